This is an optimization exercise on Yosys and OpenROAD, whose aim is small area and a short achievable clock period, not a production implementation.
At most, simulation tests tie the RTL to the original design; equivalence was not proved.
Order is by start time. A run may have started before the one above it ended, and the first run may already hold edits.
The series may have gaps, and a smaller design here may also do less where the tests do not look.
The RTL of runs 4 to 10 was laid out without a check of its function.
Power and IR drop assume default switching activity.

===== run.sh =====
#!/bin/bash
# synth_recipe.tcl (not shown) runs the flow's synth.tcl, then flattens the netlist and writes it again
# the make line also repeats each setting of config.mk as NAME=value (left out here)
make -C /OpenROAD-flow-scripts/flow DESIGN_CONFIG=/design/flow/config.mk WORK_HOME=/design/flow/orfs CLKGATE_MAP_FILE= SYNTH_SCRIPT=/design/flow/synth_recipe.tcl finish

===== config.mk =====
export PLATFORM = sky130hd
export DESIGN_NAME = processor
export DESIGN_NICKNAME = processor
export VERILOG_FILES = /design/flow/design.v
export SDC_FILE = /design/flow/constraint.sdc
export NUM_CORES = 4
export LEC_CHECK = 0
export CAP_MARGIN = 20
export CORE_MARGIN = 2
export CORE_UTILIZATION = 40
export SETUP_SLACK_MARGIN = 0.1
export SLEW_MARGIN = 20

===== constraint.sdc =====
create_clock -name core_clock -period 7.5 [get_ports {clk}]
set_input_delay 1.5000 -clock core_clock [delete_from_list [all_inputs] [get_ports {clk}]]
set_output_delay 1.5000 -clock core_clock [all_outputs]
set_load 0.01 [all_outputs]

===== design.v =====
module MUX_2to1(inp1,inp2,sel,out);
input [31:0]inp1;
input [31:0]inp2;
input sel;
output wire [31:0]out;
assign out = (sel == 0)?(inp1):(inp2);
endmodule
module PipeReg(q, d, clk);
parameter n = 70;
output reg [n-1:0]q;
input [n-1:0]d;
input clk;
always@(posedge clk)
begin
	q <= d;
end
endmodule
module PipeReg1(q, d, clk);
parameter n = 103;
output reg [n-1:0]q;
input [n-1:0]d;
input clk;
always@(posedge clk)
begin
	q <= d;
end
endmodule
module PipeRegD(q, d, clk);
parameter n = 109;
output reg [n-1:0]q;
input [n-1:0]d;
input clk;
always@(posedge clk)
begin
	q <= d;
end
endmodule
module PipeRegI(q, d, clk);
parameter n = 32;
output reg [n-1:0]q;
input [n-1:0]d;
input clk;
always@(posedge clk)
begin
	q <= d;
end
endmodule
module alu_ADD(A,B,Y,cpsr);
input [31:0] A,B;
output wire [3:0] cpsr;
output wire [31:0] Y;
assign {cpsr[3], Y} = A + B;
assign cpsr[2] = ~|Y;
assign cpsr[1] = Y[31];
assign cpsr[0] = A[31]^B[31]^Y[31]^cpsr[3];
endmodule
module alu_AND(A,B,Y);
input [31:0] A,B;
output wire [31:0] Y;
assign Y = A&B;
endmodule
module alu_EXOR(A,B,Y);
input [31:0] A,B;
output wire [31:0] Y;
assign Y = A^B;
endmodule
module alu_NOT(A,B,Y);
input [31:0] A,B;
output wire [31:0] Y;
assign Y = ~A;
endmodule
module alu_OR(A,B,Y);
input [31:0] A,B;
output wire [31:0] Y;
assign Y = A|B;
     endmodule
module alu_SUB(A,B,Y,cpsr);
input [31:0] A,B;
output wire [3:0] cpsr;
output wire [31:0] Y;
assign {cpsr[3], Y} = A + ~B + 1;
assign cpsr[2] = ~|Y;
assign cpsr[1] = Y[31];
assign cpsr[0] = (A[31]^B[31]^Y[31]^cpsr[3]);
endmodule
module alu_compare(A,B,Y,cpsr);
input [31:0] A,B;
output wire [3:0] cpsr;
output wire [31:0] Y;
alu_SUB cmp_sub(A,B,Y,cpsr);
endmodule
module alu_mov(A, B, Y);
input [31:0] A, B;
output [31:0] Y;
assign Y = B;
endmodule
module alu(
		input clk,
		input rst,
		input valid,
		input [5:0] opcode,
		input [31:0] A,
		input [31:0] B,
		input s,
		input [23:0] pc_br,
		output reg [31:0] result,
		output reg [3:0] cpsr,
		output reg Br
		);
reg[3:0] mem;
reg upd;
wire [31:0] radd, rsub, r_and, ror, rnot, rxor, rcmp, rmov;
wire [3:0] cadd, csub, ccmp;
alu_ADD adder(A, B, radd, cadd);
alu_SUB sub(A, B, rsub, csub);
alu_AND andgate(A, B, r_and);
alu_OR orgate(A, B, ror);
alu_NOT notgate(A, B, rnot);
alu_EXOR exorgate(A, B, rxor);
alu_compare cmp(A, B, rcmp, ccmp);
alu_mov mov(A, B, rmov);
always@(*)
begin
 result = 32'd0;
 cpsr = 4'd0;
 upd = 1'b0;
 Br = 1'b0;
 case(opcode)
   6'b000110 :  begin
                result = radd;
                cpsr = cadd; upd = s;
   		end
   6'b001001 :  begin
                result = rsub;
                cpsr = csub; upd = s;
                end
   6'b001011 : 
                result = r_and;
   6'b001010 : 
                result = ror;
   6'b001100 :  
                result = rnot;
   6'b001110 : 
                result = rxor;
   6'b011101 :  begin
                result = rcmp;
	        cpsr = ccmp; upd = s;
		end
   6'b011100:	
   		result = rmov;
   6'b100100:   begin
		Br = valid & mem[2];
		result = {8'b00000000 , pc_br};
		end	
   default: ;
endcase
end
always @(posedge clk)
begin
 if (rst)
   mem <= 4'd0;
 else if (valid & upd)
   mem <= cpsr;
end
endmodule
module shifter(
			output [31:0] B,
			input [31:0] Rm,
			input shift,
			input shift_enable,
			input [4:0] shift_imm);
reg [31:0] temp;
always@(*)
begin
	if(shift_enable)
	begin
		if(shift)
		begin
			temp = Rm << shift_imm;
		end
		else
		begin
			temp = Rm >> shift_imm;
		end
	end
	else
	begin
		temp = Rm;
	end
end
assign B = temp;
endmodule
module sign_extend(in, out);
input [15:0] in;
output [31:0] out;
assign out = {{16{in[15]}}, in[15:0]};
endmodule
module control(instr, rn, rm, rd, imm, memEn, regW, regRn, regRm, ls, I, S, opcode, shift, shift_imm, shiftEn);
input [31:0] instr;
output reg [3:0] rn, rm, rd;
output reg memEn, regW, regRn, regRm, I, S, ls, shift, shiftEn;
output reg [4:0] shift_imm;
output reg [5:0] opcode;
output reg [15:0] imm;
reg temp;
always@(instr)
begin
	I = instr[31];
	S = instr[30];
	memEn = instr[29] & instr[28];
	ls = instr[27];
	temp = instr[29] | instr[28];
	if((memEn == 1'b1) && (instr[27] == 0))
		regW = 0;
	else 
		regW = 1;
	regRn = 1;
	regRm = ~I;
	rn = instr[23:20];
	rm = instr[3:0];
	if(temp == 1)
		rd = instr[23:20];
	else 
		rd = instr[19:16];
	opcode = instr[29:24];
	shiftEn = ~I;
	shift = instr[15];
	shift_imm = instr[14:10];
	imm = instr[15:0];
end
endmodule
module decoder(
		input [31:0]instr,
		output [3:0]rn,
		output [3:0]rm,
		output [31:0]imm_ext,
		output [5:0]opcode,
		output rn_en,
		output rm_en,
		output s, 
		output i,
		output m_en,
		output rw_en, 
		output w_en,
		output sh_en, 
		output sh,
		output [4:0]sh_imm,
		output [3:0]rd
		);
wire [15:0]imm;
control ctrl(instr, rn, rm, rd, imm, m_en, w_en, rn_en, rm_en, rw_en, i, s, opcode, sh, sh_imm, sh_en);
sign_extend s_ext(imm, imm_ext);
endmodule
module registerfile
  (input clk,
   input write,
   input [3:0] wrAddr,
   input [31:0] wrData,
   input [3:0] rdAddrm,
   output [31:0] rdDatam,
   input [3:0] rdAddrn,
   output [31:0] rdDatan);
   reg [31:0] 	 mem [0:15];
   assign rdDatam = mem[rdAddrm];
   assign rdDatan = mem[rdAddrn];
   always @(posedge clk)
   begin
      if (write) 
		begin
				mem[wrAddr] <= wrData;
		end
   end
endmodule
module fetch(
    input clk,
    input rst,
    input [31:0] br_pc,
    input Br,
    output [31:0] imem_addr,
    input [31:0] imem_rdata,
    output reg [31:0] instr
    );
    reg [31:0] pc;
    assign imem_addr = Br ? br_pc : pc;
    always @(posedge clk) begin
        instr <= imem_rdata;
        if (rst)
            pc <= 32'd0;
        else
            pc <= imem_addr + 32'd1;
    end
endmodule
module write_back(		
				output [31:0] result,
				output reg [3:0] Rd,
				output reg write,
				input [31:0] data_in,
				input [31:0] alu_in,
				input [3:0] Rd_in,
				input w_en,
				input mem_enable);
MUX_2to1 wb(alu_in, data_in, mem_enable, result);
always@(*)
begin
Rd = Rd_in;
write = w_en;
end
endmodule
module processor(
    input clk,
    input rst,
    output [31:0] imem_addr,
    input [31:0] imem_rdata,
    output dmem_en,
    output dmem_we,
    output [31:0] dmem_addr,
    output [31:0] dmem_wdata,
    input [31:0] dmem_rdata,
    output wb_en,
    output [3:0] wb_addr,
    output [31:0] wb_data
    );
wire [31:0] instr;  
wire [31:0]IF_out;  
wire [3:0]rn, rm, rd;
wire [31:0] imm_ext;
wire [5:0]opcode;
wire rn_en, rm_en, s, i, m_en, rw_en, w_en, sh_en, sh;
wire [4:0]sh_imm;
wire write;
wire [3:0]wAddr;
wire [31:0]wData;
wire [108:0]de_out;
wire [31:0] Rn_v, Rm_v;
wire [31:0]B, alu_result;
wire [31:0]B_v;
wire [3:0] cpsr;
wire Br;
wire brm_en, brw_en;
wire [102:0]em_out;
wire [31:0]d_out;
wire [69:0]mw_out;
reg if_valid, id_valid, ex_valid, mem_valid, wb_valid;
always @(posedge clk) begin
	if (rst) begin
		if_valid <= 1'b0;
		id_valid <= 1'b0;
		ex_valid <= 1'b0;
		mem_valid <= 1'b0;
		wb_valid <= 1'b0;
	end
	else begin
		if_valid <= 1'b1;
		id_valid <= if_valid & ~Br;
		ex_valid <= id_valid & ~Br;
		mem_valid <= ex_valid;
		wb_valid <= mem_valid;
	end
end
fetch Fetch_stage(clk, rst, alu_result, Br, imem_addr, imem_rdata, instr);
PipeRegI IF_ID(IF_out, instr, clk);
decoder Decstage(IF_out, rn, rm, imm_ext, opcode, rn_en, rm_en, s, i, m_en, rw_en, w_en, sh_en, sh, sh_imm, rd);
registerfile RegFile(clk, write, wAddr, wData, rm, Rm_v, rn, Rn_v);
MUX_2to1 imm_mux(Rm_v, imm_ext, i, B_v);
PipeRegD ID_EX(de_out, {IF_out[23:0], Rn_v, B_v, s, opcode, m_en, rw_en, w_en, rd, sh_en, sh, sh_imm}, clk);
assign brm_en = (de_out[13]&(~Br));
assign brw_en = (de_out[11]&(~Br));
shifter sft(B, de_out[52:21], de_out[5], de_out[6], de_out[4:0]);
alu exec(clk, rst, ex_valid, de_out[19:14], de_out[84:53], B, de_out[20], de_out[108:85], alu_result, cpsr, Br);
PipeReg1 EX_MEM(em_out, {alu_result, B, de_out[84:53], brm_en, de_out[12], brw_en, de_out[10:7]}, clk);
assign dmem_en = mem_valid & em_out[6];
assign dmem_we = dmem_en & ~em_out[5];
assign dmem_addr = em_out[70:39];
assign dmem_wdata = em_out[38:7];
assign d_out = dmem_rdata;
PipeReg MEM_WB(mw_out, {em_out[102:71], d_out, em_out[6], em_out[3:0], em_out[4]}, clk);
write_back Wb(wData, wAddr, write, mw_out[37:6], mw_out[69:38], mw_out[4:1], mw_out[0] & wb_valid, mw_out[5]);
assign wb_en = write;
assign wb_addr = wAddr;
assign wb_data = wData;
endmodule

==> results of run 1 <==
-- worst max-delay path, stage by stage (launching register included) --
cell and delay, ns:
dfxtp_4 0.43, buf_4 0.16, bufbuf_16 0.31, mux2i_1 0.12
buf_4 0.17, a22oi_1 0.32, nand4_1 0.18, a31oi_1 0.28
inv_1 0.13, ha_1 0.42, nor3b_1 0.10, nor4_1 0.33
buf_4 0.17, o21bai_1 0.09, buf_4 0.17, o41ai_4 0.33
buf_4 0.19, o21ai_1 0.10, xnor2_1 0.23, a21oi_2 0.14
a21oi_2 0.21, clkdlybuf4s50_1 0.56
-- repair_timing --
| item | 4_1_cts | 5_1_grt |
|---|---|---|
| setup buffers | 11 | 10 |
| resized for setup | 57 | 72 |
| hold buffers | 0 | 0 |
| setup endpoints to repair | 14 | 15 |
| gates cloned | 3 | 0 |
| pin swaps | 3 | 14 |
-- sequential cells by signal, summed over array words and instances, names as in the netlist --
name               cells
EX_MEM.q             103
Fetch_stage.instr     32
Fetch_stage.pc        32
ID_EX.q              102
IF_ID.q               32
MEM_WB.q              70
RegFile.mem          512
ex_valid               1
exec.mem               1
id_valid               1
if_valid               1
mem_valid              1
wb_valid               1
-- metrics by stage --
stage | utilization (%) | total power [mW] | cells
after floorplan | - | 7.02 | 3413
after CTS | 48.0 | 13.0 | 5305
final | 48.4 | 13.0 | 5323
after detailed placement | 44.7 | 8.21 | 5116
after global placement | 44.7 | 8.23 | 5116
after global routing | 48.4 | 13.5 | 5315
-- routing by layer --
metal / part of all wire (%) / vias to the layer above
met4: 4.9 / 6
met3: 8.9 / 333
li1: - / 13861
met2: 46 / 1672
met5: 0.023 / -
met1: 40 / 16439
-- cells in the final DEF (no fill, tap or decap), types with 15 or more instances in the layout --
cell	n
o21ai_0	107
o211ai_1	28
a221oi_1	22
o221ai_1	28
o31ai_1	17
nor3_1	40
dfxtp_1	352
nor2b_1	32
nand3_1	50
a31oi_1	18
xnor2_1	45
a211oi_1	34
inv_1	113
mux2_2	77
ha_1	93
edfxtp_1	512
o22ai_1	27
and2_1	15
mux2i_1	86
clkinv_2	17
mux4_2	328
clkbuf_16	100
a21oi_1	100
o21a_1	20
nor2_1	194
nand2_1	233
buf_4	336
a21oi_2	18
nand4_1	27
or3_1	18
a221o_1	19
nor4_1	17
and3_1	16
xor2_1	18
nand2b_1	32
or2_2	17
clkdlybuf4s50_1	195
dfxtp_2	16
a22oi_1	15
-- where the power goes --
group	internal [mW]	switching, mW
Clock	2.73	2.04
Combinational	1.13	1.56
Sequential	5.37	0.210
-- Yosys cell counts (45+ instances only) --
cell        n  area (sq um)
buf_4      74           556
a21oi_1   118           591
clkbuf_1  144           541
mux2_2     77           867
ha_1       99          1240
nand2_1   234           878
mux4_2    328          7390
edfxtp_1  512         15400
nor3_1     49           245
nor2_1    207           777
o21ai_0   119           596
mux2i_1   100          1000
buf_1      50           188
dfxtp_1   377          7550
xnor2_1    45           394
nand3_1    50           250
inv_1     114           428
-- path summary, 6_finish.rpt --
check,to,slack [ns],start
setup / recovery,imem_addr[23],0.19,ID_EX.q[95]
hold / removal,IF_ID.q[12],0.30,Fetch_stage.instr[12]
setup reg to reg,exec.mem[2],1.15,ID_EX.q[95]
hold reg to reg,IF_ID.q[12],0.30,Fetch_stage.instr[12]
-- kinds of logic (layout without fill, tap and decap cells) --
group | count (synthesis) | count (layout) | share of synthesized area, %
compound gates | 640 | 640 | 10.2
buf+inv | 432 | 846 | 4.50
other cells | 0 | 8 | 0
xor+xnor | 63 | 63 | 1.24
fa+ha+maj | 101 | 101 | 2.88
simple gates | 780 | 780 | 8.60
mux | 508 | 508 | 20.9
flops | 889 | 889 | 51.7
-- final cells by class --
type | instances | area, sq um | area share [%]
clock inverter | 52 | 532 | 0.996
sequential | 889 | 23000 | 43.0
timing repair buffer | 551 | 4850 | 9.09
multi-input combinational | 2092 | 20000 | 37.5
inverter | 120 | 454 | 0.851
antenna | 8 | 20.0 | 0.0375
tap | 1488 | 1860 | 3.49
clock buffer | 123 | 2680 | 5.02
==> impl_metrics.csv, run 1 <==
group,metric,value,unit
run_status,outcome,"complete, no violations",
setup_path,worstPathMaxFanout,17,
sta,drv_slew,0,
clock_tree,clk_pin_slew,0.06,ns
flow_run,drv_cap,0,
drt,dr.pass1.iters,6,
setup_path,cp-end-kind,"output pin",
place,placed_area,49400,sq um
synth,syn_area_per_cell,13.0,sq um
synth,ys_seq_area_share,51.7,%
global_routing,use_met2,45.2,%
die,die_area,114000,sq um
setup_path,required,6.00,ns
layout,fin_area,53400,sq um
clock_tree,cts_buffers,93,
sta,worst_slack,0.193,ns
pwr,vdd_drop_max,0.162,mV
setup_path,worstSetupStartpointType,"flip-flop",
clock_tree,clk_latency,0.71,ns
synth,synth-seq-cells,889,
global_routing,grtUsageMet3,5.74,%
drt,final_antenna_net_count,0,
sta,worstMarginPinSlew,1.22,ns
sta,fin_skew,0.0439,ns
sta,timing.hold.ws,0.305,ns
worst_hold_path,worstHoldPathType,"reg -> reg",
die,start_util,40.2,%
global_routing,globalRoute.totalOverflow,0,
pwr,p_leak,19.3,nW
global_routing,grt_pass1_vias,31701,
sta,min_period_over_period,97.4,%
setup_path,path_class,"reg -> out",
drt,routed_wl,164000,microns
worst_hold_path,holdPathStages,0,
clock_tree,clock-root-buffer,"clkbuf_16",
layout,fillers,9724,
sta,timing.fmax,137,MHz
layout,drive_above_1_share,28.4,%
sta,finalHoldViolCount,0,
place,numPortBuffers,200,
layout,area_growth,20.3,%
synth,syn_inst,3413,
drt,vias,32311,
pwr,cellPowerDensity,244,nW/um^2
drt,route.detailed.wl_per_inst,30.9,microns
drt,drc,0,
sta,tns,0,ns
clock_tree,cts_buffer_depth,3,
synth,synth.net_count,3580,
global_routing,track_usage,28.6,%
sta,relSlewSlack,18.7,%
global_routing,grt_max_degree,68,
clock_tree,cts_tree,"done",
global_routing,top_usage_layer,"met2",
place,dp.final_hpwl,114000,microns
drt,via_per_inst,6.07,
die,core_region_area,110000,sq um
place,gp_congestion,1.06,
setup_path,r2r_cells,25,
sta,setup_viol,0,
clock_tree,htreeDepth,3,
synth,yosysUniqueCellTypes,107,
die,fp-row-count,122,
setup_path,arrival,5.81,ns
clock_tree,clock_sinks,889,
global_routing,antenna_found_initial,15,
sta,fin_crit,7.31,ns
synth,yosys_warnings,11,
sta,rsz0062_at_grt,"yes",
die,die-width,337,microns
drt,drt-initial-drc-count,4022,
global_routing,grtUsageMet1,37.9,%
layout,finalNetCount,3914,
synth,async_flop_share,0,%
die,dieHeight,337,microns
synth,synth_edf_count,512,
place,place_worst_setup_slack,0.171,ns
synth,synthFlopType,"edfxtp_1",
die,num_io_pins,201,
synth,synth_area,44400,sq um
global_routing,grt_pass1_wl,232000,microns
==> inputs of run 2 (changes only) <==
==> design.v (replaced) <==
module alu(
    input [2:0] op,
    input [31:0] A,
    input [31:0] B,
    output reg [31:0] result
    );
wire sub = (op == 3'd1);
wire [31:0] sum = A + (B ^ {32{sub}}) + {31'd0, sub};
always @(*) begin
    case (op)
    3'd0, 3'd1: result = sum;
    3'd2: result = A & B;
    3'd3: result = A | B;
    3'd4: result = ~A;
    3'd5: result = A ^ B;
    3'd6: result = B;
    default: result = 32'd0;
    endcase
end
endmodule
module registerfile
  (input clk,
   input write,
   input [3:0] wrAddr,
   input [31:0] wrData,
   input [3:0] rdAddrm,
   output [31:0] rdDatam,
   input [3:0] rdAddrn,
   output [31:0] rdDatan);
   reg [31:0] mem [0:15];
   assign rdDatam = mem[rdAddrm];
   assign rdDatan = mem[rdAddrn];
   always @(posedge clk)
      if (write)
         mem[wrAddr] <= wrData;
endmodule
module processor(
    input clk,
    input rst,
    output [31:0] imem_addr,
    input [31:0] imem_rdata,
    output dmem_en,
    output dmem_we,
    output [31:0] dmem_addr,
    output [31:0] dmem_wdata,
    input [31:0] dmem_rdata,
    output wb_en,
    output [3:0] wb_addr,
    output [31:0] wb_data
    );
reg [31:0] pc;
reg [31:0] f_ir, d_ir;
reg f_v, d_v;
reg [31:0] e_A, e_B;
reg [4:0] e_shamt;
reg e_sh;
reg [2:0] e_op;
reg e_zupd, e_beq, e_wen, e_men, e_we;
reg [3:0] e_rd;
reg br;      
reg z;       
reg [31:0] m_A, m_B;
reg [2:0] m_op;
reg m_wen, m_en, m_we;
reg [3:0] m_rd;
reg [31:0] w_data;
reg [3:0] w_rd;
reg w_en;
assign imem_addr = br ? {8'd0, e_B[23:0]} : pc;
always @(posedge clk) begin
    f_ir <= imem_rdata;
    d_ir <= f_ir;
    f_v <= ~rst;
    d_v <= ~rst & f_v & ~br;
    if (rst)
        pc <= 32'd0;
    else
        pc <= imem_addr + 32'd1;
end
wire       d_I   = d_ir[31];
wire       d_S   = d_ir[30];
wire [5:0] d_opc = d_ir[29:24];
wire [3:0] d_rn  = d_ir[23:20];
wire [3:0] d_rm  = d_ir[3:0];
wire d_mem = d_opc[5] & d_opc[4];
wire d_ls  = d_ir[27];
wire d_regw = ~(d_mem & ~d_ls);
wire [3:0] d_rd = (d_opc[5] | d_opc[4]) ? d_rn : d_ir[19:16];
wire d_beq = (d_opc == 6'b100100);
wire d_flag = (d_opc == 6'b000110) | (d_opc == 6'b001001) | (d_opc == 6'b011101);
reg [2:0] d_op;
always @(*) begin
    case (d_opc)
    6'b000110: d_op = 3'd0;
    6'b001001: d_op = 3'd1;
    6'b011101: d_op = 3'd1;
    6'b001011: d_op = 3'd2;
    6'b001010: d_op = 3'd3;
    6'b001100: d_op = 3'd4;
    6'b001110: d_op = 3'd5;
    6'b011100: d_op = 3'd6;
    6'b100100: d_op = 3'd6;
    default:   d_op = 3'd7;
    endcase
end
wire [31:0] rf_n, rf_m;
wire [3:0] rf_waddr;
wire [31:0] rf_wdata;
wire rf_we;
registerfile RegFile(clk, rf_we, rf_waddr, rf_wdata, d_rm, rf_m, d_rn, rf_n);
wire d_useimm = d_I | d_beq;
wire [31:0] d_imm = {d_beq ? 8'd0 : {8{d_ir[15]}},
                     d_beq ? d_ir[23:16] : {8{d_ir[15]}},
                     d_ir[15:0]};
wire d_go = ~rst & d_v & ~br;
always @(posedge clk) begin
    e_A <= rf_n;
    e_B <= d_useimm ? d_imm : rf_m;
    e_shamt <= d_useimm ? 5'd0 : d_ir[14:10];
    e_sh <= d_ir[15];
    e_op <= d_op;
    e_rd <= d_rd;
    e_zupd <= d_go & d_S & d_flag;
    e_beq <= d_go & d_beq;
    e_wen <= d_go & d_regw;
    e_men <= d_go & d_mem;
    e_we <= d_go & d_mem & ~d_ls;
end
wire [31:0] e_Bs = e_sh ? (e_B << e_shamt) : (e_B >> e_shamt);
wire e_sub = e_op[0];
wire [31:0] e_y = e_Bs ^ {32{e_sub}};
wire [31:0] e_cin = {e_A[30:0] | e_y[30:0], e_sub};
wire e_zero = ((e_A ^ e_y) == e_cin);
wire e_znext = e_zupd ? e_zero : z;
always @(posedge clk) begin
    if (rst) z <= 1'b0;
    else     z <= e_znext;
    br <= d_go & d_beq & e_znext;
end
always @(posedge clk) begin
    m_A <= e_A;
    m_B <= e_Bs;
    m_op <= e_op;
    m_rd <= e_rd;
    m_wen <= ~rst & e_wen & ~br;
    m_en <= ~rst & e_men;
    m_we <= ~rst & e_we;
end
assign dmem_en = m_en;
assign dmem_we = m_we;
assign dmem_addr = m_B;
assign dmem_wdata = m_A;
wire [31:0] m_res;
alu exec(m_op, m_A, m_B, m_res);
always @(posedge clk) begin
    w_data <= m_en ? dmem_rdata : m_res;
    w_rd <= m_rd;
    w_en <= ~rst & m_wen;
end
assign rf_we = w_en;
assign rf_waddr = w_rd;
assign rf_wdata = w_data;
assign wb_en = w_en;
assign wb_addr = w_rd;
assign wb_data = w_data;
endmodule
--- a/config.mk
+++ b/config.mk
@@ -6,7 +6,8 @@
 export NUM_CORES = 4
 export LEC_CHECK = 0
+export ABC_CLOCK_PERIOD_IN_PS = 3000
 export CAP_MARGIN = 20
 export CORE_MARGIN = 2
-export CORE_UTILIZATION = 40
-export SETUP_SLACK_MARGIN = 0.1
+export CORE_UTILIZATION = 55
+export SETUP_SLACK_MARGIN = 4.4
 export SLEW_MARGIN = 20
==> run 2 against run 1 <==
  * Combinational power fell by 23%
  * Total power fell by 13%
  * Non-clock buffer count fell by 113
  * Largest cell class unchanged
  * Largest power group unchanged
==> impl_metrics.csv, run 2 <==
group,metric,value,unit
place,numPortBuffers,200,
synth,async_flop_share,0,%
run_status,outcome,"complete, no violations",
synth,ys_seq_area_share,53.1,%
die,core_region_area,71700,sq um
die,num_io_pins,201,
synth,syn_inst,2773,
clock_tree,clock_sinks,804,
synth,synthFlopType,"edfxtp_1",
pwr,vdd_drop_max,0.216,mV
worst_hold_path,worstHoldPathType,"reg -> reg",
drt,dr.pass1.iters,7,
synth,synth_top_area_share,38.4,%
drt,drt-initial-drc-count,3373,
layout,finalNetCount,3317,
sta,tns,0,ns
drt,via_per_inst,6.56,
synth,synth_area_leaders,"edfxtp_1 38%, mux4_2 20%, dfxtp_1 15%",
die,dieHeight,274,microns
pwr,p_leak,18.3,nW
setup_path,timing.critical_path.cells,"buf_12 > buf_12 > mux4_2 > mux4_2 > and2_4 > a211oi_2 > a21oi_2 > xnor2_1 > ha_1 > xor2_1 > nand4_1 > nor4_4 > a32oi_2 > nor4_1",
global_routing,track_usage,33.9,%
sta,rsz0062_at_grt,"yes",
flow_run,drv_cap,0,
layout,fillers,4894,
die,die_area,74900,sq um
layout,mostFrequentLayoutCell,"edfxtp_1",
sta,relSlewSlack,29.3,%
die,fp-row-count,98,
drt,routed_wl,129000,microns
global_routing,grt_pass1_wl,182000,microns
setup_path,critical-path-top-delay-family,"multiplexers",
setup_path,required,8.03,ns
synth,synth-seq-cells,804,
setup_path,critPathMaxStageDelay,0.53,ns
place,gp_congestion,0.933,
synth,synth_most_common_cell,"edfxtp_1",
drt,final_antenna_net_count,0,
layout,mostFrequentLayoutCells,"512 x edfxtp_1, 362 x mux4_2, 167 x dfxtp_1",
global_routing,globalRoute.totalOverflow,0,
layout,area_growth,23.6,%
sta,fin_crit,3.73,ns
pwr,total_power,11.4,mW
setup_path,slowest_stage,"mux4_2",
global_routing,grt_pass1_vias,26746,
sta,fin_skew,0.0483,ns
synth,syn_area_per_cell,14.4,sq um
global_routing,antenna_found_initial,9,
setup_path,worstPathMaxFanout,8,
drt,vias,27158,
sta,finalHoldViolCount,0,
layout,largest_reg_flops,512,
sta,worstMarginPinSlew,1.06,ns
place,dp.final_hpwl,79100,microns
pwr,p_comb_share,18.2,%
setup_path,path_class,"reg -> reg",
synth,yosysUniqueCellTypes,91,
pwr,internal_power,8.24,mW
pwr,switching_share,27.8,%
sta,timing.fmax,268,MHz
sta,drv_slew,0,
clock_tree,htreeDepth,3,
pwr,cellPowerDensity,231,nW/um^2
clock_tree,clk_pin_slew,0.06,ns
layout,drive_above_1_share,36.4,%
pwr,switchingPower,3.17,mW
synth,synth.net_count,2973,
synth,synth_top_area_cell,"edfxtp_1",
pwr,sequentialPowerShare,44.8,%
clock_tree,cts_buffers,83,
setup_path,arrival,4.26,ns
clock_tree,cts_buffer_depth,3,
layout,largest_register,"RegFile.mem",
clock_tree,clock-root-buffer,"clkbuf_16",
synth,yosys-top-cells-count,"512 x edfxtp_1, 362 x mux4_2, 292 x dfxtp_1, 168 x nor2_1, 140 x nand2_1",
synth,synth_edf_count,512,
setup_path,cp-end-kind,"flip-flop",
drt,drc,0,
synth,yosys_warnings,3,
sta,min_period_over_period,49.7,%
clock_tree,clk_latency,0.67,ns
clock_tree,cts_tree,"done",
die,die-width,274,microns
setup_path,path_buf_inv,2,
sta,setup_viol,0,
die,start_util,55.8,%
global_routing,grt_max_degree,83,
synth,synth_area,40000,sq um
pwr,pwr-share-clk,37.0,%
drt,route.detailed.wl_per_inst,31.0,microns
setup_path,worstSetupStartpointType,"flip-flop",
-- run 2: final cells by class --
cell class / count / area (sq um) / area share, %
Tap cell: 950 / 1190 / 2.40
Inverter: 139 / 534 / 1.08
Sequential cell: 804 / 21500 / 43.6
Clock inverter: 38 / 417 / 0.843
Timing Repair Buffer: 438 / 4420 / 8.94
Multi-Input combinational cell: 1651 / 18900 / 38.2
Antenna cell: 6 / 15.0 / 0.0304
Clock buffer: 116 / 2440 / 4.95
-- run 2: cells by family (layout without fill, tap and decap cells) --
| family | after synthesis | in the layout | share of synthesized area, % |
|---|---|---|---|
| other cells | 0 | 6 | 0 |
| xor+xnor | 148 | 148 | 3.24 |
| buf+inv | 318 | 731 | 3.24 |
| compound gates | 387 | 387 | 6.46 |
| fa+ha+maj | 134 | 134 | 4.21 |
| mux | 500 | 500 | 24.0 |
| flops | 804 | 804 | 53.1 |
| simple gates | 482 | 482 | 5.79 |
-- run 2: power groups by stage --
stage / Combinational, mW / Sequential (mW) / Clock [mW]
final: 2.07 / 5.11 / 4.22
after global routing: 2.21 / 5.12 / 4.45
after CTS: 1.88 / 5.10 / 4.27
after detailed placement: 1.67 / 5.22 / 0
after global placement: 1.65 / 5.21 / 0
after floorplan: 1.17 / 5.05 / 0
-- run 2: layer usage --
metal,share of wire [%],GRT usage [%]
met4,4.6,14.3
met3,9.0,5.94
met5,0.057,0
met2,48,53.6
met1,39,46.7
-- run 2: through the flow --
step / std cells / setup WS (ns) / util [%] / hold slack (ns) / cell area [sq um]
CTS: 4070 / 3.83 / 67.0 / 0.313 / 48100
global placement: 3785 / 3.12 / 59.9 / 0.310 / 43000
detailed placement: 3785 / 3.00 / 59.9 / 0.312 / 43000
floorplan: 2773 / 4.30 / - / 0.310 / 40200
finish: 4142 / 3.77 / 68.9 / 0.313 / 49400
global route: 4137 / 3.63 / 68.9 / 0.325 / 49400
-- run 2: what timing repair did --
action,in CTS,in global routing
pin swaps,58,78
setup buffers,124,64
hold buffers,0,0
setup endpoints to repair,203,78
cloned,7,2
gates resized for setup,586,172
-- run 2: worst paths after layout --
kind                                  from       end  slack (ns)  cells after the start
worst max-delay path            e_shamt[0]        br        3.77                     14
worst min-delay path              f_ir[10]  d_ir[10]        0.31                      0
worst max register to register  e_shamt[0]        br        3.77                     14
worst min register to register    f_ir[10]  d_ir[10]        0.31                      0
==> inputs of run 3 (changes only) <==
--- a/config.mk
+++ b/config.mk
@@ -6,8 +6,7 @@
 export NUM_CORES = 4
 export LEC_CHECK = 0
-export ABC_CLOCK_PERIOD_IN_PS = 3000
 export CAP_MARGIN = 20
 export CORE_MARGIN = 2
 export CORE_UTILIZATION = 55
-export SETUP_SLACK_MARGIN = 4.4
+export SETUP_SLACK_MARGIN = 0.1
 export SLEW_MARGIN = 20
==> run 3 against run 2 <==
  * Clock-buffer cell count fell by 4
  * Utilization decreased by 5.1 points
  * Synthesized cell count unchanged
  * Final area decreased by 7.3%
  * Register-to-register slack worse by 1.1 ns
  * Non-clock buffer count fell by 191
  * Largest cell class unchanged
  * Sequential power barely moved
  * Critical endpoint is now w_data[28]
  * Hold slack gained 0.0059 ns
  * Highest routed layer unchanged
  * Routed wire length decreased by 4.7%
  * Final cell count shrank 4.7%
  * Die area did not move
  * Still clean
  * Total power is 3.5% lower
==> impl_metrics.csv, run 3 <==
group,metric,value,unit
synth,yosys_warnings,3,
setup_path,cp_common_cell,"buf_4",
pwr,pwr-share-clk,38.1,%
setup_path,r2r_start,"m_op[2]",
clock_tree,postCtsResizedCells,0,
synth,synth_area,40000,sq um
setup_path,slowest_stage,"o31ai_2",
global_routing,antenna_found_initial,11,
clock_tree,clock_sinks,804,
layout,area_growth,14.5,%
drt,drt-initial-drc-count,3251,
global_routing,grt_pass1_wl,177000,microns
clock_tree,cts_tree,"done",
drt,via_per_inst,6.60,
setup_path,critPathMaxStageDelay,0.63,ns
drt,final_antenna_net_count,0,
sta,timing.fmax,208,MHz
layout,finalNetCount,3126,
pwr,switchingPower,2.99,mW
global_routing,grt_max_degree,98,
synth,synth_xor_area_share,3.24,%
drt,routed_wl,123000,microns
synth,async_flop_share,0,%
sta,min_period_over_period,64.2,%
setup_path,r2r_slack,2.68,ns
sta,fin_crit,4.82,ns
layout,mostFrequentLayoutCell,"edfxtp_1",
die,dieHeight,274,microns
setup_path,path_buf_inv,3,
pwr,vdd_drop_max,0.208,mV
setup_path,crit_start,"m_op[2]",
sta,timing.hold.ws,0.319,ns
die,die-width,274,microns
layout,largest_register,"RegFile.mem",
clock_tree,cts_setup_buffers,0,
sta,fin_skew,0.0469,ns
synth,synth-compound-area-share,6.46,%
sta,drv_slew,0,
die,fp-row-count,98,
setup_path,r2r_cells,14,
setup_path,timing.critical_path.cells,"buf_4 > nor3b_4 > buf_4 > xnor2_1 > inv_1 > fa_1 > o21ai_1 > a41oi_1 > o31ai_2 > a211oi_2 > o21a_1 > o221ai_1 > nand4b_1 > o211ai_1",
synth,synthFlopType,"edfxtp_1",
layout,largest_reg_flops,512,
drt,vias,26038,
synth,synth_area_leaders,"edfxtp_1 38%, mux4_2 20%, dfxtp_1 15%",
clock_tree,cts_buffer_depth,3,
layout,drive_above_1_share,22.2,%
synth,yosys-top-cells-count,"512 x edfxtp_1, 362 x mux4_2, 292 x dfxtp_1, 168 x nor2_1, 140 x nand2_1",
clock_tree,clock-root-buffer,"clkbuf_16",
synth,syn_area_per_cell,14.4,sq um
setup_path,arrival,5.37,ns
drt,route.detailed.wl_per_inst,31.0,microns
setup_path,worstSetupStartpointType,"flip-flop",
synth,synth_top_area_share,38.4,%
worst_hold_path,worstHoldPathType,"reg -> reg",
setup_path,required,8.05,ns
worst_hold_path,hp-start,"f_ir[15]",
drt,dr.pass1.iters,6,
die,start_util,55.8,%
sta,rsz0062_at_grt,"no",
clock_tree,holdBufCountCts,0,
sta,worstMarginPinSlew,1.10,ns
place,dp.final_hpwl,80600,microns
synth,synthAdderAreaFrac,4.21,%
die,core_region_area,71700,sq um
synth,synth_top_family_by_area,"multiplexers",
worst_hold_path,worstHoldEndpoint,"d_ir[15]",
clock_tree,clk_pin_slew,0.06,ns
synth,synth_top_area_cell,"edfxtp_1",
setup_path,path_class,"reg -> reg",
flow_run,drv_cap,0,
global_routing,track_usage,32.9,%
synth,yosysUniqueCellTypes,91,
place,gp_congestion,0.943,
setup_path,cp-end-kind,"flip-flop",
setup_path,r2r-end,"w_data[28]",
pwr,internal_power,8.02,mW
clock_tree,htreeDepth,3,
synth,synth-seq-cells,804,
synth,synth.net_count,2973,
setup_path,worstPathMaxFanout,58,
pwr,cellPowerDensity,240,nW/um^2
die,num_io_pins,201,
place,numPortBuffers,200,
pwr,p_comb_share,15.3,%
pwr,p_leak,16.3,nW
layout,mostFrequentLayoutCells,"512 x edfxtp_1, 362 x mux4_2, 277 x dfxtp_1",
drt,drc,0,
synth,synthMuxAreaShare,24.0,%
sta,setup_viol,0,
setup_path,crit_cells,14,
synth,syn_inst,2773,
global_routing,globalRoute.totalOverflow,0,
global_routing,grt_pass1_vias,25752,
synth,synth_most_common_cell,"edfxtp_1",
synth,ys_seq_area_share,53.1,%
pwr,switching_share,27.2,%
sta,tns,0,ns
sta,relSlewSlack,26.2,%
die,die_area,74900,sq um
synth,synth_edf_count,512,
pwr,sequentialPowerShare,46.6,%
worst_hold_path,holdPathStages,0,
synth,yosys.area_share.simple,5.79,%
clock_tree,cts_buffers,83,
run_status,outcome,"complete, no violations",
clock_tree,clk_latency,0.67,ns
sta,finalHoldViolCount,0,
setup_path,critical-path-top-delay-family,"compound AO/OA/AOI/OAI gates",
run 3: changes by cell type in the layout (fill, tap and decap cells not counted), sizes merged, moves of 2 or more:
cell	change
bufinv	+2
clkbuf	-6
buf	-215
clkinvlp	+2
dlymetal6s2s	-4
diode	-5
dlygate4sd2	-87
bufbuf	-6
clkdlybuf4s50	+124
run 3: area by class of cell:
type                       count  area [sq um]
tap                          950          1190
timing repair buffer         247          2390
inverter                     139           522
sequential                   804         21300
antenna                        1          2.50
fill                        5261         25900
clock buffer                 112          2330
clock inverter                44           509
multi-input combinational   1651         17600
run 3: cell families (layout without fill, tap and decap cells):
| logic type | count (synthesis) | count (layout) |
|---|---|---|
| AOI/OAI and AO/OA | 387 | 387 |
| other | 0 | 1 |
| buffers and inverters | 318 | 542 |
| DFF | 804 | 804 |
| and+or+nand+nor | 482 | 482 |
| muxes | 500 | 500 |
| xor gates and xnor gates | 148 | 148 |
| adders and majority gates | 134 | 134 |
run 3: how the worst max path moves through the flow:
stage / to / slack [ns]
after floorplan: RegFile.mem[0][0] / 3.92
after global placement: w_data[28] / 2.84
after detailed placement: w_data[28] / 2.83
after CTS: w_data[28] / 2.82
after global routing: w_data[28] / 2.51
final: w_data[28] / 2.68
run 3: stage by stage:
step                instance area (sq um)  std cells  setup WS (ns)  power, mW  utilization [%]
finish                              45800       3948           2.68       11.0             63.9
global route                        45800       3947           2.51       11.4             63.8
CTS                                 45800       3945           2.82       11.0             63.8
detailed placement                  42900       3789           2.83       6.88             59.9
global placement                    42900       3789           2.84       6.87             59.9
floorplan                           40000       2773           3.92       6.20                -
run 3: power by group through the flow:
stage / Sequential [mW] / Clock (mW) / Combinational, mW
global placement: 5.22 / 0 / 1.65
finish: 5.13 / 4.19 / 1.68
CTS: 5.13 / 4.25 / 1.67
global route: 5.14 / 4.42 / 1.82
detailed placement: 5.22 / 0 / 1.66
floorplan: 5.05 / 0 / 1.15
run 3: worst register-to-register path, cell delays in order, from the launching register on:
cell and delay, ns:
dfxtp_2 0.31, buf_4 0.33, nor3b_4 0.27, buf_4 0.56
xnor2_1 0.23, inv_1 0.08, fa_1 0.41, o21ai_1 0.30
a41oi_1 0.30, o31ai_2 0.63, a211oi_2 0.26, o21a_1 0.27
o221ai_1 0.41, nand4b_1 0.17, o211ai_1 0.21
run 3: per-layer routing:
metal	share of wire, %	global-route usage [%]	wire length [microns]	up-vias
li1	-	-	-	11052
met1	39	45.7	48000	13358
met2	48	52.4	58500	1375
met3	9.2	5.79	11300	241
met4	3.9	12.1	4730	12
met5	0.071	0	87	-
==> inputs of run 4 (changes only) <==
--- a/design.v
+++ b/design.v
@@ -19,4 +19,19 @@
 end
 endmodule
+module shifter(
+    input [31:0] in,
+    input [4:0] l,
+    input [4:0] r,
+    output [31:0] out
+    );
+reg [31:0] s;
+integer k;
+always @(*) begin
+    s = in;
+    for (k = 0; k < 5; k = k + 1)
+        s = (s & {32{~(l[k] | r[k])}}) | ((s << (1 << k)) & {32{l[k]}}) | ((s >> (1 << k)) & {32{r[k]}});
+end
+assign out = s;
+endmodule
 module registerfile
   (input clk,
@@ -24,14 +39,29 @@
    input [3:0] wrAddr,
    input [31:0] wrData,
-   input [3:0] rdAddrm,
+   input [15:0] selm,
    output [31:0] rdDatam,
-   input [3:0] rdAddrn,
+   input [15:0] seln,
    output [31:0] rdDatan);
-   reg [31:0] mem [0:15];
-   assign rdDatam = mem[rdAddrm];
-   assign rdDatan = mem[rdAddrn];
-   always @(posedge clk)
-      if (write)
-         mem[wrAddr] <= wrData;
+   reg [511:0] rf;
+   genvar r;
+   generate
+      for (r = 0; r < 16; r = r + 1) begin : g_reg
+         wire we = write & (wrAddr == r);
+         always @(posedge clk)
+            rf[32*r +: 32] <= (rf[32*r +: 32] & {32{~we}}) | (wrData & {32{we}});
+      end
+   endgenerate
+   reg [31:0] m, n;
+   integer k;
+   always @(*) begin
+      m = 32'd0;
+      n = 32'd0;
+      for (k = 0; k < 16; k = k + 1) begin
+         m = m | (rf[32*k +: 32] & {32{selm[k]}});
+         n = n | (rf[32*k +: 32] & {32{seln[k]}});
+      end
+   end
+   assign rdDatam = m;
+   assign rdDatan = n;
 endmodule
 module processor(
@@ -49,12 +79,12 @@
     output [31:0] wb_data
     );
-reg [31:0] pc;
+reg [31:0] ia;       
 reg [31:0] f_ir, d_ir;
 reg f_v, d_v;
+reg [15:0] d_seln, d_selm;   
+reg d_useimm;                
 reg [31:0] e_A, e_B;
-reg [4:0] e_shamt;
-reg e_sh;
 reg [2:0] e_op;
-reg e_zupd, e_beq, e_wen, e_men, e_we;
+reg e_zupd, e_wen, e_men, e_we;
 reg [3:0] e_rd;
 reg br;      
@@ -67,5 +97,7 @@
 reg [3:0] w_rd;
 reg w_en;
-assign imem_addr = br ? {8'd0, e_B[23:0]} : pc;
+assign imem_addr = ia;
+wire [5:0] f_opc = f_ir[29:24];
+wire f_useimm = f_ir[31] | (f_opc == 6'b100100);
 always @(posedge clk) begin
     f_ir <= imem_rdata;
@@ -73,14 +105,11 @@
     f_v <= ~rst;
     d_v <= ~rst & f_v & ~br;
-    if (rst)
-        pc <= 32'd0;
-    else
-        pc <= imem_addr + 32'd1;
+    d_useimm <= f_useimm;
+    d_seln <= 16'd1 << f_ir[23:20];
+    d_selm <= f_useimm ? 16'd0 : (16'd1 << f_ir[3:0]);
 end
-wire       d_I   = d_ir[31];
 wire       d_S   = d_ir[30];
 wire [5:0] d_opc = d_ir[29:24];
 wire [3:0] d_rn  = d_ir[23:20];
-wire [3:0] d_rm  = d_ir[3:0];
 wire d_mem = d_opc[5] & d_opc[4];
 wire d_ls  = d_ir[27];
@@ -105,40 +134,43 @@
 end
 wire [31:0] rf_n, rf_m;
-wire [3:0] rf_waddr;
-wire [31:0] rf_wdata;
-wire rf_we;
-registerfile RegFile(clk, rf_we, rf_waddr, rf_wdata, d_rm, rf_m, d_rn, rf_n);
-wire d_useimm = d_I | d_beq;
+registerfile RegFile(clk, w_en, w_rd, w_data, d_selm, rf_m, d_seln, rf_n);
 wire [31:0] d_imm = {d_beq ? 8'd0 : {8{d_ir[15]}},
                      d_beq ? d_ir[23:16] : {8{d_ir[15]}},
                      d_ir[15:0]};
+wire [4:0] d_shl = d_ir[14:10] & {5{~d_useimm &  d_ir[15]}};
+wire [4:0] d_shr = d_ir[14:10] & {5{~d_useimm & ~d_ir[15]}};
+wire [31:0] d_Bs;
+shifter sft(rf_m, d_shl, d_shr, d_Bs);
 wire d_go = ~rst & d_v & ~br;
 always @(posedge clk) begin
     e_A <= rf_n;
-    e_B <= d_useimm ? d_imm : rf_m;
-    e_shamt <= d_useimm ? 5'd0 : d_ir[14:10];
-    e_sh <= d_ir[15];
+    e_B <= d_Bs | (d_imm & {32{d_useimm}});
     e_op <= d_op;
     e_rd <= d_rd;
     e_zupd <= d_go & d_S & d_flag;
-    e_beq <= d_go & d_beq;
     e_wen <= d_go & d_regw;
     e_men <= d_go & d_mem;
     e_we <= d_go & d_mem & ~d_ls;
 end
-wire [31:0] e_Bs = e_sh ? (e_B << e_shamt) : (e_B >> e_shamt);
 wire e_sub = e_op[0];
-wire [31:0] e_y = e_Bs ^ {32{e_sub}};
+wire [31:0] e_y = e_B ^ {32{e_sub}};
 wire [31:0] e_cin = {e_A[30:0] | e_y[30:0], e_sub};
 wire e_zero = ((e_A ^ e_y) == e_cin);
 wire e_znext = e_zupd ? e_zero : z;
+wire br_next = d_go & d_beq & e_znext;
 always @(posedge clk) begin
     if (rst) z <= 1'b0;
     else     z <= e_znext;
-    br <= d_go & d_beq & e_znext;
+    br <= br_next;
+    if (br_next)
+        ia <= {8'd0, d_ir[23:0]};
+    else if (rst)
+        ia <= 32'd0;
+    else
+        ia <= ia + 32'd1;
 end
 always @(posedge clk) begin
     m_A <= e_A;
-    m_B <= e_Bs;
+    m_B <= e_B;
     m_op <= e_op;
     m_rd <= e_rd;
@@ -158,7 +190,4 @@
     w_en <= ~rst & m_wen;
 end
-assign rf_we = w_en;
-assign rf_waddr = w_rd;
-assign rf_wdata = w_data;
 assign wb_en = w_en;
 assign wb_addr = w_rd;
--- a/config.mk
+++ b/config.mk
@@ -6,7 +6,8 @@
 export NUM_CORES = 4
 export LEC_CHECK = 0
+export ABC_CLOCK_PERIOD_IN_PS = 2900
 export CAP_MARGIN = 20
 export CORE_MARGIN = 2
 export CORE_UTILIZATION = 55
-export SETUP_SLACK_MARGIN = 0.1
+export SETUP_SLACK_MARGIN = 4.6
 export SLEW_MARGIN = 20
==> run 4 against run 3 <==
  * Register-to-register slack improved by 1.0 ns
  * Critical endpoint is now w_data[23]
  * Sequential share of layout area fell by 1.6 points
  * Highest routed layer unchanged
  * Clock-buffer cell count fell by 6
  * Final cell count rose by 17%
  * Area after synthesis fell by 4.9%
  * Routed wire length rose by 31%
  * Critical path depth rose by 5
==> impl_metrics.csv, run 4 <==
group,metric,value,unit
run_status,outcome,"complete, no violations",
synth,synth_most_common_cell,"edfxtp_1",
pwr,total_power,12.0,mW
global_routing,globalRoute.totalOverflow,0,
sta,fin_crit,3.78,ns
drt,drt-initial-drc-count,4728,
synth,syn_inst,3249,
drt,route.detailed.wl_per_inst,34.8,microns
sta,finalHoldViolCount,0,
pwr,vdd_drop_max,0.227,mV
clock_tree,htreeDepth,3,
clock_tree,clk_pin_slew,0.06,ns
layout,fin_area,49100,sq um
clock_tree,clk_latency,0.68,ns
sta,worstMarginPinSlew,1.11,ns
clock_tree,cts_buffers,84,
setup_path,cp-end-kind,"flip-flop",
global_routing,grtUsageMet1,55.1,%
setup_path,worstSetupStartpointType,"flip-flop",
synth,yosysUniqueCellTypes,89,
sta,rsz0062_at_grt,"yes",
global_routing,top_usage_layer,"met2",
die,die_area,71300,sq um
die,fp-row-count,96,
die,core_region_area,68500,sq um
place,dp.final_hpwl,92000,microns
global_routing,grt_max_degree,73,
synth,yosys_warnings,4,
layout,mostFrequentLayoutCell,"edfxtp_1",
global_routing,use_met2,64.1,%
clock_tree,cts_tree,"done",
clock_tree,holdBufCountCts,0,
worst_hold_path,worstHoldPathType,"reg -> reg",
synth,synth_area_leaders,"edfxtp_1 40%, dfxtp_1 17%, a22o_1 5.9%",
layout,finalNetCount,3842,
synth,ys_seq_area_share,57.2,%
sta,tns,0,ns
global_routing,grt_pass1_wl,223000,microns
place,gp_congestion,1.00,
flow_run,drv_cap,0,
die,start_util,55.5,%
sta,min_period_over_period,50.4,%
sta,timing.hold.ws,0.326,ns
sta,drv_slew,0,
drt,dr.pass1.iters,10,
die,num_io_pins,201,
setup_path,worstPathMaxFanout,8,
clock_tree,cts_buffer_depth,3,
synth,synth_top_area_share,40.4,%
synth,synthFlopType,"edfxtp_1",
global_routing,track_usage,43.6,%
synth,synth.net_count,3442,
synth,synth_area,38000,sq um
layout,mostFrequentLayoutCells,"512 x edfxtp_1, 255 x a22o_1, 225 x buf_4",
pwr,cellPowerDensity,244,nW/um^2
layout,drive_above_1_share,26.7,%
synth,synth_top_area_cell,"edfxtp_1",
clock_tree,clock-root-buffer,"clkbuf_16",
global_routing,grt_pass1_vias,32175,
sta,relSlewSlack,25.3,%
global_routing,antenna_found_initial,9,
synth,synth-seq-cells,830,
synth,synth_edf_count,512,
sta,timing.fmax,264,MHz
drt,drc,0,
synth,yosys-top-cells-count,"512 x edfxtp_1, 318 x dfxtp_1, 257 x a22o_1, 253 x a221oi_1, 244 x nand2_1",
die,dieHeight,267,microns
drt,vias,33378,
global_routing,grtUsageMet3,13.3,%
drt,routed_wl,160000,microns
setup_path,path_class,"reg -> reg",
place,placed_area,40900,sq um
sta,fin_skew,0.0602,ns
pwr,p_leak,18.3,nW
sta,setup_viol,0,
drt,via_per_inst,7.25,
layout,final_core_util,71.8,%
clock_tree,clock_sinks,830,
die,die-width,267,microns
place,numPortBuffers,200,
layout,area_growth,29.2,%
drt,final_antenna_net_count,0,
setup_path,arrival,4.30,ns
synth,async_flop_share,0,%
setup_path,required,8.02,ns
synth,syn_area_per_cell,11.7,sq um
[run 4: cell type report]
type | instances | area, sq um
Clock buffer | 106 | 2310
Multi-Input combinational cell | 2073 | 17200
Sequential cell | 830 | 22000
Clock inverter | 51 | 686
Antenna cell | 2 | 5.00
Timing Repair Buffer | 535 | 5350
Fill cell | 4716 | 19300
Tap cell | 882 | 1100
Inverter | 125 | 469
[run 4: final timing paths]
path / from / to / slack (ns) / cells past startpoint
max reg2reg: m_op[1] / w_data[23] / 3.72 / 19
min reg2reg: f_ir[4] / d_ir[4] / 0.33 / 0
max: m_op[1] / w_data[23] / 3.72 / 19
min: f_ir[4] / d_ir[4] / 0.33 / 0
[run 4: where the power goes]
part,switching [mW],internal [mW]
logic,1.24,0.977
clock network,1.88,2.63
registers,0.252,4.99
[run 4: timing repair]
action                                 4_1_cts  5_1_grt
resized for setup                          690      220
setup endpoints to repair                  232      110
endpoints found under the hold margin        0        0
cloned                                      12        8
pin swaps                                  167      148
buffers inserted                           179       60
[run 4: logic make-up after synthesis]
kind of cell               count (synthesis)  synth area share (%)
AOI/OAI and AO/OA                       1052                  21.1
xor gates and xnor gates                 150                  3.45
adders and majority gates                127                  4.20
buffers and inverters                    347                  4.11
DFF                                      830                  57.2
muxes                                     40                  1.09
and+or+nand+nor                          703                  8.91
[run 4: through the flow]
stage / worst slack, ns / cells
2_1_floorplan: 4.17 / 3249
3_3_place_gp: 3.14 / 4186
3_5_place_dp: 3.04 / 4186
4_1_cts: 3.80 / 4534
5_1_grt: 3.63 / 4602
6_report: 3.72 / 4604
[run 4: critical path: stages (launching register included)]
cell and delay [ns]:
dfxtp_4 0.35, buf_12 0.14, nor3b_4 0.22, buf_6 0.14, buf_12 0.14, xnor2_4 0.13, buf_6 0.12, ha_4 0.19
and3_4 0.17, a311o_1 0.40, a311oi_4 0.40, o2111ai_4 0.21, buf_6 0.18, buf_6 0.11, nand2_4 0.06, a21o_1 0.14
o21ai_2 0.06, xnor2_1 0.19, o211ai_1 0.12, a22o_1 0.21
[run 4: per-layer routing]
metal  share of wire [%]  vias to the layer above
li1                    -                    13513
met1                  35                    16072
met2                  43                     2922
met3                  14                      865
met4                 8.3                        6
met5               0.026                        -
==> inputs of run 5 (changes only) <==
--- a/config.mk
+++ b/config.mk
@@ -10,4 +10,6 @@
 export CORE_MARGIN = 2
 export CORE_UTILIZATION = 55
+export CTS_BUF_LIST = sky130_fd_sc_hd__clkbuf_4 sky130_fd_sc_hd__clkbuf_8
+export CTS_CLUSTER_SIZE = 30
 export SETUP_SLACK_MARGIN = 4.6
 export SLEW_MARGIN = 20
==> run 5 against run 4 <==
  * Still clean on timing, DRC and antenna
  * Sequential share of layout area decreased by 0.40 points
  * Register-to-register slack gained 0.09 ns
  * Utilization up 1.2 points
  * First-iteration DRC count is 16% higher
  * Die area unchanged
  * Worst setup slack better by 0.089 ns
  * Clock skew is 0.0073 ns lower
  * Maximum frequency is 2.4% higher
  * Critical path depth is 3 lower
  * Clock-buffer cell count increased by 80
  * Critical endpoint is now w_data[30]
  * Highest routed layer unchanged
==> impl_metrics.csv, run 5 <==
group,metric,value,unit
synth,async_flop_share,0,%
place,numPortBuffers,200,
layout,area_growth,31.4,%
layout,mostFrequentLayoutCells,"512 x edfxtp_1, 293 x buf_4, 255 x a22o_1",
synth,yosys.area_share.simple,8.91,%
clock_tree,clk_pin_slew,0.06,ns
synth,synthMuxAreaShare,1.09,%
synth,synth-compound-area-share,21.1,%
clock_tree,cts_buffers,135,
clock_tree,clock_sinks,830,
global_routing,grt_pass1_vias,33011,
die,fp-row-count,96,
sta,worstMarginPinSlew,1.09,ns
sta,fin_skew,0.0529,ns
place,gp_congestion,1.00,
clock_tree,clock-root-buffer,"clkbuf_8",
synth,synth_xor_area_share,3.45,%
setup_path,arrival,4.41,ns
setup_path,r2r_cells,16,
drt,via_per_inst,7.22,
die,start_util,55.5,%
drt,drt-initial-drc-count,5471,
synth,synth-seq-cells,830,
synth,synth_top_area_cell,"edfxtp_1",
pwr,vdd_drop_max,0.237,mV
synth,synth_area_leaders,"edfxtp_1 40%, dfxtp_1 17%, a22o_1 5.9%",
clock_tree,cts_tree,"done",
synth,synth_area,38000,sq um
pwr,cellPowerDensity,234,nW/um^2
sta,rsz0062_at_grt,"yes",
drt,route.detailed.wl_per_inst,34.4,microns
drt,final_antenna_net_count,0,
setup_path,path_class,"reg -> reg",
setup_path,worstPathMaxFanout,8,
synth,synthFlopType,"edfxtp_1",
run_status,outcome,"complete, no violations",
die,die-width,267,microns
sta,min_period_over_period,49.3,%
place,dp.final_hpwl,92000,microns
layout,finalNetCount,3984,
global_routing,grt_pass1_wl,228000,microns
pwr,p_leak,18.8,nW
place,dp.cells,4186,
flow_run,drv_cap,0,
synth,ys_seq_area_share,57.2,%
drt,dr.pass1.iters,7,
global_routing,grt_max_degree,73,
synth,synth_most_common_cell,"edfxtp_1",
die,core_region_area,68500,sq um
clock_tree,cts_buffer_depth,3,
sta,timing.hold.ws,0.314,ns
die,dieHeight,267,microns
synth,synth_top_family_by_area,"compound AO/OA/AOI/OAI gates",
synth,yosys_warnings,4,
synth,synth.net_count,3442,
sta,finalHoldViolCount,0,
synth,yosysUniqueCellTypes,89,
die,die_area,71300,sq um
worst_hold_path,worstHoldPathType,"reg -> reg",
worst_hold_path,holdPathStages,0,
synth,syn_inst,3249,
synth,yosys-top-cells-count,"512 x edfxtp_1, 318 x dfxtp_1, 257 x a22o_1, 253 x a221oi_1, 244 x nand2_1",
global_routing,globalRoute.totalOverflow,0,
sta,fin_crit,3.70,ns
layout,mostFrequentLayoutCell,"edfxtp_1",
clock_tree,htreeDepth,4,
layout,fillers,4626,
setup_path,required,8.21,ns
sta,drv_slew,0,
sta,relSlewSlack,26.8,%
sta,tns,0,ns
sta,timing.fmax,271,MHz
global_routing,antenna_found_initial,10,
drt,vias,34544,
pwr,total_power,11.7,mW
setup_path,cp-end-kind,"flip-flop",
drt,drc,0,
layout,drive_above_1_share,35.6,%
setup_path,worstSetupStartpointType,"flip-flop",
global_routing,track_usage,44.7,%
synth,synth_edf_count,512,
clock_tree,clk_latency,0.83,ns
sta,setup_viol,0,
synth,synth_top_area_share,40.4,%
die,num_io_pins,201,
drt,routed_wl,164000,microns
synth,syn_area_per_cell,11.7,sq um
synth,synthAdderAreaFrac,4.20,%
layout,stdcell_count,4782,
## run 5: cell counts after synthesis
Identical to the previous run, type by type.
## run 5: cell families (layout without fill, tap and decap cells)
logic type / count (synthesis) / in the layout
multiplexers: 40 / 40
other: 0 / 2
buffers and inverters: 347 / 994
XOR/XNOR: 150 / 150
flip-flops: 830 / 830
AO/OA/AOI/OAI: 1052 / 1052
adder cells (fa/ha/maj): 127 / 127
AND/OR/NAND/NOR: 703 / 705
## run 5: layout make-up
| cell class | count | area [sq um] | area share, % |
|---|---|---|---|
| Multi-Input combinational cell | 2074 | 17500 | 35.1 |
| Tap cell | 882 | 1100 | 2.21 |
| Clock buffer | 186 | 2330 | 4.67 |
| Sequential cell | 830 | 22200 | 44.4 |
| Inverter | 125 | 469 | 0.939 |
| Antenna cell | 2 | 5.00 | 0.0100 |
| Clock inverter | 58 | 513 | 1.03 |
| Timing Repair Buffer | 625 | 5820 | 11.7 |
## run 5: final timing paths
path	from	slack, ns	to
worst max-delay path	m_op[2]	3.80	w_data[30]
worst min-delay path	f_ir[14]	0.31	d_ir[14]
worst max register to register	m_op[2]	3.80	w_data[30]
worst min register to register	f_ir[14]	0.31	d_ir[14]
## run 5: per-layer routing
metal  track usage [%]  part of all wire [%]
met4              29.5                   8.6
met3              14.6                    14
met1              55.8                    35
met5                 0                 0.041
met2              66.5                    42
## run 5: critical path: stages (launching register included)
cell and delay, ns:
dfxtp_4 0.35, buf_12 0.13, nor3b_4 0.25, buf_12 0.19
xnor2_4 0.13, inv_2 0.06, fa_2 0.39, nand2b_4 0.17
a2111oi_4 0.45, o41ai_4 0.14, and3_4 0.19, nor4b_4 0.25
o2111ai_2 0.17, a21boi_2 0.25, o41ai_2 0.09, mux2_2 0.28
o21ai_1 0.11
## run 5: timing repair
item	4_1_cts	5_1_grt
resized for setup	1221	252
pin swaps	162	182
gates cloned	14	8
buffers inserted	253	75
hold buffers	0	0
setup endpoints to repair	232	101
## run 5: power breakdown
group          internal (mW)  total, mW  switching [mW]
Combinational           1.03       2.34            1.31
Clock                   2.21       4.14            1.94
Sequential              4.99       5.23           0.237
## run 5: stage by stage
step,setup WS (ns),instance area [sq um],util [%]
final,3.80,50000,73.0
after global routing,3.70,50000,73.0
after CTS,3.83,47900,70.0
after detailed placement,3.04,40900,59.7
after global placement,3.14,40900,59.7
after floorplan,4.17,38200,-
==> inputs of run 6 (changes only) <==
--- a/design.v
+++ b/design.v
@@ -1,21 +1,33 @@
 module alu(
-    input [2:0] op,
+    input add, input f_and, input f_or, input f_not, input f_xor, input pass,
+    input cin,
     input [31:0] A,
     input [31:0] B,
-    output reg [31:0] result
+    output [31:0] result
     );
-wire sub = (op == 3'd1);
-wire [31:0] sum = A + (B ^ {32{sub}}) + {31'd0, sub};
+wire [31:0] p = A ^ B;
+wire [31:0] g0 = A & B;
+reg [31:0] G, P;
+integer l, i, j;
 always @(*) begin
-    case (op)
-    3'd0, 3'd1: result = sum;
-    3'd2: result = A & B;
-    3'd3: result = A | B;
-    3'd4: result = ~A;
-    3'd5: result = A ^ B;
-    3'd6: result = B;
-    default: result = 32'd0;
-    endcase
-end
+    G = g0;
+    P = p;
+    G[0] = g0[0] | (p[0] & cin);
+    for (l = 0; l < 5; l = l + 1)
+        for (i = 0; i < 32; i = i + 1)
+            if (i[l]) begin
+                j = ((i >> l) << l) - 1;
+                G[i] = G[i] | (P[i] & G[j]);
+                P[i] = P[i] & P[j];
+            end
+end
+wire [31:0] c = {G[30:0], cin};
+wire [31:0] sum = p ^ c;
+assign result = ({32{add}} & sum)
+              | ({32{f_and}} & g0)
+              | ({32{f_or}} & (A | B))
+              | ({32{f_not}} & ~A)
+              | ({32{f_xor}} & p)
+              | ({32{pass}} & B);
 endmodule
 module shifter(
@@ -23,4 +35,5 @@
     input [4:0] l,
     input [4:0] r,
+    input [4:0] n,
     output [31:0] out
     );
@@ -30,5 +43,5 @@
     s = in;
     for (k = 0; k < 5; k = k + 1)
-        s = (s & {32{~(l[k] | r[k])}}) | ((s << (1 << k)) & {32{l[k]}}) | ((s >> (1 << k)) & {32{r[k]}});
+        s = (s & {32{n[k]}}) | ((s << (1 << k)) & {32{l[k]}}) | ((s >> (1 << k)) & {32{r[k]}});
 end
 assign out = s;
@@ -84,4 +97,5 @@
 reg [15:0] d_seln, d_selm;   
 reg d_useimm;                
+reg [4:0] d_shl, d_shr, d_shn;   
 reg [31:0] e_A, e_B;
 reg [2:0] e_op;
@@ -91,5 +105,5 @@
 reg z;       
 reg [31:0] m_A, m_B;
-reg [2:0] m_op;
+reg m_add, m_and, m_or, m_not, m_xor, m_pass, m_cin;
 reg m_wen, m_en, m_we;
 reg [3:0] m_rd;
@@ -108,4 +122,7 @@
     d_seln <= 16'd1 << f_ir[23:20];
     d_selm <= f_useimm ? 16'd0 : (16'd1 << f_ir[3:0]);
+    d_shl <= f_ir[14:10] & {5{~f_useimm &  f_ir[15]}};
+    d_shr <= f_ir[14:10] & {5{~f_useimm & ~f_ir[15]}};
+    d_shn <= ~f_ir[14:10] | {5{f_useimm}};
 end
 wire       d_S   = d_ir[30];
@@ -138,8 +155,6 @@
                      d_beq ? d_ir[23:16] : {8{d_ir[15]}},
                      d_ir[15:0]};
-wire [4:0] d_shl = d_ir[14:10] & {5{~d_useimm &  d_ir[15]}};
-wire [4:0] d_shr = d_ir[14:10] & {5{~d_useimm & ~d_ir[15]}};
 wire [31:0] d_Bs;
-shifter sft(rf_m, d_shl, d_shr, d_Bs);
+shifter sft(rf_m, d_shl, d_shr, d_shn, d_Bs);
 wire d_go = ~rst & d_v & ~br;
 always @(posedge clk) begin
@@ -153,5 +168,5 @@
     e_we <= d_go & d_mem & ~d_ls;
 end
-wire e_sub = e_op[0];
+wire e_sub = (e_op == 3'd1);
 wire [31:0] e_y = e_B ^ {32{e_sub}};
 wire [31:0] e_cin = {e_A[30:0] | e_y[30:0], e_sub};
@@ -172,6 +187,12 @@
 always @(posedge clk) begin
     m_A <= e_A;
-    m_B <= e_B;
-    m_op <= e_op;
+    m_B <= e_y;
+    m_add <= (e_op == 3'd0) | (e_op == 3'd1);
+    m_and <= (e_op == 3'd2);
+    m_or <= (e_op == 3'd3);
+    m_not <= (e_op == 3'd4);
+    m_xor <= (e_op == 3'd5);
+    m_pass <= (e_op == 3'd6);
+    m_cin <= e_sub;
     m_rd <= e_rd;
     m_wen <= ~rst & e_wen & ~br;
@@ -184,7 +205,7 @@
 assign dmem_wdata = m_A;
 wire [31:0] m_res;
-alu exec(m_op, m_A, m_B, m_res);
-always @(posedge clk) begin
-    w_data <= m_en ? dmem_rdata : m_res;
+alu exec(m_add, m_and, m_or, m_not, m_xor, m_pass, m_cin, m_A, m_B, m_res);
+always @(posedge clk) begin
+    w_data <= m_res | (dmem_rdata & {32{m_en}});
     w_rd <= m_rd;
     w_en <= ~rst & m_wen;
==> config.mk (replaced) <==
export PLATFORM = sky130hd
export DESIGN_NAME = processor
export DESIGN_NICKNAME = processor
export VERILOG_FILES = /design/flow/design.v
export SDC_FILE = /design/flow/constraint.sdc
export NUM_CORES = 4
export LEC_CHECK = 0
export ABC_CLOCK_PERIOD_IN_PS = 2800
export CAP_MARGIN = 20
export CORE_MARGIN = 2
export CORE_UTILIZATION = 55
export SETUP_SLACK_MARGIN = 4.7
export SLEW_MARGIN = 20
==> run 6 against run 5 <==
  * Largest power group unchanged
  * Sequential cell count is 19 higher
  * Register-to-register slack better by 0.29 ns
  * First-iteration DRC count is 2.9% higher
  * Clock-buffer cell count is 79 lower
  * Clock power is 13% higher
  * Routed wire length is 9.0% lower
==> impl_metrics.csv, run 6 <==
group,metric,value,unit
worst_hold_path,hp-start,"f_ir[5]",
sta,fin_skew,0.0374,ns
die,core_region_area,65600,sq um
sta,setup_viol,0,
synth,ys_seq_area_share,60.9,%
setup_path,cp-end-kind,"flip-flop",
setup_path,r2r_start,"d_selm[1]",
pwr,internal_power,8.70,mW
synth,synth_edf_count,512,
layout,mostFrequentLayoutCell,"edfxtp_1",
pwr,switching_share,26.7,%
sta,rsz0062_at_grt,"yes",
die,die_area,68200,sq um
place,gp_congestion,0.990,
synth,syn_inst,2840,
synth,yosys_warnings,4,
drt,vias,30882,
drt,final_antenna_net_count,0,
layout,finalNetCount,3397,
sta,worst_slack,4.09,ns
clock_tree,clk_pin_slew,0.06,ns
sta,timing.fmax,294,MHz
global_routing,track_usage,42.9,%
sta,timing.hold.ws,0.325,ns
pwr,cellPowerDensity,256,nW/um^2
die,die-width,261,microns
drt,via_per_inst,7.40,
setup_path,worstPathMaxFanout,14,
synth,async_flop_share,0,%
layout,drive_above_1_share,27.7,%
pwr,pwr-share-clk,39.4,%
drt,routed_wl,150000,microns
sta,finalHoldViolCount,0,
clock_tree,cts_buffer_depth,3,
setup_path,crit_start,"d_selm[1]",
place,numPortBuffers,200,
clock_tree,clock_sinks,849,
synth,synth_area,36400,sq um
synth,synth_top_area_cell,"edfxtp_1",
synth,synth_top_area_share,42.3,%
die,fp-row-count,94,
global_routing,grt_pass1_wl,209000,microns
pwr,switchingPower,3.17,mW
drt,drt-initial-drc-count,5627,
sta,worstMarginPinSlew,1.14,ns
flow_run,drv_cap,0,
pwr,total_power,11.9,mW
pwr,vdd_drop_max,0.280,mV
die,start_util,55.4,%
global_routing,grt_max_degree,37,
die,num_io_pins,201,
synth,synth-seq-cells,849,
pwr,p_comb_share,15.0,%
synth,yosys-top-cells-count,"512 x edfxtp_1, 337 x dfxtp_1, 280 x a221oi_1, 274 x a22o_1, 150 x inv_1",
synth,synth.net_count,3007,
sta,drv_slew,0,
sta,relSlewSlack,24.0,%
setup_path,path_class,"reg -> reg",
synth,syn_area_per_cell,12.8,sq um
clock_tree,cts_buffers,87,
clock_tree,htreeDepth,3,
place,dp.final_hpwl,82000,microns
worst_hold_path,worstHoldPathType,"reg -> reg",
layout,area_growth,27.7,%
layout,final_core_util,70.7,%
sta,min_period_over_period,45.4,%
global_routing,antenna_found_initial,9,
pwr,sequentialPowerShare,45.6,%
clock_tree,clock-root-buffer,"clkbuf_16",
place,place_worst_setup_slack,2.96,ns
pwr,p_leak,17.2,nW
drt,dr.pass1.iters,13,
clock_tree,cts_tree,"done",
synth,synthFlopType,"edfxtp_1",
layout,mostFrequentLayoutCells,"512 x edfxtp_1, 274 x a22o_1, 216 x a221oi_1",
clock_tree,holdBufCountCts,0,
synth,synth_most_common_cell,"edfxtp_1",
sta,tns,0,ns
global_routing,globalRoute.totalOverflow,0,
synth,synth_area_leaders,"edfxtp_1 42%, dfxtp_1 19%, a221oi_1 6.7%",
synth,yosysUniqueCellTypes,67,
setup_path,worstSetupStartpointType,"flip-flop",
sta,fin_crit,3.41,ns
drt,drc,0,
drt,route.detailed.wl_per_inst,35.9,microns
global_routing,grt_pass1_vias,29802,
setup_path,required,8.03,ns
run_status,outcome,"complete, no violations",
die,dieHeight,261,microns
setup_path,arrival,3.94,ns
clock_tree,clk_latency,0.67,ns
## run 6: power by group through the flow
stage / logic (mW) / clock network (mW) / registers (mW)
CTS: 1.62 / 4.68 / 5.39
global route: 1.87 / 4.87 / 5.41
finish: 1.78 / 4.68 / 5.41
floorplan: 0.788 / 0 / 5.44
detailed placement: 1.35 / 0 / 5.55
global placement: 1.33 / 0 / 5.55
## run 6: stage by stage
step	area, sq um	std cells
3_3_place_gp	39600	3783
2_1_floorplan	36800	2840
3_5_place_dp	39600	3783
4_1_cts	45700	4133
5_1_grt	46400	4166
6_report	46400	4171
## run 6: cell families after synthesis
family                   after synthesis  share of synthesized area, %
AO/OA/AOI/OAI                        970                          22.2
AND/OR/NAND/NOR                      444                          6.16
multiplexers                          21                         0.651
flip-flops                           849                          60.9
buffers and inverters                337                          3.65
XOR/XNOR                             118                          2.84
adder cells (fa/ha/maj)              101                          3.60
## run 6: timing repair
item | CTS | global route
gates resized for setup | 688 | 155
pin swaps | 122 | 71
hold endpoints to repair | 0 | 0
setup endpoints to repair | 225 | 158
cloned | 13 | 3
buffers inserted | 176 | 30
## run 6: critical path: stages, from the launching register on
cell      delay, ns
dfxtp_4        0.41
buf_12         0.19
a22o_1         0.24
a221oi_1       0.23
nand4_1        0.18
buf_6          0.18
a222oi_1       0.39
buf_4          0.19
o211ai_1       0.12
buf_4          0.19
a22o_1         0.23
a221o_1        0.37
a221o_1        0.33
## run 6: final timing paths
path              to  slack, ns  cells past startpoint
max           e_B[0]       4.09                     12
min          d_ir[5]       0.32                      0
max reg2reg   e_B[0]       4.09                     12
min reg2reg  d_ir[5]       0.32                      0
## run 6: cell type report
cell class              instances  area (sq um)
well taps                     864          1080
inverters                     152           584
diodes                          5          12.5
repair buffers                482          4690
multi-input cells            1658         14500
flip-flops and latches        849         22500
clock buffers                 107          2350
fillers                      4490         19200
clock inverters                54           763
## run 6: layer usage
layer	track usage [%]	vias up	routed length (microns)
met5	0	-	65
met4	25.2	10	11100
met3	13.6	731	22100
met2	62.4	2858	63400
met1	56.7	15027	53000
li1	-	12256	-
==> inputs of run 7 (changes only) <==
--- a/design.v
+++ b/design.v
@@ -31,9 +31,9 @@
               | ({32{pass}} & B);
 endmodule
-module shifter(
+module shifter #(parameter LEVELS = 5) (
     input [31:0] in,
-    input [4:0] l,
-    input [4:0] r,
-    input [4:0] n,
+    input [LEVELS-1:0] l,
+    input [LEVELS-1:0] r,
+    input [LEVELS-1:0] n,
     output [31:0] out
     );
@@ -42,5 +42,5 @@
 always @(*) begin
     s = in;
-    for (k = 0; k < 5; k = k + 1)
+    for (k = 0; k < LEVELS; k = k + 1)
         s = (s & {32{n[k]}}) | ((s << (1 << k)) & {32{l[k]}}) | ((s >> (1 << k)) & {32{r[k]}});
 end
@@ -100,5 +100,6 @@
 reg [31:0] e_A, e_B;
 reg [2:0] e_op;
-reg e_zupd, e_wen, e_men, e_we;
+reg e_zupd, e_wen, e_men, e_we, e_sub;
+reg e_l4, e_r4, e_n4;    
 reg [3:0] e_rd;
 reg br;      
@@ -156,5 +157,5 @@
                      d_ir[15:0]};
 wire [31:0] d_Bs;
-shifter sft(rf_m, d_shl, d_shr, d_shn, d_Bs);
+shifter #(4) sft(rf_m, d_shl[3:0], d_shr[3:0], d_shn[3:0], d_Bs);
 wire d_go = ~rst & d_v & ~br;
 always @(posedge clk) begin
@@ -162,4 +163,8 @@
     e_B <= d_Bs | (d_imm & {32{d_useimm}});
     e_op <= d_op;
+    e_sub <= (d_op == 3'd1);
+    e_l4 <= d_shl[4];
+    e_r4 <= d_shr[4];
+    e_n4 <= d_shn[4];
     e_rd <= d_rd;
     e_zupd <= d_go & d_S & d_flag;
@@ -168,6 +173,6 @@
     e_we <= d_go & d_mem & ~d_ls;
 end
-wire e_sub = (e_op == 3'd1);
-wire [31:0] e_y = e_B ^ {32{e_sub}};
+wire [31:0] e_Bs = (e_B & {32{e_n4}}) | ((e_B << 16) & {32{e_l4}}) | ((e_B >> 16) & {32{e_r4}});
+wire [31:0] e_y = e_Bs ^ {32{e_sub}};
 wire [31:0] e_cin = {e_A[30:0] | e_y[30:0], e_sub};
 wire e_zero = ((e_A ^ e_y) == e_cin);
--- a/config.mk
+++ b/config.mk
@@ -9,5 +9,7 @@
 export CAP_MARGIN = 20
 export CORE_MARGIN = 2
-export CORE_UTILIZATION = 55
+export CORE_UTILIZATION = 50
+export CTS_CLUSTER_DIAMETER = 100
+export CTS_CLUSTER_SIZE = 24
 export SETUP_SLACK_MARGIN = 4.7
 export SLEW_MARGIN = 20
==> run 7 against run 6 <==
  * Total power fell by 15%
  * Critical path type unchanged
  * Routed wire length grew 4.1%
  * Non-clock buffer count up 14
  * Combinational power increased by 12%
  * Largest power group unchanged
  * Highest routed layer unchanged
  * Register-to-register slack improved by 0.09 ns
  * Clock skew up 0.0066 ns
  * Worst setup slack improved by 0.087 ns
==> impl_metrics.csv, run 7 <==
group,metric,value,unit
run_status,outcome,"complete, no violations",
die,dieHeight,275,microns
die,num_io_pins,201,
sta,rsz0062_at_grt,"yes",
synth,synthFlopType,"edfxtp_1",
global_routing,grt_max_degree,38,
sta,worstMarginPinSlew,1.04,ns
setup_path,crit_start,"e_n4",
sta,finalHoldViolCount,0,
pwr,total_power,10.1,mW
setup_path,arrival,3.86,ns
clock_tree,htreeDepth,2,
place,gp_congestion,1.02,
synth,synth.net_count,3152,
pwr,sequentialPowerShare,53.9,%
synth,synth_top_area_share,41.7,%
drt,wl_met1,56800,microns
synth,synth_top_area_cell,"edfxtp_1",
synth,synth_area,36800,sq um
clock_tree,holdBufCountCts,0,
sta,min_period_over_period,44.3,%
clock_tree,clock-root-buffer,"clkbuf_16",
setup_path,r2r_start,"e_n4",
worst_hold_path,worstHoldPathType,"reg -> reg",
synth,synth_area_leaders,"edfxtp_1 42%, dfxtp_1 19%, a221oi_1 6.0%",
die,start_util,50.5,%
clock_tree,cts_buffer_depth,3,
die,fp-row-count,99,
place,dp.final_hpwl,89400,microns
synth,synth_edf_count,512,
layout,final_core_util,62.9,%
sta,drv_slew,0,
drt,dr.pass1.iters,11,
sta,timing.fmax,301,MHz
global_routing,grt_pass1_wl,215000,microns
global_routing,globalRoute.totalOverflow,0,
synth,syn_area_per_cell,12.3,sq um
synth,ys_seq_area_share,60.3,%
setup_path,worstSetupStartpointType,"flip-flop",
place,numPortBuffers,200,
synth,synth_most_common_cell,"edfxtp_1",
setup_path,path_class,"reg -> reg",
sta,worst_slack,4.18,ns
flow_run,drv_cap,0,
sta,fin_skew,0.0440,ns
synth,syn_inst,2984,
drt,route.detailed.wl_per_inst,36.0,microns
synth,async_flop_share,0,%
pwr,internal_power,7.14,mW
drt,via_per_inst,7.23,
pwr,switchingPower,2.91,mW
place,place_worst_setup_slack,3.17,ns
clock_tree,cts_buffers,43,
drt,top_layer,"met5",
sta,tns,0,ns
setup_path,cp-end-kind,"flip-flop",
layout,fillers,5663,
setup_path,r2r-end,"ia[23]",
layout,mostFrequentLayoutCells,"512 x edfxtp_1, 213 x a221oi_1, 212 x a22o_1",
pwr,pwr-share-clk,26.2,%
layout,finalNetCount,3512,
global_routing,antenna_found_initial,8,
setup_path,required,8.04,ns
setup_path,worstPathMaxFanout,8,
synth,yosys-top-cells-count,"512 x edfxtp_1, 341 x dfxtp_1, 253 x a221oi_1, 213 x a22o_1, 192 x nand2_1",
setup_path,worstSetupEndpoint,"ia[23]",
layout,multi_input_area,15300,sq um
layout,drive_above_1_share,25.8,%
layout,mostFrequentLayoutCell,"edfxtp_1",
drt,wl_met2,65400,microns
drt,wl_met3,22100,microns
clock_tree,clk_pin_slew,0.10,ns
synth,yosys_warnings,4,
synth,yosysUniqueCellTypes,84,
sta,relSlewSlack,30.7,%
pwr,p_comb_share,19.8,%
pwr,switching_share,29.0,%
pwr,p_leak,16.6,nW
drt,vias,31302,
clock_tree,clock_sinks,853,
sta,setup_viol,0,
drt,routed_wl,156000,microns
die,die-width,275,microns
setup_path,r2r_cells,13,
synth,synth-seq-cells,853,
die,die_area,75900,sq um
pwr,cellPowerDensity,219,nW/um^2
pwr,vdd_drop_max,0.248,mV
layout,regArea,22500,sq um
drt,drc,0,
sta,fin_crit,3.32,ns
drt,drt-initial-drc-count,5258,
layout,area_growth,24.5,%
clock_tree,cts_tree,"done",
setup_path,r2r_slack,4.18,ns
global_routing,grt_pass1_vias,29763,
clock_tree,clk_latency,0.65,ns
drt,final_antenna_net_count,0,
die,core_region_area,73000,sq um
global_routing,track_usage,39.8,%
## run 7: cell types whose count changed in the layout (fill, tap and decap cells not counted), moves of 18 or more
cell	before	now
a22o_1	274	212
a22oi_1	67	126
nand2_1	120	173
a22oi_2	6	50
clkbuf_16	90	46
clkdlybuf4s15_2	57	14
a221oi_2	72	37
clkdlybuf4s15_1	31	65
buf_6	28	54
xnor2_2	1	20
a222oi_1	51	33
mux2_2	21	3
## run 7: critical path: stages (launching register included)
cell and delay, ns:
dfxtp_4 0.40, buf_12 0.15, a22oi_2 0.24, xnor2_1 0.17, inv_1 0.10, ha_4 0.28, xor2_2 0.16, nand4_1 0.13
nor4_2 0.37, a32oi_2 0.25, or4_4 0.52, buf_12 0.19, buf_6 0.12, o22ai_2 0.13
## run 7: cell families after synthesis
kind of cell	after synthesis	synth area share, %
AO/OA/AOI/OAI	1009	22.2
flip-flops	853	60.3
AND/OR/NAND/NOR	559	7.47
buffers and inverters	346	3.75
XOR/XNOR	110	2.62
adder cells (fa/ha/maj)	102	3.59
multiplexers	5	0.146
## run 7: worst min-delay path by stage
stage                        start  endpoint  slack, ns  cells past startpoint
after global placement    f_ir[17]  d_ir[17]       0.31                      0
after detailed placement   f_ir[5]   d_ir[5]       0.31                      0
after CTS                 d_shl[4]      e_l4       0.33                      0
after global routing       m_rd[3]   w_rd[3]       0.34                      0
after floorplan           f_ir[16]  d_ir[16]       0.31                      0
final                     d_shn[4]      e_n4       0.33                      0
## run 7: through the flow
| stage | std cells | hold slack [ns] | area, sq um |
|---|---|---|---|
| final | 4331 | 0.330 | 45900 |
| after global routing | 4329 | 0.335 | 45900 |
| after CTS | 4282 | 0.330 | 44700 |
| after detailed placement | 4028 | 0.312 | 40000 |
| after global placement | 4027 | 0.313 | 40000 |
| after floorplan | 2984 | 0.310 | 37100 |
## run 7: repair_timing
item / in CTS / in global routing
buffers inserted: 171 / 41
endpoints found under the setup margin: 223 / 156
cloned: 12 / 6
hold endpoints to repair: 0 / 0
pin swaps: 146 / 136
gates resized for setup: 753 / 230
## run 7: final cells by class
type / count / share of cell area, %
Sequential cell: 853 / 49.1
Multi-Input combinational cell: 1786 / 33.4
Timing Repair Buffer: 496 / 10.6
Tap cell: 959 / 2.62
Clock buffer: 64 / 2.52
Inverter: 159 / 1.34
Clock inverter: 7 / 0.232
Timing Repair inverter: 5 / 0.145
Antenna cell: 2 / 0.0109
## run 7: power by group through the flow
stage / logic [mW] / registers, mW / clock network [mW]
floorplan: 0.833 / 5.47 / 0
global placement: 1.44 / 5.57 / 0
detailed placement: 1.46 / 5.58 / 0
CTS: 1.80 / 5.41 / 2.65
global route: 2.09 / 5.44 / 2.81
finish: 1.99 / 5.42 / 2.64
## run 7: layer usage
metal	global-route usage (%)	up-vias
met2	58.4	2692
met3	12.0	698
met1	53.3	15281
met5	0	-
li1	-	12619
met4	20.7	12
==> inputs of run 8 (changes only) <==
==> flow/run.sh (new file) <==
#!/bin/bash
# The standard layout, with the port buffers made of buf_2 cells
# (ORFS's buffer_ports takes -buffer_cell from BUFFER_PORTS_ARGS)
set -euo pipefail
export BUFFER_PORTS_ARGS="-buffer_cell sky130_fd_sc_hd__buf_2"
bash standard.sh > standard.log 2>&1
==> standard.sh (new file) <==
#!/bin/bash
# synth_recipe.tcl (not shown) runs the flow's synth.tcl, then flattens the netlist and writes it again
# the make line also repeats each setting of config.mk as NAME=value (left out here)
make -C /OpenROAD-flow-scripts/flow DESIGN_CONFIG=/design/flow/config.mk WORK_HOME=/design/flow/orfs CLKGATE_MAP_FILE= SYNTH_SCRIPT=/design/flow/synth_recipe.tcl "${@:-finish}"
removed: run.sh
==> run 8 against run 7 <==
  * Sequential share of layout area fell by 0.58 points
  * Largest cell class unchanged
  * Combinational power hardly changed
  * Clock-buffer cell count grew 3
  * Clock skew grew 0.017 ns
  * Die area did not move
  * First-iteration DRC count increased by 5.2%
  * Still clean
  * Global-route usage is 0.60 points higher
  * Critical path type unchanged
  * Via count rose by 1.5%
  * Final cell count increased by 1.6%
  * Register-to-register slack worse by 0.05 ns
  * Non-clock buffer count increased by 63
==> impl_metrics.csv, run 8 <==
group,metric,value,unit
pwr,switching_share,28.9,%
die,fp-row-count,99,
drt,vias,31771,
sta,worstMarginPinSlew,1.15,ns
synth,async_flop_share,0,%
sta,rsz0062_at_grt,"yes",
die,core_region_area,73000,sq um
setup_path,r2r_slack,4.13,ns
setup_path,worstSetupStartpointType,"flip-flop",
pwr,p_comb_share,19.6,%
global_routing,antenna_found_initial,15,
clock_tree,holdBufCountCts,0,
die,start_util,50.5,%
drt,drt-initial-drc-count,5529,
synth,synthAdderAreaFrac,3.59,%
sta,finalHoldViolCount,0,
drt,drc,0,
place,numPortBuffers,200,
synth,synth.net_count,3152,
worst_hold_path,worstHoldPathType,"reg -> reg",
run_status,outcome,"complete, no violations",
pwr,sequentialPowerShare,54.4,%
synth,synth-compound-area-share,22.2,%
flow_run,drv_cap,0,
setup_path,path_class,"reg -> reg",
synth,synth-seq-cells,853,
global_routing,grt_max_degree,38,
synth,yosysUniqueCellTypes,84,
drt,dr.pass1.iters,11,
layout,regArea,22400,sq um
sta,fin_skew,0.0609,ns
synth,yosys-top-cells-count,"512 x edfxtp_1, 341 x dfxtp_1, 253 x a221oi_1, 213 x a22o_1, 192 x nand2_1",
synth,synth_area,36800,sq um
sta,setup_viol,0,
global_routing,globalRoute.totalOverflow,0,
place,dp.final_hpwl,88800,microns
layout,fillers,5520,
setup_path,worstPathMaxFanout,8,
setup_path,r2r-end,"ia[17]",
synth,ys_seq_area_share,60.3,%
synth,synthMuxAreaShare,0.146,%
sta,timing.fmax,296,MHz
worst_hold_path,hp-start,"d_shr[4]",
synth,synth_top_family_by_area,"compound AO/OA/AOI/OAI gates",
worst_hold_path,holdPathStages,0,
pwr,internal_power,7.11,mW
setup_path,r2r_cells,13,
synth,syn_area_per_cell,12.3,sq um
synth,synth_edf_count,512,
pwr,p_leak,17.2,nW
clock_tree,clk_latency,0.66,ns
clock_tree,htreeDepth,2,
die,die-width,275,microns
pwr,switchingPower,2.88,mW
setup_path,r2r_start,"e_n4",
synth,synth_area_leaders,"edfxtp_1 42%, dfxtp_1 19%, a221oi_1 6.0%",
layout,drive_above_1_share,32.0,%
pwr,vdd_drop_max,0.280,mV
clock_tree,cts_tree,"done",
clock_tree,clock-root-buffer,"clkbuf_16",
setup_path,arrival,3.86,ns
clock_tree,cts_buffers,42,
synth,synth_top_area_cell,"edfxtp_1",
layout,mostFrequentLayoutCells,"512 x edfxtp_1, 267 x dfxtp_1, 243 x buf_4",
place,gp_congestion,0.982,
sta,tns,0,ns
sta,fin_crit,3.37,ns
die,dieHeight,275,microns
global_routing,grt_pass1_wl,218000,microns
synth,synth_top_area_share,41.7,%
layout,mostFrequentLayoutCell,"edfxtp_1",
layout,finalNetCount,3576,
global_routing,grt_pass1_vias,30051,
drt,final_antenna_net_count,0,
setup_path,required,7.99,ns
layout,final_core_util,63.3,%
clock_tree,cts_buffer_depth,3,
sta,drv_slew,0,
synth,yosys_warnings,4,
pwr,pwr-share-clk,26.0,%
synth,synthFlopType,"edfxtp_1",
drt,routed_wl,159000,microns
synth,synth_most_common_cell,"edfxtp_1",
sta,timing.hold.ws,0.329,ns
synth,synth_xor_area_share,2.62,%
worst_hold_path,worstHoldEndpoint,"e_r4",
drt,route.detailed.wl_per_inst,36.1,microns
setup_path,cp-end-kind,"flip-flop",
drt,via_per_inst,7.22,
layout,multi_input_area,15800,sq um
sta,min_period_over_period,45.0,%
synth,syn_inst,2984,
clock_tree,clock_sinks,853,
pwr,cellPowerDensity,216,nW/um^2
layout,area_growth,25.5,%
synth,yosys.area_share.simple,7.47,%
die,num_io_pins,201,
die,die_area,75900,sq um
global_routing,track_usage,40.4,%
sta,relSlewSlack,23.2,%
clock_tree,clk_pin_slew,0.09,ns
[run 8: cell types whose count changed in the layout (fill, tap and decap cells not counted), sizes merged]
cell and delta:
clkdlybuf4s15 -79, diode +2, clkbuf -14, clkinv -1
inv +2, dlygate4sd2 -22, buf +248, clkdlybuf4s50 -67
[run 8: worst max-delay path, stage by stage (launching register included)]
cell and delay [ns]:
dfxtp_4 0.40, buf_16 0.16, a22oi_2 0.29, xnor2_2 0.16, inv_1 0.09, ha_4 0.28, xor2_2 0.15, nand4_1 0.13
nor4_2 0.37, a32oi_2 0.26, or4_4 0.57, buf_12 0.22, inv_16 0.09, o31ai_2 0.06
[run 8: worst max-delay path by stage]
| stage | startpoint | end | slack (ns) | cells past startpoint |
|---|---|---|---|---|
| after floorplan | m_A[0] | w_data[16] | 4.60 | 12 |
| after global placement | d_selm[3] | e_B[0] | 3.44 | 10 |
| after detailed placement | d_selm[3] | e_B[0] | 3.41 | 10 |
| after CTS | e_n4 | ia[17] | 4.18 | 13 |
| after global routing | e_n4 | ia[17] | 4.06 | 13 |
| final | e_n4 | ia[17] | 4.13 | 13 |
[run 8: area by class of cell]
class | instances | share of cell area (%)
Sequential cell | 853 | 48.5
Multi-Input combinational cell | 1786 | 34.3
Timing Repair Buffer | 559 | 10.3
Tap cell | 959 | 2.60
Clock buffer | 67 | 2.52
Inverter | 159 | 1.33
Timing Repair inverter | 7 | 0.254
Clock inverter | 6 | 0.157
Antenna cell | 4 | 0.0217
[run 8: cell families after synthesis]
family	after synthesis
XOR/XNOR	110
AND/OR/NAND/NOR	559
flip-flops	853
AO/OA/AOI/OAI	1009
buffers and inverters	346
multiplexers	5
adder cells (fa/ha/maj)	102
[run 8: power by group through the flow]
stage | Combinational [mW] | Clock, mW | Sequential, mW
6_report | 1.96 | 2.60 | 5.44
3_3_place_gp | 1.36 | 0 | 5.56
2_1_floorplan | 0.833 | 0 | 5.47
5_1_grt | 2.06 | 2.77 | 5.46
3_5_place_dp | 1.38 | 0 | 5.57
4_1_cts | 1.70 | 2.61 | 5.44
[run 8: repair_timing]
item | 4_1_cts | 5_1_grt
gates resized for setup | 485 | 240
setup buffers | 166 | 101
pin swaps | 171 | 179
setup endpoints to repair | 127 | 104
gates cloned | 22 | 5
[run 8: through the flow]
stage	power (mW)	area [sq um]	std cells	worst slack, ns
after floorplan	6.31	37100	2984	4.60
after global placement	6.92	39000	4028	3.44
after CTS	9.75	44200	4290	4.18
after detailed placement	6.94	39100	4029	3.41
after global routing	10.3	46200	4397	4.06
final	9.99	46200	4400	4.13
[run 8: per-layer routing]
layer / GRT usage (%) / part of all wire, % / up-vias
met5: 0 / 0.054 / -
met2: 57.6 / 42 / 2861
met1: 53.6 / 36 / 15416
li1: - / - / 12769
met3: 13.6 / 15 / 711
met4: 23.4 / 7.4 / 14
==> inputs of run 9 (changes only) <==
==> run.sh (new file) <==
#!/bin/bash
# synth_recipe.tcl (not shown) runs the flow's synth.tcl, then flattens the netlist and writes it again
# the make line also repeats each setting of config.mk as NAME=value (left out here)
make -C /OpenROAD-flow-scripts/flow DESIGN_CONFIG=/design/flow/config.mk WORK_HOME=/design/flow/orfs CLKGATE_MAP_FILE= SYNTH_SCRIPT=/design/flow/synth_recipe.tcl finish
--- a/config.mk
+++ b/config.mk
@@ -12,4 +12,4 @@
 export CTS_CLUSTER_DIAMETER = 100
 export CTS_CLUSTER_SIZE = 24
-export SETUP_SLACK_MARGIN = 4.7
+export SETUP_SLACK_MARGIN = 4.0
 export SLEW_MARGIN = 20
removed: flow/run.sh
removed: standard.sh
==> run 9 against run 8 <==
  * Routed wire length fell by 5.8%
  * Sequential cell count did not move
  * Clock skew fell by 0.023 ns
  * Maximum frequency fell by 4.3%
  * Sequential share of layout area rose by 4.4 points
  * Non-clock buffer count fell by 238
  * Critical endpoint is now e_B[20]
==> impl_metrics.csv, run 9 <==
group,metric,value,unit
run_status,outcome,"complete, no violations",
sta,fin_skew,0.0376,ns
sta,finalHoldViolCount,0,
synth,yosys_warnings,4,
worst_hold_path,worstHoldPathType,"reg -> reg",
synth,yosys-top-cells-count,"512 x edfxtp_1, 341 x dfxtp_1, 253 x a221oi_1, 213 x a22o_1, 192 x nand2_1",
drt,vias,30070,
synth,synth_area,36800,sq um
sta,setup_viol,0,
synth,synth_most_common_cell,"edfxtp_1",
global_routing,antenna_found_initial,6,
place,gp_congestion,0.963,
setup_path,arrival,3.93,ns
pwr,cellPowerDensity,230,nW/um^2
synth,synth_edf_count,512,
clock_tree,htreeDepth,2,
synth,synth.net_count,3152,
setup_path,worstSetupStartpointType,"flip-flop",
sta,rsz0062_at_grt,"yes",
setup_path,r2r_cells,8,
setup_path,path_class,"reg -> reg",
layout,mostFrequentLayoutCell,"edfxtp_1",
layout,fillers,6004,
drt,drt-initial-drc-count,5079,
layout,area_growth,14.2,%
synth,synthFlopType,"edfxtp_1",
clock_tree,clock-root-buffer,"clkbuf_16",
synth,yosysUniqueCellTypes,84,
synth,synth_area_leaders,"edfxtp_1 42%, dfxtp_1 19%, a221oi_1 6.0%",
place,dp.cells,4028,
layout,drive_above_1_share,9.62,%
drt,route.detailed.wl_per_inst,36.1,microns
pwr,vdd_drop_max,0.265,mV
die,start_util,50.5,%
clock_tree,cts_buffer_depth,3,
flow_run,drv_cap,0,
global_routing,globalRoute.totalOverflow,0,
sta,timing.fmax,284,MHz
die,fp-row-count,99,
worst_hold_path,holdPathStages,0,
layout,finalNetCount,3331,
drt,dr.pass1.iters,10,
layout,stdcell_count,4153,
layout,mostFrequentLayoutCells,"512 x edfxtp_1, 302 x dfxtp_1, 249 x a221oi_1",
clock_tree,holdBufCountCts,0,
synth,async_flop_share,0,%
synth,synth_top_area_cell,"edfxtp_1",
sta,tns,0,ns
global_routing,track_usage,38.5,%
drt,routed_wl,150000,microns
synth,syn_inst,2984,
synth,synth_top_area_share,41.7,%
synth,syn_area_per_cell,12.3,sq um
sta,min_period_over_period,47.0,%
die,num_io_pins,201,
drt,final_antenna_net_count,0,
sta,relSlewSlack,30.2,%
place,dp.final_hpwl,89700,microns
sta,fin_crit,3.52,ns
clock_tree,clock_sinks,853,
clock_tree,clk_pin_slew,0.10,ns
die,die_area,75900,sq um
setup_path,required,7.91,ns
clock_tree,cts_tree,"done",
drt,drc,0,
global_routing,grt_max_degree,38,
die,core_region_area,73000,sq um
setup_path,worstPathMaxFanout,32,
clock_tree,cts_buffers,42,
place,numPortBuffers,200,
global_routing,grt_pass1_wl,208000,microns
synth,ys_seq_area_share,60.3,%
pwr,p_leak,14.9,nW
sta,worstMarginPinSlew,1.04,ns
global_routing,grt_pass1_vias,28551,
drt,via_per_inst,7.24,
synth,synth-seq-cells,853,
die,dieHeight,275,microns
die,die-width,275,microns
sta,drv_slew,0,
clock_tree,clk_latency,0.63,ns
setup_path,cp-end-kind,"flip-flop",
-- run 9: layout make-up --
| cell class | count | area [sq um] | share of cell area (%) |
|---|---|---|---|
| antenna | 3 | 7.51 | 0.0178 |
| clock buffer | 66 | 1170 | 2.79 |
| clock inverter | 6 | 93.8 | 0.223 |
| inverter | 159 | 602 | 1.43 |
| multi-input combinational | 1785 | 13700 | 32.6 |
| sequential | 853 | 22300 | 52.9 |
| tap | 959 | 1200 | 2.85 |
| timing repair buffer | 321 | 3000 | 7.13 |
| timing repair inverter | 1 | 8.76 | 0.0208 |
-- run 9: cells by family after synthesis --
kind of cell / synth area share, %
xor+xnor: 2.62
simple gates: 7.47
fa+ha+maj: 3.59
compound gates: 22.2
mux: 0.146
buf+inv: 3.75
flops: 60.3
-- run 9: repair_timing --
action | in CTS | in global routing
cloned | 1 | 0
pin swaps | 18 | 16
resized for setup | 70 | 57
hold endpoints to repair | 0 | 0
setup endpoints to repair | 94 | 75
buffers inserted | 33 | 16
-- run 9: where the power goes --
part / total, mW / switching [mW] / internal [mW]
logic: 1.57 / 0.925 / 0.646
registers: 5.49 / 0.302 / 5.19
clock network: 2.62 / 1.49 / 1.14
-- run 9: path summary, 6_finish.rpt --
path               from      end  slack [ns]
max          d_selm[10]  e_B[20]        3.98
min             f_ir[5]  d_ir[5]        0.32
max reg2reg  d_selm[10]  e_B[20]        3.98
min reg2reg     f_ir[5]  d_ir[5]        0.32
-- run 9: through the flow --
| stage | total power, mW | setup WS (ns) | area [sq um] | hold WS (ns) | util [%] |
|---|---|---|---|---|---|
| detailed placement | 7.03 | 3.17 | 39900 | 0.312 | 54.7 |
| floorplan | 6.28 | 4.18 | 36800 | 0.310 | - |
| finish | 9.69 | 3.98 | 42100 | 0.325 | 57.7 |
| global route | 10.0 | 3.95 | 42100 | 0.336 | 57.7 |
| global placement | 7.01 | 2.94 | 39900 | 0.310 | 54.7 |
| CTS | 9.63 | 4.00 | 41700 | 0.333 | 57.1 |
-- run 9: worst max-delay path, stage by stage (launching register included) --
cell and delay (ns):
dfxtp_1 0.31, buf_4 0.36, a22oi_1 0.28, nand2_1 0.09, or4_1 0.75, a222oi_1 0.39, o2111ai_2 0.34, a222oi_1 0.47
o211ai_1 0.29
-- run 9: layer usage --
layer,track usage [%],routed length [microns],up-vias
met4,18.8,9540,6
li1,-,-,12241
met1,51.3,54300,14715
met5,0,42,-
met3,10.1,20900,571
met2,58.6,65000,2537
==> inputs of run 10 (changes only) <==
--- a/config.mk
+++ b/config.mk
@@ -6,5 +6,5 @@
 export NUM_CORES = 4
 export LEC_CHECK = 0
-export ABC_CLOCK_PERIOD_IN_PS = 2800
+export ABC_AREA = 1
 export CAP_MARGIN = 20
 export CORE_MARGIN = 2
==> run 10 against run 9 <==
  * Still clean
  * Routed wire length shrank 5.4%
  * Sequential power up 0.9%
  * Clock skew down 0.0071 ns
  * Hold slack gained 0.0091 ns
  * Global-route usage shrank 3.2 points
  * First-iteration DRC count down 24%
  * Largest cell class unchanged
==> impl_metrics.csv, run 10 <==
group,metric,value,unit
layout,finalNetCount,4521,
layout,fin_area,42900,sq um
die,core_region_area,76100,sq um
layout,stdcell_count,5411,
setup_path,cp-end-kind,"output pin",
flow_run,drv_cap,0,
run_status,outcome,"complete, no violations",
drt,dr.pass1.iters,6,
place,numPortBuffers,200,
setup_path,worstSetupEndpoint,"wb_data[24]",
setup_path,path_buf_inv,1,
setup_path,crit_cells,1,
drt,route.detailed.wl_per_inst,26.2,microns
setup_path,arrival,1.93,ns
synth,synth_edf_count,512,
die,num_io_pins,201,
drt,drt-initial-drc-count,3840,
global_routing,track_usage,35.3,%
global_routing,globalRoute.totalOverflow,0,
sta,rsz0062_at_grt,"no",
setup_path,r2r_slack,4.22,ns
sta,finalHoldViolCount,0,
synth,yosys_warnings,4,
die,dieHeight,282,microns
die,die_area,79300,sq um
sta,drv_slew,0,
setup_path,worstPathMaxFanout,17,
setup_path,slowest_stage,"clkdlybuf4s50_1",
setup_path,crit_start,"w_data[24]",
pwr,vdd_drop_max,0.229,mV
synth,async_flop_share,0,%
sta,min_period_over_period,45.7,%
global_routing,antenna_found_initial,5,
drt,routed_wl,142000,microns
clock_tree,htreeDepth,2,
place,dp.cells,5331,
layout,fillers,6920,
clock_tree,cts_buffers,42,
die,die-width,282,microns
layout,mostFrequentLayoutCell,"nand2_1",
global_routing,grt_max_degree,35,
setup_path,r2r-end,"ia[1]",
sta,timing.fmax,291,MHz
sta,timing.hold.ws,0.334,ns
layout,mostFrequentLayoutCells,"1,667 x nand2_1, 512 x edfxtp_1, 278 x dfxtp_1",
synth,synth_area_leaders,"edfxtp_1 40%, dfxtp_1 18%, nand2_1 16%",
layout,area_growth,11.3,%
drt,drc,0,
die,start_util,50.7,%
synth,synth_area,38500,sq um
layout,multi_input_area,14500,sq um
sta,worstMarginPinSlew,1.10,ns
synth,syn_area_per_cell,9.15,sq um
setup_path,r2r_start,"e_sub",
sta,setup_viol,0,
place,gp_congestion,0.921,
sta,tns,0,ns
pwr,p_leak,17.6,nW
synth,yosys-top-cells-count,"1,668 x nand2_1, 512 x edfxtp_1, 341 x dfxtp_1, 277 x nor2_1, 266 x inv_1",
synth,syn_inst,4213,
layout,regArea,22300,sq um
setup_path,worstSetupStartpointType,"flip-flop",
synth,synth_top_area_cell,"edfxtp_1",
synth,synth_most_common_cell,"nand2_1",
worst_hold_path,holdPathStages,0,
sta,fin_crit,3.43,ns
sta,relSlewSlack,26.4,%
global_routing,grt_pass1_vias,29198,
setup_path,r2r_cells,14,
drt,final_antenna_net_count,0,
synth,synthFlopType,"edfxtp_1",
synth,ys_seq_area_share,57.6,%
drt,via_per_inst,5.84,
clock_tree,clk_latency,0.63,ns
setup_path,critical-path-top-delay-family,"buffers and inverters",
synth,synth_top_area_share,39.9,%
layout,final_core_util,56.4,%
clock_tree,clk_pin_slew,0.10,ns
clock_tree,clock-root-buffer,"clkbuf_16",
global_routing,grt_pass1_wl,200000,microns
clock_tree,clock_sinks,853,
synth,yosysUniqueCellTypes,56,
clock_tree,cts_buffer_depth,3,
die,fp-row-count,101,
clock_tree,cts_tree,"done",
setup_path,path_class,"reg -> out",
synth,synth-seq-cells,853,
pwr,cellPowerDensity,224,nW/um^2
drt,vias,31592,
worst_hold_path,worstHoldPathType,"reg -> reg",
setup_path,timing.critical_path.cells,"clkdlybuf4s50_1",
place,placed_area,41500,sq um
synth,synth.net_count,4381,
sta,fin_skew,0.0305,ns
layout,drive_above_1_share,6.00,%
place,dp.final_hpwl,86500,microns
setup_path,required,6.00,ns
setup_path,critPathMaxStageDelay,0.71,ns
==> run 10: cell count changes after synthesis, sizes merged, moves of 30 or more <==
cell	change
a222oi	-33
a22oi	-174
nor2	+169
clkbuf	-46
o21ai	+48
nand3	+212
nand2	+1484
xnor2	-36
buf	+30
inv	+117
a221oi	-154
a22o	-189
==> run 10: where the power goes <==
part,internal [mW],leakage (nW),switching [mW]
Combinational,0.538,9.36,0.908
Clock,1.12,0.590,1.50
Sequential,5.22,7.60,0.313
Total,6.88,17.6,2.73
==> run 10: what timing repair did <==
action	4_1_cts	5_1_grt
buffers inserted	0	8
hold buffers	0	0
cloned	0	0
endpoints found under the setup margin	49	35
resized for setup	27	15
==> run 10: through the flow <==
step,total power [mW],worst slack [ns]
finish,9.61,4.07
global route,9.94,4.01
CTS,9.59,4.00
detailed placement,7.04,3.09
global placement,7.03,3.14
floorplan,6.30,4.57
==> run 10: area by class of cell <==
class | count | area share, %
sequential | 853 | 51.9
multi-input combinational | 2918 | 33.9
timing repair buffer | 267 | 5.87
tap | 1030 | 3.00
clock buffer | 65 | 2.70
inverter | 271 | 2.41
clock inverter | 6 | 0.178
antenna | 1 | 0.00583
==> run 10: cell families (layout without fill, tap and decap cells) <==
family / Yosys count / after routing / share of synthesized area, %
and+or+nand+nor: 2316 / 2316 / 24.7
DFF: 853 / 853 / 57.6
buffers and inverters: 442 / 609 / 5.02
AOI/OAI and AO/OA: 430 / 430 / 7.63
adders and majority gates: 102 / 102 / 3.43
xor gates and xnor gates: 70 / 70 / 1.63
other: 0 / 1 / 0
==> run 10: worst min-delay path by stage <==
stage	start	endpoint	slack [ns]
2_1_floorplan	f_ir[16]	d_ir[16]	0.31
3_3_place_gp	f_ir[17]	d_ir[17]	0.31
3_5_place_dp	f_ir[17]	d_ir[17]	0.31
4_1_cts	m_rd[0]	w_rd[0]	0.33
5_1_grt	e_rd[3]	m_rd[3]	0.34
6_report	f_ir[16]	d_ir[16]	0.33
==> run 10: routing by layer <==
| layer | vias up | share of wire (%) | track usage, % |
|---|---|---|---|
| li1 | 14361 | - | - |
| met1 | 15130 | 40 | 49.0 |
| met2 | 1780 | 43 | 53.2 |
| met3 | 319 | 12 | 7.84 |
| met4 | 2 | 4.8 | 15.4 |
| met5 | - | 0.0092 | 0 |
==> inputs of run 11 (changes only) <==
--- a/design.v
+++ b/design.v
@@ -35,5 +35,4 @@
     input [LEVELS-1:0] l,
     input [LEVELS-1:0] r,
-    input [LEVELS-1:0] n,
     output [31:0] out
     );
@@ -43,5 +42,5 @@
     s = in;
     for (k = 0; k < LEVELS; k = k + 1)
-        s = (s & {32{n[k]}}) | ((s << (1 << k)) & {32{l[k]}}) | ((s >> (1 << k)) & {32{r[k]}});
+        s = (s & {32{~(l[k] | r[k])}}) | ((s << (1 << k)) & {32{l[k]}}) | ((s >> (1 << k)) & {32{r[k]}});
 end
 assign out = s;
@@ -97,9 +96,9 @@
 reg [15:0] d_seln, d_selm;   
 reg d_useimm;                
-reg [4:0] d_shl, d_shr, d_shn;   
+reg [4:0] d_shl, d_shr;   
 reg [31:0] e_A, e_B;
 reg [2:0] e_op;
 reg e_zupd, e_wen, e_men, e_we, e_sub;
-reg e_l4, e_r4, e_n4;    
+reg e_l4, e_r4;    
 reg [3:0] e_rd;
 reg br;      
@@ -107,5 +106,5 @@
 reg [31:0] m_A, m_B;
 reg m_add, m_and, m_or, m_not, m_xor, m_pass, m_cin;
-reg m_wen, m_en, m_we;
+reg m_wen, m_en, m_we, m_ld;
 reg [3:0] m_rd;
 reg [31:0] w_data;
@@ -125,5 +124,4 @@
     d_shl <= f_ir[14:10] & {5{~f_useimm &  f_ir[15]}};
     d_shr <= f_ir[14:10] & {5{~f_useimm & ~f_ir[15]}};
-    d_shn <= ~f_ir[14:10] | {5{f_useimm}};
 end
 wire       d_S   = d_ir[30];
@@ -157,5 +155,5 @@
                      d_ir[15:0]};
 wire [31:0] d_Bs;
-shifter #(4) sft(rf_m, d_shl[3:0], d_shr[3:0], d_shn[3:0], d_Bs);
+shifter #(4) sft(rf_m, d_shl[3:0], d_shr[3:0], d_Bs);
 wire d_go = ~rst & d_v & ~br;
 always @(posedge clk) begin
@@ -166,5 +164,4 @@
     e_l4 <= d_shl[4];
     e_r4 <= d_shr[4];
-    e_n4 <= d_shn[4];
     e_rd <= d_rd;
     e_zupd <= d_go & d_S & d_flag;
@@ -173,5 +170,5 @@
     e_we <= d_go & d_mem & ~d_ls;
 end
-wire [31:0] e_Bs = (e_B & {32{e_n4}}) | ((e_B << 16) & {32{e_l4}}) | ((e_B >> 16) & {32{e_r4}});
+wire [31:0] e_Bs = (e_B & {32{~(e_l4 | e_r4)}}) | ((e_B << 16) & {32{e_l4}}) | ((e_B >> 16) & {32{e_r4}});
 wire [31:0] e_y = e_Bs ^ {32{e_sub}};
 wire [31:0] e_cin = {e_A[30:0] | e_y[30:0], e_sub};
@@ -204,4 +201,5 @@
     m_en <= ~rst & e_men;
     m_we <= ~rst & e_we;
+    m_ld <= e_men & ~e_we;
 end
 assign dmem_en = m_en;
@@ -212,5 +210,5 @@
 alu exec(m_add, m_and, m_or, m_not, m_xor, m_pass, m_cin, m_A, m_B, m_res);
 always @(posedge clk) begin
-    w_data <= m_res | (dmem_rdata & {32{m_en}});
+    w_data <= m_res | (dmem_rdata & {32{m_ld}});
     w_rd <= m_rd;
     w_en <= ~rst & m_wen;
--- a/config.mk
+++ b/config.mk
@@ -6,5 +6,5 @@
 export NUM_CORES = 4
 export LEC_CHECK = 0
-export ABC_AREA = 1
+export ABC_CLOCK_PERIOD_IN_PS = 2800
 export CAP_MARGIN = 20
 export CORE_MARGIN = 2
==> run 11 against run 10 <==
  * Clock power hardly changed
  * Sequential share of layout area increased by 1.9 points
  * First-iteration DRC count rose by 7.9%
  * Critical endpoint is now e_B[17]
  * Largest cell class unchanged
  * Largest power group unchanged
  * Highest routed layer unchanged
==> impl_metrics.csv, run 11 <==
group,metric,value,unit
run_status,outcome,"complete, no violations",
clock_tree,clock_sinks,848,
global_routing,grtUsageMet1,49.1,%
sta,rsz0062_at_grt,"yes",
pwr,sequentialPowerShare,56.9,%
synth,synth_area,36400,sq um
setup_path,worstSetupStartpointType,"flip-flop",
drt,via_per_inst,7.09,
die,start_util,50.7,%
setup_path,required,8.01,ns
setup_path,cp-end-kind,"flip-flop",
pwr,pwr-share-clk,27.1,%
sta,relSlewSlack,23.8,%
flow_run,drv_cap,0,
global_routing,grt_pass1_vias,27395,
pwr,p_comb_share,16.1,%
synth,synth-seq-cells,848,
setup_path,worstPathMaxFanout,31,
clock_tree,clock-root-buffer,"clkbuf_16",
synth,synthFlopType,"edfxtp_1",
worst_hold_path,holdPathStages,0,
pwr,switchingPower,2.77,mW
synth,synth_edf_count,512,
clock_tree,htreeDepth,2,
sta,tns,0,ns
pwr,p_leak,14.3,nW
layout,mostFrequentLayoutCell,"edfxtp_1",
die,core_region_area,71900,sq um
synth,yosysUniqueCellTypes,74,
synth,synth_top_area_share,42.2,%
sta,worst_slack,3.92,ns
worst_hold_path,worstHoldPathType,"reg -> reg",
layout,drive_above_1_share,9.51,%
sta,finalHoldViolCount,0,
drt,route.detailed.wl_per_inst,34.9,microns
drt,vias,28626,
die,dieHeight,274,microns
setup_path,r2r_cells,10,
drt,dr.pass1.iters,8,
global_routing,track_usage,36.5,%
clock_tree,cts_tree,"done",
drt,drc,0,
layout,final_core_util,57.3,%
die,die-width,274,microns
global_routing,globalRoute.totalOverflow,0,
place,numPortBuffers,200,
sta,setup_viol,0,
synth,synth_most_common_cell,"edfxtp_1",
synth,yosys-top-cells-count,"512 x edfxtp_1, 336 x dfxtp_1, 281 x a221oi_1, 251 x a22o_1, 169 x nand2_1",
synth,synth.net_count,3077,
clock_tree,clk_pin_slew,0.11,ns
sta,fin_skew,0.0579,ns
layout,mostFrequentLayoutCells,"512 x edfxtp_1, 292 x dfxtp_1, 275 x a221oi_1",
die,fp-row-count,98,
setup_path,path_class,"reg -> reg",
synth,ys_seq_area_share,60.7,%
setup_path,slowest_stage,"and4_2",
global_routing,use_met2,55.8,%
layout,finalNetCount,3219,
synth,syn_inst,2909,
die,num_io_pins,201,
clock_tree,cts_buffer_depth,3,
global_routing,antenna_found_initial,8,
setup_path,arrival,4.08,ns
sta,drv_slew,0,
sta,fin_crit,3.58,ns
place,gp_congestion,0.970,
clock_tree,clk_latency,0.66,ns
clock_tree,holdBufCountCts,0,
synth,syn_area_per_cell,12.5,sq um
place,place_worst_setup_slack,2.86,ns
global_routing,grt_pass1_wl,196000,microns
drt,final_antenna_net_count,0,
setup_path,critPathMaxStageDelay,0.51,ns
die,die_area,75000,sq um
synth,synth_area_leaders,"edfxtp_1 42%, dfxtp_1 18%, a221oi_1 6.8%",
pwr,vdd_drop_max,0.249,mV
global_routing,top_usage_layer,"met2",
sta,min_period_over_period,47.7,%
synth,synth_top_area_cell,"edfxtp_1",
layout,area_growth,13.0,%
pwr,cellPowerDensity,235,nW/um^2
global_routing,grt_max_degree,42,
sta,worstMarginPinSlew,1.14,ns
pwr,internal_power,6.93,mW
setup_path,timing.critical_path.cells,"buf_4 > a22o_1 > a221oi_1 > and4_2 > o22ai_1 > o21ai_0 > nand2_1 > a221oi_2 > inv_1 > a221o_1",
drt,routed_wl,141000,microns
synth,yosys_warnings,4,
pwr,switching_share,28.5,%
clock_tree,cts_buffers,42,
drt,drt-initial-drc-count,4142,
place,dp.final_hpwl,84000,microns
sta,timing.fmax,279,MHz
pwr,total_power,9.69,mW
synth,async_flop_share,0,%
global_routing,grtUsageMet3,9.69,%
[run 11: cell count changes after synthesis, moves of 40 or more]
| cell | before | now |
|---|---|---|
| a22oi_1 | 2 | 87 |
| inv_1 | 266 | 146 |
| nor2_1 | 277 | 118 |
| nand2_1 | 1668 | 169 |
| nand3_1 | 221 | 31 |
| xnor2_1 | 20 | 60 |
| a22o_1 | 32 | 251 |
| o22ai_1 | 36 | 79 |
| a221oi_1 | 101 | 281 |
[run 11: layout make-up]
class	count	area, sq um
fill	5918	30700
sequential	848	22200
multi-input combinational	1717	13200
timing repair buffer	292	2730
tap	950	1190
clock buffer	68	1160
inverter	148	567
clock inverter	7	109
timing repair inverter	2	10.0
antenna	3	7.51
[run 11: repair_timing]
| item | 4_1_cts | 5_1_grt |
|---|---|---|
| pin swaps | 5 | 8 |
| resized for setup | 68 | 65 |
| setup endpoints to repair | 96 | 83 |
| buffers inserted | 5 | 22 |
| cloned | 3 | 2 |
[run 11: cell families after synthesis]
group,synth area share (%)
DFF,60.7
muxes,0.151
adders and majority gates,3.63
AOI/OAI and AO/OA,21.7
buffers and inverters,4.14
and+or+nand+nor,6.87
xor gates and xnor gates,2.79
[run 11: critical path: cells and delay by family, from the launching register on]
family / cells / cell delay (ns)
AO/OA/AOI/OAI: 6 / 1.89
buffers and inverters: 2 / 0.46
flip-flops: 1 / 0.34
AND/OR/NAND/NOR: 2 / 0.69
[run 11: routing by layer]
layer | routed length (microns) | up-vias | part of all wire [%]
li1 | - | 11803 | -
met1 | 54200 | 14125 | 38
met2 | 62300 | 2203 | 44
met3 | 17400 | 493 | 12
met4 | 7080 | 2 | 5.0
met5 | 13 | - | 0.0092
[run 11: path summary, 6_finish.rpt]
check	start	endpoint	slack, ns
min reg2reg	f_ir[8]	d_ir[8]	0.33
max reg2reg	d_selm[1]	e_B[17]	3.92
min	f_ir[8]	d_ir[8]	0.33
max	d_selm[1]	e_B[17]	3.92
[run 11: metrics by stage]
step | hold WS [ns] | instances | instance area (sq um)
floorplan | 0.310 | 2909 | 36400
global placement | 0.310 | 3925 | 39300
detailed placement | 0.314 | 3925 | 39300
CTS | 0.335 | 4008 | 40800
global route | 0.340 | 4032 | 41200
finish | 0.333 | 4035 | 41200
[run 11: power groups by stage]
stage               logic (mW)  registers, mW  clock network [mW]
floorplan                0.851           5.47                   0
global placement          1.45           5.60                   0
detailed placement        1.46           5.60                   0
CTS                       1.49           5.50                2.65
global route              1.66           5.53                2.81
finish                    1.56           5.51                2.62
==> inputs of run 12 (changes only) <==
==> flow/run.sh (new file) <==
#!/bin/bash
# The standard layout (standard.sh, all of its steps) with two changes
# passed to the ORFS scripts through their environment:
#  - the port buffers that buffer_ports inserts are buf_1 cells
#  - clock tree synthesis inserts no dummy loads
# make's output goes to make.log; each ORFS step keeps its own log under orfs/logs.
set -euo pipefail
export BUFFER_PORTS_ARGS="-buffer_cell sky130_fd_sc_hd__buf_1"
export CTS_ARGS="-sink_clustering_enable -repair_clock_nets -sink_clustering_size 24 -sink_clustering_max_diameter 100 -dont_use_dummy_load"
bash standard.sh > make.log 2>&1
==> standard.sh (new file) <==
#!/bin/bash
# synth_recipe.tcl (not shown) runs the flow's synth.tcl, then flattens the netlist and writes it again
# the make line also repeats each setting of config.mk as NAME=value (left out here)
make -C /OpenROAD-flow-scripts/flow DESIGN_CONFIG=/design/flow/config.mk WORK_HOME=/design/flow/orfs CLKGATE_MAP_FILE= SYNTH_SCRIPT=/design/flow/synth_recipe.tcl "${@:-finish}"
removed: run.sh
==> run 12 against run 11 <==
  * First-iteration DRC count up 2.8%
  * Non-clock buffer count is 16 lower
  * Die area unchanged
  * Hold slack got worse by 0.021 ns
  * Total power shrank 3.3%
  * Via count increased by 0.10%
  * Sequential cell count did not move
  * Clock power is 6% lower
  * Maximum frequency increased by 2.4%
  * Sequential share of layout area up 2.2 points
  * Clock-buffer cell count down 25
  * Critical endpoint is now e_B[14]
  * Largest cell class unchanged
==> impl_metrics.csv, run 12 <==
group,metric,value,unit
layout,area_growth,8.39,%
clock_tree,htreeDepth,2,
synth,synth-compound-area-share,21.7,%
clock_tree,clk_latency,0.63,ns
layout,mostFrequentLayoutCell,"edfxtp_1",
global_routing,antenna_found_initial,10,
synth,synth_area,36400,sq um
setup_path,cp_common_cell,"a221oi_1",
synth,synth-seq-cells,848,
synth,yosysUniqueCellTypes,74,
synth,synthAdderAreaFrac,3.63,%
drt,dr.pass1.iters,6,
global_routing,grt_pass1_vias,27441,
clock_tree,cts_buffer_depth,3,
clock_tree,holdBufCountCts,0,
setup_path,path_class,"reg -> reg",
drt,via_per_inst,7.19,
clock_tree,clock_sinks,848,
place,place_worst_setup_slack,2.90,ns
clock_tree,cts_buffers,43,
synth,synth_top_area_share,42.2,%
pwr,vdd_drop_max,0.152,mV
sta,fin_skew,0.0646,ns
setup_path,cp-end-kind,"flip-flop",
drt,final_antenna_net_count,0,
drt,vias,28655,
setup_path,crit_start,"d_selm[1]",
sta,relSlewSlack,24.3,%
drt,drc,0,
synth,yosys-top-cells-count,"512 x edfxtp_1, 336 x dfxtp_1, 281 x a221oi_1, 251 x a22o_1, 169 x nand2_1",
synth,async_flop_share,0,%
layout,drive_above_1_share,7.48,%
run_status,outcome,"complete, no violations",
synth,synth_area_leaders,"edfxtp_1 42%, dfxtp_1 18%, a221oi_1 6.8%",
pwr,p_leak,13.6,nW
die,die_area,75000,sq um
synth,synth_xor_area_share,2.79,%
place,dp.final_hpwl,82900,microns
drt,route.detailed.wl_per_inst,35.0,microns
synth,ys_seq_area_share,60.7,%
sta,finalHoldViolCount,0,
setup_path,critPathMaxStageDelay,0.47,ns
synth,synthMuxAreaShare,0.151,%
layout,mostFrequentLayoutCells,"512 x edfxtp_1, 327 x dfxtp_1, 278 x a221oi_1",
sta,timing.hold.ws,0.312,ns
setup_path,slowest_stage,"a221oi_1",
sta,worst_slack,4.01,ns
sta,fin_crit,3.49,ns
pwr,cellPowerDensity,237,nW/um^2
drt,routed_wl,139000,microns
synth,yosys.area_share.simple,6.87,%
clock_tree,clk_pin_slew,0.11,ns
synth,synth_edf_count,512,
sta,worstMarginPinSlew,1.13,ns
setup_path,required,7.99,ns
sta,min_period_over_period,46.6,%
synth,synth.net_count,3077,
drt,drt-initial-drc-count,4260,
setup_path,worstSetupStartpointType,"flip-flop",
layout,stdcell_count,3985,
place,gp_congestion,0.971,
synth,synth_top_family_by_area,"compound AO/OA/AOI/OAI gates",
die,core_region_area,71900,sq um
clock_tree,clock-root-buffer,"clkbuf_16",
die,dieHeight,274,microns
layout,final_core_util,54.9,%
flow_run,drv_cap,0,
sta,setup_viol,0,
die,num_io_pins,201,
global_routing,grt_max_degree,41,
worst_hold_path,worstHoldPathType,"reg -> reg",
sta,timing.fmax,286,MHz
place,numPortBuffers,200,
synth,synthFlopType,"edfxtp_1",
global_routing,track_usage,36.0,%
clock_tree,cts_tree,"done",
sta,drv_slew,0,
worst_hold_path,hp-start,"e_A[13]",
synth,yosys_warnings,4,
layout,finalNetCount,3203,
die,start_util,50.7,%
global_routing,grt_pass1_wl,194000,microns
synth,syn_inst,2909,
synth,synth_top_area_cell,"edfxtp_1",
setup_path,worstPathMaxFanout,32,
setup_path,timing.critical_path.cells,"buf_4 > a22o_1 > a221oi_1 > and4_2 > nor2_1 > a221oi_1 > o211ai_1 > a221oi_2 > o22ai_1 > a211o_1",
die,die-width,274,microns
sta,rsz0062_at_grt,"yes",
synth,synth_most_common_cell,"edfxtp_1",
setup_path,arrival,3.98,ns
place,dp.cells,3927,
global_routing,globalRoute.totalOverflow,0,
setup_path,r2r_start,"d_selm[1]",
sta,tns,0,ns
synth,syn_area_per_cell,12.5,sq um
die,fp-row-count,98,
==> run 12: cell count changes in the layout (fill, tap and decap cells not counted), sizes merged <==
cell           previous run  this run
clkdlybuf4s50           200         0
diode                     3         2
buf                      90       275
clkinvlp                  5         2
clkinv                    6         1
clkbuf                   70        44
==> run 12: layout make-up <==
cell class,count,area [sq um]
Sequential cell,848,22100
Clock buffer,43,1080
Tap cell,950,1190
Multi-Input combinational cell,1717,13200
Antenna cell,2,5.00
Timing Repair Buffer,276,1360
Inverter,148,559
Fill cell,6105,32400
Timing Repair inverter,1,5.00
==> run 12: repair_timing <==
action | 4_1_cts | 5_1_grt
buffers inserted | 1 | 8
pin swaps | 5 | 7
hold endpoints to repair | 0 | 0
gates resized for setup | 38 | 43
endpoints found under the setup margin | 58 | 52
gates cloned | 1 | 3
==> run 12: path summary, 6_finish.rpt <==
check / end / slack, ns / cells after the start
setup / recovery: e_B[14] / 4.01 / 10
hold / removal: m_A[13] / 0.31 / 0
setup reg to reg: e_B[14] / 4.01 / 10
hold reg to reg: m_A[13] / 0.31 / 0
==> run 12: cell families (layout without fill, tap and decap cells) <==
kind of cell	Yosys count	count (layout)
flip-flops	848	848
AND/OR/NAND/NOR	505	507
buffers and inverters	346	468
other	0	2
XOR/XNOR	116	116
AO/OA/AOI/OAI	987	987
adder cells (fa/ha/maj)	102	102
multiplexers	5	5
==> run 12: stage by stage <==
stage / instance area, sq um / power (mW)
3_3_place_gp: 38000 / 6.91
6_report: 39500 / 9.37
3_5_place_dp: 38000 / 6.93
5_1_grt: 39500 / 9.68
2_1_floorplan: 36400 / 6.32
4_1_cts: 39300 / 9.33
==> run 12: worst max-delay path, delay by kind of cell, from the launching register on <==
kind                   cells  cell delay (ns)
buffers and inverters      1             0.36
AND/OR/NAND/NOR            2             0.50
flip-flops                 1             0.32
AO/OA/AOI/OAI              7             2.16
==> run 12: power breakdown <==
| group | total, mW | internal, mW | switching, mW |
|---|---|---|---|
| clock | 2.46 | 1.03 | 1.43 |
| sequential | 5.51 | 5.18 | 0.331 |
| combinational | 1.40 | 0.518 | 0.885 |
==> run 12: routing by layer <==
layer	up-vias	track usage [%]	wire length, microns
li1	11731	-	-
met4	4	17.7	8360
met1	14180	47.9	52700
met2	2201	55.6	61700
met5	-	0	27
met3	539	8.49	16500
==> inputs of run 13 (changes only) <==
--- a/config.mk
+++ b/config.mk
@@ -6,5 +6,5 @@
 export NUM_CORES = 4
 export LEC_CHECK = 0
-export ABC_CLOCK_PERIOD_IN_PS = 2800
+export ABC_AREA = 1
 export CAP_MARGIN = 20
 export CORE_MARGIN = 2
==> run 13 against run 12 <==
  * Highest routed layer is now met4
  * Sequential power increased by 1%
  * Still clean on timing, DRC and antenna
  * Sequential share of layout area decreased by 2.3 points
  * Hold slack better by 0.012 ns
  * Global-route usage down 0.63 points
==> impl_metrics.csv, run 13 <==
group,metric,value,unit
die,core_region_area,75700,sq um
layout,regArea,22100,sq um
pwr,total_power,9.48,mW
global_routing,grt_max_degree,34,
clock_tree,clock-root-buffer,"clkbuf_16",
die,fp-row-count,101,
global_routing,antenna_found_initial,5,
synth,syn_inst,4239,
die,dieHeight,280,microns
pwr,cellPowerDensity,230,nW/um^2
setup_path,slowest_stage,"dfxtp_1",
global_routing,grt_pass1_vias,29133,
clock_tree,holdBufCountCts,0,
sta,fin_crit,3.42,ns
synth,synth_top_area_cell,"edfxtp_1",
setup_path,r2r_cells,17,
synth,yosysUniqueCellTypes,53,
place,numPortBuffers,200,
layout,finalNetCount,4547,
run_status,outcome,"complete, no violations",
setup_path,timing.critical_path.cells,"buf_1",
synth,synthFlopType,"edfxtp_1",
drt,dr.pass1.iters,6,
pwr,p_leak,16.7,nW
global_routing,use_met2,53.2,%
sta,timing.hold.ws,0.324,ns
sta,fin_skew,0.0450,ns
setup_path,critPathMaxStageDelay,1.08,ns
layout,mostFrequentLayoutCells,"1,669 x nand2_1, 512 x edfxtp_1, 310 x dfxtp_1",
layout,final_core_util,54.4,%
setup_path,critical-path-top-delay-family,"flip-flops",
layout,area_growth,7.98,%
clock_tree,clock_sinks,848,
drt,route.detailed.wl_per_inst,26.3,microns
pwr,vdd_drop_max,0.210,mV
sta,rsz0062_at_grt,"no",
sta,min_period_over_period,45.6,%
sta,setup_viol,0,
clock_tree,cts_tree,"done",
flow_run,drv_cap,0,
place,dp.final_hpwl,86400,microns
synth,yosys_warnings,4,
synth,synth-seq-cells,848,
synth,synth.net_count,4407,
setup_path,cp-end-kind,"output pin",
global_routing,grt_pass1_wl,200000,microns
setup_path,path_buf_inv,1,
drt,via_per_inst,5.93,
drt,vias,31746,
place,gp_congestion,0.961,
synth,synth_area_leaders,"edfxtp_1 40%, dfxtp_1 18%, nand2_1 16%",
sta,relSlewSlack,23.7,%
setup_path,required,6.00,ns
sta,drv_slew,0,
drt,drc,0,
synth,syn_area_per_cell,9.00,sq um
drt,routed_wl,141000,microns
place,placed_area,40000,sq um
setup_path,worstSetupStartpointType,"flip-flop",
layout,fin_area,41200,sq um
clock_tree,htreeDepth,2,
die,die-width,280,microns
layout,drive_above_1_share,4.41,%
die,start_util,50.4,%
sta,finalHoldViolCount,0,
setup_path,arrival,1.92,ns
global_routing,track_usage,35.4,%
global_routing,grtUsageMet3,6.07,%
setup_path,path_class,"reg -> out",
clock_tree,cts_buffer_depth,3,
synth,ys_seq_area_share,57.9,%
drt,drt-initial-drc-count,3899,
layout,fillers,6896,
die,num_io_pins,201,
clock_tree,clk_latency,0.62,ns
setup_path,worstPathMaxFanout,17,
synth,async_flop_share,0,%
sta,worstMarginPinSlew,1.14,ns
synth,synth_area,38200,sq um
global_routing,grtUsageMet1,51.0,%
worst_hold_path,holdPathStages,0,
layout,mostFrequentLayoutCell,"nand2_1",
layout,multi_input_area,14400,sq um
global_routing,globalRoute.totalOverflow,0,
global_routing,top_usage_layer,"met2",
sta,tns,0,ns
clock_tree,cts_buffers,43,
synth,synth_top_area_share,40.3,%
sta,timing.fmax,292,MHz
synth,synth_most_common_cell,"nand2_1",
synth,yosys-top-cells-count,"1,670 x nand2_1, 512 x edfxtp_1, 336 x dfxtp_1, 286 x nor2_1, 279 x nand3_1",
synth,synth_edf_count,512,
setup_path,crit_cells,1,
clock_tree,clk_pin_slew,0.10,ns
die,die_area,78500,sq um
worst_hold_path,worstHoldPathType,"reg -> reg",
drt,final_antenna_net_count,0,
run 13: worst reg2reg max path, cell delays in order (launching register included):
cell       delay (ns)
dfxtp_1          0.42
fa_1             0.21
inv_1            0.05
fa_1             0.39
inv_1            0.11
nand3_1          0.08
nand2_1          0.11
nand3_1          0.08
nand2_1          0.13
nand3_1          0.12
nand2_1          0.18
nand3_1          0.15
nand2_4          0.13
inv_1            0.06
fa_1             0.47
o22ai_1          0.08
a221oi_1         0.23
o2111ai_1        0.14
run 13: worst paths after layout:
check        startpoint     endpoint  slack, ns
min             e_rd[3]      m_rd[3]       0.32
min reg2reg     e_rd[3]      m_rd[3]       0.32
max reg2reg      m_A[0]   w_data[16]       4.22
max          w_data[22]  wb_data[22]       4.08
run 13: repair_timing:
| action | in CTS | in global routing |
|---|---|---|
| cloned | 0 | 1 |
| pin swaps | 0 | 2 |
| buffers inserted | 0 | 1 |
| gates resized for setup | 3 | 8 |
| setup endpoints to repair | 9 | 34 |
run 13: final cells by class:
class,instances,area share (%)
tap,978,2.97
antenna,1,0.00607
inverter,278,2.55
timing repair buffer,268,3.06
clock buffer,43,2.61
sequential,848,53.7
multi-input combinational,2940,35.1
run 13: stage by stage:
step	std cells	setup slack [ns]
after global routing	5355	4.02
after global placement	5310	3.99
after detailed placement	5310	3.90
after CTS	5353	4.05
final	5356	4.08
after floorplan	4239	4.48
run 13: logic make-up after synthesis:
family | after synthesis | share of synthesized area (%)
AND/OR/NAND/NOR | 2361 | 25.1
flip-flops | 848 | 57.9
buffers and inverters | 452 | 4.68
AO/OA/AOI/OAI | 410 | 7.29
adder cells (fa/ha/maj) | 102 | 3.46
XOR/XNOR | 66 | 1.53
run 13: metal layers:
metal,wire length [microns],share of wire (%)
met5,0,0
met2,60500,43
met1,58700,42
met3,15500,11
met4,6460,4.6
run 13: power by group:
part	leakage (nW)	switching [mW]	internal [mW]
sequential	7.49	0.338	5.23
combinational	8.68	1.00	0.442
clock	0.530	1.44	1.03
total	16.7	2.78	6.70
==> inputs of run 14 (changes only) <==
--- a/design.v
+++ b/design.v
@@ -94,5 +94,5 @@
 reg [31:0] f_ir, d_ir;
 reg f_v, d_v;
-reg [15:0] d_seln, d_selm;   
+reg [15:0] d_selm;           
 reg d_useimm;                
 reg [4:0] d_shl, d_shr;   
@@ -120,5 +120,4 @@
     d_v <= ~rst & f_v & ~br;
     d_useimm <= f_useimm;
-    d_seln <= 16'd1 << f_ir[23:20];
     d_selm <= f_useimm ? 16'd0 : (16'd1 << f_ir[3:0]);
     d_shl <= f_ir[14:10] & {5{~f_useimm &  f_ir[15]}};
@@ -150,5 +149,5 @@
 end
 wire [31:0] rf_n, rf_m;
-registerfile RegFile(clk, w_en, w_rd, w_data, d_selm, rf_m, d_seln, rf_n);
+registerfile RegFile(clk, w_en, w_rd, w_data, d_selm, rf_m, 16'd1 << d_rn, rf_n);
 wire [31:0] d_imm = {d_beq ? 8'd0 : {8{d_ir[15]}},
                      d_beq ? d_ir[23:16] : {8{d_ir[15]}},
==> run 14 against run 13 <==
  * Critical path type is now reg -> reg
  * Utilization up 0.22 points
  * Still clean on timing, DRC and antenna
  * Non-clock buffer count unchanged
  * Maximum frequency up 1.9%
  * Via count down 2.3%
  * Sequential share of layout area down 0.12 points
  * Highest routed layer is now met5
  * First-iteration DRC count up 6.3%
  * Final area down 1.3%
==> impl_metrics.csv, run 14 <==
group,metric,value,unit
synth,synth.net_count,4275,
synth,synth_area,37600,sq um
layout,drive_above_1_share,4.56,%
sta,fin_skew,0.0820,ns
sta,timing.hold.ws,0.333,ns
global_routing,globalRoute.totalOverflow,0,
place,dp.final_hpwl,87600,microns
die,die-width,278,microns
clock_tree,clk_pin_slew,0.10,ns
setup_path,critPathMaxStageDelay,0.59,ns
synth,synthFlopType,"edfxtp_1",
layout,regArea,21800,sq um
clock_tree,clock_sinks,832,
synth,synth_area_leaders,"edfxtp_1 41%, dfxtp_1 17%, nand2_1 15%",
synth,yosysUniqueCellTypes,49,
clock_tree,cts_buffers,43,
drt,via_per_inst,5.95,
synth,yosys_warnings,4,
synth,synth_most_common_cell,"nand2_1",
global_routing,grt_pass1_vias,28647,
flow_run,drv_cap,0,
pwr,p_leak,16.4,nW
sta,fin_crit,3.36,ns
global_routing,grt_max_degree,33,
die,die_area,77300,sq um
setup_path,timing.critical_path.cells,"inv_1 > nand3_1 > inv_1 > buf_4 > nand2_1 > nand4_1 > a2111oi_0 > nand4_1",
pwr,cellPowerDensity,228,nW/um^2
sta,drv_slew,0,
synth,yosys-top-cells-count,"1,502 x nand2_1, 512 x edfxtp_1, 320 x dfxtp_1, 307 x inv_1, 264 x nor2_1",
drt,route.detailed.wl_per_inst,26.9,microns
global_routing,grt_pass1_wl,199000,microns
die,core_region_area,74400,sq um
drt,vias,31031,
setup_path,critical-path-top-delay-family,"buffers and inverters",
setup_path,worstPathMaxFanout,24,
clock_tree,clk_latency,0.63,ns
setup_path,arrival,3.78,ns
sta,setup_viol,0,
place,gp_congestion,0.928,
clock_tree,clock-root-buffer,"clkbuf_16",
worst_hold_path,worstHoldPathType,"reg -> reg",
sta,tns,0,ns
sta,timing.fmax,298,MHz
setup_path,path_buf_inv,3,
die,dieHeight,278,microns
die,start_util,50.5,%
sta,worstMarginPinSlew,1.11,ns
drt,routed_wl,140000,microns
clock_tree,holdBufCountCts,0,
die,fp-row-count,100,
synth,synth_top_area_cell,"edfxtp_1",
die,num_io_pins,201,
place,place_worst_setup_slack,3.33,ns
sta,worst_slack,4.14,ns
layout,antenna_cells,0,
sta,finalHoldViolCount,0,
synth,async_flop_share,0,%
drt,dr.pass1.iters,6,
clock_tree,htreeDepth,2,
drt,final_antenna_net_count,0,
synth,syn_area_per_cell,9.15,sq um
setup_path,worstSetupStartpointType,"flip-flop",
drt,drc,0,
pwr,vdd_drop_max,0.270,mV
layout,fillers,6831,
layout,mostFrequentLayoutCells,"1,499 x nand2_1, 512 x edfxtp_1, 307 x inv_1",
synth,synth-seq-cells,832,
global_routing,track_usage,35.7,%
layout,multi_input_area,14100,sq um
pwr,total_power,9.28,mW
layout,area_growth,8.29,%
layout,mostFrequentLayoutCell,"nand2_1",
layout,finalNetCount,4420,
drt,drt-initial-drc-count,4143,
setup_path,required,7.93,ns
place,numPortBuffers,200,
setup_path,slowest_stage,"dfxtp_1",
clock_tree,cts_buffer_depth,3,
setup_path,path_class,"reg -> reg",
global_routing,antenna_found_initial,5,
clock_tree,cts_tree,"done",
synth,syn_inst,4107,
synth,synth_edf_count,512,
sta,relSlewSlack,24.9,%
sta,rsz0062_at_grt,"no",
setup_path,cp-end-kind,"flip-flop",
synth,ys_seq_area_share,58.0,%
sta,min_period_over_period,44.8,%
run_status,outcome,"complete, no violations",
synth,synth_top_area_share,40.9,%
-- run 14: changes by cell type after synthesis, moves of 15 or more --
| cell | delta |
|---|---|
| a2111oi_0 | +15 |
| a22o_1 | +40 |
| nand3_1 | -31 |
| dfxtp_1 | -16 |
| nand2_1 | -168 |
| inv_1 | +35 |
| nor2_1 | -22 |
| o21ai_0 | +27 |
-- run 14: cells by family after synthesis --
family,synth area share (%)
AOI/OAI and AO/OA,8.67
buffers and inverters,5.04
DFF,58.0
xor gates and xnor gates,1.63
and+or+nand+nor,23.2
adders and majority gates,3.52
-- run 14: final timing paths --
kind | from | end | slack, ns | cells past startpoint
worst min-delay path | f_ir[19] | d_ir[19] | 0.33 | 0
worst min register to register | f_ir[19] | d_ir[19] | 0.33 | 0
worst max-delay path | d_ir[23] | e_A[10] | 4.14 | 8
worst max register to register | d_ir[23] | e_A[10] | 4.14 | 8
-- run 14: final cells by class --
| cell class | instances | share of cell area (%) |
|---|---|---|
| inverters | 315 | 2.92 |
| multi-input cells | 2792 | 34.7 |
| well taps | 969 | 2.98 |
| repair buffers | 268 | 3.10 |
| clock buffers | 43 | 2.65 |
| flip-flops and latches | 832 | 53.6 |
-- run 14: where the power goes --
group / internal [mW] / switching (mW)
sequential: 5.12 / 0.319
clock: 1.03 / 1.43
combinational: 0.437 / 0.950
total: 6.58 / 2.69
-- run 14: routing by layer --
metal | track usage [%] | part of all wire (%) | vias up
li1 | - | - | 14056
met1 | 50.1 | 41 | 14905
met2 | 54.1 | 43 | 1753
met3 | 7.11 | 11 | 315
met4 | 15.3 | 4.8 | 2
met5 | 0 | 0.0078 | -
-- run 14: through the flow --
stage	cells	area, sq um	util, %
global route	5219	40700	54.6
global placement	5173	39500	53.1
detailed placement	5173	39500	53.1
floorplan	4107	37600	-
finish	5219	40700	54.6
CTS	5216	40600	54.5
-- run 14: timing repair --
action                     in CTS  in global routing
resized for setup               4                 14
pin swaps                       0                  3
cloned                          0                  1
setup endpoints to repair      34                 40
buffers inserted                0                  2
==> inputs of run 15 (changes only) <==
--- a/config.mk
+++ b/config.mk
@@ -12,4 +12,4 @@
 export CTS_CLUSTER_DIAMETER = 100
 export CTS_CLUSTER_SIZE = 24
-export SETUP_SLACK_MARGIN = 4.0
+export SETUP_SLACK_MARGIN = 4.8
 export SLEW_MARGIN = 20
==> run 15 against run 14 <==
  * Still clean on timing, DRC and antenna
  * Final area grew 6.5%
  * Combinational power grew 34%
  * Routed wire length grew 2.9%
  * Critical path depth grew 5
  * Clock-buffer cell count shrank 1
  * Via count grew 2.2%
  * Synthesized cell count is the same
  * Worst setup slack gained 0.40 ns
  * Utilization grew 3.6 points
  * Largest power group unchanged
==> impl_metrics.csv, run 15 <==
group,metric,value,unit
global_routing,grt_pass1_vias,29962,
clock_tree,cts_buffer_depth,3,
layout,mostFrequentLayoutCell,"nand2_1",
sta,fin_crit,2.96,ns
sta,relSlewSlack,33.8,%
synth,synth-seq-cells,832,
synth,yosysUniqueCellTypes,49,
layout,fin_area,43300,sq um
sta,drv_slew,0,
synth,synth.net_count,4275,
setup_path,r2r_slack,4.54,ns
synth,synth_most_common_cell,"nand2_1",
setup_path,worstSetupStartpointType,"flip-flop",
synth,async_flop_share,0,%
run_status,outcome,"complete, no violations",
global_routing,globalRoute.totalOverflow,0,
drt,drc,0,
clock_tree,clock-root-buffer,"clkbuf_16",
sta,finalHoldViolCount,0,
global_routing,use_met2,55.5,%
synth,ys_seq_area_share,58.0,%
sta,min_period_over_period,39.4,%
clock_tree,cts_tree,"done",
synth,yosys-top-cells-count,"1,502 x nand2_1, 512 x edfxtp_1, 320 x dfxtp_1, 307 x inv_1, 264 x nor2_1",
flow_run,drv_cap,0,
drt,routed_wl,145000,microns
global_routing,grt_max_degree,33,
drt,final_antenna_net_count,0,
setup_path,r2r-end,"ia[7]",
place,gp_congestion,0.951,
drt,route.detailed.wl_per_inst,27.0,microns
clock_tree,cts_buffers,42,
synth,synth_edf_count,512,
sta,worstMarginPinSlew,0.983,ns
sta,setup_viol,0,
setup_path,worstPathMaxFanout,16,
worst_hold_path,worstHoldPathType,"reg -> reg",
place,numPortBuffers,200,
synth,synth_area,37600,sq um
die,die-width,278,microns
setup_path,required,8.02,ns
synth,yosys_warnings,4,
die,die_area,77300,sq um
die,core_region_area,74400,sq um
pwr,vdd_drop_max,0.192,mV
synth,synth_top_area_cell,"edfxtp_1",
worst_hold_path,holdPathStages,0,
clock_tree,clk_latency,0.63,ns
die,fp-row-count,100,
drt,via_per_inst,5.92,
synth,synth_top_area_share,40.9,%
layout,finalNetCount,4558,
synth,synthFlopType,"edfxtp_1",
global_routing,grt_pass1_wl,205000,microns
global_routing,antenna_found_initial,2,
place,dp.final_hpwl,87600,microns
sta,rsz0062_at_grt,"yes",
global_routing,grtUsageMet1,50.0,%
layout,drive_above_1_share,15.0,%
layout,final_core_util,58.2,%
setup_path,r2r_cells,13,
synth,syn_inst,4107,
drt,drt-initial-drc-count,4126,
clock_tree,clock_sinks,832,
clock_tree,clk_pin_slew,0.09,ns
layout,mostFrequentLayoutCells,"1,464 x nand2_1, 512 x edfxtp_1, 297 x inv_1",
setup_path,r2r_start,"e_l4",
die,dieHeight,278,microns
pwr,p_leak,17.7,nW
place,placed_area,39500,sq um
global_routing,grtUsageMet3,7.81,%
synth,synth_area_leaders,"edfxtp_1 41%, dfxtp_1 17%, nand2_1 15%",
sta,fin_skew,0.0766,ns
synth,syn_area_per_cell,9.15,sq um
global_routing,track_usage,36.7,%
drt,vias,31722,
sta,timing.fmax,338,MHz
clock_tree,htreeDepth,2,
layout,area_growth,15.4,%
drt,dr.pass1.iters,7,
sta,tns,0,ns
setup_path,cp-end-kind,"flip-flop",
setup_path,worstSetupEndpoint,"ia[7]",
layout,fillers,6586,
die,start_util,50.5,%
global_routing,top_usage_layer,"met2",
setup_path,path_class,"reg -> reg",
setup_path,arrival,3.47,ns
die,num_io_pins,201,
pwr,cellPowerDensity,222,nW/um^2
setup_path,crit_start,"e_l4",
==> run 15: metal layers <==
| layer | share of wire, % | vias to the layer above |
|---|---|---|
| met4 | 5.8 | 2 |
| met5 | 0.0090 | - |
| met2 | 44 | 1790 |
| met1 | 40 | 15237 |
| li1 | - | 14335 |
| met3 | 11 | 358 |
==> run 15: critical path, stage by stage (launching register included) <==
cell,delay [ns]
dfxtp_4,0.39
inv_8,0.12
nand2_8,0.13
o22ai_1,0.23
xor2_1,0.31
ha_1,0.31
xnor2_1,0.14
nor3_2,0.17
nand4_1,0.11
nand3b_1,0.31
nand2_4,0.19
nand2_8,0.16
nand2_8,0.20
o21ai_1,0.08
==> run 15: timing repair <==
| action | 4_1_cts | 5_1_grt |
|---|---|---|
| setup buffers | 112 | 18 |
| hold buffers | 0 | 0 |
| pin swaps | 47 | 41 |
| gates resized for setup | 301 | 205 |
| setup endpoints to repair | 206 | 148 |
| cloned | 11 | 0 |
==> run 15: report_power, final <==
part	internal, mW	switching (mW)
Combinational	0.656	1.20
Clock	1.00	1.42
Sequential	5.13	0.213
==> run 15: stage by stage <==
step | power [mW] | hold WS, ns | setup slack (ns) | instances
3_3_place_gp | 6.88 | 0.312 | 3.42 | 5174
4_1_cts | 9.46 | 0.331 | 4.60 | 5339
6_report | 9.62 | 0.330 | 4.54 | 5358
3_5_place_dp | 6.89 | 0.312 | 3.41 | 5174
2_1_floorplan | 6.22 | 0.310 | 4.80 | 4107
5_1_grt | 9.95 | 0.336 | 4.46 | 5357
==> run 15: logic make-up after synthesis <==
kind of cell               count (synthesis)  synth area share (%)
and+or+nand+nor                         2143                  23.2
DFF                                      832                  58.0
buffers and inverters                    484                  5.04
AOI/OAI and AO/OA                        477                  8.67
adders and majority gates                102                  3.52
xor gates and xnor gates                  69                  1.63
==> run 15: worst min path at each step <==
stage	startpoint	end	slack, ns
after global placement	f_ir[30]	d_ir[30]	0.31
after CTS	f_ir[22]	d_ir[22]	0.33
after floorplan	f_ir[16]	d_ir[16]	0.31
final	f_ir[23]	d_ir[23]	0.33
after global routing	f_ir[4]	d_ir[4]	0.34
after detailed placement	f_ir[17]	d_ir[17]	0.31
==> run 15: layout make-up <==
| class | count | area, sq um | share of cell area, % |
|---|---|---|---|
| diodes | 1 | 2.50 | 0.00577 |
| clock buffers | 42 | 1050 | 2.43 |
| inverters | 315 | 1240 | 2.87 |
| multi-input cells | 2797 | 15200 | 35.1 |
| flip-flops and latches | 832 | 22100 | 50.9 |
| well taps | 969 | 1210 | 2.80 |
| repair buffers | 398 | 2530 | 5.84 |
| repair inverters | 4 | 40.0 | 0.0924 |
==> inputs of run 16 (changes only) <==
--- a/config.mk
+++ b/config.mk
@@ -12,4 +12,4 @@
 export CTS_CLUSTER_DIAMETER = 100
 export CTS_CLUSTER_SIZE = 24
-export SETUP_SLACK_MARGIN = 4.8
+export SETUP_SLACK_MARGIN = 4.4
 export SLEW_MARGIN = 20
==> run 16 against run 15 <==
  * Still clean
  * Synthesized cell count unchanged
  * Routed wire length decreased by 2.4%
  * Clock power about the same
  * Sequential share of layout area increased by 2.3 points
  * Worst setup slack got worse by 0.067 ns
  * Area after synthesis unchanged
  * Final cell count decreased by 2.2%
  * Non-clock buffer count decreased by 113
  * Critical path type is now reg -> out
  * Critical endpoint is now wb_data[2]
  * Largest cell class unchanged
  * Highest routed layer unchanged
==> impl_metrics.csv, run 16 <==
group,metric,value,unit
clock_tree,cts_buffer_depth,3,
place,gp_congestion,0.928,
drt,drc,0,
clock_tree,htreeDepth,2,
synth,synth_area_leaders,"edfxtp_1 41%, dfxtp_1 17%, nand2_1 15%",
synth,synth_top_area_share,40.9,%
setup_path,r2r_start,"e_l4",
worst_hold_path,hp-start,"f_ir[19]",
sta,worstMarginPinSlew,1.09,ns
die,dieHeight,278,microns
setup_path,path_buf_inv,1,
sta,tns,0,ns
synth,synthFlopType,"edfxtp_1",
sta,fin_crit,3.02,ns
drt,drt-initial-drc-count,4059,
die,die-width,278,microns
layout,area_growth,9.28,%
setup_path,required,6.00,ns
synth,synth_area,37600,sq um
global_routing,grt_max_degree,33,
global_routing,antenna_found_initial,4,
drt,route.detailed.wl_per_inst,26.9,microns
clock_tree,holdBufCountCts,0,
layout,drive_above_1_share,6.23,%
clock_tree,clock_sinks,832,
setup_path,path_class,"reg -> out",
global_routing,globalRoute.totalOverflow,0,
pwr,vdd_drop_max,0.270,mV
sta,min_period_over_period,40.3,%
setup_path,slowest_stage,"dfxtp_1",
layout,antenna_cells,0,
layout,regArea,21800,sq um
drt,routed_wl,141000,microns
setup_path,worstPathMaxFanout,17,
place,place_worst_setup_slack,3.33,ns
clock_tree,cts_tree,"done",
setup_path,cp-end-kind,"output pin",
place,numPortBuffers,200,
global_routing,grtUsageMet3,7.35,%
layout,mostFrequentLayoutCells,"1,496 x nand2_1, 512 x edfxtp_1, 303 x inv_1",
layout,multi_input_area,14300,sq um
synth,yosysUniqueCellTypes,49,
sta,drv_slew,0,
layout,fillers,6781,
clock_tree,clock-root-buffer,"clkbuf_16",
sta,fin_skew,0.0843,ns
place,dp.final_hpwl,87600,microns
pwr,p_leak,16.5,nW
synth,ys_seq_area_share,58.0,%
synth,synth_edf_count,512,
global_routing,use_met2,54.0,%
sta,timing.fmax,331,MHz
die,die_area,77300,sq um
sta,worst_slack,4.48,ns
drt,via_per_inst,5.93,
global_routing,top_usage_layer,"met2",
drt,dr.pass1.iters,7,
global_routing,track_usage,35.8,%
layout,finalNetCount,4440,
setup_path,worstSetupStartpointType,"flip-flop",
synth,syn_inst,4107,
layout,mostFrequentLayoutCell,"nand2_1",
worst_hold_path,worstHoldPathType,"reg -> reg",
setup_path,critPathMaxStageDelay,0.68,ns
global_routing,grt_pass1_wl,199000,microns
global_routing,grt_pass1_vias,28752,
synth,yosys-top-cells-count,"1,502 x nand2_1, 512 x edfxtp_1, 320 x dfxtp_1, 307 x inv_1, 264 x nor2_1",
setup_path,critical-path-top-delay-family,"flip-flops",
setup_path,timing.critical_path.cells,"buf_1",
drt,final_antenna_net_count,0,
synth,synth-seq-cells,832,
setup_path,crit_start,"w_data[2]",
global_routing,grtUsageMet1,50.1,%
synth,synth.net_count,4275,
die,num_io_pins,201,
sta,rsz0062_at_grt,"no",
sta,finalHoldViolCount,0,
synth,synth_top_area_cell,"edfxtp_1",
sta,timing.hold.ws,0.333,ns
clock_tree,clk_pin_slew,0.10,ns
die,fp-row-count,100,
pwr,cellPowerDensity,227,nW/um^2
setup_path,arrival,1.52,ns
synth,synth_most_common_cell,"nand2_1",
clock_tree,cts_buffers,43,
synth,async_flop_share,0,%
clock_tree,clk_latency,0.64,ns
run_status,outcome,"complete, no violations",
die,start_util,50.5,%
synth,syn_area_per_cell,9.15,sq um
sta,relSlewSlack,26.3,%
drt,vias,31047,
flow_run,drv_cap,0,
sta,setup_viol,0,
synth,yosys_warnings,4,
die,core_region_area,74400,sq um
[run 16: repair_timing]
item | in CTS | in global routing
setup endpoints to repair | 86 | 67
buffers inserted | 4 | 15
gates resized for setup | 42 | 46
pin swaps | 4 | 8
gates cloned | 2 | 2
[run 16: power by group]
part	switching, mW	internal, mW
Clock	1.43	1.03
Sequential	0.317	5.12
Combinational	0.969	0.458
Total	2.71	6.61
[run 16: cell type report]
type | instances | share of cell area, %
clock buffers | 43 | 2.62
inverters | 315 | 2.94
multi-input cells | 2793 | 34.8
flip-flops and latches | 832 | 53.2
well taps | 969 | 2.95
repair buffers | 285 | 3.46
repair inverters | 2 | 0.0396
[run 16: cells by family (layout without fill, tap and decap cells)]
group | after synthesis | after routing | share of synthesized area, %
DFF | 832 | 832 | 58.0
AOI/OAI and AO/OA | 477 | 477 | 8.67
xor gates and xnor gates | 69 | 69 | 1.63
buffers and inverters | 484 | 645 | 5.04
and+or+nand+nor | 2143 | 2145 | 23.2
adders and majority gates | 102 | 102 | 3.52
[run 16: per-stage QoR]
step	power [mW]	utilization, %	cell area, sq um	std cells
3_5_place_dp	6.89	53.1	39500	5173
2_1_floorplan	6.22	-	37600	4107
6_report	9.32	55.1	41100	5239
3_3_place_gp	6.88	53.1	39500	5173
5_1_grt	9.65	55.1	41100	5239
4_1_cts	9.28	54.7	40700	5222
[run 16: path summary, 6_finish.rpt]
path           endpoint  slack (ns)  depth (start not counted)
max          wb_data[2]        4.48                          1
min            d_ir[19]        0.33                          0
max reg2reg      ia[10]        4.48                         13
min reg2reg    d_ir[19]        0.33                          0
[run 16: metal layers]
| layer | vias up | routed length, microns |
|---|---|---|
| met4 | 4 | 7260 |
| li1 | 14096 | - |
| met1 | 14900 | 57100 |
| met3 | 337 | 15700 |
| met2 | 1710 | 61000 |
| met5 | - | 31 |
==> inputs of run 17 (changes only) <==
--- a/design.v
+++ b/design.v
@@ -100,5 +100,4 @@
 reg [2:0] e_op;
 reg e_zupd, e_wen, e_men, e_we, e_sub;
-reg e_l4, e_r4;    
 reg [3:0] e_rd;
 reg br;      
@@ -154,5 +153,5 @@
                      d_ir[15:0]};
 wire [31:0] d_Bs;
-shifter #(4) sft(rf_m, d_shl[3:0], d_shr[3:0], d_Bs);
+shifter #(5) sft(rf_m, d_shl, d_shr, d_Bs);
 wire d_go = ~rst & d_v & ~br;
 always @(posedge clk) begin
@@ -161,6 +160,4 @@
     e_op <= d_op;
     e_sub <= (d_op == 3'd1);
-    e_l4 <= d_shl[4];
-    e_r4 <= d_shr[4];
     e_rd <= d_rd;
     e_zupd <= d_go & d_S & d_flag;
@@ -169,6 +166,5 @@
     e_we <= d_go & d_mem & ~d_ls;
 end
-wire [31:0] e_Bs = (e_B & {32{~(e_l4 | e_r4)}}) | ((e_B << 16) & {32{e_l4}}) | ((e_B >> 16) & {32{e_r4}});
-wire [31:0] e_y = e_Bs ^ {32{e_sub}};
+wire [31:0] e_y = e_B ^ {32{e_sub}};
 wire [31:0] e_cin = {e_A[30:0] | e_y[30:0], e_sub};
 wire e_zero = ((e_A ^ e_y) == e_cin);
--- a/config.mk
+++ b/config.mk
@@ -12,4 +12,4 @@
 export CTS_CLUSTER_DIAMETER = 100
 export CTS_CLUSTER_SIZE = 24
-export SETUP_SLACK_MARGIN = 4.4
+export SETUP_SLACK_MARGIN = 5.0
 export SLEW_MARGIN = 20
==> run 17 against run 16 <==
  * Still clean
  * Combinational power rose by 38%
  * Register-to-register slack improved by 0.23 ns
  * Clock power fell by 2%
  * Sequential cell count fell by 2
  * Global-route usage rose by 0.87 points
  * Die area rose by 0.15%
  * Routed wire length rose by 4.2%
  * Area after synthesis rose by 0.15%
  * Critical path depth rose by 2
  * Non-clock buffer count rose by 187
  * Sequential power barely moved
  * Hold slack got worse by 0.00082 ns
==> impl_metrics.csv, run 17 <==
group,metric,value,unit
run_status,outcome,"complete, no violations",
global_routing,grt_pass1_wl,205000,microns
layout,stdcell_count,5442,
clock_tree,clk_latency,0.63,ns
sta,drv_slew,0,
layout,fin_area,45800,sq um
synth,syn_inst,4130,
die,die-width,278,microns
sta,finalHoldViolCount,0,
synth,synth-seq-cells,830,
pwr,vdd_drop_max,0.177,mV
sta,fin_crit,2.84,ns
layout,drive_above_1_share,21.4,%
place,placed_area,39700,sq um
sta,relSlewSlack,34.4,%
synth,synth_top_area_cell,"edfxtp_1",
synth,synth.net_count,4298,
layout,mostFrequentLayoutCell,"nand2_1",
layout,finalNetCount,4641,
global_routing,grt_max_degree,33,
worst_hold_path,hp-start,"f_ir[22]",
drt,drc,0,
die,fp-row-count,100,
setup_path,worstPathMaxFanout,2,
die,core_region_area,74400,sq um
drt,route.detailed.wl_per_inst,27.0,microns
layout,fillers,6247,
global_routing,globalRoute.totalOverflow,0,
drt,final_antenna_net_count,0,
layout,regArea,22100,sq um
sta,rsz0062_at_grt,"yes",
pwr,cellPowerDensity,214,nW/um^2
worst_hold_path,worstHoldPathType,"reg -> reg",
die,dieHeight,278,microns
clock_tree,htreeDepth,2,
synth,syn_area_per_cell,9.11,sq um
flow_run,drv_cap,0,
pwr,p_leak,19.0,nW
synth,synth_most_common_cell,"nand2_1",
die,start_util,50.5,%
synth,ys_seq_area_share,57.8,%
synth,yosysUniqueCellTypes,50,
sta,timing.hold.ws,0.332,ns
synth,synth_edf_count,512,
global_routing,antenna_found_initial,8,
place,numPortBuffers,200,
die,die_area,77500,sq um
setup_path,r2r_slack,4.71,ns
synth,yosys_warnings,4,
place,dp.final_hpwl,87400,microns
worst_hold_path,holdPathStages,0,
setup_path,worstSetupStartpointType,"flip-flop",
place,dp.cells,5195,
sta,tns,0,ns
sta,worstMarginPinSlew,0.983,ns
setup_path,cp-end-kind,"output pin",
drt,via_per_inst,5.94,
worst_hold_path,worstHoldEndpoint,"d_ir[22]",
setup_path,r2r-end,"w_data[6]",
synth,synth_area_leaders,"edfxtp_1 41%, dfxtp_1 17%, nand2_1 16%",
synth,yosys-top-cells-count,"1,557 x nand2_1, 512 x edfxtp_1, 318 x dfxtp_1, 287 x inv_1, 274 x nand3_1",
global_routing,track_usage,36.7,%
synth,synth_area,37600,sq um
setup_path,r2r_start,"m_cin",
sta,setup_viol,0,
synth,synthFlopType,"edfxtp_1",
pwr,total_power,9.78,mW
drt,dr.pass1.iters,8,
place,gp_congestion,0.959,
synth,async_flop_share,0,%
layout,mostFrequentLayoutCells,"1,470 x nand2_1, 512 x edfxtp_1, 277 x inv_1",
die,num_io_pins,201,
sta,min_period_over_period,37.8,%
clock_tree,cts_buffer_depth,3,
clock_tree,clock-root-buffer,"clkbuf_16",
setup_path,arrival,1.34,ns
setup_path,path_class,"reg -> out",
clock_tree,cts_tree,"done",
setup_path,required,6.00,ns
setup_path,r2r_cells,15,
clock_tree,clock_sinks,830,
sta,timing.fmax,352,MHz
sta,fin_skew,0.0472,ns
drt,routed_wl,147000,microns
clock_tree,clk_pin_slew,0.10,ns
clock_tree,cts_buffers,41,
drt,vias,32336,
drt,drt-initial-drc-count,3786,
layout,multi_input_area,15800,sq um
layout,area_growth,21.7,%
synth,synth_top_area_share,40.9,%
global_routing,grt_pass1_vias,30033,
[run 17: cell types whose count changed in the layout (fill, tap and decap cells not counted), moves of 60 or more]
cell / before / now
buf_4: 82 / 215
buf_1: 199 / 65
buf_6: 1 / 144
o21ai_0: 121 / 61
dfxtp_4: 2 / 84
nand2_2: 5 / 68
dfxtp_1: 272 / 163
nand3_2: 8 / 76
[run 17: how the worst max path moves through the flow]
stage / start / endpoint / cells after the start
after floorplan: m_A[0] / w_data[16] / 18
after global placement: d_ir[23] / e_A[20] / 8
after detailed placement: d_ir[23] / e_A[16] / 9
after CTS: m_B[0] / w_data[16] / 17
after global routing: m_B[0] / w_data[16] / 17
final: m_B[0] / dmem_addr[0] / 3
[run 17: kinds of logic after synthesis]
| group | share of synthesized area [%] |
|---|---|
| buffers and inverters | 4.91 |
| AOI/OAI and AO/OA | 8.16 |
| DFF | 57.8 |
| adders and majority gates | 3.51 |
| xor gates and xnor gates | 1.61 |
| and+or+nand+nor | 24.0 |
[run 17: critical path, cell delays in order, from the launching register on]
cell	delay, ns
dfxtp_4	0.36
buf_4	0.13
buf_4	0.13
buf_6	0.12
[run 17: per-stage QoR]
step | utilization (%) | setup slack [ns]
final | 61.5 | 4.66
after global routing | 61.5 | 4.59
after global placement | 53.3 | 3.99
after detailed placement | 53.3 | 3.82
after floorplan | - | 4.75
after CTS | 59.4 | 4.75
[run 17: repair_timing]
| item | 4_1_cts | 5_1_grt |
|---|---|---|
| resized for setup | 677 | 300 |
| setup endpoints to repair | 257 | 236 |
| pin swaps | 51 | 70 |
| hold buffers | 0 | 0 |
| buffers inserted | 160 | 34 |
| cloned | 7 | 3 |
[run 17: power breakdown]
part           leakage (nW)  switching [mW]  internal, mW
clock network         0.505            1.41         0.982
registers              7.41           0.259          5.16
logic                  11.1            1.18         0.795
total                  19.0            2.85          6.93
[run 17: final cells by class]
class                   instances  share of cell area [%]
flip-flops and latches        830                    48.4
clock buffers                  41                    2.24
inverters                     294                    2.50
well taps                     969                    2.65
repair buffers                472                    9.66
multi-input cells            2831                    34.4
repair inverters                3                   0.107
diodes                          2                  0.0109
[run 17: per-layer routing]
| layer | wire, microns | global-route usage (%) |
|---|---|---|
| met5 | 53 | 0 |
| met2 | 62100 | 54.2 |
| met3 | 16900 | 7.94 |
| met1 | 58600 | 50.8 |
| met4 | 9370 | 19.3 |
==> inputs of run 18 (changes only) <==
--- a/config.mk
+++ b/config.mk
@@ -12,4 +12,4 @@
 export CTS_CLUSTER_DIAMETER = 100
 export CTS_CLUSTER_SIZE = 24
-export SETUP_SLACK_MARGIN = 5.0
+export SETUP_SLACK_MARGIN = 4.6
 export SLEW_MARGIN = 20
==> run 18 against run 17 <==
  * Clock skew increased by 0.024 ns
  * Utilization decreased by 6.2 points
  * Critical endpoint is now e_A[20]
  * Worst setup slack got worse by 0.030 ns
  * Highest routed layer is now met4
  * Routed wire length decreased by 4.5%
  * Non-clock buffer count decreased by 182
  * Critical path depth increased by 5
==> impl_metrics.csv, run 18 <==
group,metric,value,unit
sta,drv_slew,0,
drt,routed_wl,140000,microns
synth,ys_seq_area_share,57.8,%
sta,fin_crit,2.87,ns
global_routing,grt_pass1_wl,199000,microns
synth,synth_area_leaders,"edfxtp_1 41%, dfxtp_1 17%, nand2_1 16%",
place,numPortBuffers,200,
drt,final_antenna_net_count,0,
die,num_io_pins,201,
clock_tree,cts_buffers,41,
setup_path,r2r-end,"e_A[20]",
setup_path,worstPathMaxFanout,18,
layout,finalNetCount,4457,
clock_tree,cts_tree,"done",
clock_tree,clk_pin_slew,0.09,ns
drt,vias,31079,
synth,yosys-top-cells-count,"1,557 x nand2_1, 512 x edfxtp_1, 318 x dfxtp_1, 287 x inv_1, 274 x nand3_1",
clock_tree,clock-root-buffer,"clkbuf_16",
synth,synth_edf_count,512,
global_routing,grt_max_degree,33,
synth,synth_top_family_by_area,"simple AND/OR/NAND/NOR gates",
sta,worstMarginPinSlew,1.02,ns
drt,drt-initial-drc-count,4023,
synth,synth_top_area_cell,"edfxtp_1",
drt,route.detailed.wl_per_inst,26.7,microns
synth,synthMuxAreaShare,0,%
sta,fin_skew,0.0708,ns
die,fp-row-count,100,
synth,syn_inst,4130,
layout,mostFrequentLayoutCell,"nand2_1",
pwr,pwr-share-clk,25.7,%
setup_path,r2r_start,"d_ir[20]",
synth,synth_top_area_share,40.9,%
clock_tree,htreeDepth,2,
synth,synthAdderAreaFrac,3.51,%
pwr,vdd_drop_max,0.158,mV
setup_path,cp-end-kind,"flip-flop",
synth,synthFlopType,"edfxtp_1",
setup_path,r2r_slack,4.63,ns
sta,rsz0062_at_grt,"yes",
setup_path,worstSetupStartpointType,"flip-flop",
synth,synth_area,37600,sq um
layout,final_core_util,55.2,%
pwr,p_comb_share,14.8,%
synth,synth_xor_area_share,1.61,%
layout,mostFrequentLayoutCells,"1,552 x nand2_1, 512 x edfxtp_1, 282 x inv_1",
clock_tree,clock_sinks,830,
synth,yosysUniqueCellTypes,50,
pwr,cellPowerDensity,225,nW/um^2
global_routing,antenna_found_initial,4,
layout,regArea,21900,sq um
global_routing,track_usage,35.7,%
drt,dr.pass1.iters,6,
synth,yosys_warnings,4,
drt,via_per_inst,5.91,
pwr,switchingPower,2.68,mW
sta,setup_viol,0,
clock_tree,clk_latency,0.63,ns
drt,drc,0,
layout,fillers,6777,
worst_hold_path,hp-start,"f_ir[20]",
run_status,outcome,"complete, no violations",
die,start_util,50.5,%
pwr,internal_power,6.58,mW
die,dieHeight,278,microns
synth,synth_most_common_cell,"nand2_1",
global_routing,globalRoute.totalOverflow,0,
setup_path,arrival,3.37,ns
setup_path,r2r_cells,8,
pwr,switching_share,28.9,%
die,die-width,278,microns
synth,syn_area_per_cell,9.11,sq um
sta,min_period_over_period,38.2,%
clock_tree,holdBufCountCts,0,
synth,synth.net_count,4298,
setup_path,path_class,"reg -> reg",
layout,drive_above_1_share,6.48,%
die,core_region_area,74400,sq um
sta,timing.fmax,349,MHz
global_routing,grt_pass1_vias,28751,
sta,tns,0,ns
place,dp.final_hpwl,86300,microns
flow_run,drv_cap,0,
pwr,sequentialPowerShare,59.5,%
clock_tree,cts_buffer_depth,3,
die,die_area,77500,sq um
sta,relSlewSlack,31.9,%
synth,synth-seq-cells,830,
worst_hold_path,worstHoldPathType,"reg -> reg",
synth,async_flop_share,0,%
worst_hold_path,worstHoldEndpoint,"d_ir[20]",
sta,finalHoldViolCount,0,
layout,area_growth,9.31,%
synth,yosys.area_share.simple,24.0,%
worst_hold_path,holdPathStages,0,
setup_path,required,8.00,ns
pwr,p_leak,16.5,nW
place,gp_congestion,0.945,
layout,multi_input_area,14400,sq um
synth,synth-compound-area-share,8.16,%
==> run 18: cell counts after synthesis <==
No cell type changed its count.
==> run 18: logic make-up (layout without fill, tap and decap cells) <==
kind of cell / after synthesis / after routing
AND/OR/NAND/NOR: 2218 / 2219
XOR/XNOR: 69 / 69
adder cells (fa/ha/maj): 102 / 102
AO/OA/AOI/OAI: 442 / 442
flip-flops: 830 / 830
buffers and inverters: 469 / 625
other: 0 / 2
==> run 18: through the flow <==
step	cells	instance area (sq um)	hold WS [ns]	setup slack (ns)	power [mW]
after global placement	5194	39600	0.310	4.04	6.88
final	5258	41100	0.329	4.63	9.26
after CTS	5250	40900	0.335	4.60	9.23
after floorplan	4130	37600	0.310	4.64	6.24
after global routing	5256	41100	0.341	4.53	9.57
after detailed placement	5194	39600	0.314	4.01	6.89
==> run 18: layout make-up <==
class	count	area share [%]
inverters	294	2.72
well taps	969	2.95
clock buffers	41	2.49
repair buffers	290	3.68
diodes	2	0.0122
flip-flops and latches	830	53.2
multi-input cells	2832	35.0
==> run 18: worst max-delay path: stages (launching register included) <==
cell       delay, ns
dfxtp_1         0.48
nor2_1          0.14
nand3_1         0.37
inv_1           0.51
buf_4           0.44
nand2_1         0.11
nand4_1         0.09
a2111oi_0       0.50
nand2_1         0.09
==> run 18: what timing repair did <==
action                     4_1_cts  5_1_grt
setup endpoints to repair      112       88
gates resized for setup         56       48
pin swaps                        2       10
buffers inserted                14        6
cloned                           1        0
==> run 18: worst max path at each step <==
stage | startpoint | end | slack, ns | depth (start not counted)
after global placement | e_sub | ia[1] | 4.04 | 14
final | d_ir[20] | e_A[20] | 4.63 | 8
after floorplan | m_B[0] | w_data[16] | 4.64 | 18
after detailed placement | e_sub | ia[15] | 4.01 | 14
after CTS | w_data[15] | wb_data[15] | 4.60 | 1
after global routing | m_B[0] | w_data[16] | 4.53 | 17
==> run 18: power by group through the flow <==
stage	Combinational [mW]	Sequential, mW	Clock (mW)
2_1_floorplan	0.797	5.44	0
3_3_place_gp	1.28	5.61	0
3_5_place_dp	1.29	5.60	0
4_1_cts	1.32	5.50	2.40
5_1_grt	1.49	5.53	2.54
6_report	1.37	5.51	2.38
==> run 18: metal layers <==
layer / GRT usage [%] / wire, microns
met5: 0 / 0
met4: 15.4 / 7120
met3: 7.19 / 16500
met2: 54.3 / 60800
met1: 49.7 / 55900
==> inputs of run 19 (changes only) <==
--- a/config.mk
+++ b/config.mk
@@ -9,5 +9,5 @@
 export CAP_MARGIN = 20
 export CORE_MARGIN = 2
-export CORE_UTILIZATION = 50
+export CORE_UTILIZATION = 62
 export CTS_CLUSTER_DIAMETER = 100
 export CTS_CLUSTER_SIZE = 24
==> run 19 against run 18 <==
  * Still clean
  * Final area shrank 0.45%
  * Clock skew shrank 0.022 ns
  * Clock power shrank 2%
  * Clock-buffer cell count shrank 1
  * First-iteration DRC count grew 11%
  * Non-clock buffer count is the same
  * Via count grew 1.3%
  * Sequential share of layout area grew 0.19 points
  * Sequential power is essentially flat
  * Hold slack gained 0.0029 ns
  * Highest routed layer is now met5
==> impl_metrics.csv, run 19 <==
group,metric,value,unit
clock_tree,htreeDepth,2,
global_routing,grt_pass1_wl,189000,microns
sta,timing.hold.ws,0.332,ns
layout,drive_above_1_share,6.72,%
layout,fin_area,40900,sq um
sta,drv_slew,0,
drt,wl_met1,48800,microns
die,num_io_pins,201,
setup_path,path_class,"reg -> reg",
sta,fin_crit,2.95,ns
drt,routed_wl,132000,microns
synth,synthFlopType,"edfxtp_1",
die,fp-row-count,90,
sta,worst_slack,4.55,ns
pwr,vdd_drop_max,0.246,mV
global_routing,grt_max_degree,33,
sta,worstMarginPinSlew,1.00,ns
synth,synth_xor_area_share,1.61,%
die,die_area,62700,sq um
synth,synthMuxAreaShare,0,%
synth,yosysUniqueCellTypes,50,
drt,final_antenna_net_count,0,
layout,multi_input_area,14500,sq um
place,place_worst_setup_slack,3.48,ns
synth,synth_top_area_cell,"edfxtp_1",
synth,yosys_warnings,4,
layout,mostFrequentLayoutCell,"nand2_1",
synth,synth-seq-cells,830,
synth,yosys-top-cells-count,"1,557 x nand2_1, 512 x edfxtp_1, 318 x dfxtp_1, 287 x inv_1, 274 x nand3_1",
die,dieHeight,250,microns
setup_path,worstSetupStartpointType,"flip-flop",
drt,drc,0,
pwr,cellPowerDensity,225,nW/um^2
synth,synth_top_family_by_area,"simple AND/OR/NAND/NOR gates",
synth,synth_top_area_share,40.9,%
place,numPortBuffers,200,
synth,syn_area_per_cell,9.11,sq um
setup_path,required,7.90,ns
global_routing,antenna_found_initial,8,
synth,synth-compound-area-share,8.16,%
place,gp_congestion,0.981,
synth,yosys.area_share.simple,24.0,%
sta,timing.fmax,339,MHz
clock_tree,holdBufCountCts,0,
clock_tree,clock_sinks,830,
place,placed_area,39300,sq um
synth,synthAdderAreaFrac,3.51,%
layout,stdcell_count,5072,
sta,finalHoldViolCount,0,
global_routing,track_usage,41.6,%
setup_path,worstPathMaxFanout,3,
layout,area_growth,8.82,%
layout,finalNetCount,4458,
layout,regArea,21800,sq um
clock_tree,cts_buffers,40,
synth,async_flop_share,0,%
die,die-width,250,microns
setup_path,cp-end-kind,"flip-flop",
drt,dr.pass1.iters,6,
clock_tree,cts_buffer_depth,3,
synth,synth.net_count,4298,
sta,relSlewSlack,32.8,%
clock_tree,clock-root-buffer,"clkbuf_16",
drt,drt-initial-drc-count,4468,
place,dp.final_hpwl,81100,microns
clock_tree,cts_tree,"done",
setup_path,arrival,3.35,ns
flow_run,drv_cap,0,
setup_path,crit_start,"m_A[0]",
synth,syn_inst,4130,
sta,tns,0,ns
global_routing,grt_pass1_vias,28887,
worst_hold_path,hp-start,"m_rd[1]",
clock_tree,clk_latency,0.62,ns
drt,via_per_inst,6.21,
synth,synth_area_leaders,"edfxtp_1 41%, dfxtp_1 17%, nand2_1 16%",
sta,rsz0062_at_grt,"yes",
sta,min_period_over_period,39.4,%
die,start_util,62.6,%
run_status,outcome,"complete, no violations",
synth,synth_area,37600,sq um
drt,top_layer,"met5",
worst_hold_path,worstHoldPathType,"reg -> reg",
layout,final_core_util,68.1,%
die,core_region_area,60100,sq um
sta,setup_viol,0,
synth,ys_seq_area_share,57.8,%
drt,wl_met2,56400,microns
setup_path,r2r_start,"m_A[0]",
global_routing,globalRoute.totalOverflow,0,
pwr,p_leak,16.5,nW
drt,vias,31472,
synth,synth_edf_count,512,
pwr,total_power,9.19,mW
synth,synth_most_common_cell,"nand2_1",
layout,mostFrequentLayoutCells,"1,548 x nand2_1, 512 x edfxtp_1, 280 x inv_1",
place,dp.cells,5003,
drt,wl_met3,18300,microns
sta,fin_skew,0.0485,ns
layout,fillers,4935,
drt,route.detailed.wl_per_inst,26.1,microns
clock_tree,clk_pin_slew,0.10,ns
[run 19: layout make-up]
class	count	share of cell area, %
timing repair buffer	290	3.69
sequential	830	53.4
inverter	294	2.76
antenna	2	0.0122
clock buffer	40	2.45
timing repair inverter	1	0.0214
tap	782	2.39
multi-input combinational	2833	35.3
[run 19: routing by layer]
metal  up-vias  GRT usage, %
li1      14162             -
met1     14545          56.9
met2      2273          61.8
met3       482          9.75
met4        10          22.6
met5         -             0
[run 19: cells by family (layout without fill, tap and decap cells)]
kind of cell    count (synthesis)  count (layout)
compound gates                442             442
xor+xnor                       69              69
fa+ha+maj                     102             102
buf+inv                       469             625
flops                         830             830
other cells                     0               2
simple gates                 2218            2220
[run 19: repair_timing]
item	CTS	global route
resized for setup	59	50
setup endpoints to repair	108	90
gates cloned	0	3
pin swaps	6	15
buffers inserted	13	10
[run 19: report_power, final]
part	switching [mW]	total, mW	internal [mW]
registers	0.343	5.48	5.14
logic	0.917	1.38	0.458
clock network	1.38	2.34	0.958
total	2.64	9.19	6.56
[run 19: critical path, stage by stage (launching register included)]
cell,delay [ns]
dfxtp_4,0.37
fa_2,0.20
inv_2,0.04
fa_2,0.35
inv_2,0.07
nand3_2,0.06
nand2_2,0.10
nand3_2,0.07
nand2_2,0.10
nand2_4,0.07
a21oi_4,0.22
nand3_1,0.10
nand2_1,0.12
nand3_1,0.10
nand2_1,0.13
xnor2_1,0.07
o21ai_0,0.59
[run 19: final timing paths]
path	endpoint	slack [ns]	cells after the start
setup / recovery	w_data[12]	4.55	16
hold / removal	w_rd[1]	0.33	0
setup reg to reg	w_data[12]	4.55	16
hold reg to reg	w_rd[1]	0.33	0
==> inputs of run 20 (changes only) <==
--- a/config.mk
+++ b/config.mk
@@ -9,7 +9,7 @@
 export CAP_MARGIN = 20
 export CORE_MARGIN = 2
-export CORE_UTILIZATION = 62
+export CORE_UTILIZATION = 50
 export CTS_CLUSTER_DIAMETER = 100
 export CTS_CLUSTER_SIZE = 24
-export SETUP_SLACK_MARGIN = 4.6
+export SETUP_SLACK_MARGIN = 4.5
 export SLEW_MARGIN = 20
==> run 20 against run 19 <==
  * First-iteration DRC count shrank 19%
  * Total power grew 0.76%
  * Register-to-register slack gained 0.08 ns
  * Clock-buffer cell count grew 1
  * Sequential cell count unchanged
  * Critical path type is now reg -> out
  * Largest cell class unchanged
==> impl_metrics.csv, run 20 <==
group,metric,value,unit
layout,fin_area,41000,sq um
setup_path,r2r_slack,4.63,ns
setup_path,critPathMaxStageDelay,0.47,ns
clock_tree,cts_buffers,41,
place,placed_area,39600,sq um
drt,drt-initial-drc-count,3624,
global_routing,track_usage,35.5,%
setup_path,arrival,1.45,ns
synth,syn_area_per_cell,9.11,sq um
clock_tree,clock_sinks,830,
setup_path,cp-end-kind,"output pin",
pwr,vdd_drop_max,0.162,mV
synth,synth.net_count,4298,
setup_path,crit_cells,2,
clock_tree,htreeDepth,2,
global_routing,grt_max_degree,33,
setup_path,crit_start,"w_data[8]",
setup_path,r2r-end,"e_B[23]",
drt,dr.pass1.iters,6,
layout,area_growth,9.08,%
sta,relSlewSlack,32.8,%
sta,tns,0,ns
place,dp.final_hpwl,86700,microns
die,start_util,50.5,%
clock_tree,clk_latency,0.63,ns
setup_path,worstSetupStartpointType,"flip-flop",
synth,yosys-top-cells-count,"1,557 x nand2_1, 512 x edfxtp_1, 318 x dfxtp_1, 287 x inv_1, 274 x nand3_1",
synth,synthMuxAreaShare,0,%
layout,finalNetCount,4455,
synth,syn_inst,4130,
setup_path,required,6.00,ns
global_routing,globalRoute.totalOverflow,0,
setup_path,path_buf_inv,2,
setup_path,timing.critical_path.cells,"buf_6 > buf_1",
synth,synth_top_area_share,40.9,%
pwr,total_power,9.26,mW
synth,yosys_warnings,4,
synth,synth_area,37600,sq um
drt,routed_wl,139000,microns
sta,finalHoldViolCount,0,
die,die_area,77500,sq um
clock_tree,cts_tree,"done",
synth,synth_top_family_by_area,"simple AND/OR/NAND/NOR gates",
layout,drive_above_1_share,6.32,%
synth,synth_top_area_cell,"edfxtp_1",
die,fp-row-count,100,
drt,via_per_inst,5.88,
global_routing,grt_pass1_wl,198000,microns
synth,synth_edf_count,512,
synth,synth_xor_area_share,1.61,%
setup_path,worstPathMaxFanout,17,
sta,min_period_over_period,39.4,%
layout,mostFrequentLayoutCells,"1,553 x nand2_1, 512 x edfxtp_1, 282 x inv_1",
synth,synth_area_leaders,"edfxtp_1 41%, dfxtp_1 17%, nand2_1 16%",
flow_run,drv_cap,0,
sta,drv_slew,0,
run_status,outcome,"complete, no violations",
synth,yosys.area_share.simple,24.0,%
synth,synth-compound-area-share,8.16,%
synth,synthAdderAreaFrac,3.51,%
sta,rsz0062_at_grt,"no",
pwr,cellPowerDensity,226,nW/um^2
setup_path,critical-path-top-delay-family,"flip-flops",
worst_hold_path,worstHoldPathType,"reg -> reg",
clock_tree,clock-root-buffer,"clkbuf_16",
sta,fin_crit,2.95,ns
setup_path,r2r_start,"d_selm[11]",
global_routing,grt_pass1_vias,28870,
setup_path,path_class,"reg -> out",
synth,ys_seq_area_share,57.8,%
die,num_io_pins,201,
sta,timing.fmax,339,MHz
die,die-width,278,microns
drt,vias,30883,
global_routing,antenna_found_initial,6,
clock_tree,cts_buffer_depth,3,
sta,fin_skew,0.0644,ns
drt,drc,0,
setup_path,slowest_stage,"dfxtp_2",
clock_tree,clk_pin_slew,0.08,ns
die,dieHeight,278,microns
synth,synth_most_common_cell,"nand2_1",
synth,yosysUniqueCellTypes,50,
drt,route.detailed.wl_per_inst,26.4,microns
drt,final_antenna_net_count,0,
setup_path,r2r_cells,15,
synth,synth-seq-cells,830,
synth,synthFlopType,"edfxtp_1",
place,gp_congestion,0.935,
synth,async_flop_share,0,%
place,numPortBuffers,200,
die,core_region_area,74400,sq um
sta,worstMarginPinSlew,1.00,ns
layout,mostFrequentLayoutCell,"nand2_1",
sta,setup_viol,0,
pwr,p_leak,16.4,nW
setup_path,worstSetupEndpoint,"wb_data[8]",
run 20: cell counts after synthesis:
No cell type changed its count.
run 20: routing by layer:
| metal | global-route usage, % | part of all wire [%] |
|---|---|---|
| met2 | 53.6 | 43 |
| met1 | 49.1 | 41 |
| met5 | 0.250 | 0 |
| met4 | 17.5 | 5.8 |
| met3 | 6.67 | 10 |
run 20: cell type report:
type | instances | area, sq um
multi-input combinational | 2831 | 14400
clock buffer | 41 | 1030
fill | 6717 | 33400
tap | 969 | 1210
timing repair buffer | 289 | 1500
sequential | 830 | 21800
antenna | 1 | 2.50
inverter | 294 | 1130
run 20: logic make-up (layout without fill, tap and decap cells):
logic type / Yosys count / in the layout
AO/OA/AOI/OAI: 442 / 442
XOR/XNOR: 69 / 69
adder cells (fa/ha/maj): 102 / 102
buffers and inverters: 469 / 624
flip-flops: 830 / 830
other: 0 / 1
AND/OR/NAND/NOR: 2218 / 2218
run 20: worst min path at each step:
stage / from / to / cells after the start
after floorplan: f_ir[16] / d_ir[16] / 0
after global placement: f_ir[18] / d_ir[18] / 0
after detailed placement: f_ir[18] / d_ir[18] / 0
after CTS: f_ir[8] / d_ir[8] / 0
after global routing: e_rd[1] / m_rd[1] / 0
final: e_rd[1] / m_rd[1] / 0
run 20: report_power, final:
part           switching, mW  internal (mW)  leakage [nW]
Sequential             0.364           5.14          7.36
Combinational          0.917          0.464          8.58
Clock                   1.40          0.981         0.505
Total                   2.68           6.59          16.4
run 20: metrics by stage:
stage | setup slack, ns | hold WS [ns] | utilization, % | std cells
4_1_cts | 4.42 | 0.334 | 54.9 | 5244
2_1_floorplan | 4.57 | 0.310 | - | 4130
3_5_place_dp | 3.66 | 0.312 | 53.2 | 5194
5_1_grt | 4.50 | 0.338 | 55.1 | 5254
3_3_place_gp | 3.68 | 0.310 | 53.2 | 5194
6_report | 4.55 | 0.333 | 55.1 | 5255
run 20: what timing repair did:
action                     in CTS  in global routing
gates cloned                    0                  0
pin swaps                       1                  4
setup buffers                   9                 10
hold buffers                    0                  0
gates resized for setup        41                 32
setup endpoints to repair     107                 63
==> inputs of run 21 (changes only) <==
--- a/config.mk
+++ b/config.mk
@@ -6,5 +6,5 @@
 export NUM_CORES = 4
 export LEC_CHECK = 0
-export ABC_AREA = 1
+export ABC_CLOCK_PERIOD_IN_PS = 2800
 export CAP_MARGIN = 20
 export CORE_MARGIN = 2
@@ -12,4 +12,4 @@
 export CTS_CLUSTER_DIAMETER = 100
 export CTS_CLUSTER_SIZE = 24
-export SETUP_SLACK_MARGIN = 4.5
+export SETUP_SLACK_MARGIN = 4.6
 export SLEW_MARGIN = 20
==> run 21 against run 20 <==
  * Still clean on timing, DRC and antenna
  * Area after synthesis shrank 2.1%
  * Combinational power grew 31%
  * Total power grew 3.6%
  * Die area shrank 2.1%
  * Final cell count shrank 19%
  * Sequential power shrank 2%
  * Maximum frequency shrank 13%
  * Register-to-register slack lost 0.54 ns
  * Final area grew 8.0%
  * Routed wire length grew 13%
  * First-iteration DRC count grew 38%
  * Critical path type is now reg -> reg
==> impl_metrics.csv, run 21 <==
group,metric,value,unit
layout,mostFrequentLayoutCell,"edfxtp_1",
synth,yosysUniqueCellTypes,86,
layout,final_core_util,60.7,%
setup_path,required,7.96,ns
sta,setup_viol,0,
synth,async_flop_share,0,%
sta,finalHoldViolCount,0,
synth,synth_top_area_cell,"edfxtp_1",
sta,timing.fmax,294,MHz
place,place_worst_setup_slack,2.90,ns
layout,area_growth,20.3,%
flow_run,drv_cap,0,
drt,final_antenna_net_count,0,
sta,timing.hold.ws,0.321,ns
clock_tree,clk_pin_slew,0.09,ns
synth,syn_area_per_cell,12.2,sq um
clock_tree,htreeDepth,2,
global_routing,globalRoute.totalOverflow,0,
global_routing,grt_pass1_vias,29873,
setup_path,worstSetupStartpointType,"flip-flop",
layout,drive_above_1_share,22.0,%
synth,synth_area_leaders,"edfxtp_1 42%, dfxtp_1 17%, a221oi_1 6.9%",
die,start_util,50.5,%
global_routing,grt_max_degree,37,
sta,rsz0062_at_grt,"yes",
place,dp.cells,4044,
synth,ys_seq_area_share,59.1,%
sta,drv_slew,0,
drt,vias,31327,
layout,multi_input_area,16000,sq um
worst_hold_path,worstHoldPathType,"reg -> reg",
clock_tree,cts_buffers,41,
synth,synth.net_count,3186,
place,numPortBuffers,200,
synth,yosys_warnings,4,
synth,yosys-top-cells-count,"512 x edfxtp_1, 318 x dfxtp_1, 289 x a221oi_1, 261 x a22o_1, 158 x inv_1",
die,dieHeight,275,microns
synth,synth_top_area_share,41.8,%
setup_path,cp-end-kind,"flip-flop",
global_routing,grt_pass1_wl,218000,microns
run_status,outcome,"complete, no violations",
synth,synth_area,36800,sq um
pwr,cellPowerDensity,217,nW/um^2
setup_path,path_class,"reg -> reg",
die,core_region_area,73000,sq um
clock_tree,cts_tree,"done",
sta,relSlewSlack,34.9,%
sta,fin_skew,0.0742,ns
clock_tree,cts_buffer_depth,3,
synth,synthFlopType,"edfxtp_1",
pwr,vdd_drop_max,0.208,mV
die,die_area,75800,sq um
global_routing,track_usage,40.4,%
layout,fillers,5725,
sta,tns,0,ns
synth,syn_inst,3018,
synth,synth-seq-cells,830,
die,die-width,275,microns
clock_tree,clock_sinks,830,
synth,synth_edf_count,512,
sta,fin_crit,3.41,ns
sta,worstMarginPinSlew,0.974,ns
synth,synth_most_common_cell,"edfxtp_1",
layout,finalNetCount,3480,
drt,via_per_inst,7.32,
place,dp.final_hpwl,87900,microns
sta,worst_slack,4.09,ns
setup_path,arrival,3.87,ns
drt,route.detailed.wl_per_inst,36.7,microns
place,gp_congestion,1.01,
layout,regArea,21900,sq um
layout,mostFrequentLayoutCells,"512 x edfxtp_1, 264 x dfxtp_1, 261 x a22o_1",
drt,routed_wl,157000,microns
setup_path,worstPathMaxFanout,8,
pwr,p_leak,15.5,nW
layout,stdcell_count,4279,
drt,dr.pass1.iters,9,
die,fp-row-count,99,
clock_tree,clock-root-buffer,"clkbuf_16",
sta,min_period_over_period,45.4,%
global_routing,antenna_found_initial,10,
die,num_io_pins,201,
clock_tree,clk_latency,0.64,ns
drt,drc,0,
drt,drt-initial-drc-count,5010,
## run 21: cell types whose count changed after synthesis, moves of 29 or more
cell      delta
a221oi_1   +190
nand3_1    -250
nand2_1   -1401
xor2_1      +43
a22oi_1     +40
o22ai_1     +64
inv_1      -129
a22o_1     +207
nor2_1     -154
clkbuf_1    +29
## run 21: stage by stage
step                instance area (sq um)  total power, mW
detailed placement                  38600             6.85
CTS                                 43500             9.44
finish                              44300             9.59
floorplan                           36900             6.22
global placement                    38600             6.83
global route                        44300             9.87
## run 21: kinds of logic after synthesis
family | share of synthesized area, %
AO/OA/AOI/OAI | 23.4
XOR/XNOR | 2.62
adder cells (fa/ha/maj) | 3.59
buffers and inverters | 4.19
flip-flops | 59.1
multiplexers | 0.211
AND/OR/NAND/NOR | 6.98
## run 21: area by class of cell
| type | count | area share [%] |
|---|---|---|
| clock buffers | 41 | 2.32 |
| well taps | 959 | 2.71 |
| repair inverters | 2 | 0.0226 |
| repair buffers | 448 | 7.95 |
| flip-flops and latches | 830 | 49.4 |
| inverters | 159 | 1.37 |
| diodes | 10 | 0.0565 |
| multi-input cells | 1830 | 36.2 |
## run 21: path summary, 6_finish.rpt
path / startpoint / endpoint / slack, ns / cells after the start
worst max-delay path: d_selm[1] / e_B[29] / 4.09 / 12
worst min-delay path: m_rd[2] / w_rd[2] / 0.32 / 0
worst max register to register: d_selm[1] / e_B[29] / 4.09 / 12
worst min register to register: m_rd[2] / w_rd[2] / 0.32 / 0
## run 21: timing repair
action,in CTS,in global routing
hold buffers,0,0
gates resized for setup,506,143
gates cloned,23,0
buffers inserted,141,19
pin swaps,161,85
endpoints found under the setup margin,125,97
## run 21: power breakdown
part	internal (mW)	leakage [nW]	switching, mW
sequential	5.07	7.43	0.326
combinational	0.722	7.54	1.09
clock	0.981	0.505	1.41
## run 21: metal layers
| metal | up-vias | global-route usage (%) | share of wire, % |
|---|---|---|---|
| li1 | 12557 | - | - |
| met3 | 714 | 11.8 | 13 |
| met1 | 15379 | 52.0 | 36 |
| met5 | - | 1.25 | 0.093 |
| met4 | 4 | 24.5 | 7.5 |
| met2 | 2673 | 60.4 | 43 |
## run 21: critical path, cell delays in order, from the launching register on
cell and delay (ns):
dfxtp_4 0.40, buf_12 0.14, buf_16 0.15, a22o_1 0.26, a221oi_4 0.21, and4_4 0.41
o22ai_4 0.12, a211oi_4 0.36, buf_4 0.18, a21oi_2 0.05, or3_4 0.43, o2bb2ai_2 0.14
a221o_1 0.36
==> inputs of run 22 (changes only) <==
--- a/config.mk
+++ b/config.mk
@@ -6,5 +6,5 @@
 export NUM_CORES = 4
 export LEC_CHECK = 0
-export ABC_CLOCK_PERIOD_IN_PS = 2800
+export ABC_AREA = 1
 export CAP_MARGIN = 20
 export CORE_MARGIN = 2
@@ -14,2 +14,3 @@
 export SETUP_SLACK_MARGIN = 4.6
 export SLEW_MARGIN = 20
+export TNS_END_PERCENT = 10
==> run 22 against run 21 <==
  * Register-to-register slack better by 0.42 ns
  * Non-clock buffer count is 163 lower
  * Die area is 2.2% higher
  * Critical endpoint is now wb_data[30]
  * Highest routed layer unchanged
==> impl_metrics.csv, run 22 <==
group,metric,value,unit
run_status,outcome,"complete, no violations",
pwr,sequentialPowerShare,59.5,%
layout,area_growth,8.76,%
worst_hold_path,hp-start,"f_ir[20]",
sta,setup_viol,0,
drt,routed_wl,140000,microns
setup_path,critical-path-top-delay-family,"flip-flops",
synth,syn_inst,4130,
setup_path,crit_start,"w_data[30]",
synth,syn_area_per_cell,9.11,sq um
setup_path,path_class,"reg -> out",
synth,yosys-top-cells-count,"1,557 x nand2_1, 512 x edfxtp_1, 318 x dfxtp_1, 287 x inv_1, 274 x nand3_1",
global_routing,grt_max_degree,33,
clock_tree,cts_buffer_depth,3,
layout,finalNetCount,4452,
setup_path,r2r_start,"e_sub",
die,start_util,50.5,%
clock_tree,cts_tree,"done",
pwr,vdd_drop_max,0.158,mV
drt,final_antenna_net_count,0,
place,gp_congestion,0.945,
synth,synth_most_common_cell,"nand2_1",
global_routing,grt_pass1_wl,198000,microns
pwr,switchingPower,2.68,mW
place,dp.final_hpwl,86300,microns
sta,worstMarginPinSlew,1.36,ns
sta,rsz0062_at_grt,"yes",
die,core_region_area,74400,sq um
layout,regArea,21800,sq um
synth,synth_area,37600,sq um
pwr,p_comb_share,14.7,%
global_routing,globalRoute.totalOverflow,0,
clock_tree,cts_buffers,41,
setup_path,timing.critical_path.cells,"buf_1",
drt,drt-initial-drc-count,3992,
layout,mostFrequentLayoutCells,"1,553 x nand2_1, 512 x edfxtp_1, 283 x inv_1",
sta,tns,0,ns
clock_tree,clock-root-buffer,"clkbuf_16",
sta,min_period_over_period,40.6,%
drt,dr.pass1.iters,6,
clock_tree,clk_latency,0.63,ns
sta,drv_slew,0,
synth,synth-seq-cells,830,
layout,drive_above_1_share,5.91,%
sta,finalHoldViolCount,0,
pwr,p_leak,16.4,nW
layout,final_core_util,55.0,%
setup_path,cp-end-kind,"output pin",
clock_tree,clk_pin_slew,0.10,ns
worst_hold_path,worstHoldPathType,"reg -> reg",
setup_path,critPathMaxStageDelay,0.71,ns
synth,yosys_warnings,4,
die,num_io_pins,201,
global_routing,grt_pass1_vias,28647,
die,dieHeight,278,microns
synth,synth_area_leaders,"edfxtp_1 41%, dfxtp_1 17%, nand2_1 16%",
sta,fin_skew,0.0741,ns
clock_tree,holdBufCountCts,0,
synth,synth_top_area_share,40.9,%
drt,via_per_inst,5.92,
place,numPortBuffers,200,
drt,drc,0,
layout,mostFrequentLayoutCell,"nand2_1",
pwr,switching_share,28.9,%
setup_path,slowest_stage,"dfxtp_1",
pwr,pwr-share-clk,25.8,%
die,fp-row-count,100,
synth,synth_edf_count,512,
die,die_area,77500,sq um
pwr,internal_power,6.57,mW
setup_path,path_buf_inv,1,
global_routing,track_usage,35.5,%
synth,synth_top_area_cell,"edfxtp_1",
layout,fillers,6796,
sta,relSlewSlack,9.16,%
drt,route.detailed.wl_per_inst,26.7,microns
synth,ys_seq_area_share,57.8,%
synth,async_flop_share,0,%
pwr,cellPowerDensity,226,nW/um^2
setup_path,worstSetupStartpointType,"flip-flop",
synth,synth.net_count,4298,
drt,vias,31116,
synth,yosysUniqueCellTypes,50,
sta,timing.fmax,329,MHz
global_routing,antenna_found_initial,5,
layout,multi_input_area,14300,sq um
flow_run,drv_cap,0,
setup_path,arrival,1.54,ns
sta,fin_crit,3.04,ns
clock_tree,htreeDepth,2,
setup_path,required,6.00,ns
synth,synthFlopType,"edfxtp_1",
setup_path,worstPathMaxFanout,17,
clock_tree,clock_sinks,830,
die,die-width,278,microns
run 22: changes by cell type after synthesis, moves of 29 or more:
cell      before   now
o22ai_1       69     5
a221oi_1     289    99
a22o_1       261    54
nor2_1       112   266
xor2_1        62    19
a22oi_1       47     7
clkbuf_1     129   100
nand2_1      156  1557
inv_1        158   287
nand3_1       24   274
run 22: kinds of logic after synthesis:
| logic type | share of synthesized area (%) |
|---|---|
| AO/OA/AOI/OAI | 8.16 |
| XOR/XNOR | 1.61 |
| adder cells (fa/ha/maj) | 3.51 |
| buffers and inverters | 4.91 |
| flip-flops | 57.8 |
| AND/OR/NAND/NOR | 24.0 |
run 22: per-layer routing:
metal	GRT usage [%]	part of all wire, %	routed length, microns
met2	54.2	44	61100
met1	49.5	40	56700
met4	14.9	4.8	6690
met3	6.98	11	15800
met5	0	0.0086	12
run 22: final timing paths:
path	to	slack, ns	cells past startpoint
setup / recovery	wb_data[30]	4.46	1
hold / removal	d_ir[20]	0.33	0
setup reg to reg	ia[31]	4.51	11
hold reg to reg	d_ir[20]	0.33	0
run 22: layout make-up:
type / instances / share of cell area [%]
flip-flops and latches: 830 / 53.3
multi-input cells: 2832 / 35.1
repair buffers: 285 / 3.47
well taps: 969 / 2.96
inverters: 294 / 2.71
diodes: 1 / 0.00612
clock buffers: 41 / 2.51
run 22: metrics by stage:
stage                     power (mW)  instance area, sq um  setup slack (ns)  cells  hold slack, ns
final                           9.25                 40900              4.46   5252           0.329
after global routing            9.56                 40900              4.39   5251           0.341
after CTS                       9.21                 40800              4.37   5244           0.335
after detailed placement        6.89                 39600              4.01   5194           0.314
after global placement          6.88                 39600              4.04   5194           0.310
after floorplan                 6.24                 37600              4.64   4130           0.310
run 22: repair_timing:
item / in CTS / in global routing
gates cloned: 0 / 1
setup endpoints to repair: 112 / 139
pin swaps: 1 / 10
resized for setup: 14 / 35
buffers inserted: 9 / 6
run 22: power by group through the flow:
stage	logic, mW	clock network, mW	registers (mW)
3_3_place_gp	1.28	0	5.61
4_1_cts	1.31	2.40	5.50
5_1_grt	1.49	2.54	5.53
3_5_place_dp	1.29	0	5.60
6_report	1.36	2.38	5.50
2_1_floorplan	0.797	0	5.44
==> inputs of run 23 (changes only) <==
--- a/flow/run.sh
+++ b/flow/run.sh
@@ -7,4 +7,4 @@
 set -euo pipefail
 export BUFFER_PORTS_ARGS="-buffer_cell sky130_fd_sc_hd__buf_1"
-export CTS_ARGS="-sink_clustering_enable -repair_clock_nets -sink_clustering_size 24 -sink_clustering_max_diameter 100 -dont_use_dummy_load"
+export CTS_ARGS="-sink_clustering_enable -repair_clock_nets -sink_clustering_size 32 -sink_clustering_max_diameter 80 -dont_use_dummy_load"
 bash standard.sh > make.log 2>&1
--- a/config.mk
+++ b/config.mk
@@ -10,7 +10,6 @@
 export CORE_MARGIN = 2
 export CORE_UTILIZATION = 50
-export CTS_CLUSTER_DIAMETER = 100
-export CTS_CLUSTER_SIZE = 24
+export CTS_CLUSTER_DIAMETER = 80
+export CTS_CLUSTER_SIZE = 32
 export SETUP_SLACK_MARGIN = 4.6
 export SLEW_MARGIN = 20
-export TNS_END_PERCENT = 10
==> run 23 against run 22 <==
  * Clock-buffer cell count fell by 1
  * First-iteration DRC count grew 0.78%
  * Final area grew 0.64%
  * Sequential share of layout area is 0.16 points lower
  * Worst setup slack better by 0.18 ns
  * Maximum frequency up 6.4%
  * Area after synthesis stayed put
  * Hold slack improved by 0.0021 ns
  * Sequential cell count unchanged
  * Largest cell class unchanged
==> impl_metrics.csv, run 23 <==
group,metric,value,unit
sta,min_period_over_period,38.1,%
pwr,sequentialPowerShare,59.7,%
layout,final_core_util,55.3,%
setup_path,timing.critical_path.cells,"fa_2 > inv_2 > fa_2 > inv_2 > nand3_2 > nand2_2 > nand3_2 > nand2_2 > nand2_4 > a21oi_4 > nand3_2 > nand2_4 > inv_2 > fa_1 > o221ai_2 > nor2_1 > o2111ai_1",
drt,vias,31081,
die,num_io_pins,201,
synth,synthFlopType,"edfxtp_1",
drt,drt-initial-drc-count,4023,
drt,wl_met2,61200,microns
sta,worst_slack,4.64,ns
sta,rsz0062_at_grt,"yes",
drt,top_layer,"met4",
global_routing,grt_pass1_vias,28689,
sta,timing.fmax,350,MHz
synth,synth_area,37600,sq um
clock_tree,clk_latency,0.64,ns
setup_path,critPathMaxStageDelay,0.51,ns
sta,tns,0,ns
place,gp_congestion,0.945,
synth,synth.net_count,4298,
clock_tree,clock-root-buffer,"clkbuf_16",
setup_path,cp-end-kind,"flip-flop",
place,place_worst_setup_slack,4.01,ns
synth,yosysUniqueCellTypes,50,
global_routing,grt_max_degree,33,
clock_tree,clock_sinks,830,
worst_hold_path,worstHoldPathType,"reg -> reg",
layout,fillers,6788,
layout,drive_above_1_share,6.74,%
clock_tree,cts_buffer_depth,3,
setup_path,slowest_stage,"fa_1",
pwr,cellPowerDensity,224,nW/um^2
layout,mostFrequentLayoutCell,"nand2_1",
die,core_region_area,74400,sq um
sta,relSlewSlack,31.9,%
die,die_area,77500,sq um
clock_tree,cts_buffers,40,
global_routing,antenna_found_initial,3,
synth,synth_most_common_cell,"nand2_1",
flow_run,drv_cap,0,
layout,mostFrequentLayoutCells,"1,551 x nand2_1, 512 x edfxtp_1, 282 x inv_1",
pwr,switching_share,28.9,%
drt,routed_wl,141000,microns
worst_hold_path,hp-start,"f_ir[6]",
die,die-width,278,microns
sta,drv_slew,0,
synth,async_flop_share,0,%
setup_path,r2r_start,"m_A[0]",
setup_path,worstPathMaxFanout,4,
place,numPortBuffers,200,
place,dp.final_hpwl,86300,microns
layout,finalNetCount,4459,
drt,wl_met3,16000,microns
drt,drc,0,
setup_path,crit_start,"m_A[0]",
drt,final_antenna_net_count,0,
global_routing,grt_pass1_wl,199000,microns
sta,fin_crit,2.86,ns
clock_tree,clk_pin_slew,0.09,ns
die,dieHeight,278,microns
synth,ys_seq_area_share,57.8,%
synth,yosys-top-cells-count,"1,557 x nand2_1, 512 x edfxtp_1, 318 x dfxtp_1, 287 x inv_1, 274 x nand3_1",
pwr,vdd_drop_max,0.158,mV
synth,synth-seq-cells,830,
drt,wl_met1,56500,microns
sta,worstMarginPinSlew,1.02,ns
run_status,outcome,"complete, no violations",
synth,synth_edf_count,512,
die,start_util,50.5,%
setup_path,required,7.97,ns
setup_path,worstSetupStartpointType,"flip-flop",
pwr,total_power,9.24,mW
synth,synth_top_area_cell,"edfxtp_1",
layout,area_growth,9.46,%
pwr,p_leak,16.5,nW
clock_tree,cts_tree,"done",
pwr,internal_power,6.57,mW
global_routing,globalRoute.totalOverflow,0,
sta,setup_viol,0,
sta,fin_skew,0.0997,ns
sta,finalHoldViolCount,0,
setup_path,arrival,3.33,ns
synth,syn_area_per_cell,9.11,sq um
pwr,p_comb_share,14.9,%
synth,yosys_warnings,4,
clock_tree,holdBufCountCts,0,
clock_tree,htreeDepth,2,
synth,syn_inst,4130,
drt,via_per_inst,5.91,
pwr,switchingPower,2.67,mW
drt,route.detailed.wl_per_inst,26.7,microns
setup_path,path_class,"reg -> reg",
global_routing,track_usage,35.7,%
die,fp-row-count,100,
synth,synth_top_area_share,40.9,%
synth,synth_area_leaders,"edfxtp_1 41%, dfxtp_1 17%, nand2_1 16%",
drt,dr.pass1.iters,6,
pwr,pwr-share-clk,25.4,%
==> run 23: routing by layer <==
layer / up-vias / GRT usage [%]
li1: 14154 / -
met1: 14904 / 49.5
met2: 1740 / 54.6
met3: 283 / 7.38
met4: 0 / 15.1
met5: - / 0
==> run 23: kinds of logic (layout without fill, tap and decap cells) <==
family	count (synthesis)	count (layout)	synth area share, %
simple gates	2218	2219	24.0
fa+ha+maj	102	102	3.51
buf+inv	469	627	4.91
xor+xnor	69	69	1.61
other cells	0	2	0
flops	830	830	57.8
compound gates	442	442	8.16
==> run 23: stage by stage <==
stage          hold slack, ns  area, sq um  std cells
6_report                0.331        41200       5260
3_3_place_gp            0.310        39600       5194
3_5_place_dp            0.314        39600       5194
2_1_floorplan           0.310        37600       4130
4_1_cts                 0.333        40900       5248
5_1_grt                 0.334        41200       5258
==> run 23: worst max-delay path, delay by kind of cell (launching register included) <==
family                   cells  cell delay (ns)
AO/OA/AOI/OAI                3             0.42
adder cells (fa/ha/maj)      3             1.05
flip-flops                   1             0.37
buffers and inverters        3             0.15
AND/OR/NAND/NOR              8             0.74
==> run 23: worst paths after layout <==
path	to	slack, ns	cells past startpoint
setup / recovery	w_data[16]	4.64	17
hold / removal	d_ir[6]	0.33	0
setup reg to reg	w_data[16]	4.64	17
hold reg to reg	d_ir[6]	0.33	0
==> run 23: area by class of cell <==
class | instances | area, sq um | share of cell area [%]
diodes | 2 | 5.00 | 0.0122
well taps | 969 | 1210 | 2.94
inverters | 294 | 1120 | 2.72
multi-input cells | 2832 | 14400 | 35.0
flip-flops and latches | 830 | 21900 | 53.1
clock buffers | 40 | 1000 | 2.43
repair buffers | 293 | 1550 | 3.76
==> run 23: repair_timing <==
action,4_1_cts,5_1_grt
pin swaps,2,11
resized for setup,63,58
setup endpoints to repair,112,89
cloned,1,0
setup buffers,13,10
==> run 23: power by group through the flow <==
| stage | clock (mW) | sequential [mW] | combinational (mW) |
|---|---|---|---|
| after floorplan | 0 | 5.44 | 0.797 |
| after detailed placement | 0 | 5.60 | 1.29 |
| after CTS | 2.37 | 5.51 | 1.32 |
| final | 2.35 | 5.51 | 1.38 |
| after global routing | 2.51 | 5.54 | 1.50 |
| after global placement | 0 | 5.61 | 1.28 |

==> re-timing with driven ports <==
In the flow no input, the clock included, has a driving cell. The finished layouts below were timed again as built, in two steps.
Step 1 (the two cells are an assumption about what drives the block):
set clk [get_ports {clk}]
set_driving_cell -lib_cell sky130_fd_sc_hd__clkbuf_16 $clk
set_driving_cell -lib_cell sky130_fd_sc_hd__buf_2 [delete_from_list [all_inputs] $clk]
Step 2 times the ports against the registers' clock, not the clock port: input delays grow and output delays shrink by t, the midpoint of the rising clock arrivals with the driver on.
Three values: ideal ports, drivers, drivers and shift; two values: the first two.
run	t, ns	setup slack, ns	hold WS [ns]	worst setup path after step 2
run 1	0.758	0.193 / 0.118 / 0.877	0.305 / 0.305 / 0.305	register to output
run 2	0.716	3.775 / 3.775 / 3.775	0.313 / 0.313 / 0.313	register to register
run 3	0.716	2.683 / 2.683 / 2.683	0.319 / 0.319 / 0.319	register to register
run 4	0.722	3.716 / 3.716 / 3.716	0.326 / 0.326 / 0.326	register to register
run 5	0.867	3.805 / 3.805 / 3.805	0.314 / 0.314 / 0.314	register to register
run 6	0.716	4.094 / 4.094 / 4.021	0.325 / 0.325 / 0.325	input to register
run 7	0.694	4.181 / 4.181 / 3.842	0.330 / 0.330 / 0.330	input to register
run 8	0.692	4.127 / 4.127 / 3.784	0.329 / 0.329 / 0.329	input to register
run 9	0.681	3.976 / 3.976 / 3.957	0.325 / 0.325 / 0.325	input to register
run 10	0.677	4.069 / 4.002 / 3.618	0.334 / 0.334 / 0.334	input to register
run 11	0.701	3.922 / 3.922 / 3.922	0.333 / 0.333 / 0.333	register to register
run 12	0.655	4.007 / 4.007 / 4.007	0.312 / 0.312 / 0.312	register to register
run 13	0.670	4.079 / 4.008 / 4.111	0.324 / 0.324 / 0.324	input to register
run 14	0.660	4.143 / 4.120 / 4.143	0.333 / 0.333 / 0.333	register to register
run 15	0.654	4.544 / 4.544 / 4.151	0.330 / 0.330 / 0.330	input to register
run 16	0.661	4.477 / 4.410 / 4.193	0.333 / 0.333 / 0.333	input to register
run 17	0.674	4.662 / 4.595 / 4.264	0.332 / 0.332 / 0.332	input to register
run 18	0.660	4.632 / 4.577 / 4.265	0.329 / 0.329 / 0.329	input to register
run 19	0.656	4.546 / 4.546 / 4.193	0.332 / 0.332 / 0.332	input to register
run 20	0.667	4.546 / 4.479 / 4.191	0.333 / 0.333 / 0.333	input to register
run 21	0.677	4.093 / 4.093 / 4.093	0.321 / 0.321 / 0.321	register to register
run 22	0.663	4.458 / 4.388 / 4.119	0.329 / 0.329 / 0.329	input to register
run 23	0.667	4.642 / 4.570 / 4.238	0.331 / 0.331 / 0.331	input to register
After both steps every run listed still meets setup and hold. The setup slack of run 10, which loses most, moves by -0.067 ns with the drivers and by -0.451 ns with both steps.
